From an optimization exercise on the open Yosys and OpenROAD flow, aimed at small area; shortcuts taken in it are not production practice.
Where RTL was checked, it was by simulation tests only, not by an equivalence proof against the original.
Order is by start time. A run may have started before the one above it ended, and the first run may already hold edits.
The series may have gaps, and a smaller design here may also do less where the tests do not look.
For run 8, only the layout was checked, not whether the RTL still works.
Power figures rest on the tool's default switching activity, not on a simulated workload. The flow treats the clock pin as an ideal source, which a real chip does not have.

===== flow/config.mk =====
export PLATFORM = sky130hd
export DESIGN_NAME = BinaryCalculatorTop
export DESIGN_NICKNAME = BinaryCalculatorTop
export VERILOG_FILES = /design/flow/design.v
export SDC_FILE = /design/flow/constraint.sdc
export NUM_CORES = 4
export LEC_CHECK = 0
export CAP_MARGIN = 20
export CORE_MARGIN = 2
export CORE_UTILIZATION = 40
export SLEW_MARGIN = 20

===== flow/constraint.sdc =====
create_clock -name core_clock -period 15.0 [get_ports {Clk}]
set_input_delay 3.0000 -clock core_clock [delete_from_list [all_inputs] [get_ports {Clk}]]
set_output_delay 3.0000 -clock core_clock [all_outputs]
set_load 0.01 [all_outputs]

===== flow/design.v =====
module mux2to1(out,d0, d1, sel);
  parameter WIDTH=8;
  output [WIDTH-1:0] out;
  input [WIDTH-1:0] d0,d1;
  input sel;
  assign out=(sel)?d1:d0;
endmodule
module m_alu(A, B, ALU_Sel, ALU_Out, Flag);
  input [7:0] A,B;   
  input [3:0] ALU_Sel; 
  output [7:0] ALU_Out;  
  output  reg [3:0] Flag;  
	reg [7:0] ALU_Result;
	reg [8:0] tmp;
    assign ALU_Out = ALU_Result;  
    always @(*)
    begin
        Flag = 4'h0;
        tmp = 9'h0;
        case(ALU_Sel)
        4'b0000:  
          begin
          if((A+B)>8'hff) begin
              ALU_Result = 8'h0;
              Flag[1]=1;
            end
            else begin
              ALU_Result = A + B;
              Flag[1]= 0;
            end
          end 
        4'b0001:  
          begin
            if(A<B) begin
              ALU_Result = 8'h0;
              Flag[3] = 1;  
            end
            else begin
              ALU_Result = A - B ; 
              Flag[3] = 0;
            end
          end
        4'b0010:  
          begin
            if((A>8'hf) && (B>8'hf)) begin
              ALU_Result = 8'h0;
              Flag[2]=1;
            end
            else begin
              ALU_Result = A * B;
              Flag[2]=0;
            end
          end
        4'b0011:  
          begin
            if(A<B || B==8'h0) begin
            ALU_Result = 8'h0;
              Flag[3] = 1;  
            end
            else begin
              ALU_Result = A / B;
              Flag[3] = 0;  
            end
          end
        4'b0100:  
          begin
             ALU_Result = A << B; 
             tmp = {1'b0,A} + {1'b0,B};
             Flag[1] = tmp[8];  
          end
         4'b0101:  
           begin
             tmp = {A,1'b0};
             tmp = tmp >> B;
             ALU_Result = tmp[8:1];
             Flag[1] = tmp[0];
           end
         4'b0110:  
           ALU_Result = A & B;
         4'b0111:  
           ALU_Result = A | B;
          4'b1000:  
           ALU_Result = A ^ B;
          4'b1001:  
            ALU_Result = ~(A ^ B);
          4'b1010:  
            ALU_Result = ~(A & B);
          4'b1011:  
           ALU_Result = ~(A | B);
          4'b1100,4'b1101,4'b1110,4'b1111: 
            begin
            ALU_Result = 8'h0 ; Flag = 4'h0;
            end
          default: begin ALU_Result = 8'h0 ; Flag = 4'h0; end
        endcase
      if (ALU_Result == 8'h0)
          Flag[0]=1;  
      else
        Flag[0]=0;
    end
endmodule
module DFlipFlop(input Clk,
                 input Reset,
                 input D,
                 output Out);
    reg OutTmp;
    assign Out = OutTmp;
    always @(posedge Clk, posedge Reset)begin
        if(Reset) begin
            OutTmp <= 1'b0;
        end else begin
            OutTmp <= D;
        end
    end
endmodule
module DecodificatorKey(input Clk,
                        input Reset,
                        input ValidCmd,
                        input InputKey,
                        output Active,  
                        output Mode);
    wire CurrentS0;
    wire CurrentS1;
    wire CurrentS2;
    wire NextS0;
    wire NextS1;
    wire NextS2;
    assign NextS2 = CurrentS1 & (!InputKey & ValidCmd & !CurrentS2 & CurrentS0 | CurrentS2 & !CurrentS0) | 
                    CurrentS2 & !CurrentS1 & (CurrentS0 | ValidCmd); 
    assign NextS1 = ValidCmd & !CurrentS1 & 
                    (!InputKey & !CurrentS2 & CurrentS0 | InputKey & CurrentS2 & !CurrentS0) |
                    CurrentS1 & !CurrentS0 & 
                    (InputKey & ValidCmd | CurrentS2);
    assign NextS0 = InputKey & ValidCmd & !CurrentS2 & !CurrentS0 | 
                    CurrentS2 & !CurrentS1  & (CurrentS0 | !InputKey & ValidCmd);
    DFlipFlop DFlipFlop_CurrentS0(.Clk(Clk),
                                  .Reset(Reset),
                                  .D(NextS0),
                                  .Out(CurrentS0));
    DFlipFlop DFlipFlop_CurrentS1(.Clk(Clk),
                                  .Reset(Reset),
                                  .D(NextS1),
                                  .Out(CurrentS1));
    DFlipFlop DFlipFlop_CurrentS2(.Clk(Clk),
                                  .Reset(Reset),
                                  .D(NextS2),
                                  .Out(CurrentS2));
    assign Mode = CurrentS2 & CurrentS1 & !CurrentS0;
    assign Active = (CurrentS2 & CurrentS1 & !CurrentS0) |
                    (CurrentS2 & !CurrentS1 & CurrentS0);
endmodule
module Control_RW_Flow(input Clk,
                       input Reset,
                       input RW,
                       input ValidCmd,
                       input TransferDone,
                       input Active,
                       input Mode,
                       output reg AccessMem,
                       output reg RWMem,
                       output reg SampleData,
                       output reg TransferData,
                       output reg Busy);
    localparam IDLE                 = 3'b000;
    localparam READ_MEMORY          = 3'b001;
    localparam SAMPLE_DATA          = 3'b010;
    localparam TRANFER_DATA         = 3'b011;  
    localparam WRITE_MEMORY         = 3'b100;
    reg [2:0] ControllerCurrentState;
    reg [2:0] ControllerNextState;
    always @(ValidCmd, Active, Mode, RW, TransferDone, ControllerCurrentState)begin
        case(ControllerCurrentState)
            IDLE:
              if ( ValidCmd && !RW && Active && Mode && !TransferDone)begin
                    ControllerNextState = READ_MEMORY;
                end else if( ValidCmd && RW && Active && Mode) begin
                    ControllerNextState = WRITE_MEMORY;
                end else if ( ValidCmd && Active && !Mode && !TransferDone ) begin
                    ControllerNextState = SAMPLE_DATA;
                end else begin
                    ControllerNextState = IDLE;
                end
            READ_MEMORY:
                if ( Active && Mode && !TransferDone) begin
                    ControllerNextState = SAMPLE_DATA;
                end else begin
                    ControllerNextState = IDLE;
                end
            WRITE_MEMORY:
                if(ValidCmd && RW && Active && Mode) begin
                    ControllerNextState = WRITE_MEMORY;
                end else begin
                    ControllerNextState = IDLE;
                end
            SAMPLE_DATA:
                if( Active && !TransferDone) begin
                    ControllerNextState = TRANFER_DATA;
                end else begin
                    ControllerNextState = SAMPLE_DATA;
                end
            TRANFER_DATA: 
                if(Active && !TransferDone) begin
                    ControllerNextState = TRANFER_DATA;
                end else if (Active && TransferDone)begin
                    ControllerNextState = IDLE;
                end else begin
                    ControllerNextState = IDLE;
                end
            default: ControllerNextState = IDLE;
        endcase
    end
    always @(posedge Clk, posedge Reset)begin
        if(Reset)begin
            ControllerCurrentState <= IDLE;
        end else begin
            ControllerCurrentState <= ControllerNextState;
        end
    end
    always @(ControllerCurrentState)begin
        AccessMem    = ControllerCurrentState == READ_MEMORY ||
                       ControllerCurrentState == WRITE_MEMORY      ? 1'b1 : 1'b0;
        RWMem        = ControllerCurrentState == WRITE_MEMORY      ? 1'b1 : 1'b0;
        SampleData   = ControllerCurrentState == SAMPLE_DATA       ? 1'b1 : 1'b0;
        TransferData = ControllerCurrentState == TRANFER_DATA      ? 1'b1 : 1'b0;
        Busy         = ControllerCurrentState != IDLE              ? 1'b1 : 1'b0;
    end
endmodule
module Controller(input Clk,
                  input Reset,
                  input ValidCmd,
                  input RW,
                  input InputKey,
                  input TransferDone,
                  output Busy,
                  output Active,
                  output Mode,
                  output AccessMem,
                  output RWMem,
                  output SampleData,
                  output TransferData);
    DecodificatorKey DecodificatorKeyInst(.Clk(Clk),
                                          .Reset(Reset),
                                          .ValidCmd(ValidCmd),
                                          .InputKey(InputKey),
                                          .Active(Active),
                                          .Mode(Mode));
    Control_RW_Flow Control_RW_FLowInst(.Clk(Clk),
                                        .Reset(Reset),
                                        .RW(RW),
                                        .ValidCmd(ValidCmd),
                                        .TransferDone(TransferDone),
                                        .Busy(Busy),
                                        .Active(Active),
                                        .Mode(Mode),
                                        .AccessMem(AccessMem),
                                        .RWMem(RWMem),
                                        .SampleData(SampleData),
                                        .TransferData(TransferData));
endmodule
module concatenator (out,inA,inB,inC,inD,inE);
  parameter WIDTH0=8;
  parameter WIDTH1=4;
  output [(3*WIDTH0+2*WIDTH1)-1:0] out;
  input [WIDTH0-1:0] inA, inB,inC;
  input [WIDTH1-1:0] inD, inE;
  assign out={inE,inD,inC,inB,inA};
endmodule
module Memory#(parameter AddrSize = 8,
               parameter DataSize = 32)(
               input                Clk,
               input                Reset,
               input[DataSize-1: 0] Din,
               input[AddrSize-1: 0] Addr,
               input                Valid,
               input                R_W,  
               output[DataSize-1: 0] Dout
               );
    reg [DataSize-1: 0] MemoryBank [(2**AddrSize)-1: 0];  
    reg [DataSize-1: 0] AccesMemLocation;
    integer MemAddr;
    assign Dout = AccesMemLocation;
    always @(posedge Clk, posedge Reset)begin
        if(Reset) begin
          AccesMemLocation <= {DataSize{1'b0}};
            for(MemAddr = 0; MemAddr < (2 ** AddrSize); MemAddr = MemAddr + 1)begin
                MemoryBank[MemAddr] <= {DataSize{1'b0}};
            end
        end else begin
            if( Valid && R_W )begin
                MemoryBank[Addr] <= Din;
            end else if( Valid && !R_W)begin
                AccesMemLocation <= MemoryBank[Addr];
            end
        end
    end
endmodule
module SerialTranceiver(
    input Reset,
    input Clk,
    input[31:0] DataIn,
    input Sample,
    input StartTx,
    input TxTick,  
    output TxBusy,
    output reg TxDone,
    output DataOut  
);
    reg[31:0] DataInTmp;
    reg TransferData;
    reg TransferSerialInProgress;
    reg[31:0] CountDataBits;
    assign TxBusy = TransferSerialInProgress;
    assign DataOut = TransferSerialInProgress & DataInTmp[CountDataBits[4:0]];
    always @(posedge Clk, posedge Reset)begin
        if(Reset)begin
            DataInTmp <= 32'b0;
            TransferData <= 0;
          	TxDone <= 1'b0;
            CountDataBits <= 32'd31;
            TransferSerialInProgress <= 1'b0;
        end else begin
            TxDone <= 1'b0;
            if(Sample && !TxBusy)begin
                DataInTmp <= DataIn;
            end
            if(StartTx && !TxBusy && !TransferData && !TxDone) begin
                TransferData <= 1'b1;
            end
            if(TxTick)begin
                if(TransferData && !TransferSerialInProgress)begin
                    TransferSerialInProgress <= 1'b1;
                end else if(TransferSerialInProgress && CountDataBits > 0) begin
                    CountDataBits <= CountDataBits - 1; 
                end else if(TransferSerialInProgress && CountDataBits == 0)begin
                    TransferSerialInProgress <= 0;
                    CountDataBits <= 32'd31;
                    TransferData <= 1'b0;
                    TxDone <= 1'b1;
                end
            end
        end
    end
endmodule
module FrequencyDivider(
    input Reset,
    input Clk,
    input[31:0] Din,
    input ConfigDiv,
    input Enable,
    output ClkOutput,
    output TxTick  
);
    reg[31:0] FrequenceDivTarget;
    reg[31:0] CountFreqDiv;
    assign ClkOutput = Enable && (FrequenceDivTarget == 1'b1 ? 1'b1 : CountFreqDiv <= (FrequenceDivTarget >> 1) ? 1'b1: 1'b0);
    assign TxTick    = Enable && (CountFreqDiv == FrequenceDivTarget);
    always @(posedge Clk, posedge Reset)begin
        if(Reset)begin
            FrequenceDivTarget <= 32'h1;
        end else if (ConfigDiv && !Enable) begin  
            if(Din > 1'b1)begin
                FrequenceDivTarget <= Din;
            end else begin
                FrequenceDivTarget <= 1'b1;
            end
        end
    end
    always @(posedge Clk, posedge Reset)begin
        if(Reset)begin
            CountFreqDiv <= 32'h1;
        end else begin
            if (Enable) begin
                if (CountFreqDiv == FrequenceDivTarget)begin
                    CountFreqDiv <= 1;
                end else if( CountFreqDiv < FrequenceDivTarget) begin
                    CountFreqDiv <= CountFreqDiv + 1'b1;
                end
            end else if (!Enable) begin
                CountFreqDiv <= 32'h1;
            end
        end
    end
endmodule
module BinaryCalculatorTop(
    input Clk,
    input Reset,
    input ConfigDiv,
    input[31:0] Din,
    input ValidCmd,
    input InputKey,
    input RWMem,
    input[7:0] Addr,
    input[3:0] Sel,
    input[7:0] InA,
    input[7:0] InB,
    output CalcActive,
    output CalcMode,
    output CalcBusy,
    output DoutValid,
    output DataOut,
    output ClkTx);
    wire ResetTmp;
    wire[7:0] MuxATmp;
    wire[7:0] MuxBTmp;
    wire[3:0] MuxSelTmp;
    wire[7:0] AluOutTmp;
    wire[3:0] AluFlagsTmp;
    wire[31:0] ConcatenatorOutTmp;
    wire CtrlRWTmp;
  	wire CtrlModeTmp;
    wire CtrlActiveTmp;
  	wire CtrlBusyTmp;
    wire CtrlAccesMemTmp;
    wire CtrlRWMemTmp;
    wire CtrlSampleDataTmp;
    wire CtrlTransferDataTmp;
    wire[31:0] MemoryDoutTmp;
    wire[31:0] TxDinTmp;
    wire TxTransferDone;
    wire TxTickTmp;
    assign ResetTmp = Reset;  
  	assign CtrlRWTmp = RWMem & CtrlActiveTmp;
  	assign CalcActive = CtrlActiveTmp;
  	assign CalcMode   = CtrlModeTmp;
  	assign CalcBusy   = CtrlBusyTmp;
  	mux2to1 #(.WIDTH(8))MuxInA_inst(.out(MuxATmp),
                                     .d0(InA),
                                     .d1(8'h0),
                                     .sel(ResetTmp));
  	mux2to1 #(.WIDTH(8))MuxInB_inst(.out(MuxBTmp),
                                     .d0(InB),
                                     .d1(8'h0),
                                     .sel(ResetTmp));
  	mux2to1 #(.WIDTH(4))MuxSel_inst(.out(MuxSelTmp),
                                     .d0(Sel),
                                     .d1(4'h0),
                                     .sel(ResetTmp));
    m_alu Alu_inst(.A(MuxATmp),
                   .B(MuxBTmp),
                   .ALU_Sel(MuxSelTmp),
                   .ALU_Out(AluOutTmp),
                   .Flag(AluFlagsTmp));
    Controller Controller_inst(.Clk(Clk),
                               .Reset(Reset),
                               .ValidCmd(ValidCmd),
                               .RW(CtrlRWTmp),
                               .InputKey(InputKey),
                               .TransferDone(TxTransferDone),
                               .Busy(CtrlBusyTmp),
                               .Active(CtrlActiveTmp),
                               .Mode(CtrlModeTmp),
                               .AccessMem(CtrlAccesMemTmp),
                               .RWMem(CtrlRWMemTmp),
                               .SampleData(CtrlSampleDataTmp),
                               .TransferData(CtrlTransferDataTmp));
  	concatenator #(.WIDTH0(8), .WIDTH1(4))Concatenator_inst(.out(ConcatenatorOutTmp),
                                                            .inA(MuxATmp),
                                                            .inB(MuxBTmp),
                                                            .inC(AluOutTmp),
                                                            .inD(MuxSelTmp),
                                                            .inE(AluFlagsTmp));
  	Memory  #(.AddrSize(5), .DataSize(32))Memory_inst(.Clk(Clk),
                                                      .Reset(ResetTmp),
                                                      .Din(ConcatenatorOutTmp),
                                                      .Addr(Addr[4:0]),
                                                      .Valid(CtrlAccesMemTmp),
                                                      .R_W(CtrlRWMemTmp),
                                                      .Dout(MemoryDoutTmp));
  	mux2to1 #(.WIDTH(32))MuxTransceiver_inst(.out(TxDinTmp),
                                              .d0(ConcatenatorOutTmp),
                                              .d1(MemoryDoutTmp),
                                              .sel(CalcMode));
  SerialTranceiver Registru_Shift_ParalelLoad_inst(.Clk(Clk),
                                                   .Reset(Reset),
                                                   .DataIn(TxDinTmp),
                                                   .Sample(CtrlSampleDataTmp),
                                                   .StartTx(CtrlTransferDataTmp),
                                                   .TxTick(TxTickTmp),
                                                   .TxBusy(DoutValid),
                                                   .TxDone(TxTransferDone),
                                                   .DataOut(DataOut));
  FrequencyDivider FrequencyDivider_inst(.Reset(ResetTmp),
                                         .Clk(Clk),
                                         .Din(Din),
                                         .ConfigDiv(ConfigDiv),
                                         .Enable(CalcActive),
                                         .ClkOutput(ClkTx),
                                         .TxTick(TxTickTmp));
endmodule

===== flow/run.sh =====
#!/bin/bash
# synth_recipe.tcl (not shown) runs the flow's synth.tcl, then flattens the netlist and writes it again
# the make line also repeats each setting of config.mk as NAME=value (left out here)
make -C /OpenROAD-flow-scripts/flow DESIGN_CONFIG=/design/flow/config.mk WORK_HOME=/design/flow/orfs CLKGATE_MAP_FILE= SYNTH_SCRIPT=/design/flow/synth_recipe.tcl finish

==> results of run 1 <==
-- metrics by stage --
| stage | total power, mW | util (%) |
|---|---|---|
| 6_report | 7.48 | 45.4 |
| 5_1_grt | 7.74 | 45.4 |
| 4_1_cts | 7.50 | 45.3 |
| 3_5_place_dp | 4.24 | 42.2 |
| 3_3_place_gp | 4.24 | 42.2 |
| 2_1_floorplan | 3.98 | - |
-- sequential cells by signal, summed over array words and instances, names as in the netlist, named ones only --
name,cells
Controller_inst.Control_RW_FLowInst.ControllerCurrentState,3
FrequencyDivider_inst.CountFreqDiv,32
FrequencyDivider_inst.FrequenceDivTarget,32
Memory_inst.AccesMemLocation,32
Memory_inst.MemoryBank,1024
Registru_Shift_ParalelLoad_inst.CountDataBits,32
Registru_Shift_ParalelLoad_inst.DataInTmp,32
Registru_Shift_ParalelLoad_inst.TransferData,1
Registru_Shift_ParalelLoad_inst.TransferSerialInProgress,1
Registru_Shift_ParalelLoad_inst.TxDone,1
-- power groups by stage --
stage | clock network (mW) | logic, mW | registers [mW]
final | 3.29 | 0.908 | 3.28
after global routing | 3.45 | 1.00 | 3.28
after CTS | 3.32 | 0.904 | 3.28
after detailed placement | 0 | 0.898 | 3.34
after global placement | 0 | 0.898 | 3.34
after floorplan | 0 | 0.657 | 3.32
-- cells by family after synthesis --
| logic type | synth area share, % |
|---|---|
| AOI/OAI and AO/OA | 20.3 |
| xor gates and xnor gates | 1.47 |
| adders and majority gates | 3.75 |
| buffers and inverters | 4.04 |
| DFF | 53.5 |
| muxes | 2.79 |
| and+or+nand+nor | 14.2 |
-- routing by layer --
metal / global-route usage [%] / wire, um / vias to the layer above
met3: 5.27 / 18700 / 503
li1: - / - / 20500
met1: 41.8 / 89700 / 23000
met4: 11.7 / 8920 / 8
met2: 45.1 / 93200 / 2150
met5: 0 / 45 / -
-- critical path, delay by kind of cell --
family / cells / cell delay (ns)
mux: 5 / 1.21
simple gates: 12 / 3.37
compound gates: 23 / 3.92
fa+ha+maj: 7 / 2.15
buf+inv: 2 / 0.73
-- worst max-delay path by stage --
stage	startpoint	cells past startpoint	endpoint
finish	InB[4]	49	Memory_inst.MemoryBank[16][28]
global route	InB[4]	49	Memory_inst.MemoryBank[16][28]
CTS	InB[4]	49	Memory_inst.MemoryBank[16][28]
detailed placement	InB[4]	49	Memory_inst.MemoryBank[16][28]
global placement	InB[5]	49	Memory_inst.MemoryBank[15][28]
floorplan	Reset	50	Memory_inst.MemoryBank[31][28]
-- cell type report --
| type | instances | area [um2] | area share (%) |
|---|---|---|---|
| multi-input combinational | 4078 | 24400 | 38.6 |
| inverter | 111 | 433 | 0.686 |
| sequential | 1193 | 29900 | 47.3 |
| clock buffer | 188 | 3830 | 6.07 |
| antenna | 1 | 2.50 | 0.00397 |
| timing repair buffer | 200 | 1760 | 2.79 |
| clock inverter | 43 | 502 | 0.795 |
| tap | 1876 | 2350 | 3.72 |
-- placed cells by master (no fill, tap or decap), types with 67 or more instances in the layout --
cell                              netlist  final
sky130_fd_sc_hd__ha_1                 144    141
sky130_fd_sc_hd__a221oi_1             119    119
sky130_fd_sc_hd__o21ai_0             1060   1056
sky130_fd_sc_hd__inv_1                108    107
sky130_fd_sc_hd__clkbuf_16              0    136
sky130_fd_sc_hd__nor2_1               252    224
sky130_fd_sc_hd__a21oi_1              140    137
sky130_fd_sc_hd__nand4_1               99     99
sky130_fd_sc_hd__nand2_1             1162   1128
sky130_fd_sc_hd__a22o_1               111    111
sky130_fd_sc_hd__xnor2_1               73     73
sky130_fd_sc_hd__buf_4                  1    126
sky130_fd_sc_hd__a22oi_1              198    197
sky130_fd_sc_hd__clkdlybuf4s50_1        0     67
sky130_fd_sc_hd__dfrtp_1             1186   1186
==> flow_results.org, run 1 <==
** Outcome
- The run finished with no timing, DRC or antenna violations.

** Logic synthesis
- Synthesized instance count :: between 5000 and 6000
- Summed over its instances, the top area cell type makes up between 50% and 60% of the synthesized netlist area.
- Syn Std Cell Area :: between 50000 and 60000 um2
- Ranking of synthesized cells by area :: sky130_fd_sc_hd__dfrtp_1 53%, sky130_fd_sc_hd__o21ai_0 9.5%, sky130_fd_sc_hd__nand2_1 7.8%, sky130_fd_sc_hd__ha_1 3.2%, sky130_fd_sc_hd__clkbuf_1 2.9%
- Counting flops and latches in the post-synthesis netlist gives 1193.
- Count leader, synth :: sky130_fd_sc_hd__dfrtp_1
- During synthesis, Yosys emitted a total of 7 warnings.
- Register area share after synthesis :: 53.5%
- Yosys mapped a number of flops with a built-in enable equal to 0.
- Syn Area/Cell :: 9.53 um2
- Synth Flop Type :: sky130_fd_sc_hd__dfrtp_1
- Synthesis instantiated between 80 and 90 different standard cells from the library.
- Counting every net in the synthesized netlist gives 6082.
- Fraction of registers with async set or reset after synthesis :: 100%
- Biggest area consumer among synthesized cells :: sky130_fd_sc_hd__dfrtp_1
- By count the netlist is led by 1186 x sky130_fd_sc_hd__dfrtp_1, 1162 x sky130_fd_sc_hd__nand2_1, 1060 x sky130_fd_sc_hd__o21ai_0, 430 x sky130_fd_sc_hd__clkbuf_1, 252 x sky130_fd_sc_hd__nor2_1.

** Critical path
- The setup check on the worst reg-to-reg path leaves a slack of approximately 11 ns.
- The critical path is of the in -> reg type.
- Signal arrival time at the worst endpoint :: between 10 and 15 ns
- Maximum net fanout on the critical path :: 32
- On the critical path, the stage with the largest delay is an instance of sky130_fd_sc_hd__clkdlybuf4s50_1.
- Critical path launch point type :: input pin
- Crit-path max cell delay :: 0.55 ns
- Data on the critical path is required at its endpoint by 15.67 ns.
- Reg2Reg Depth :: 7
- Worst r2r dst :: Memory_inst.MemoryBank[2][27]
- Critical Path End Type :: flip-flop
- Cell type with the highest occurrence count on the critical path :: sky130_fd_sc_hd__o21a_1

** Hold path
- Along the worst hold path, the cell count comes to 2.
- For hold timing, the worst endpoint is Memory_inst.MemoryBank[24][24].
- Type of the tightest min-delay check :: reg -> reg
- Hold_sp :: Memory_inst.MemoryBank[24][24]

** Timing
- Derived from the worst setup path, the maximum achievable clock frequency is approximately 0.073 GHz.
- For the final routed database, the setup TNS stands at 0 ns.
- After layout, the worst path uses between 90% and 100% of the clock period.
- On the final layout, the worst hold slack is 0.477 ns.
- Setup repair after global routing left no endpoint under its margin.
- Post-route setup slack :: 1.25 ns
- Setup violations remaining at the end of the flow were counted as 0.
- Final min period :: about 14 ns
- The total count of hold-check failures in the final report was 0.
- For the pin with the worst max-slew slack, the measured transition is approximately 1.2 ns.
- The count of pins over their slew limit is 0.
- In this run the tightest slew margin relative to its limit is between 20% and 30%.
- Clock skew on the completed layout was measured at a little over 0.02 ns.

** Clock network
- The tree is rooted in a sky130_fd_sc_hd__clkbuf_16.
- Counting the buffers created by CTS gives 131.
- TritonCTS built the clock tree.
- Clock tree buffer depth :: 3
- Post-CTS repair changed the size of 0 cells.
- Clock input transition at the sequential cells of the worst setup and hold paths :: about 0.060 ns
- Buffers inserted to repair hold after CTS numbered 0.
- For the worst-skew pair, the clock arrives at the later sink with an insertion delay of roughly 0.77 ns.
- Postcts setup bufs :: 0
- The clock drives around 1200 sinks.
- The clock tree synthesis step divided the H-tree into 4 levels.

** Placed design
- The HPWL after detailed placement is 120000 um.
- In this run the tool buffered the top-level ports with 68 buffer cells.
- Once placement finished, the instance area stood at between 50000 and 60000 um2.
- Cells after DPL :: approximately 7500
- Routability-driven placement congestion ratio :: 0.917
- Timing analysis after detailed placement gives a worst setup slack of ~0.5 ns.

** Floorplan
- Io pins :: between 70 and 80
- Initial standard-cell utilization of the core :: about two fifths
- Die area :: 143000 um2
- Die height :: ~380 um
- Core Region :: 139000 um2
- The die is between 300 and 400 um wide.
- After floorplanning, the core was divided into 137 placement rows.

** Drt
- Initial drt markers :: ~5200
- Wires add up to approximately 210000 um.
- After detailed routing, the number of vias per cell comes to 6.01.
- DR pass1 iterations :: 6
- The detail route stage leaves a number of antenna-violating nets equal to 0.
- The routed layout has around 46000 vias.
- In the routed design, unresolved DRC markers number 0.
- Wire length per cell after detailed routing :: 27.4 um

** Pwr
- Dividing total power by cell area gives a power density of ~120 nW/um2.
- The internal power of the cells totals 5.52 mW.
- Across the VDD grid, the largest voltage drop is around 0.11 mV.
- The clock network accounts for between 40% and 50% of the total power.
- Summed over all nets, the switching power comes to between 1.5 and 2 mW.
- Static Leak :: around 28 nW
- Combinational logic is responsible for 12.1% of the overall power.
- Net Sw Frac :: between 20% and 30%
- Sequential cells burn between 40 and 50% of the power.

** Cells and area
- Net count of the finished layout :: just under 6000
- With fillers left out, the area of the finished cells amounts to 63100 um2.
- In the final layout, the share of cells above drive strength 1 is a little under a tenth.
- Final cell count without fillers :: ~7700
- Fillers :: about 13000
- From synthesis to final layout, the design area changed by 13.0%.

** Global routing
- Total global routing track utilization :: about 30%
- Initial antenna violation count :: 12
- Vias in the first global route :: ~44000
- Overflow left after global routing :: 0
- Wire length of the first global-routing pass :: approximately 310000 um
- Entering global routing, the biggest net connects 197 pins.

** Flow run
- Max-cap violation count :: 0
==> inputs of run 2 (changes only) <==
--- a/flow/design.v
+++ b/flow/design.v
@@ -1,10 +1,3 @@
-module mux2to1(out,d0, d1, sel);
-  parameter WIDTH=8;
-  output [WIDTH-1:0] out;
-  input [WIDTH-1:0] d0,d1;
-  input sel;
-  assign out=(sel)?d1:d0;
-endmodule
 module m_alu(A, B, ALU_Sel, ALU_Out, Flag);
   input [7:0] A,B;   
   input [3:0] ALU_Sel; 
@@ -257,83 +250,69 @@
                                         .SampleData(SampleData),
                                         .TransferData(TransferData));
 endmodule
-module concatenator (out,inA,inB,inC,inD,inE);
-  parameter WIDTH0=8;
-  parameter WIDTH1=4;
-  output [(3*WIDTH0+2*WIDTH1)-1:0] out;
-  input [WIDTH0-1:0] inA, inB,inC;
-  input [WIDTH1-1:0] inD, inE;
-  assign out={inE,inD,inC,inB,inA};
-endmodule
-module Memory#(parameter AddrSize = 8,
-               parameter DataSize = 32)(
-               input                Clk,
-               input                Reset,
-               input[DataSize-1: 0] Din,
-               input[AddrSize-1: 0] Addr,
-               input                Valid,
-               input                R_W,  
-               output[DataSize-1: 0] Dout
-               );
-    reg [DataSize-1: 0] MemoryBank [(2**AddrSize)-1: 0];  
-    reg [DataSize-1: 0] AccesMemLocation;
-    integer MemAddr;
-    assign Dout = AccesMemLocation;
-    always @(posedge Clk, posedge Reset)begin
-        if(Reset) begin
-          AccesMemLocation <= {DataSize{1'b0}};
-            for(MemAddr = 0; MemAddr < (2 ** AddrSize); MemAddr = MemAddr + 1)begin
-                MemoryBank[MemAddr] <= {DataSize{1'b0}};
-            end
+module Memory(
+    input        Clk,
+    input        Reset,
+    input [19:0] Din,
+    input [4:0]  WAddr,
+    input        We,
+    input [4:0]  Addr,
+    input        Rd,
+    output[19:0] Dout,
+    output       DValid);
+    reg [19:0] Bank [0:31];
+    reg [31:0] Valid;
+    reg [4:0]  ReadAddr;
+    integer i;
+    always @(posedge Clk) begin
+        if (We) Bank[WAddr] <= Din;
+    end
+    always @(posedge Clk, posedge Reset) begin
+        if (Reset) begin
+            Valid    <= 32'b0;
+            ReadAddr <= 5'b0;
         end else begin
-            if( Valid && R_W )begin
-                MemoryBank[Addr] <= Din;
-            end else if( Valid && !R_W)begin
-                AccesMemLocation <= MemoryBank[Addr];
-            end
+            if (We) Valid[WAddr] <= 1'b1;
+            if (Rd) ReadAddr <= Addr;
         end
     end
+    assign Dout   = Bank[ReadAddr];
+    assign DValid = Valid[ReadAddr];
 endmodule
 module SerialTranceiver(
     input Reset,
     input Clk,
-    input[31:0] DataIn,
-    input Sample,
+    input[31:0] DataIn,  
     input StartTx,
     input TxTick,  
     output TxBusy,
     output reg TxDone,
-    output DataOut  
+    output DataOut
 );
-    reg[31:0] DataInTmp;
     reg TransferData;
     reg TransferSerialInProgress;
-    reg[31:0] CountDataBits;
+    reg[4:0] CountDataBits;
     assign TxBusy = TransferSerialInProgress;
-    assign DataOut = TransferSerialInProgress & DataInTmp[CountDataBits[4:0]];
+    assign DataOut = TransferSerialInProgress & DataIn[CountDataBits];
     always @(posedge Clk, posedge Reset)begin
         if(Reset)begin
-            DataInTmp <= 32'b0;
             TransferData <= 0;
-          	TxDone <= 1'b0;
-            CountDataBits <= 32'd31;
+            TxDone <= 1'b0;
+            CountDataBits <= 5'd31;
             TransferSerialInProgress <= 1'b0;
         end else begin
             TxDone <= 1'b0;
-            if(Sample && !TxBusy)begin
-                DataInTmp <= DataIn;
-            end
             if(StartTx && !TxBusy && !TransferData && !TxDone) begin
                 TransferData <= 1'b1;
             end
             if(TxTick)begin
                 if(TransferData && !TransferSerialInProgress)begin
                     TransferSerialInProgress <= 1'b1;
-                end else if(TransferSerialInProgress && CountDataBits > 0) begin
-                    CountDataBits <= CountDataBits - 1; 
-                end else if(TransferSerialInProgress && CountDataBits == 0)begin
+                end else if(TransferSerialInProgress && CountDataBits != 5'd0) begin
+                    CountDataBits <= CountDataBits - 1'b1;
+                end else if(TransferSerialInProgress)begin
                     TransferSerialInProgress <= 0;
-                    CountDataBits <= 32'd31;
+                    CountDataBits <= 5'd31;
                     TransferData <= 1'b0;
                     TxDone <= 1'b1;
                 end
@@ -350,34 +329,44 @@
     output ClkOutput,
     output TxTick  
 );
-    reg[31:0] FrequenceDivTarget;
-    reg[31:0] CountFreqDiv;
-    assign ClkOutput = Enable && (FrequenceDivTarget == 1'b1 ? 1'b1 : CountFreqDiv <= (FrequenceDivTarget >> 1) ? 1'b1: 1'b0);
-    assign TxTick    = Enable && (CountFreqDiv == FrequenceDivTarget);
+    reg[30:0] Half;
+    reg       Odd;
+    reg[30:0] Count;
+    reg       High;
+    reg       Extra;
+    wire Upper0 = (Count[30:1] == 30'd0);
+    wire IsOne  = Upper0 & Count[0];
+    wire IsZero = Upper0 & !Count[0];
+    assign ClkOutput = Enable & (IsZero | High);
+    assign TxTick    = Enable & (IsZero | (!High & IsOne & !Extra));
+    wire      Load     = ConfigDiv && !Enable;
+    wire[30:0] HalfNext = Load ? Din[31:1] : Half;
     always @(posedge Clk, posedge Reset)begin
         if(Reset)begin
-            FrequenceDivTarget <= 32'h1;
-        end else if (ConfigDiv && !Enable) begin  
-            if(Din > 1'b1)begin
-                FrequenceDivTarget <= Din;
-            end else begin
-                FrequenceDivTarget <= 1'b1;
-            end
+            Half <= 31'd0;
+            Odd  <= 1'b1;
+        end else begin
+            Half <= HalfNext;
+            if (Load) Odd <= Din[0];
         end
     end
-    always @(posedge Clk, posedge Reset)begin
-        if(Reset)begin
-            CountFreqDiv <= 32'h1;
-        end else begin
-            if (Enable) begin
-                if (CountFreqDiv == FrequenceDivTarget)begin
-                    CountFreqDiv <= 1;
-                end else if( CountFreqDiv < FrequenceDivTarget) begin
-                    CountFreqDiv <= CountFreqDiv + 1'b1;
-                end
-            end else if (!Enable) begin
-                CountFreqDiv <= 32'h1;
+    always @(posedge Clk)begin
+        if (!Enable) begin
+            Count <= HalfNext;
+            High  <= 1'b1;
+        end else if (IsOne) begin
+            if (High) begin
+                High  <= 1'b0;
+                Count <= Half;
+                Extra <= Odd;
+            end else if (Extra) begin
+                Extra <= 1'b0;
+            end else begin
+                High  <= 1'b1;
+                Count <= Half;
             end
+        end else if (!IsZero) begin
+            Count <= Count - 1'b1;
         end
     end
 endmodule
@@ -399,47 +388,25 @@
     output DoutValid,
     output DataOut,
     output ClkTx);
-    wire ResetTmp;
-    wire[7:0] MuxATmp;
-    wire[7:0] MuxBTmp;
-    wire[3:0] MuxSelTmp;
-    wire[7:0] AluOutTmp;
-    wire[3:0] AluFlagsTmp;
-    wire[31:0] ConcatenatorOutTmp;
     wire CtrlRWTmp;
-  	wire CtrlModeTmp;
+    wire CtrlModeTmp;
     wire CtrlActiveTmp;
-  	wire CtrlBusyTmp;
+    wire CtrlBusyTmp;
     wire CtrlAccesMemTmp;
     wire CtrlRWMemTmp;
     wire CtrlSampleDataTmp;
     wire CtrlTransferDataTmp;
-    wire[31:0] MemoryDoutTmp;
+    wire[19:0] MemoryDoutTmp;
+    wire MemoryValidTmp;
+    wire[7:0] AluOutTmp;
+    wire[3:0] AluFlagsTmp;
     wire[31:0] TxDinTmp;
     wire TxTransferDone;
     wire TxTickTmp;
-    assign ResetTmp = Reset;  
-  	assign CtrlRWTmp = RWMem & CtrlActiveTmp;
-  	assign CalcActive = CtrlActiveTmp;
-  	assign CalcMode   = CtrlModeTmp;
-  	assign CalcBusy   = CtrlBusyTmp;
-  	mux2to1 #(.WIDTH(8))MuxInA_inst(.out(MuxATmp),
-                                     .d0(InA),
-                                     .d1(8'h0),
-                                     .sel(ResetTmp));
-  	mux2to1 #(.WIDTH(8))MuxInB_inst(.out(MuxBTmp),
-                                     .d0(InB),
-                                     .d1(8'h0),
-                                     .sel(ResetTmp));
-  	mux2to1 #(.WIDTH(4))MuxSel_inst(.out(MuxSelTmp),
-                                     .d0(Sel),
-                                     .d1(4'h0),
-                                     .sel(ResetTmp));
-    m_alu Alu_inst(.A(MuxATmp),
-                   .B(MuxBTmp),
-                   .ALU_Sel(MuxSelTmp),
-                   .ALU_Out(AluOutTmp),
-                   .Flag(AluFlagsTmp));
+    assign CtrlRWTmp = RWMem & CtrlActiveTmp;
+    assign CalcActive = CtrlActiveTmp;
+    assign CalcMode   = CtrlModeTmp;
+    assign CalcBusy   = CtrlBusyTmp;
     Controller Controller_inst(.Clk(Clk),
                                .Reset(Reset),
                                .ValidCmd(ValidCmd),
@@ -453,33 +420,33 @@
                                .RWMem(CtrlRWMemTmp),
                                .SampleData(CtrlSampleDataTmp),
                                .TransferData(CtrlTransferDataTmp));
-  	concatenator #(.WIDTH0(8), .WIDTH1(4))Concatenator_inst(.out(ConcatenatorOutTmp),
-                                                            .inA(MuxATmp),
-                                                            .inB(MuxBTmp),
-                                                            .inC(AluOutTmp),
-                                                            .inD(MuxSelTmp),
-                                                            .inE(AluFlagsTmp));
-  	Memory  #(.AddrSize(5), .DataSize(32))Memory_inst(.Clk(Clk),
-                                                      .Reset(ResetTmp),
-                                                      .Din(ConcatenatorOutTmp),
-                                                      .Addr(Addr[4:0]),
-                                                      .Valid(CtrlAccesMemTmp),
-                                                      .R_W(CtrlRWMemTmp),
-                                                      .Dout(MemoryDoutTmp));
-  	mux2to1 #(.WIDTH(32))MuxTransceiver_inst(.out(TxDinTmp),
-                                              .d0(ConcatenatorOutTmp),
-                                              .d1(MemoryDoutTmp),
-                                              .sel(CalcMode));
-  SerialTranceiver Registru_Shift_ParalelLoad_inst(.Clk(Clk),
+    wire MemWe = (CtrlAccesMemTmp & CtrlRWMemTmp) |
+                 (CtrlSampleDataTmp & !CtrlModeTmp & !DoutValid);
+    Memory Memory_inst(.Clk(Clk),
+                       .Reset(Reset),
+                       .Din({Sel, InB, InA}),
+                       .WAddr(Addr[4:0] & {5{CtrlModeTmp}}),
+                       .We(MemWe),
+                       .Addr(Addr[4:0]),
+                       .Rd(CtrlAccesMemTmp & !CtrlRWMemTmp),
+                       .Dout(MemoryDoutTmp),
+                       .DValid(MemoryValidTmp));
+    m_alu Alu_inst(.A(MemoryDoutTmp[7:0]),
+                   .B(MemoryDoutTmp[15:8]),
+                   .ALU_Sel(MemoryDoutTmp[19:16]),
+                   .ALU_Out(AluOutTmp),
+                   .Flag(AluFlagsTmp));
+    assign TxDinTmp = {32{MemoryValidTmp}} &
+                      {AluFlagsTmp, MemoryDoutTmp[19:16], AluOutTmp, MemoryDoutTmp[15:0]};
+    SerialTranceiver Registru_Shift_ParalelLoad_inst(.Clk(Clk),
                                                    .Reset(Reset),
                                                    .DataIn(TxDinTmp),
-                                                   .Sample(CtrlSampleDataTmp),
                                                    .StartTx(CtrlTransferDataTmp),
                                                    .TxTick(TxTickTmp),
                                                    .TxBusy(DoutValid),
                                                    .TxDone(TxTransferDone),
                                                    .DataOut(DataOut));
-  FrequencyDivider FrequencyDivider_inst(.Reset(ResetTmp),
+    FrequencyDivider FrequencyDivider_inst(.Reset(Reset),
                                          .Clk(Clk),
                                          .Din(Din),
                                          .ConfigDiv(ConfigDiv),
==> flow_results.org, run 2 <==
** Floorplan
- The row count was 109 (was 137).
- The x dimension of the die came to 302 um (was 378 um).
- The height of the chip is 302 um (was 378 um).
- The top-level port count came to 72 (unchanged).
- The initial standard-cell utilization of the core came to 40.3% (was 40.2%).
- The core box area came to 88100 um2 (was 139000 um2).
- Die area :: 91100 um2 (was 143000 um2)

** Cells and area
- Register name with the most flops :: Memory_inst.Bank (was Memory_inst.MemoryBank)
- Flip-flop count of the largest register, all copies and words added :: 640 (was 1024)
- The layout overhead on the synthesized area came to 18.0% (was 13.0%).
- Top Registers :: Memory_inst.Bank x640, Memory_inst.Valid x32
- The count of non-filler cells in the finished layout was 4039 (was 7690).
- Net count of the finished layout :: 2971 (was 5939)
- The leading cell type in the layout, fill and taps excluded is sky130_fd_sc_hd__edfxtp_1 (was sky130_fd_sc_hd__dfrtp_1).
- Post-route cell area :: 41900 um2 (was 63100 um2)
- Commonest cells after routing, fill and taps aside :: 672 x sky130_fd_sc_hd__edfxtp_1, 313 x sky130_fd_sc_hd__mux2i_1, 200 x sky130_fd_sc_hd__buf_4, 164 x sky130_fd_sc_hd__nand2_1, 137 x sky130_fd_sc_hd__a21oi_1 (was 1186 x sky130_fd_sc_hd__dfrtp_1, 1128 x sky130_fd_sc_hd__nand2_1, 1056 x sky130_fd_sc_hd__o21ai_0, 224 x sky130_fd_sc_hd__nor2_1, 197 x sky130_fd_sc_hd__a22oi_1)
- The share of final-layout standard cells stronger than drive strength 1 is 18.9% (was 9.01%).

** Timing
- Achievable frequency :: 0.0627 GHz (was 0.0727 GHz)
- The total count of hold-check failures in the final report was 0 (unchanged).
- The part of the cycle the worst path needs is 106% (was 91.7%).
- Hold_ws :: 0.467 ns (was 0.477 ns)
- Final min period :: 15.96 ns (was 13.75 ns)
- Worst slew margin :: 27.7% (was 20.2%)
- Total setup violations reported at the end of the flow :: 1 (was 0)
- Post-route setup slack :: -0.958 ns (was 1.25 ns)
- The count of pins over their slew limit came to 0 (unchanged).
- The worst clock skew on the final layout was 0.0352 ns (was 0.0208 ns).
- The slew at the pin closest to its max-slew limit is 1.08 ns (was 1.20 ns).
- Setup repair after global routing missed its margin :: true (was false)

** Placed design
- Total half-perimeter wirelength after legalization and detailed placement :: 60000 um (was 120000 um)
- The number of placed instances, taps included was 3852 (was 7453).
- Number of port buffers :: 68 (unchanged)
- Routability-driven placement congestion ratio :: 0.927 (was 0.917)
- The instance area at placement is 38700 um2 (was 58700 um2).
- Worst slack at placement :: -1.35 ns (was 0.501 ns)

** Hold path
- Capture endpoint of the worst hold path :: Memory_inst.Valid[2] (was Memory_inst.MemoryBank[24][24])
- Type of the tightest min-delay check :: reg -> reg (unchanged)
- The worst hold path depth is 1 (was 2).
- The hold path startpoint was Memory_inst.Valid[2] (was Memory_inst.MemoryBank[24][24]).

** Critical path
- Signal arrival time at the worst endpoint :: 12.96 ns (was 14.42 ns)
- Cell type with the highest occurrence count on the critical path :: sky130_fd_sc_hd__o21a_1 (unchanged)
- The biggest cell delay along the critical path came to 0.57 ns (was 0.55 ns).
- Reg-to-reg critical path startpoint :: FrequencyDivider_inst.Count[17]
- The worst setup path category was reg -> out (was in -> reg).
- Critical path launch point type :: flip-flop (was input pin)
- The kind of capture point of the worst setup path is an output port (was flip-flop).
- The highest net fanout along the worst path is 7 (was 32).
- Setup slack, reg-to-reg :: 11.01 ns (was 11.28 ns)
- The cell with the biggest individual delay on the critical path was sky130_fd_sc_hd__dfrtp_4 (was sky130_fd_sc_hd__clkdlybuf4s50_1).
- Data required time of the worst path :: 12.00 ns (was 15.67 ns)
- The endpoint of the most critical register-to-register path was Registru_Shift_ParalelLoad_inst.CountDataBits[4] (was Memory_inst.MemoryBank[2][27]).
- The number of cells traversed by the worst register-to-register path came to 10 (was 7).

** Logic synthesis
- Library cells used by synthesis :: 84 (was 88)
- Post-synth EDFFs :: 672 (was 0)
- The proportion of register bits with asynchronous set or reset after synthesis is 11.0% (was 100%).
- Syn Area/Cell :: 13.9 um2 (was 9.53 um2)
- The post-synthesis cell area came to 35500 um2 (was 55800 um2).
- The instance count of the mapped netlist came to 2559 (was 5858).
- The area fraction of the dominant cell type after synthesis is 56.9% (was 53.1%).
- Biggest area consumer among synthesized cells :: sky130_fd_sc_hd__edfxtp_1 (was sky130_fd_sc_hd__dfrtp_1)
- The synthesized netlist net count is 2724 (was 6082).
- The cell with the most instances after synthesis was sky130_fd_sc_hd__edfxtp_1 (was sky130_fd_sc_hd__dfrtp_1).
- Most frequent cells after synthesis: 672 x sky130_fd_sc_hd__edfxtp_1, 319 x sky130_fd_sc_hd__mux2i_1, 171 x sky130_fd_sc_hd__nor2_1, 165 x sky130_fd_sc_hd__nand2_1, 143 x sky130_fd_sc_hd__a21oi_1 (was 1186 x sky130_fd_sc_hd__dfrtp_1, 1162 x sky130_fd_sc_hd__nand2_1, 1060 x sky130_fd_sc_hd__o21ai_0, 430 x sky130_fd_sc_hd__clkbuf_1, 252 x sky130_fd_sc_hd__nor2_1).
- Ranking of synthesized cells by area :: sky130_fd_sc_hd__edfxtp_1 57%, sky130_fd_sc_hd__mux2i_1 9.0%, sky130_fd_sc_hd__dfrtp_1 5.4%, sky130_fd_sc_hd__ha_1 3.0%, sky130_fd_sc_hd__a21oi_1 2.0% (was sky130_fd_sc_hd__dfrtp_1 53%, sky130_fd_sc_hd__o21ai_0 9.5%, sky130_fd_sc_hd__nand2_1 7.8%, sky130_fd_sc_hd__ha_1 3.2%, sky130_fd_sc_hd__clkbuf_1 2.9%)
- Warnings, synthesis :: 6 (was 7)
- The most common flop cell mapped by yosys was sky130_fd_sc_hd__edfxtp_1 (was sky130_fd_sc_hd__dfrtp_1).
- Number of storage elements in the synthesis netlist :: 756 (was 1193)
- Register area share after synthesis :: 62.8% (was 53.5%)

** Global routing
- Total global routing track utilization :: 21.3% (was 29.6%)
- The total grt overflow was 0 (unchanged).
- The first-pass GRT wire length is 145000 um (was 309000 um).
- The maximum number of pins on one net before global-route repair came to 84 (was 197).
- Vias in the first global route :: 22700 (was 43700)
- The initial antenna violation count is 3 (was 12).

** Pwr
- The leakage power of the design came to 14.3 nW (was 27.7 nW).
- Worst IR Drop VDD :: 0.121 mV (was 0.107 mV)
- Total power of the final layout :: 5.36 mW (was 7.48 mW)
- The power per cell area is 128 nW/um2 (was 119 nW/um2).

** Drt
- Initial drt markers :: 1830 (was 5243)
- Antenna Violating Nets Remaining :: 0 (unchanged)
- The number of vias after detailed routing was 22700 (was 46200).
- The routed length per placed instance is 24.2 um (was 27.4 um).
- The first-pass detailed-route iteration total came to 5 (was 6).
- The total wire length after detailed routing is 97600 um (was 210000 um).
- The number of vias per cell is 5.61 (was 6.01).
- Post-detailed-route DRC marker count :: 0 (unchanged)

** Clock network
- The number of hold buffers added after cts came to 0 (unchanged).
- Clock tree buffer depth :: 3 (unchanged)
- The clock tree root driver cell is sky130_fd_sc_hd__clkbuf_16 (unchanged).
- The worst-skew pair later-pin latency is 0.64 ns (was 0.77 ns).
- TritonCTS Sinks :: 756 (was 1193)
- The count of H-tree levels built during CTS was 3 (was 4).
- The number of CTS-inserted buffers was 80 (was 131).
- The TritonCTS clock tree was done (unchanged).
- The clock transition at the registers of the reported paths was 0.06 ns (about the same).

** Outcome
- Status :: finished with violations (was no timing/DRC/antenna violations)
- SO Faults :: negative setup slack

** Flow run
- The count of max-cap constraint violations is 0 (unchanged).
==> run 2: changes by cell type in the layout (fill, tap and decap cells not counted), sizes merged, moves of 59 or more <==
cell,before,now
dfrtp,1186,77
o21ai,1092,55
nand2,1162,165
edfxtp,0,672
mux2i,64,319
a221oi,120,2
a22oi,198,91
buf,133,237
a22o,111,19
nand4,100,9
clkbuf,188,100
nor2,252,174
ha,144,85
==> run 2: worst max path at each step <==
stage | startpoint | end | slack [ns] | depth (start not counted)
global placement | Memory_inst.ReadAddr[2] | DataOut | -1.23 | 64
CTS | Memory_inst.ReadAddr[1] | DataOut | -0.92 | 67
floorplan | Memory_inst.ReadAddr[1] | DataOut | -0.23 | 67
global route | Memory_inst.ReadAddr[1] | DataOut | -1.58 | 70
detailed placement | Memory_inst.ReadAddr[2] | DataOut | -1.35 | 62
finish | Memory_inst.ReadAddr[1] | DataOut | -0.96 | 70
==> run 2: cell type report <==
class	count	area (um2)
Clock inverter	49	497
Clock buffer	100	2090
Timing Repair Buffer	300	2800
Inverter	66	249
Antenna cell	1	2.50
Tap cell	1165	1460
Sequential cell	756	22300
Multi-Input combinational cell	1602	12500
Fill cell	7722	46200
==> run 2: routing by layer <==
metal	GRT usage (%)	wire [um]	share of wire [%]	vias up
li1	-	-	-	10300
met1	29.0	42800	44	11600
met2	35.9	47700	49	666
met3	2.59	4510	4.6	161
met4	6.60	2640	2.7	2
met5	0	13	0.013	-
==> run 2: kinds of logic (layout without fill, tap and decap cells) <==
| kind of cell | count (synthesis) | count (layout) | synth area share (%) |
|---|---|---|---|
| DFF | 756 | 756 | 62.8 |
| buffers and inverters | 201 | 515 | 2.99 |
| muxes | 409 | 409 | 12.7 |
| xor gates and xnor gates | 62 | 62 | 1.61 |
| other | 0 | 1 | 0 |
| and+or+nand+nor | 561 | 561 | 7.31 |
| adders and majority gates | 100 | 100 | 3.81 |
| AOI/OAI and AO/OA | 470 | 470 | 8.80 |
==> run 2: worst max-delay path: cells and delay by family, from the launching register on <==
family | cells | cell delay, ns
mux | 6 | 1.17
buf+inv | 7 | 1.12
fa+ha+maj | 7 | 2.04
simple gates | 17 | 2.32
compound gates | 33 | 5.06
flops | 1 | 0.57
==> run 2: what timing repair did <==
item                       CTS  global route
gates resized for setup     45            11
gates cloned                 4             0
pin swaps                   32            14
hold endpoints to repair     0             0
buffers inserted            27             5
setup endpoints to repair    1             1
==> run 2: stage by stage <==
stage | util (%) | TNS [ns]
3_3_place_gp | 43.9 | -1.23
5_1_grt | 47.5 | -1.58
6_report | 47.5 | -0.958
3_5_place_dp | 43.9 | -1.35
2_1_floorplan | - | -0.231
4_1_cts | 47.4 | -0.915
==> run 2: power breakdown <==
| part | internal [mW] | total (mW) | switching (mW) | leakage, nW |
|---|---|---|---|---|
| sequential | 2.33 | 2.35 | 0.0193 | 7.17 |
| combinational | 0.485 | 1.08 | 0.594 | 5.86 |
| clock | 1.09 | 1.93 | 0.842 | 1.25 |
| total | 3.90 | 5.36 | 1.45 | 14.3 |
==> inputs of run 3 (changes only) <==
==> flow/design.v (replaced) <==
module m_alu(A, B, ALU_Sel, ALU_Out, Flag);
  input [7:0] A,B;
  input [3:0] ALU_Sel;
  output reg [7:0] ALU_Out;
  output reg [3:0] Flag;
  function automatic [8:0] add8(input [7:0] a, input [7:0] b, input cin);
    integer i;
    reg c;
    begin
      c = cin;
      for (i = 0; i < 8; i = i + 1) begin
        add8[i] = a[i] ^ b[i] ^ c;
        c = (a[i] & b[i]) | (a[i] & c) | (b[i] & c);
      end
      add8[8] = c;
    end
  endfunction
  wire       Sub = ALU_Sel[0];
  wire [8:0] Sum = add8(A, B ^ {8{Sub}}, Sub);
  wire       Less = !Sum[8];       
  wire       BZero = (B == 8'h0);
  reg [7:0] Quot;
  reg [7:0] Rem;
  reg [7:0] Diff;
  reg       C;
  integer k, i;
  always @(*) begin
    Rem = A;
    for (k = 7; k >= 0; k = k - 1) begin
      C = 1'b1;
      Diff = Rem;
      for (i = k; i < 8; i = i + 1) begin
        Diff[i] = Rem[i] ^ !B[i-k] ^ C;
        C = (Rem[i] & !B[i-k]) | (Rem[i] & C) | (!B[i-k] & C);
      end
      Quot[k] = C & ((B >> (8-k)) == 8'h0);
      if (Quot[k]) Rem = Diff;
    end
  end
  wire [7:0] Prod = A * B;
  wire       Big  = (A[7:4] != 4'h0) && (B[7:4] != 4'h0);
  wire [7:0] Shl  = (B[7:3] != 5'h0) ? 8'h0 : (A << B[2:0]);
  wire [8:0] Shr  = (B[7:4] != 4'h0) ? 9'h0 : ({A, 1'b0} >> B[3:0]);
  always @(*) begin
    Flag = 4'h0;
    case (ALU_Sel)
      4'd0: ALU_Out = Sum[7:0];
      4'd1: begin ALU_Out = Less ? 8'h0 : Sum[7:0]; Flag[3] = Less; end
      4'd2: begin ALU_Out = Big ? 8'h0 : Prod; Flag[2] = Big; end
      4'd3: begin ALU_Out = BZero ? 8'h0 : Quot; Flag[3] = Less | BZero; end
      4'd4: begin ALU_Out = Shl; Flag[1] = Sum[8]; end
      4'd5: begin ALU_Out = Shr[8:1]; Flag[1] = Shr[0]; end
      4'd6: ALU_Out = A & B;
      4'd7: ALU_Out = A | B;
      4'd8: ALU_Out = A ^ B;
      4'd9: ALU_Out = ~(A ^ B);
      4'd10: ALU_Out = ~(A & B);
      4'd11: ALU_Out = ~(A | B);
      default: ALU_Out = 8'h0;
    endcase
    Flag[0] = (ALU_Out == 8'h0);
  end
endmodule
module MemWriteMux(
    input [31:0]  We,
    input [31:0]  NWe,    
    input [19:0]  Din,
    input [639:0] Q,
    output[639:0] D);
    genvar w;
    generate
        for (w = 0; w < 32; w = w + 1) begin : word
            assign D[w*20 +: 20] = ({20{We[w]}} & Din) | ({20{NWe[w]}} & Q[w*20 +: 20]);
        end
    endgenerate
endmodule
module MemReadMux(
    input [31:0]  Sel,
    input [671:0] Q,    
    output reg [20:0] Dout);
    integer w;
    always @(*) begin
        Dout = 21'b0;
        for (w = 0; w < 32; w = w + 1)
            Dout = Dout | ({21{Sel[w]}} & Q[w*21 +: 21]);
    end
endmodule
module BinaryCalculatorTop(
    input Clk,
    input Reset,
    input ConfigDiv,
    input[31:0] Din,
    input ValidCmd,
    input InputKey,
    input RWMem,
    input[7:0] Addr,
    input[3:0] Sel,
    input[7:0] InA,
    input[7:0] InB,
    output CalcActive,
    output CalcMode,
    output CalcBusy,
    output DoutValid,
    output DataOut,
    output ClkTx);
    reg KeyS0, KeyS1, KeyS2;
    wire NextS2 = KeyS1 & (!InputKey & ValidCmd & !KeyS2 & KeyS0 | KeyS2 & !KeyS0) |
                  KeyS2 & !KeyS1 & (KeyS0 | ValidCmd);
    wire NextS1 = ValidCmd & !KeyS1 &
                  (!InputKey & !KeyS2 & KeyS0 | InputKey & KeyS2 & !KeyS0) |
                  KeyS1 & !KeyS0 & (InputKey & ValidCmd | KeyS2);
    wire NextS0 = InputKey & ValidCmd & !KeyS2 & !KeyS0 |
                  KeyS2 & !KeyS1 & (KeyS0 | !InputKey & ValidCmd);
    always @(posedge Clk, posedge Reset) begin
        if (Reset) begin
            KeyS0 <= 1'b0; KeyS1 <= 1'b0; KeyS2 <= 1'b0;
        end else begin
            KeyS0 <= NextS0; KeyS1 <= NextS1; KeyS2 <= NextS2;
        end
    end
    wire Mode   = KeyS2 & KeyS1 & !KeyS0;
    wire Active = (KeyS2 & KeyS1 & !KeyS0) | (KeyS2 & !KeyS1 & KeyS0);
    assign CalcActive = Active;
    assign CalcMode   = Mode;
    localparam IDLE         = 3'b000;
    localparam READ_MEMORY  = 3'b001;
    localparam SAMPLE_DATA  = 3'b010;
    localparam TRANFER_DATA = 3'b011;
    localparam WRITE_MEMORY = 3'b100;
    reg [2:0] State;
    reg [2:0] NextState;
    wire      RW = RWMem & Active;
    wire      TransferDone;
    always @(*) begin
        case (State)
            IDLE:
                if (ValidCmd && !RW && Active && Mode && !TransferDone)
                    NextState = READ_MEMORY;
                else if (ValidCmd && RW && Active && Mode)
                    NextState = WRITE_MEMORY;
                else if (ValidCmd && Active && !Mode && !TransferDone)
                    NextState = SAMPLE_DATA;
                else
                    NextState = IDLE;
            READ_MEMORY:
                NextState = (Active && Mode && !TransferDone) ? SAMPLE_DATA : IDLE;
            WRITE_MEMORY:
                NextState = (ValidCmd && RW && Active && Mode) ? WRITE_MEMORY : IDLE;
            SAMPLE_DATA:
                NextState = (Active && !TransferDone) ? TRANFER_DATA : SAMPLE_DATA;
            TRANFER_DATA:
                NextState = (Active && !TransferDone) ? TRANFER_DATA : IDLE;
            default: NextState = IDLE;
        endcase
    end
    always @(posedge Clk, posedge Reset) begin
        if (Reset) State <= IDLE;
        else       State <= NextState;
    end
    wire StReadMem  = (State == READ_MEMORY);
    wire StWriteMem = (State == WRITE_MEMORY);
    wire StSample   = (State == SAMPLE_DATA);
    wire StTransfer = (State == TRANFER_DATA);
    assign CalcBusy = (State != IDLE);
    reg [639:0] Bank;
    reg [31:0]  Valid;
    reg [4:0]   ReadAddr;
    wire        TxBusy;
    wire        MemWe = StWriteMem | (StSample & !Mode & !TxBusy);
    wire [4:0]  WAddr = Addr[4:0] & {5{Mode}};
    wire [31:0] WordWe;
    wire [31:0] WordRd;
    wire [639:0] BankNext;
    wire [671:0] ReadQ;
    wire [20:0]  ReadWord;
    genvar w;
    generate
        for (w = 0; w < 32; w = w + 1) begin : words
            assign WordWe[w] = MemWe & (WAddr == w);
            assign WordRd[w] = (ReadAddr == w);
            assign ReadQ[w*21 +: 21] = {Valid[w], Bank[w*20 +: 20]};
        end
    endgenerate
    MemWriteMux MemWriteMux_inst(.We(WordWe), .NWe(~WordWe), .Din({Sel, InB, InA}),
                                 .Q(Bank), .D(BankNext));
    MemReadMux  MemReadMux_inst(.Sel(WordRd), .Q(ReadQ), .Dout(ReadWord));
    always @(posedge Clk) begin
        Bank <= BankNext;
    end
    always @(posedge Clk, posedge Reset) begin
        if (Reset) begin
            Valid    <= 32'b0;
            ReadAddr <= 5'b0;
        end else begin
            Valid <= Valid | WordWe;
            if (StReadMem) ReadAddr <= Addr[4:0];
        end
    end
    wire [7:0] AluOut;
    wire [3:0] AluFlags;
    m_alu Alu_inst(.A(ReadWord[7:0]), .B(ReadWord[15:8]), .ALU_Sel(ReadWord[19:16]),
                   .ALU_Out(AluOut), .Flag(AluFlags));
    reg  [11:0] AluReg;
    always @(posedge Clk) begin
        AluReg <= {AluFlags, AluOut};
    end
    wire [31:0] TxWord = {AluReg[11:8], ReadWord[19:16], AluReg[7:0], ReadWord[15:0]};
    reg [30:0] Half;
    reg        Odd;
    reg [30:0] Count;
    reg        High;
    reg        Extra;
    wire       Load     = ConfigDiv & !Active;
    wire [30:0] HalfNext = Load ? Din[31:1] : Half;
    wire       Upper0   = (Count[30:1] == 30'd0);
    wire       IsOne    = Upper0 & Count[0];
    wire       IsZero   = Upper0 & !Count[0];
    wire       HoldOne  = !High & Extra;
    wire       Reload   = !Active | IsZero | (IsOne & !HoldOne);
    wire       TxTick   = Active & (IsZero | (!High & IsOne & !Extra));
    assign ClkTx = Active & (IsZero | High);
    always @(posedge Clk, posedge Reset) begin
        if (Reset) begin
            Half <= 31'd0;
            Odd  <= 1'b1;
        end else begin
            Half <= HalfNext;
            if (Load) Odd <= Din[0];
        end
    end
    always @(posedge Clk) begin
        Count <= Reload ? HalfNext : Count - {30'd0, !(IsOne & HoldOne)};
        if (!Active) begin
            High <= 1'b1;
        end else if (IsOne) begin
            if (High) begin
                High  <= 1'b0;
                Extra <= Odd;
            end else if (Extra) begin
                Extra <= 1'b0;
            end else begin
                High  <= 1'b1;
            end
        end
    end
    reg       TransferData;
    reg       InProgress;
    reg       TxDone;
    reg [4:0] CountBits;
    assign TxBusy       = InProgress;
    assign TransferDone = TxDone;
    assign DoutValid    = InProgress;
    assign DataOut      = InProgress & ReadWord[20] & TxWord[CountBits];
    always @(posedge Clk, posedge Reset) begin
        if (Reset) begin
            TransferData <= 1'b0;
            TxDone       <= 1'b0;
            CountBits    <= 5'd31;
            InProgress   <= 1'b0;
        end else begin
            TxDone <= 1'b0;
            if (StTransfer && !InProgress && !TransferData && !TxDone)
                TransferData <= 1'b1;
            if (TxTick) begin
                if (TransferData && !InProgress) begin
                    InProgress <= 1'b1;
                end else if (InProgress && CountBits != 5'd0) begin
                    CountBits <= CountBits - 1'b1;
                end else if (InProgress) begin
                    InProgress   <= 1'b0;
                    CountBits    <= 5'd31;
                    TransferData <= 1'b0;
                    TxDone       <= 1'b1;
                end
            end
        end
    end
endmodule
--- a/flow/config.mk
+++ b/flow/config.mk
@@ -9,3 +9,4 @@
 export CORE_MARGIN = 2
 export CORE_UTILIZATION = 40
 export SLEW_MARGIN = 20
+export SYNTH_HIERARCHICAL = 1
==> flow_results.org, run 3 <==
** Floorplan
- The initial standard-cell utilization of the core came to 40.2% (was 40.3%).
- The top-level port count was 72 (unchanged).
- Die area :: 85900 um2 (was 91100 um2)
- The row count is 106 (was 109).
- The core box area is 83200 um2 (was 88100 um2).
- The x dimension of the die was 293 um (was 302 um).
- Die height :: 293 um (was 302 um)

** Clock network
- The count of H-tree levels built during CTS is 3 (unchanged).
- Clock tree buffer depth :: 3 (unchanged)
- The TritonCTS clock tree is done (unchanged).
- Clock input transition at the sequential cells of the worst setup and hold paths :: 0.06 ns (about the same)
- The TritonCTS sink count came to 768 (was 756).
- Insertion delay of the later-clocked pin in the worst-skew pair :: 0.64 ns (about the same)
- Clock root buffer :: sky130_fd_sc_hd__clkbuf_16 (unchanged)
- Number of CTS-inserted buffers :: 81 (was 80)

** Drt
- DRT Wirelength :: 112000 um (was 97600 um)
- The number of vias after detailed routing was 26800 (was 22700).
- Drt via density :: 6.23 (was 5.61)
- Wire length per cell after detailed routing :: 26.0 um (was 24.2 um)
- Antenna Violating Nets Remaining :: 0 (unchanged)
- DR pass1 iterations :: 6 (was 5)
- The number of design rule violations left after detail routing is 0 (unchanged).
- Initial drt markers :: 2716 (was 1830)

** Timing
- The worst clock skew on the final layout came to 0.0293 ns (was 0.0352 ns).
- The fmax is 0.0696 GHz (was 0.0627 GHz).
- Number of max-slew violations in the final report :: 0 (unchanged)
- Portion of the clock cycle consumed by the worst path in the final layout :: 95.7% (was 106%)
- The total count of hold-check failures in the final report came to 0 (unchanged).
- Total setup violations reported at the end of the flow :: 0 (was 1)
- The relative max-transition margin came to 35.5% (was 27.7%).
- The final critical delay including setup and external delays is 14.36 ns (was 15.96 ns).
- Slew at the pin closest to its max-slew limit :: 0.966 ns (was 1.08 ns)

** Flow run
- The count of max-cap constraint violations was 0 (unchanged).

** Cells and area
- The final layout net count is 3313 (was 2971).
- Top Registers: Bank x640, Valid x32 (was Memory_inst.Bank x640, Memory_inst.Valid x32).
- Area taken by multi-input logic gates :: 15600 um2 (was 12500 um2)
- Commonest cells after routing, fill and taps aside: 684 x sky130_fd_sc_hd__dfxtp_1, 640 x sky130_fd_sc_hd__a22o_1, 337 x sky130_fd_sc_hd__a22oi_1, 235 x sky130_fd_sc_hd__buf_4, 117 x sky130_fd_sc_hd__nor2_1 (was 672 x sky130_fd_sc_hd__edfxtp_1, 313 x sky130_fd_sc_hd__mux2i_1, 200 x sky130_fd_sc_hd__buf_4, 164 x sky130_fd_sc_hd__nand2_1, 137 x sky130_fd_sc_hd__a21oi_1).
- The leading cell type in the layout, fill and taps excluded was sky130_fd_sc_hd__dfxtp_1 (was sky130_fd_sc_hd__edfxtp_1).
- The most flop-heavy register was Bank (was Memory_inst.Bank).
- The final cell area excluding filler cells was 38700 um2 (was 41900 um2).
- Flip-flop count of the largest register, all copies and words added :: 640 (unchanged)
- The layout overhead on the synthesized area is 15.8% (was 18.0%).
- Register cell area after layout :: 15800 um2 (was 22300 um2)
- Final core occ :: 46.5% (was 47.5%)
- Final cell count without fillers :: 4305 (was 4039)
- The share of final-layout standard cells stronger than drive strength 1 is 17.6% (was 18.9%).
- The number of fillers in the final layout was 7471 (was 7722).

** Logic synthesis
- Ranking of synthesized cells by area :: sky130_fd_sc_hd__dfxtp_1 41%, sky130_fd_sc_hd__a22o_1 17%, sky130_fd_sc_hd__a22oi_1 7.7%, sky130_fd_sc_hd__dfrtp_1 5.8%, sky130_fd_sc_hd__buf_6 2.6% (was sky130_fd_sc_hd__edfxtp_1 57%, sky130_fd_sc_hd__mux2i_1 9.0%, sky130_fd_sc_hd__dfrtp_1 5.4%, sky130_fd_sc_hd__ha_1 3.0%, sky130_fd_sc_hd__a21oi_1 2.0%)
- The count of flip-flops with a built-in enable after synthesis is 1 (was 672).
- Count leader, synth :: sky130_fd_sc_hd__dfxtp_1 (was sky130_fd_sc_hd__edfxtp_1)
- Number of storage elements in the synthesis netlist :: 768 (was 756)
- The instance count of the mapped netlist was 3055 (was 2559).
- Library cells used by synthesis :: 90 (was 84)
- The proportion of register bits with asynchronous set or reset after synthesis was 10.8% (was 11.0%).
- Syn_nets :: 3213 (was 2724)
- The sequential fraction of the synthesis area came to 47.3% (was 62.8%).
- The post-synthesis cell area is 33400 um2 (was 35500 um2).
- The synthesized area per cell came to 10.9 um2 (was 13.9 um2).
- Fraction of post-synthesis cell area in the top cell type by area :: 41.0% (was 56.9%)
- The most common flop cell mapped by yosys is sky130_fd_sc_hd__dfxtp_1 (was sky130_fd_sc_hd__edfxtp_1).
- The dominant cell type by area after synthesis is sky130_fd_sc_hd__dfxtp_1 (was sky130_fd_sc_hd__edfxtp_1).
- Warnings, synthesis :: 9 (was 6)
- Most frequent cells after synthesis :: 684 x sky130_fd_sc_hd__dfxtp_1, 640 x sky130_fd_sc_hd__a22o_1, 342 x sky130_fd_sc_hd__a22oi_1, 171 x sky130_fd_sc_hd__buf_2, 122 x sky130_fd_sc_hd__nor2_1 (was 672 x sky130_fd_sc_hd__edfxtp_1, 319 x sky130_fd_sc_hd__mux2i_1, 171 x sky130_fd_sc_hd__nor2_1, 165 x sky130_fd_sc_hd__nand2_1, 143 x sky130_fd_sc_hd__a21oi_1)

** Critical path
- Crit-path max cell delay :: 0.65 ns (was 0.57 ns)
- Cell type with the highest occurrence count on the critical path :: sky130_fd_sc_hd__fa_2 (was sky130_fd_sc_hd__o21a_1)
- The highest net fanout along the worst path was 10 (was 7).
- The kind of capture point of the worst setup path was a flip-flop (was output port).
- The worst path arrival time is 14.93 ns (was 12.96 ns).
- Kind of cell adding the most delay to the critical path :: adder cells (was compound AO/OA/AOI/OAI gates)
- Buffers and inverters on the worst path :: 8 (was 7)
- The cell with the biggest individual delay on the critical path was sky130_fd_sc_hd__or4_4 (was sky130_fd_sc_hd__dfrtp_4).
- The data required time at the worst endpoint came to 15.57 ns (was 12.00 ns).
- Category of the most critical setup path :: reg -> reg (was reg -> out)
- Critical path launch point type :: flip-flop (unchanged)

** Global routing
- The overall fraction of global-route tracks in use was 25.4% (was 21.3%).
- The first-pass GRT wire length was 169000 um (was 145000 um).
- Maximum number of pins on one net before global-route repair :: 47 (was 84)
- Vias in the first global route :: 27200 (was 22700)
- Overflow left after global routing :: 0 (unchanged)
- The initial antenna violation count came to 8 (was 3).

** Placed design
- The instance area at placement came to 35600 um2 (was 38700 um2).
- The post-detailed-placement half-perimeter wirelength is 72600 um (was 60000 um).
- The count of input and output buffers came to 68 (unchanged).
- The number of placed instances, taps included was 4138 (was 3852).
- The final estimated routing congestion in global placement came to 0.914 (was 0.927).

** Hold path
- Type of the tightest min-delay check :: reg -> reg (unchanged)

** Pwr
- Static Leak :: 15.7 nW (was 14.3 nW)
- The power per cell area was 170 nW/um2 (was 128 nW/um2).
- Worst IR Drop VDD :: 0.197 mV (was 0.121 mV)

** Outcome
- Status: no timing/DRC/antenna violations (was finished with violations).
## run 3: cell types whose count changed in the layout (fill, tap and decap cells not counted), moves of 85 or more
cell                       previous run  this run
sky130_fd_sc_hd__a22oi_1             91       337
sky130_fd_sc_hd__edfxtp_1           672         1
sky130_fd_sc_hd__mux2i_1            313        19
sky130_fd_sc_hd__nand4_1              8        93
sky130_fd_sc_hd__a21oi_1            137        27
sky130_fd_sc_hd__dfxtp_1              1       684
sky130_fd_sc_hd__a22o_1              19       640
## run 3: final cells by class
class | instances | share of cell area, %
diodes | 3 | 0.0194
clock buffers | 121 | 6.22
clock inverters | 29 | 0.899
inverters | 86 | 0.837
multi-input cells | 1895 | 40.3
flip-flops and latches | 768 | 40.9
well taps | 1080 | 3.49
repair buffers | 323 | 7.33
## run 3: logic make-up after synthesis
group	Yosys count	synth area share (%)
flops	768	47.3
mux	100	4.12
fa+ha+maj	93	4.26
compound gates	1122	27.3
simple gates	520	8.60
xor+xnor	60	1.57
buf+inv	392	6.81
## run 3: final timing paths
check,start,cells after the start,slack [ns],to
max,ReadAddr[1],61,0.64,AluReg[0]
min,Valid[15],1,0.47,Valid[15]
max reg2reg,ReadAddr[1],61,0.64,AluReg[0]
min reg2reg,Valid[15],1,0.47,Valid[15]
max in group asynchronous,Reset,3,11.01,KeyS0
min in group asynchronous,Reset,2,2.85,State[1]
## run 3: layer usage
metal  up-vias  share of wire (%)  GRT usage [%]
li1      11900                  -              -
met1     13400                 43           34.6
met5         -              0.031              0
met4         6                3.8           10.2
met2      1252                 45           40.1
met3       228                8.4           4.34
## run 3: worst reg2reg max path: cells and delay by family, from the launching register on
kind | cells | cell delay [ns]
flip-flops | 1 | 0.43
AND/OR/NAND/NOR | 21 | 3.85
AO/OA/AOI/OAI | 13 | 2.22
multiplexers | 1 | 0.35
buffers and inverters | 8 | 1.19
adder cells (fa/ha/maj) | 18 | 6.28
## run 3: per-module statistics from Yosys (local to each module, per instance)
module | times used | area, um2 | cells
BinaryCalculatorTop | 1 | 19000 | 1211
MemWriteMux | 1 | 6920 | 828
m_alu | 1 | 3900 | 511
MemReadMux | 1 | 3560 | 505
## run 3: through the flow
step	hold WS [ns]	setup TNS, ns	total power, mW	setup WS, ns
after floorplan	0.435	0	3.64	0.0165
after global placement	0.450	-0.580	4.35	-0.357
after detailed placement	0.452	-0.759	4.41	-0.446
after CTS	0.469	0	6.49	0.0563
after global routing	0.476	-0.0440	6.95	-0.0242
final	0.468	0	6.59	0.641
## run 3: timing repair
action | in CTS | in global routing
hold buffers | 0 | 0
gates cloned | 0 | 0
setup buffers | 3 | 10
setup endpoints to repair | 2 | 2
pin swaps | 11 | 43
resized for setup | 13 | 49
hold endpoints to repair | 0 | 0
## run 3: power by group
group          internal [mW]  switching [mW]  total, mW
Sequential              2.11          0.0365       2.14
Clock                   1.19           0.863       2.05
Combinational           1.03            1.36       2.39
==> inputs of run 4 (changes only) <==
--- a/flow/config.mk
+++ b/flow/config.mk
@@ -9,4 +9,3 @@
 export CORE_MARGIN = 2
 export CORE_UTILIZATION = 40
 export SLEW_MARGIN = 20
-export SYNTH_HIERARCHICAL = 1
==> flow_results.org, run 4 <==
** Timing
- Setup repair after global routing missed its margin :: true
- The relative max-transition margin is 19.4% (was 35.5%).
- The part of the cycle the worst path needs was 101% (was 95.7%).
- The final setup violation count is 2 (was 0).
- Setup skew after layout :: 0.0455 ns (was 0.0293 ns)
- Final min period :: 15.11 ns (was 14.36 ns)
- The post-route worst hold slack is 0.469 ns (was 0.468 ns).
- Achievable frequency :: 0.0662 GHz (was 0.0696 GHz)
- The slew at the pin closest to its max-slew limit was 1.21 ns (was 0.966 ns).
- The final worst-path setup slack came to -0.113 ns (was 0.641 ns).
- The count of pins over their slew limit came to 0 (unchanged).
- The total count of hold-check failures in the final report came to 0 (unchanged).

** Drt
- The number of design rule violations left after detail routing was 0 (unchanged).
- The number of nets with antenna violations after routing is 0 (unchanged).
- The total wire length after detailed routing came to 117000 um (was 112000 um).
- Drt via density :: 6.12 (was 6.23)
- The routed length per placed instance is 29.4 um (was 26.0 um).
- The number of vias after detailed routing came to 24300 (was 26800).
- Initial drt markers :: 3119 (was 2716)
- The first-pass detailed-route iteration total came to 5 (was 6).

** Outcome
- Status: finished with violations (was no timing/DRC/antenna violations).
- The violated checks flagged are negative setup slack.

** Logic synthesis
- The synthesized area per cell is 13.8 um2 (was 10.9 um2).
- Synth Flop Type :: sky130_fd_sc_hd__edfxtp_1 (was sky130_fd_sc_hd__dfxtp_1)
- Most frequent cells after synthesis: 641 x sky130_fd_sc_hd__edfxtp_1, 205 x sky130_fd_sc_hd__nand3_1, 140 x sky130_fd_sc_hd__nor2_1, 135 x sky130_fd_sc_hd__a22oi_1, 97 x sky130_fd_sc_hd__nand2_1 (was 684 x sky130_fd_sc_hd__dfxtp_1, 640 x sky130_fd_sc_hd__a22o_1, 342 x sky130_fd_sc_hd__a22oi_1, 171 x sky130_fd_sc_hd__buf_2, 122 x sky130_fd_sc_hd__nor2_1).
- The dominant cell type by area after synthesis is sky130_fd_sc_hd__edfxtp_1 (was sky130_fd_sc_hd__dfxtp_1).
- Register area share after synthesis :: 65.9% (was 47.3%)
- Count leader, synth :: sky130_fd_sc_hd__edfxtp_1 (was sky130_fd_sc_hd__dfxtp_1)
- Warnings, synthesis :: 3 (was 9)
- The proportion of register bits with asynchronous set or reset after synthesis was 10.8% (unchanged).
- The area fraction of the dominant cell type after synthesis was 57.1% (was 41.0%).
- The instance count of the mapped netlist came to 2444 (was 3055).
- Post-synth EDFFs :: 641 (was 1)
- The synthesized netlist net count came to 2602 (was 3213).
- Syn Std Cell Area :: 33700 um2 (was 33400 um2)
- Ranking of synthesized cells by area: sky130_fd_sc_hd__edfxtp_1 57%, sky130_fd_sc_hd__dfrtp_1 5.7%, sky130_fd_sc_hd__nand3_1 3.0%, sky130_fd_sc_hd__a22oi_1 3.0%, sky130_fd_sc_hd__dfxtp_1 2.6% (was sky130_fd_sc_hd__dfxtp_1 41%, sky130_fd_sc_hd__a22o_1 17%, sky130_fd_sc_hd__a22oi_1 7.7%, sky130_fd_sc_hd__dfrtp_1 5.8%, sky130_fd_sc_hd__buf_6 2.6%).
- Number of storage elements in the synthesis netlist :: 768 (unchanged)
- The number of distinct library cell variants in the gate-level netlist after synthesis came to 89 (was 90).

** Critical path
- Crit-path max cell delay :: 0.54 ns (was 0.65 ns)
- Cell type with the highest occurrence count on the critical path :: sky130_fd_sc_hd__fa_2 (unchanged)
- The kind of capture point of the worst setup path was a flip-flop (unchanged).
- The startpoint type of the worst setup path is a flip-flop (unchanged).
- Maximum net fanout on the critical path :: 9 (was 10)
- The worst path arrival time came to 15.65 ns (was 14.93 ns).
- Cell with the largest stage delay on the worst path :: sky130_fd_sc_hd__a222oi_1 (was sky130_fd_sc_hd__or4_4)
- Data required time of the worst path :: 15.54 ns (was 15.57 ns)
- Category of the most critical setup path :: reg -> reg (unchanged)

** Clock network
- Clock tree buffer depth :: 3 (unchanged)
- The TritonCTS sink count was 768 (unchanged).
- Clock root buffer :: sky130_fd_sc_hd__clkbuf_16 (unchanged)
- The count of H-tree levels built during CTS came to 3 (unchanged).
- The number of hold buffers added after cts came to 0 (unchanged).
- Clock tree from TritonCTS :: done (unchanged)
- The clock transition at the registers of the reported paths is 0.06 ns (about the same).
- The number of CTS-inserted buffers came to 82 (was 81).
- The worst-skew pair later-pin latency came to 0.64 ns (about the same).

** Global routing
- Vias in the first global route :: 23700 (was 27200)
- Overflow left after global routing :: 0 (unchanged)
- Total global routing track utilization :: 26.9% (was 25.4%)
- The first-pass GRT wire length came to 168000 um (was 169000 um).
- The maximum number of pins on one net before global-route repair was 53 (was 47).
- Initial antenna violation count :: 3 (was 8)

** Floorplan
- Std cell rows :: 106 (unchanged)
- The core box area is 83600 um2 (was 83200 um2).
- Initial standard-cell utilization of the core :: 40.3% (was 40.2%)
- Die area :: 86600 um2 (was 85900 um2)
- Die X-Extent :: 294 um (was 293 um)
- Die height :: 294 um (was 293 um)
- Io pins :: 72 (unchanged)

** Pwr
- The leakage power of the design was 15.3 nW (was 15.7 nW).
- The net switching power was 1.13 mW (was 2.26 mW).
- Int Pwr :: 3.69 mW (was 4.33 mW)
- The maximum vdd ir drop was 0.126 mV (was 0.197 mV).
- The share of total power consumed by net switching is 23.4% (was 34.3%).
- Sequential power share :: 49.1% (was 32.5%)
- Pwr Density :: 115 nW/um2 (was 170 nW/um2)
- Gate power share :: 8.5% (was 36.3%)
- The relative contribution of the clock network to total power was 42.4% (was 31.2%).
- Total power of the final layout :: 4.81 mW (was 6.59 mW)

** Placed design
- Number of port buffers :: 68 (unchanged)
- Total half-perimeter wirelength after legalization and detailed placement :: 76400 um (was 72600 um)
- The final estimated routing congestion in global placement came to 0.926 (was 0.914).

** Cells and area
- The leading cell type in the layout, fill and taps excluded is sky130_fd_sc_hd__edfxtp_1 (was sky130_fd_sc_hd__dfxtp_1).
- Commonest cells after routing, fill and taps aside :: 641 x sky130_fd_sc_hd__edfxtp_1, 325 x sky130_fd_sc_hd__buf_4, 205 x sky130_fd_sc_hd__nand3_1, 135 x sky130_fd_sc_hd__a22oi_1, 95 x sky130_fd_sc_hd__nor2_1 (was 684 x sky130_fd_sc_hd__dfxtp_1, 640 x sky130_fd_sc_hd__a22o_1, 337 x sky130_fd_sc_hd__a22oi_1, 235 x sky130_fd_sc_hd__buf_4, 117 x sky130_fd_sc_hd__nor2_1)
- The antenna diode instance count came to 0 (was 3).
- Area growth, synth to finish :: 23.9% (was 15.8%)
- Net count of the finished layout :: 2984 (was 3313)
- The share of final-layout standard cells stronger than drive strength 1 is 27.4% (was 17.6%).

** Hold path
- Type of the tightest min-delay check :: reg -> reg (unchanged)

** Flow run
- The count of max-cap constraint violations is 0 (unchanged).
## run 4: cell types whose count changed in the layout (fill, tap and decap cells not counted), sizes merged, moves of 22 or more
cell     delta
edfxtp    +640
or2        +31
and3       +65
nand3     +187
a22oi     -207
a2111oi    +22
a22o      -634
buf       +125
dfxtp     -640
## run 4: final cells by class
type | instances | area, um2
Timing Repair Buffer | 434 | 3780
Fill cell | 7095 | 41800
Tap cell | 1080 | 1350
Clock inverter | 37 | 485
Inverter | 73 | 279
Sequential cell | 768 | 22200
Clock buffer | 111 | 2250
Multi-Input combinational cell | 1467 | 11400
## run 4: stage by stage
stage                     instances  worst slack, ns  util [%]  setup TNS (ns)  area [um2]
final                          3970           -0.113      50.0          -0.148       41800
after global routing           3970           -0.572      50.0           -1.06       41800
after CTS                      3956           -0.158      49.6          -0.224       41500
after detailed placement       3780           -0.452      45.9          -0.831       38300
after global placement         3773           -0.317      45.7          -0.567       38100
after floorplan                2444           -0.176         -          -0.272       34000
## run 4: power by group through the flow
stage	clock network, mW	registers [mW]	logic, mW
2_1_floorplan	0	2.40	0.232
3_3_place_gp	0	2.41	0.384
3_5_place_dp	0	2.41	0.394
4_1_cts	2.05	2.37	0.403
5_1_grt	2.14	2.37	0.445
6_report	2.04	2.36	0.408
## run 4: worst max-delay path: cells and delay by family (launching register included)
kind | cells | cell delay [ns]
AOI/OAI and AO/OA | 6 | 1.31
and+or+nand+nor | 15 | 2.45
muxes | 4 | 0.99
buffers and inverters | 13 | 1.32
DFF | 1 | 0.39
adders and majority gates | 25 | 8.56
## run 4: repair_timing
action                                  in CTS  in global routing
endpoints found under the hold margin        0                  0
resized for setup                           39                 46
cloned                                       0                  0
setup buffers                               28                 10
pin swaps                                   26                 29
endpoints found under the setup margin       2                  2
## run 4: cells by family (layout without fill, tap and decap cells)
family / count (synthesis) / count (layout) / share of synthesized area, %
simple gates: 818 / 818 / 13.1
flops: 768 / 768 / 65.9
xor+xnor: 54 / 54 / 1.40
compound gates: 374 / 374 / 8.23
mux: 124 / 124 / 4.36
fa+ha+maj: 97 / 97 / 4.47
buf+inv: 209 / 655 / 2.50
## run 4: final timing paths
kind	startpoint	end	slack, ns	depth (start not counted)
setup / recovery	ReadAddr[1]	AluReg[0]	-0.11	63
hold / removal	Valid[20]	Valid[20]	0.47	1
setup reg to reg	ReadAddr[1]	AluReg[0]	-0.11	63
hold reg to reg	Valid[20]	Valid[20]	0.47	1
max in group asynchronous	Reset	ReadAddr[3]	10.94	3
min in group asynchronous	Reset	Half[29]	2.87	2
## run 4: routing by layer
layer / vias up / part of all wire [%] / global-route usage (%)
met1: 12400 / 39 / 36.9
met4: 4 / 4.5 / 10.9
met2: 1398 / 46 / 42.4
met3: 293 / 10 / 4.74
li1: 10200 / - / -
met5: - / 0.023 / 0
==> inputs of run 5 (changes only) <==
--- a/flow/design.v
+++ b/flow/design.v
@@ -37,10 +37,41 @@
       if (Quot[k]) Rem = Diff;
     end
   end
-  wire [7:0] Prod = A * B;
+  reg [7:0] Prod;
+  reg       P, S, Cm;
+  integer r, j;
+  always @(*) begin
+    Prod = A & {8{B[0]}};
+    for (r = 1; r < 8; r = r + 1) begin
+      Cm = 1'b0;
+      for (j = r; j < 8; j = j + 1) begin
+        P  = A[j-r] & B[r];
+        S  = Prod[j] ^ P ^ Cm;
+        Cm = (Prod[j] & P) | (Prod[j] & Cm) | (P & Cm);
+        Prod[j] = S;
+      end
+    end
+  end
   wire       Big  = (A[7:4] != 4'h0) && (B[7:4] != 4'h0);
   wire [7:0] Shl  = (B[7:3] != 5'h0) ? 8'h0 : (A << B[2:0]);
   wire [8:0] Shr  = (B[7:4] != 4'h0) ? 9'h0 : ({A, 1'b0} >> B[3:0]);
+  reg [3:0] Tt;
+  always @(*) begin
+    case (ALU_Sel)
+      4'd6:  Tt = 4'b1000;   
+      4'd7:  Tt = 4'b1110;   
+      4'd8:  Tt = 4'b0110;   
+      4'd9:  Tt = 4'b1001;   
+      4'd10: Tt = 4'b0111;   
+      4'd11: Tt = 4'b0001;   
+      default: Tt = 4'b0000;
+    endcase
+  end
+  reg [7:0] Logic;
+  integer m;
+  always @(*)
+    for (m = 0; m < 8; m = m + 1)
+      Logic[m] = Tt[{A[m], B[m]}];
   always @(*) begin
     Flag = 4'h0;
     case (ALU_Sel)
@@ -50,13 +81,7 @@
       4'd3: begin ALU_Out = BZero ? 8'h0 : Quot; Flag[3] = Less | BZero; end
       4'd4: begin ALU_Out = Shl; Flag[1] = Sum[8]; end
       4'd5: begin ALU_Out = Shr[8:1]; Flag[1] = Shr[0]; end
-      4'd6: ALU_Out = A & B;
-      4'd7: ALU_Out = A | B;
-      4'd8: ALU_Out = A ^ B;
-      4'd9: ALU_Out = ~(A ^ B);
-      4'd10: ALU_Out = ~(A & B);
-      4'd11: ALU_Out = ~(A | B);
-      default: ALU_Out = 8'h0;
+      default: ALU_Out = Logic;
     endcase
     Flag[0] = (ALU_Out == 8'h0);
   end
--- a/flow/config.mk
+++ b/flow/config.mk
@@ -7,5 +7,8 @@
 export LEC_CHECK = 0
 export CAP_MARGIN = 20
 export CORE_MARGIN = 2
-export CORE_UTILIZATION = 40
+export CORE_UTILIZATION = 60
+export CTS_CLUSTER_DIAMETER = 100
+export CTS_CLUSTER_SIZE = 30
 export SLEW_MARGIN = 20
+export SYNTH_HIERARCHICAL = 1
==> flow_results.org, run 5 <==
** Outcome
- Status: no timing/DRC/antenna violations (was finished with violations).

** Logic synthesis
- The number of register bits inferred by synthesis was 768 (unchanged).
- Library cells used by synthesis :: 95 (was 89)
- Synthesized instance count :: 3057 (was 2444)
- Count leader, synth :: sky130_fd_sc_hd__dfxtp_1 (was sky130_fd_sc_hd__edfxtp_1)
- Ranking of synthesized cells by area :: sky130_fd_sc_hd__dfxtp_1 41%, sky130_fd_sc_hd__a22o_1 17%, sky130_fd_sc_hd__a22oi_1 7.6%, sky130_fd_sc_hd__dfrtp_1 5.8%, sky130_fd_sc_hd__buf_2 2.5% (was sky130_fd_sc_hd__edfxtp_1 57%, sky130_fd_sc_hd__dfrtp_1 5.7%, sky130_fd_sc_hd__nand3_1 3.0%, sky130_fd_sc_hd__a22oi_1 3.0%, sky130_fd_sc_hd__dfxtp_1 2.6%)
- The synthesized netlist net count is 3190 (was 2602).
- The dominant cell type by area after synthesis is sky130_fd_sc_hd__dfxtp_1 (was sky130_fd_sc_hd__edfxtp_1).
- Synth Flop Type :: sky130_fd_sc_hd__dfxtp_1 (was sky130_fd_sc_hd__edfxtp_1)
- Syn Area/Cell :: 10.9 um2 (was 13.8 um2)
- The post-synthesis cell area was 33200 um2 (was 33700 um2).
- The area fraction of the dominant cell type after synthesis is 41.2% (was 57.1%).
- The sequential fraction of the synthesis area was 47.6% (was 65.9%).
- The count of flip-flops with a built-in enable after synthesis was 1 (was 641).
- Most frequent cells after synthesis: 684 x sky130_fd_sc_hd__dfxtp_1, 638 x sky130_fd_sc_hd__a22o_1, 336 x sky130_fd_sc_hd__a22oi_1, 166 x sky130_fd_sc_hd__buf_2, 115 x sky130_fd_sc_hd__nor2_1 (was 641 x sky130_fd_sc_hd__edfxtp_1, 205 x sky130_fd_sc_hd__nand3_1, 140 x sky130_fd_sc_hd__nor2_1, 135 x sky130_fd_sc_hd__a22oi_1, 97 x sky130_fd_sc_hd__nand2_1).
- Warnings, synthesis :: 9 (was 3)
- The proportion of register bits with asynchronous set or reset after synthesis came to 10.8% (unchanged).

** Drt
- Drt via density :: 6.94 (was 6.12)
- Uppermost routed layer :: met5 (unchanged)
- Metal2 WL :: 45100 um (was 53700 um)
- The starting DRC count in detailed routing is 2792 (was 3119).
- The number of design rule violations left after detail routing is 0 (unchanged).
- The wire length the detailed router placed on met1 was 43700 um (was 46000 um).
- DRT Wirelength :: 102000 um (was 117000 um)
- The number of nets with antenna violations after routing came to 0 (unchanged).
- The number of vias after detailed routing was 26500 (was 24300).
- DR pass1 iterations :: 6 (was 5)
- Wire length per cell after detailed routing :: 26.7 um (was 29.4 um)
- Detail Route met3 WL :: 9960 um (was 11900 um)

** Timing
- Portion of the clock cycle consumed by the worst path in the final layout :: 96.9% (was 101%)
- Total setup violations reported at the end of the flow :: 0 (was 2)
- The count of pins over their slew limit came to 0 (unchanged).
- The worst clock skew on the final layout came to 0.0386 ns (was 0.0455 ns).
- The total count of hold-check failures in the final report came to 0 (unchanged).
- Final min period :: 14.53 ns (was 15.11 ns)
- The post-route worst hold slack was 0.480 ns (was 0.469 ns).
- Worst slew margin :: 30.3% (was 19.4%)
- Slew at the pin closest to its max-slew limit :: 1.03 ns (was 1.21 ns)
- Achievable frequency :: 0.0688 GHz (was 0.0662 GHz)
- Post-route setup slack :: 0.470 ns (was -0.113 ns)

** Critical path
- Kind of cell adding the most delay to the critical path :: adder cells (unchanged)
- The biggest cell delay along the critical path came to 0.64 ns (was 0.54 ns).
- Data required time of the worst path :: 15.52 ns (was 15.54 ns)
- The critical path buffer and inverter count is 7 (was 13).
- The dominant cell type by count on the critical path is sky130_fd_sc_hd__fa_2 (unchanged).
- The kind of capture point of the worst setup path is a flip-flop (unchanged).
- Maximum net fanout on the critical path :: 5 (was 9)
- The worst setup path category is reg -> reg (unchanged).
- Cell with the largest stage delay on the worst path :: sky130_fd_sc_hd__or4_4 (was sky130_fd_sc_hd__a222oi_1)
- The startpoint type of the worst setup path is a flip-flop (unchanged).
- Signal arrival time at the worst endpoint :: 15.05 ns (was 15.65 ns)
- Setup slack, reg-to-reg :: 0.47 ns (was -0.11 ns)

** Placed design
- Routability-driven placement congestion ratio :: 0.933 (was 0.926)
- The instance area at placement was 34900 um2 (was 38300 um2).
- The post-detailed-placement half-perimeter wirelength is 68600 um (was 76400 um).
- The pre-CTS setup slack was -0.595 ns (was -0.452 ns).
- The count of input and output buffers is 68 (unchanged).

** Cells and area
- The layout overhead on the synthesized area was 8.90% (was 23.9%).
- The final cell area excluding filler cells came to 36200 um2 (was 41800 um2).
- Final core occ :: 65.9% (was 50.0%)
- Flip-flop count of the largest register, all copies and words added :: 640
- Register name with the most flops :: Bank
- Commonest cells after routing, fill and taps aside :: 684 x sky130_fd_sc_hd__dfxtp_1, 638 x sky130_fd_sc_hd__a22o_1, 315 x sky130_fd_sc_hd__a22oi_1, 239 x sky130_fd_sc_hd__buf_4, 101 x sky130_fd_sc_hd__nor2_1 (was 641 x sky130_fd_sc_hd__edfxtp_1, 325 x sky130_fd_sc_hd__buf_4, 205 x sky130_fd_sc_hd__nand3_1, 135 x sky130_fd_sc_hd__a22oi_1, 95 x sky130_fd_sc_hd__nor2_1)
- Net count of the finished layout :: 3233 (was 2984)
- The leading cell type in the layout, fill and taps excluded is sky130_fd_sc_hd__dfxtp_1 (was sky130_fd_sc_hd__edfxtp_1).
- The largest registers in the layout are Bank x640, Valid x32.
- Fraction of layout cells with a size suffix above 1 :: 16.4% (was 27.4%)

** Clock network
- The TritonCTS clock tree is done (unchanged).
- Clock input transition at the sequential cells of the worst setup and hold paths :: 0.12 ns (was 0.06 ns)
- The count of H-tree levels built during CTS is 1 (was 3).
- The clock tree root driver cell is sky130_fd_sc_hd__clkbuf_16 (unchanged).
- The number of CTS-inserted buffers is 29 (was 82).
- TritonCTS Sinks :: 768 (unchanged)
- Clock tree buffer depth :: 3 (unchanged)
- Insertion delay of the later-clocked pin in the worst-skew pair :: 0.67 ns (was 0.64 ns)

** Floorplan
- Io pins :: 72 (unchanged)
- Die area :: 57200 um2 (was 86600 um2)
- Initial standard-cell utilization of the core :: 60.5% (was 40.3%)
- The row count was 86 (was 106).
- Core Region :: 54900 um2 (was 83600 um2)
- The height of the chip came to 239 um (was 294 um).
- The x dimension of the die came to 239 um (was 294 um).

** Global routing
- The initial antenna violation count came to 9 (was 3).
- The overall fraction of global-route tracks in use came to 34.8% (was 26.9%).
- The via count of the first global-routing pass is 25000 (was 23700).
- The maximum number of pins on one net before global-route repair came to 84 (was 53).
- Overflow left after global routing :: 0 (unchanged)
- The first-pass GRT wire length came to 154000 um (was 168000 um).

** Hold path
- Type of the tightest min-delay check :: reg -> reg (unchanged)

** Pwr
- The overall power after layout is 4.61 mW (was 4.81 mW).
- The leakage power of the design was 14.4 nW (was 15.3 nW).
- The power per cell area was 127 nW/um2 (was 115 nW/um2).
- The maximum vdd ir drop came to 0.112 mV (was 0.126 mV).

** Flow run
- Max-cap violation count :: 0 (unchanged)
## run 5: cell types whose count changed in the layout (fill, tap and decap cells not counted), moves of 34 or more
| cell | before | now |
|---|---|---|
| sky130_fd_sc_hd__a22o_1 | 8 | 638 |
| sky130_fd_sc_hd__a22oi_1 | 135 | 315 |
| sky130_fd_sc_hd__edfxtp_1 | 641 | 1 |
| sky130_fd_sc_hd__dfxtp_1 | 44 | 684 |
| sky130_fd_sc_hd__and3_1 | 61 | 7 |
| sky130_fd_sc_hd__clkbuf_16 | 83 | 30 |
| sky130_fd_sc_hd__mux2_2 | 72 | 38 |
| sky130_fd_sc_hd__nand3_1 | 205 | 15 |
| sky130_fd_sc_hd__buf_4 | 325 | 239 |
## run 5: worst reg2reg max path, delay by kind of cell, from the launching register on
kind	cells	cell delay [ns]
buffers and inverters	7	0.99
AOI/OAI and AO/OA	13	1.87
and+or+nand+nor	22	4.47
adders and majority gates	20	6.65
DFF	1	0.45
## run 5: kinds of logic (layout without fill, tap and decap cells)
group	count (synthesis)	in the layout	share of synthesized area (%)
buffers and inverters	398	453	6.79
other	0	1	0
adder cells (fa/ha/maj)	69	69	3.45
XOR/XNOR	52	52	1.41
multiplexers	93	93	4.00
AND/OR/NAND/NOR	529	529	8.73
flip-flops	768	768	47.6
AO/OA/AOI/OAI	1148	1148	28.0
## run 5: timing repair
| item | in CTS | in global routing |
|---|---|---|
| resized for setup | 42 | 46 |
| endpoints found under the setup margin | 2 | 2 |
| hold endpoints to repair | 0 | 0 |
| pin swaps | 17 | 22 |
| hold buffers | 0 | 0 |
| buffers inserted | 2 | 5 |
## run 5: routing by layer
layer | global-route usage, % | up-vias
met5 | 0 | -
met2 | 52.8 | 1336
li1 | - | 11800
met4 | 10.4 | 6
met1 | 50.4 | 13200
met3 | 6.37 | 161
## run 5: modules after synthesis, one instance, submodules excluded
module | flip-flops and latches | times used | area (um2) | cells inside
BinaryCalculatorTop | 768 | 1 | 19000 | 1228
MemWriteMux | 0 | 1 | 6920 | 828
m_alu | 0 | 1 | 3710 | 496
MemReadMux | 0 | 1 | 3560 | 505
## run 5: where the power goes
group | leakage (nW) | internal [mW] | switching, mW
logic | 7.36 | 0.633 | 0.814
registers | 6.60 | 2.11 | 0.0395
clock network | 0.397 | 0.375 | 0.640
total | 14.4 | 3.12 | 1.49
## run 5: through the flow
step,TNS (ns),instances
3_3_place_gp,-0.741,3766
5_1_grt,-0.0522,3816
4_1_cts,0,3811
3_5_place_dp,-1.16,3766
2_1_floorplan,0,3057
6_report,0,3817
## run 5: cell type report
class	instances	area [um2]
antenna	1	2.50
fill	4311	18700
sequential	768	15800
inverter	88	335
timing repair buffer	322	2780
multi-input combinational	1891	15500
clock buffer	41	792
clock inverter	2	28.8
tap	704	881
## run 5: final timing paths
| check | start | endpoint | cells past startpoint |
|---|---|---|---|
| worst max-delay path | ReadAddr[0] | AluReg[8] | 62 |
| worst min register to register | Valid[10] | Valid[10] | 1 |
| worst max register to register | ReadAddr[0] | AluReg[8] | 62 |
| max in group asynchronous | Reset | ReadAddr[3] | 2 |
| worst min-delay path | Valid[10] | Valid[10] | 1 |
| min in group asynchronous | Reset | Valid[17] | 2 |
==> inputs of run 6 (changes only) <==
--- a/flow/config.mk
+++ b/flow/config.mk
@@ -8,7 +8,5 @@
 export CAP_MARGIN = 20
 export CORE_MARGIN = 2
 export CORE_UTILIZATION = 60
-export CTS_CLUSTER_DIAMETER = 100
-export CTS_CLUSTER_SIZE = 30
 export SLEW_MARGIN = 20
 export SYNTH_HIERARCHICAL = 1
==> flow_results.org, run 6 <==
** Outcome
- Status :: no timing/DRC/antenna violations (unchanged)

** Pwr
- Static Leak :: 15.3 nW (was 14.4 nW)
- Worst IR Drop VDD :: 0.112 mV (about the same)
- The power per cell area is 148 nW/um2 (was 127 nW/um2).

** Clock network
- The maximum clock path buffer count is 3 (unchanged).
- The number of CTS-inserted buffers is 79 (was 29).
- Hold buffers post-CTS :: 0 (unchanged)
- The worst-skew pair later-pin latency is 0.64 ns (was 0.67 ns).
- The clock tree root driver cell is sky130_fd_sc_hd__clkbuf_16 (unchanged).
- Number of H-tree levels :: 3 (was 1)
- TritonCTS Sinks :: 768 (unchanged)
- Clock input transition at the sequential cells of the worst setup and hold paths :: 0.06 ns (was 0.12 ns)
- The TritonCTS clock tree was done (unchanged).

** Drt
- Drt via density :: 6.87 (was 6.94)
- Initial drt markers :: 2768 (was 2792)
- DR pass1 iterations :: 6 (unchanged)
- The number of nets with antenna violations after routing is 0 (unchanged).
- DRT Wirelength :: 104000 um (was 102000 um)
- Post-detailed-route DRC marker count :: 0 (unchanged)
- The routed length per placed instance came to 26.5 um (was 26.7 um).
- The number of vias after detailed routing is 26900 (was 26500).

** Logic synthesis
- Syn Std Cell Area :: 33200 um2 (unchanged)
- The cell with the most instances after synthesis is sky130_fd_sc_hd__dfxtp_1 (unchanged).
- The proportion of register bits with asynchronous set or reset after synthesis is 10.8% (unchanged).
- Fraction of post-synthesis cell area in the top cell type by area :: 41.2% (unchanged)
- The synthesized area per cell is 10.9 um2 (unchanged).
- Post-synth EDFFs :: 1 (unchanged)
- The synthesized netlist net count came to 3190 (unchanged).
- Most frequent cells after synthesis :: 684 x sky130_fd_sc_hd__dfxtp_1, 638 x sky130_fd_sc_hd__a22o_1, 336 x sky130_fd_sc_hd__a22oi_1, 166 x sky130_fd_sc_hd__buf_2, 115 x sky130_fd_sc_hd__nor2_1 (unchanged)
- The instance count of the mapped netlist is 3057 (unchanged).
- The most common flop cell mapped by yosys is sky130_fd_sc_hd__dfxtp_1 (unchanged).
- Register area share after synthesis :: 47.6% (unchanged)
- The number of distinct library cell variants in the gate-level netlist after synthesis is 95 (unchanged).
- The number of register bits inferred by synthesis came to 768 (unchanged).
- The number of warnings reported in the yosys synthesis log came to 9 (unchanged).
- Ranking of synthesized cells by area: sky130_fd_sc_hd__dfxtp_1 41%, sky130_fd_sc_hd__a22o_1 17%, sky130_fd_sc_hd__a22oi_1 7.6%, sky130_fd_sc_hd__dfrtp_1 5.8%, sky130_fd_sc_hd__buf_2 2.5% (unchanged).
- The dominant cell type by area after synthesis was sky130_fd_sc_hd__dfxtp_1 (unchanged).

** Timing
- The final worst-path setup slack is 0.495 ns (was 0.470 ns).
- The slew at the pin closest to its max-slew limit was 1.05 ns (was 1.03 ns).
- The part of the cycle the worst path needs is 96.7% (was 96.9%).
- Setup skew after layout :: 0.0223 ns (was 0.0386 ns)
- Final min period :: 14.51 ns (was 14.53 ns)
- The count of pins over their slew limit is 0 (unchanged).
- The final setup violation count came to 0 (unchanged).
- The total count of hold-check failures in the final report was 0 (unchanged).
- Achievable frequency :: 0.0689 GHz (was 0.0688 GHz)
- The relative max-transition margin came to 29.2% (was 30.3%).

** Hold path
- Type of the tightest min-delay check :: reg -> reg (unchanged)

** Cells and area
- Net count of the finished layout :: 3283 (was 3233)
- Most frequent standard cell in the layout excluding fill and tap cells :: sky130_fd_sc_hd__dfxtp_1 (unchanged)
- The layout overhead on the synthesized area came to 14.4% (was 8.90%).
- The number of fillers in the final layout was 4089 (was 4311).
- Register cell area after layout :: 15800 um2 (unchanged)
- Fraction of layout cells with a size suffix above 1 :: 18.8% (was 16.4%)
- Flip-flop count of the largest register, all copies and words added :: 640 (unchanged)
- Register name with the most flops :: Bank (unchanged)
- Top Registers :: Bank x640, Valid x32 (unchanged)
- Commonest cells after routing, fill and taps aside :: 684 x sky130_fd_sc_hd__dfxtp_1, 638 x sky130_fd_sc_hd__a22o_1, 317 x sky130_fd_sc_hd__a22oi_1, 240 x sky130_fd_sc_hd__buf_4, 101 x sky130_fd_sc_hd__nor2_1 (was 684 x sky130_fd_sc_hd__dfxtp_1, 638 x sky130_fd_sc_hd__a22o_1, 315 x sky130_fd_sc_hd__a22oi_1, 239 x sky130_fd_sc_hd__buf_4, 101 x sky130_fd_sc_hd__nor2_1)
- The final standard cell utilization of the core was 69.3% (was 65.9%).
- The area occupied by multi-input gates was 15500 um2 (about the same).

** Placed design
- Worst slack at placement :: -0.595 ns (unchanged)
- Number of port buffers :: 68 (unchanged)
- The post-detailed-placement half-perimeter wirelength came to 68600 um (unchanged).
- The final estimated routing congestion in global placement is 0.933 (unchanged).

** Global routing
- Wire length of the first global-routing pass :: 157000 um (was 154000 um)
- Vias in the first global route :: 25800 (was 25000)
- Total global routing track utilization :: 35.7% (was 34.8%)
- The initial antenna violation count was 9 (unchanged).
- Overflow left after global routing :: 0 (unchanged)
- Maximum number of pins on one net before global-route repair :: 84 (unchanged)

** Critical path
- The data required time at the worst endpoint came to 15.49 ns (was 15.52 ns).
- Cell with the largest stage delay on the worst path :: sky130_fd_sc_hd__or4_4 (unchanged)
- The highest net fanout along the worst path came to 5 (unchanged).
- The dominant cell type by count on the critical path was sky130_fd_sc_hd__fa_2 (unchanged).
- The worst setup path category was reg -> reg (unchanged).
- The biggest cell delay along the critical path came to 0.64 ns (about the same).
- Critical path launch point type :: flip-flop (unchanged)
- The worst path arrival time was 15.00 ns (was 15.05 ns).
- Critical Path End Type :: flip-flop (unchanged)

** Floorplan
- The height of the chip was 239 um (unchanged).
- Initial standard-cell utilization of the core :: 60.5% (unchanged)
- Die area :: 57200 um2 (unchanged)
- Std cell rows :: 86 (unchanged)
- The x dimension of the die was 239 um (unchanged).
- Io pins :: 72 (unchanged)
- Core Region :: 54900 um2 (unchanged)

** Flow run
- Max-cap violation count :: 0 (unchanged)
-- run 6: modules after synthesis (local to each module, per instance) --
module,cells,flops+latches,area (um2)
MemWriteMux,828,0,6920
m_alu,496,0,3710
MemReadMux,505,0,3560
BinaryCalculatorTop,1228,768,19000
-- run 6: path summary, 6_finish.rpt --
kind | slack [ns] | startpoint | cells after the start | endpoint
worst min register to register | 0.47 | Valid[27] | 1 | Valid[27]
max in group asynchronous | 11.49 | Reset | 2 | ReadAddr[4]
worst max register to register | 0.49 | ReadAddr[0] | 62 | AluReg[8]
worst min-delay path | 0.47 | Valid[27] | 1 | Valid[27]
worst max-delay path | 0.49 | ReadAddr[0] | 62 | AluReg[8]
min in group asynchronous | 2.92 | Reset | 2 | Half[8]
-- run 6: cell type report --
cell class              instances  area share (%)
flip-flops and latches        768            41.6
clock inverters                25           0.681
multi-input cells            1891            40.9
clock buffers                 123            6.38
diodes                          1         0.00658
repair buffers                322            7.27
inverters                      88           0.882
well taps                     704            2.32
-- run 6: cell families after synthesis --
family,count (synthesis),synth area share [%]
xor gates and xnor gates,52,1.41
DFF,768,47.6
AOI/OAI and AO/OA,1148,28.0
and+or+nand+nor,529,8.73
adders and majority gates,69,3.45
muxes,93,4.00
buffers and inverters,398,6.79
-- run 6: repair_timing --
item / CTS / global route
pin swaps: 14 / 21
setup buffers: 1 / 6
gates cloned: 0 / 0
setup endpoints to repair: 2 / 2
resized for setup: 43 / 43
-- run 6: routing by layer --
metal  vias up  share of wire, %  global-route usage [%]
met4         2               3.8                    13.5
met1     13500                42                    50.2
met2      1351                44                    53.6
met3       217               9.8                    8.27
li1      11900                 -                       -
met5         -             0.011                       0
-- run 6: per-stage QoR --
| stage | total power [mW] | std cells | TNS [ns] | hold slack (ns) | instance area [um2] |
|---|---|---|---|---|---|
| 2_1_floorplan | 3.06 | 3057 | 0 | 0.433 | 33200 |
| 3_3_place_gp | 3.48 | 3766 | -0.741 | 0.450 | 34900 |
| 3_5_place_dp | 3.53 | 3766 | -1.16 | 0.453 | 34900 |
| 4_1_cts | 5.56 | 3915 | 0 | 0.469 | 37800 |
| 5_1_grt | 5.84 | 3921 | -0.0838 | 0.481 | 38000 |
| 6_report | 5.62 | 3922 | 0 | 0.467 | 38000 |
-- run 6: where the power goes --
part / internal (mW) / total (mW) / switching, mW
clock network: 1.18 / 2.02 / 0.843
registers: 2.11 / 2.15 / 0.0398
logic: 0.633 / 1.45 / 0.816
total: 3.92 / 5.62 / 1.70
-- run 6: worst max-delay path: cells and delay by family (launching register included) --
kind            cells  cell delay, ns
fa+ha+maj          20            6.66
simple gates       22            4.45
compound gates     13            1.86
buf+inv             7            0.99
flops               1            0.44
==> inputs of run 7 (changes only) <==
--- a/flow/design.v
+++ b/flow/design.v
@@ -19,38 +19,25 @@
   wire [8:0] Sum = add8(A, B ^ {8{Sub}}, Sub);
   wire       Less = !Sum[8];       
   wire       BZero = (B == 8'h0);
-  reg [7:0] Quot;
-  reg [7:0] Rem;
-  reg [7:0] Diff;
-  reg       C;
-  integer k, i;
-  always @(*) begin
-    Rem = A;
-    for (k = 7; k >= 0; k = k - 1) begin
-      C = 1'b1;
-      Diff = Rem;
-      for (i = k; i < 8; i = i + 1) begin
-        Diff[i] = Rem[i] ^ !B[i-k] ^ C;
-        C = (Rem[i] & !B[i-k]) | (Rem[i] & C) | (!B[i-k] & C);
+  wire [8:0] ALowZero, BLowZero;    
+  genvar z;
+  generate
+    for (z = 0; z <= 8; z = z + 1) begin : lz
+      if (z == 0) begin : z0
+        assign ALowZero[z] = 1'b1;
+        assign BLowZero[z] = 1'b1;
+      end else begin : zn
+        assign ALowZero[z] = ALowZero[z-1] & !A[z-1];
+        assign BLowZero[z] = BLowZero[z-1] & !B[z-1];
       end
-      Quot[k] = C & ((B >> (8-k)) == 8'h0);
-      if (Quot[k]) Rem = Diff;
     end
-  end
-  reg [7:0] Prod;
-  reg       P, S, Cm;
-  integer r, j;
+  endgenerate
+  reg ProdZero;
+  integer zi;
   always @(*) begin
-    Prod = A & {8{B[0]}};
-    for (r = 1; r < 8; r = r + 1) begin
-      Cm = 1'b0;
-      for (j = r; j < 8; j = j + 1) begin
-        P  = A[j-r] & B[r];
-        S  = Prod[j] ^ P ^ Cm;
-        Cm = (Prod[j] & P) | (Prod[j] & Cm) | (P & Cm);
-        Prod[j] = S;
-      end
-    end
+    ProdZero = 1'b0;
+    for (zi = 0; zi <= 8; zi = zi + 1)
+      ProdZero = ProdZero | (ALowZero[zi] & BLowZero[8-zi]);
   end
   wire       Big  = (A[7:4] != 4'h0) && (B[7:4] != 4'h0);
   wire [7:0] Shl  = (B[7:3] != 5'h0) ? 8'h0 : (A << B[2:0]);
@@ -77,13 +64,17 @@
     case (ALU_Sel)
       4'd0: ALU_Out = Sum[7:0];
       4'd1: begin ALU_Out = Less ? 8'h0 : Sum[7:0]; Flag[3] = Less; end
-      4'd2: begin ALU_Out = Big ? 8'h0 : Prod; Flag[2] = Big; end
-      4'd3: begin ALU_Out = BZero ? 8'h0 : Quot; Flag[3] = Less | BZero; end
+      4'd2: begin ALU_Out = 8'h0; Flag[2] = Big; end
+      4'd3: begin ALU_Out = 8'h0; Flag[3] = Less | BZero; end
       4'd4: begin ALU_Out = Shl; Flag[1] = Sum[8]; end
       4'd5: begin ALU_Out = Shr[8:1]; Flag[1] = Shr[0]; end
       default: ALU_Out = Logic;
     endcase
-    Flag[0] = (ALU_Out == 8'h0);
+    case (ALU_Sel)
+      4'd2:    Flag[0] = Big | ProdZero;
+      4'd3:    Flag[0] = Less | BZero;
+      default: Flag[0] = (ALU_Out == 8'h0);
+    endcase
   end
 endmodule
 module MemWriteMux(
@@ -102,13 +93,32 @@
 module MemReadMux(
     input [31:0]  Sel,
     input [671:0] Q,    
-    output reg [20:0] Dout);
-    integer w;
-    always @(*) begin
-        Dout = 21'b0;
-        for (w = 0; w < 32; w = w + 1)
-            Dout = Dout | ({21{Sel[w]}} & Q[w*21 +: 21]);
-    end
+    output[20:0]  Dout);
+    genvar c, g;
+    generate
+        for (c = 0; c < 21; c = c + 1) begin : col
+            wire [10:0] GroupN;
+            for (g = 0; g < 10; g = g + 1) begin : grp
+                MemAoi3 aoi(.A1(Sel[3*g]),   .B1(Q[(3*g)*21 + c]),
+                            .A2(Sel[3*g+1]), .B2(Q[(3*g+1)*21 + c]),
+                            .A3(Sel[3*g+2]), .B3(Q[(3*g+2)*21 + c]),
+                            .Y(GroupN[g]));
+            end
+            MemAoi2 aoi_last(.A1(Sel[30]), .B1(Q[30*21 + c]),
+                             .A2(Sel[31]), .B2(Q[31*21 + c]),
+                             .Y(GroupN[10]));
+            MemNand11 nand_col(.A(GroupN), .Y(Dout[c]));
+        end
+    endgenerate
+endmodule
+module MemAoi3(input A1, input B1, input A2, input B2, input A3, input B3, output Y);
+    assign Y = !((A1 & B1) | (A2 & B2) | (A3 & B3));
+endmodule
+module MemAoi2(input A1, input B1, input A2, input B2, output Y);
+    assign Y = !((A1 & B1) | (A2 & B2));
+endmodule
+module MemNand11(input [10:0] A, output Y);
+    assign Y = !(&A);
 endmodule
 module BinaryCalculatorTop(
     input Clk,
@@ -225,11 +235,42 @@
     wire [3:0] AluFlags;
     m_alu Alu_inst(.A(ReadWord[7:0]), .B(ReadWord[15:8]), .ALU_Sel(ReadWord[19:16]),
                    .ALU_Out(AluOut), .Flag(AluFlags));
-    reg  [11:0] AluReg;
+    wire [7:0] OpA   = ReadWord[7:0];
+    wire [7:0] OpB   = ReadWord[15:8];
+    wire [3:0] OpSel = ReadWord[19:16];
+    reg  [3:0]  AluFlagReg;
+    reg  [7:0]  AluRes;
+    reg  [7:0]  MdRem;
+    reg  [3:0]  MdStep;      
+    wire        MdStart = StSample | StReadMem;
+    wire        MdOp    = (OpSel[3:1] == 3'b001);   
+    wire        MdDiv   = OpSel[0];
+    wire        MdRun   = !MdStep[3];
+    wire [2:0]  MdBit   = ~MdStep[2:0];             
+    wire        ABit    = OpA[MdBit];
+    wire        BBit    = OpB[MdBit];
+    wire [7:0]  MdX     = MdDiv ? {MdRem[6:0], ABit} : {AluRes[6:0], 1'b0};
+    wire [7:0]  MdY     = MdDiv ? ~OpB : (OpA & {8{BBit}});
+    wire [8:0]  MdSum   = {1'b0, MdX} + {1'b0, MdY} + {8'd0, MdDiv};
+    wire        QBit    = MdRem[7] | MdSum[8];
+    wire        MdKill  = MdDiv ? (OpB == 8'd0) : ((OpA[7:4] != 4'd0) & (OpB[7:4] != 4'd0));
     always @(posedge Clk) begin
-        AluReg <= {AluFlags, AluOut};
+        AluFlagReg <= AluFlags;
+        if (MdStart) begin
+            MdStep <= 4'd0;
+            MdRem  <= 8'd0;
+            AluRes <= 8'd0;
+        end else begin
+            if (MdRun) MdStep <= MdStep + 1'b1;
+            if (MdRun) MdRem  <= QBit ? MdSum[7:0] : MdX;
+            if (!MdOp)
+                AluRes <= AluOut;
+            else if (MdRun)
+                AluRes <= MdDiv ? {AluRes[6:0], QBit} : MdSum[7:0];
+        end
     end
-    wire [31:0] TxWord = {AluReg[11:8], ReadWord[19:16], AluReg[7:0], ReadWord[15:0]};
+    wire [7:0] ResultOut = AluRes & {8{!(MdOp & MdKill)}};
+    wire [31:0] TxWord = {AluFlagReg, ReadWord[19:16], ResultOut, ReadWord[15:0]};
     reg [30:0] Half;
     reg        Odd;
     reg [30:0] Count;
--- a/flow/config.mk
+++ b/flow/config.mk
@@ -8,5 +8,7 @@
 export CAP_MARGIN = 20
 export CORE_MARGIN = 2
 export CORE_UTILIZATION = 60
+export CTS_CLUSTER_DIAMETER = 80
+export CTS_CLUSTER_SIZE = 26
 export SLEW_MARGIN = 20
 export SYNTH_HIERARCHICAL = 1
==> flow_results.org, run 7 <==
** Placed design
- Area after detailed placement :: 32400 um2 (was 34900 um2)
- The count of input and output buffers was 68 (unchanged).
- The post-detailed-placement half-perimeter wirelength is 61700 um (was 68600 um).
- Cells after DPL :: 3431 (was 3766)
- Worst slack at placement :: 6.82 ns (was -0.595 ns)
- The final estimated routing congestion in global placement came to 0.884 (was 0.933).

** Pwr
- Static Leak :: 12.9 nW (was 15.3 nW)
- Worst IR Drop VDD :: 0.105 mV (was 0.112 mV)
- The overall power after layout is 3.89 mW (was 5.62 mW).
- The power per cell area came to 116 nW/um2 (was 148 nW/um2).

** Drt
- Drt via density :: 7.29 (was 6.87)
- The number of vias after detailed routing is 25500 (was 26900).
- The first-pass detailed-route iteration total was 11 (was 6).
- The total wire length after detailed routing came to 100000 um (was 104000 um).
- The routed length per placed instance came to 28.7 um (was 26.5 um).
- The starting DRC count in detailed routing is 3970 (was 2768).
- Antenna Violating Nets Remaining :: 0 (unchanged)
- Post-detailed-route DRC marker count :: 0 (unchanged)

** Logic synthesis
- Syn_nets :: 2931 (was 3190)
- Synthesized instance count :: 2846 (was 3057)
- Library cells used by synthesis :: 91 (was 95)
- The sequential fraction of the synthesis area is 50.4% (was 47.6%).
- Most frequent cells after synthesis :: 696 x sky130_fd_sc_hd__dfxtp_1, 640 x sky130_fd_sc_hd__a22o_1, 210 x sky130_fd_sc_hd__a222oi_1, 140 x sky130_fd_sc_hd__buf_2, 101 x sky130_fd_sc_hd__a21oi_1 (was 684 x sky130_fd_sc_hd__dfxtp_1, 638 x sky130_fd_sc_hd__a22o_1, 336 x sky130_fd_sc_hd__a22oi_1, 166 x sky130_fd_sc_hd__buf_2, 115 x sky130_fd_sc_hd__nor2_1)
- The cell with the most instances after synthesis is sky130_fd_sc_hd__dfxtp_1 (unchanged).
- Dominant combinational cell family by area after synthesis :: compound AO/OA/AOI/OAI gates (unchanged)
- Fraction of registers with async set or reset after synthesis :: 10.6% (was 10.8%)
- Complex-gate fraction of the synthesized area :: 30.0% (was 28.0%)
- Ranking of synthesized cells by area: sky130_fd_sc_hd__dfxtp_1 44%, sky130_fd_sc_hd__a22o_1 18%, sky130_fd_sc_hd__a222oi_1 6.6%, sky130_fd_sc_hd__dfrtp_1 6.1%, sky130_fd_sc_hd__buf_6 2.5% (was sky130_fd_sc_hd__dfxtp_1 41%, sky130_fd_sc_hd__a22o_1 17%, sky130_fd_sc_hd__a22oi_1 7.6%, sky130_fd_sc_hd__dfrtp_1 5.8%, sky130_fd_sc_hd__buf_2 2.5%).
- Xor/xnor cell area share of the yosys netlist :: 1.29% (was 1.41%)
- Biggest area consumer among synthesized cells :: sky130_fd_sc_hd__dfxtp_1 (unchanged)
- The post-synthesis cell area was 31800 um2 (was 33200 um2).
- Warnings, synthesis :: 8 (was 9)
- The adder and majority cell fraction of the synthesized area is 0.994% (was 3.45%).
- Post-synth EDFFs :: 1 (unchanged)
- Syn Area/Cell :: 11.2 um2 (was 10.9 um2)
- Post-synthesis share of cell area spent on and, or, nand and nor gates :: 7.78% (was 8.73%)
- The area fraction of the dominant cell type after synthesis came to 43.8% (was 41.2%).
- Number of storage elements in the synthesis netlist :: 780 (was 768)
- Synth Flop Type :: sky130_fd_sc_hd__dfxtp_1 (unchanged)
- Share of synthesized area spent on multiplexers :: 3.47% (was 4.00%)

** Critical path
- Category of the most critical setup path :: reg -> out (was reg -> reg)
- Setup slack, reg-to-reg :: 6.55 ns (was 0.49 ns)
- The biggest cell delay along the critical path is 1.13 ns (was 0.64 ns).
- The startpoint of the lowest-slack register-to-register path was ReadAddr[2] (was ReadAddr[0]).
- The cell with the biggest individual delay on the critical path was sky130_fd_sc_hd__a222oi_1 (was sky130_fd_sc_hd__or4_4).
- The highest net fanout along the worst path is 21 (was 5).
- Cell type with the highest occurrence count on the critical path :: sky130_fd_sc_hd__nand2_1 (was sky130_fd_sc_hd__fa_2)
- Data required time of the worst path :: 12.00 ns (was 15.49 ns)
- Critical Path End Type :: output port (was flip-flop)
- The number of cells traversed by the worst register-to-register path was 22 (was 62).
- The worst path arrival time is 5.82 ns (was 15.00 ns).
- Worst r2r dst :: AluFlagReg[0] (was AluReg[8])
- The critical path goes through nand2_1 -> nor2_2 -> a222oi_1 -> nand4_1 -> or3_1 -> nor2_1 -> nand2_1 -> o221ai_1 -> o21ai_0 -> a41o_1 -> clkdlybuf4s50_1.
- The startpoint type of the worst setup path was a flip-flop (unchanged).

** Cells and area
- Area growth, synth to finish :: 5.40% (was 14.4%)
- The area used by sequential logic in the layout was 16000 um2 (was 15800 um2).
- Top Registers: Bank x640, Valid x32 (unchanged).
- The final standard cell utilization of the core came to 63.8% (was 69.3%).
- Most frequent standard cell in the layout excluding fill and tap cells :: sky130_fd_sc_hd__dfxtp_1 (unchanged)
- Register name with the most flops :: Bank (unchanged)
- Commonest cells after routing, fill and taps aside :: 696 x sky130_fd_sc_hd__dfxtp_1, 640 x sky130_fd_sc_hd__a22o_1, 210 x sky130_fd_sc_hd__a222oi_1, 101 x sky130_fd_sc_hd__a21oi_1, 94 x sky130_fd_sc_hd__buf_4 (was 684 x sky130_fd_sc_hd__dfxtp_1, 638 x sky130_fd_sc_hd__a22o_1, 317 x sky130_fd_sc_hd__a22oi_1, 240 x sky130_fd_sc_hd__buf_4, 101 x sky130_fd_sc_hd__nor2_1)
- The count of non-filler cells in the finished layout is 3494 (was 3922).
- The number of flip-flops under the largest register name is 640 (unchanged).
- Fillers :: 4214 (was 4089)
- Post-route cell area :: 33600 um2 (was 38000 um2)
- Net count of the finished layout :: 2868 (was 3283)
- Fraction of layout cells with a size suffix above 1 :: 9.63% (was 18.8%)
- Area taken by multi-input logic gates :: 13900 um2 (was 15500 um2)

** Hold path
- Type of the tightest min-delay check :: reg -> reg (unchanged)
- Capture endpoint of the worst hold path :: Valid[19] (was Valid[27])
- The hold path startpoint is Valid[19] (was Valid[27]).
- Worst Hold Depth :: 1 (unchanged)

** Clock network
- TritonCTS Sinks :: 780 (was 768)
- The count of H-tree levels built during CTS was 2 (was 3).
- Clock tree buffer depth :: 3 (unchanged)
- Clock input transition at the sequential cells of the worst setup and hold paths :: 0.10 ns (was 0.06 ns)
- Clock tree from TritonCTS :: done (unchanged)
- Post-cts gate resize count :: 0 (was 43)
- Insertion delay of the later-clocked pin in the worst-skew pair :: 0.62 ns (was 0.64 ns)
- The clock tree root driver cell is sky130_fd_sc_hd__clkbuf_16 (unchanged).
- Postcts setup bufs :: 0 (was 1)
- Number of CTS-inserted buffers :: 38 (was 79)
- The number of hold buffers added after cts was 0 (unchanged).

** Timing
- Final min period :: 8.82 ns (was 14.51 ns)
- The relative max-transition margin came to 18.4% (was 29.2%).
- The part of the cycle the worst path needs was 58.8% (was 96.7%).
- Hold_ws :: 0.476 ns (was 0.467 ns)
- The worst clock skew on the final layout was 0.0498 ns (was 0.0223 ns).
- The final worst-path setup slack was 6.18 ns (was 0.495 ns).
- The slew at the pin closest to its max-slew limit was 1.22 ns (was 1.05 ns).
- Post-route setup TNS :: 0 ns (unchanged)
- The total count of hold-check failures in the final report came to 0 (unchanged).
- Achievable frequency :: 0.113 GHz (was 0.0689 GHz)
- Setup repair after global routing left no endpoint under its margin.
- The count of pins over their slew limit came to 0 (unchanged).
- The final setup violation count is 0 (unchanged).

** Global routing
- Vias in the first global route :: 23700 (was 25800)
- Overflow left after global routing :: 0 (unchanged)
- The maximum number of pins on one net before global-route repair came to 62 (was 84).
- Total global routing track utilization :: 35.5% (was 35.7%)
- Initial antenna violation count :: 6 (was 9)
- The first-pass GRT wire length is 149000 um (was 157000 um).

** Flow run
- Max-cap violation count :: 0 (unchanged)

** Floorplan
- The initial standard-cell utilization of the core is 60.6% (was 60.5%).
- Die height :: 234 um (was 239 um)
- The x dimension of the die was 234 um (was 239 um).
- Std cell rows :: 84 (was 86)
- Core Region :: 52600 um2 (was 54900 um2)
- The total die area is 54900 um2 (was 57200 um2).
- Io pins :: 72 (unchanged)

** Outcome
- Status :: no timing/DRC/antenna violations (unchanged)
==> run 7: how the worst max path moves through the flow <==
stage | start | end | slack (ns)
after floorplan | ReadAddr[2] | AluFlagReg[0] | 7.85
after global placement | ReadAddr[1] | AluFlagReg[0] | 6.92
after detailed placement | ReadAddr[2] | AluFlagReg[0] | 6.82
after CTS | ReadAddr[0] | DataOut | 6.43
after global routing | ReadAddr[2] | DataOut | 6.12
final | ReadAddr[0] | DataOut | 6.18
==> run 7: Yosys stat by module, one instance, submodules excluded, excerpt <==
module	cell area [um2]	times used	cells	flops+latches
BinaryCalculatorTop	20200	1	1441	780
MemNand11	23.8	21	4	0
MemAoi2	12.5	21	1	0
MemWriteMux	6920	1	828	0
MemAoi3	10.0	210	1	0
m_alu	1820	1	262	0
==> run 7: area by class of cell <==
type                    instances  share of cell area, %
multi-input cells            1744                   41.4
flip-flops and latches        780                   47.8
repair buffers                162                   4.13
clock buffers                  53                   3.10
inverters                      57                  0.641
diodes                          2                 0.0149
clock inverters                 8                  0.317
well taps                     688                   2.57
==> run 7: cells by family (layout without fill, tap and decap cells) <==
kind of cell | Yosys count | in the layout
adders and majority gates | 20 | 20
xor gates and xnor gates | 47 | 47
DFF | 780 | 780
AOI/OAI and AO/OA | 1126 | 1126
muxes | 83 | 83
and+or+nand+nor | 468 | 468
buffers and inverters | 322 | 280
other | 0 | 2
==> run 7: report_power, final <==
| group | internal [mW] | leakage [nW] | total [mW] | switching, mW |
|---|---|---|---|---|
| Combinational | 0.211 | 5.67 | 0.551 | 0.340 |
| Sequential | 2.11 | 6.69 | 2.14 | 0.0272 |
| Clock | 0.503 | 0.555 | 1.20 | 0.696 |
| Total | 2.83 | 12.9 | 3.89 | 1.06 |
==> run 7: metal layers <==
layer | vias to the layer above | wire length (um) | track usage [%]
li1 | 11100 | - | -
met1 | 12700 | 42700 | 53.2
met2 | 1443 | 41900 | 50.3
met3 | 156 | 11800 | 7.56
met4 | 0 | 3710 | 12.7
met5 | - | 0 | 0
==> run 7: worst max-delay path: cells and delay by family, from the launching register on <==
family / cells / cell delay [ns]
buffers and inverters: 1 / 0.47
flip-flops: 1 / 0.42
AND/OR/NAND/NOR: 6 / 2.34
AO/OA/AOI/OAI: 4 / 1.94
==> inputs of run 8 (changes only) <==
--- a/flow/design.v
+++ b/flow/design.v
@@ -277,12 +277,23 @@
     reg        High;
     reg        Extra;
     wire       Load     = ConfigDiv & !Active;
-    wire [30:0] HalfNext = Load ? Din[31:1] : Half;
+    wire [30:0] HalfNext;
+    wire [30:0] CountNext;
+    wire       Reload;
+    wire [30:0] CountDec;
+    genvar hb;
+    generate
+        for (hb = 0; hb < 31; hb = hb + 1) begin : divmux
+            Sel2 half_mux(.S(Load), .SN(!Load), .A(Din[hb+1]), .B(Half[hb]), .Y(HalfNext[hb]));
+            Sel2 count_mux(.S(Reload), .SN(!Reload), .A(HalfNext[hb]), .B(CountDec[hb]), .Y(CountNext[hb]));
+        end
+    endgenerate
     wire       Upper0   = (Count[30:1] == 30'd0);
     wire       IsOne    = Upper0 & Count[0];
     wire       IsZero   = Upper0 & !Count[0];
     wire       HoldOne  = !High & Extra;
-    wire       Reload   = !Active | IsZero | (IsOne & !HoldOne);
+    assign     Reload   = !Active | IsZero | (IsOne & !HoldOne);
+    assign     CountDec = Count - {30'd0, !(IsOne & HoldOne)};
     wire       TxTick   = Active & (IsZero | (!High & IsOne & !Extra));
     assign ClkTx = Active & (IsZero | High);
     always @(posedge Clk, posedge Reset) begin
@@ -295,7 +306,7 @@
         end
     end
     always @(posedge Clk) begin
-        Count <= Reload ? HalfNext : Count - {30'd0, !(IsOne & HoldOne)};
+        Count <= CountNext;
         if (!Active) begin
             High <= 1'b1;
         end else if (IsOne) begin
@@ -342,3 +353,6 @@
         end
     end
 endmodule
+module Sel2(input S, input SN, input A, input B, output Y);
+    assign Y = (S & A) | (SN & B);
+endmodule
==> flow/flow/run.sh (new file) <==
#!/bin/bash
# The standard layout, with the port buffers made of the smallest buffer
# cell (buf_1) instead of the one buffer_ports picks by default.
set -e
export BUFFER_PORTS_ARGS="-buffer_cell sky130_fd_sc_hd__buf_1"
bash standard.sh > standard.log 2>&1
==> flow/standard.sh (new file) <==
#!/bin/bash
# synth_recipe.tcl (not shown) runs the flow's synth.tcl, then flattens the netlist and writes it again
# the make line also repeats each setting of config.mk as NAME=value (left out here)
make -C /OpenROAD-flow-scripts/flow DESIGN_CONFIG=/design/flow/config.mk WORK_HOME=/design/flow/orfs CLKGATE_MAP_FILE= SYNTH_SCRIPT=/design/flow/synth_recipe.tcl "${@:-finish}"
removed: flow/run.sh
==> flow_results.org, run 8 <==
** Timing
- The final setup violation count came to 0 (unchanged).
- Post-route setup TNS :: 0 ns (unchanged)
- Achievable frequency :: 0.117 GHz (was 0.113 GHz)
- Setup skew after layout :: 0.0280 ns (was 0.0498 ns)
- The slew at the pin closest to its max-slew limit was 1.13 ns (was 1.22 ns).
- The final critical delay including setup and external delays came to 8.56 ns (was 8.82 ns).
- Portion of the clock cycle consumed by the worst path in the final layout :: 57.1% (was 58.8%)
- Worst slew margin :: 24.4% (was 18.4%)
- Setup repair after global routing missed its margin: false (unchanged).
- The total count of hold-check failures in the final report came to 0 (unchanged).
- The count of pins over their slew limit is 0 (unchanged).

** Drt
- Initial drt markers :: 3827 (was 3970)
- The total wire length after detailed routing was 99400 um (was 100000 um).
- The first-pass detailed-route iteration total came to 9 (was 11).
- Via total after detailed routing :: 25400 (was 25500)
- The number of design rule violations left after detail routing came to 0 (unchanged).
- Wire length per cell after detailed routing :: 28.8 um (was 28.7 um)
- Drt via density :: 7.37 (was 7.29)
- The number of nets with antenna violations after routing is 0 (unchanged).

** Hold path
- Type of the tightest min-delay check :: reg -> reg (unchanged)
- The worst hold path depth is 2 (was 1).

** Logic synthesis
- Biggest area consumer among synthesized cells :: sky130_fd_sc_hd__dfxtp_1 (unchanged)
- Synthesized-area fraction occupied by adder cells :: 0.999% (was 0.994%)
- Dominant combinational cell family by area after synthesis :: compound AO/OA/AOI/OAI gates (unchanged)
- Library cells used by synthesis :: 96 (was 91)
- Syn Std Cell Area :: 31700 um2 (was 31800 um2)
- Number of storage elements in the synthesis netlist :: 780 (unchanged)
- Count leader, synth :: sky130_fd_sc_hd__a22o_1 (was sky130_fd_sc_hd__dfxtp_1)
- The sequential fraction of the synthesis area was 50.7% (was 50.4%).
- Warnings, synthesis :: 8 (unchanged)
- Xor/xnor cell area share of the yosys netlist :: 1.24% (was 1.29%)
- The mux contribution to synthesized area came to 2.33% (was 3.47%).
- The most common flop cell mapped by yosys is sky130_fd_sc_hd__dfxtp_1 (unchanged).
- The synthesized netlist net count is 2883 (was 2931).
- The simple-gate area share of the yosys netlist was 7.96% (was 7.78%).
- The count of flip-flops with a built-in enable after synthesis was 1 (unchanged).
- Complex-gate fraction of the synthesized area :: 30.9% (was 30.0%)
- Synthesized instance count :: 2798 (was 2846)
- Most frequent cells after synthesis :: 702 x sky130_fd_sc_hd__a22o_1, 696 x sky130_fd_sc_hd__dfxtp_1, 210 x sky130_fd_sc_hd__a222oi_1, 137 x sky130_fd_sc_hd__buf_2, 99 x sky130_fd_sc_hd__nor2_1 (was 696 x sky130_fd_sc_hd__dfxtp_1, 640 x sky130_fd_sc_hd__a22o_1, 210 x sky130_fd_sc_hd__a222oi_1, 140 x sky130_fd_sc_hd__buf_2, 101 x sky130_fd_sc_hd__a21oi_1)
- The synthesized area per cell was 11.3 um2 (was 11.2 um2).
- The area fraction of the dominant cell type after synthesis was 44.0% (was 43.8%).
- Ranking of synthesized cells by area :: sky130_fd_sc_hd__dfxtp_1 44%, sky130_fd_sc_hd__a22o_1 19%, sky130_fd_sc_hd__a222oi_1 6.6%, sky130_fd_sc_hd__dfrtp_1 6.1%, sky130_fd_sc_hd__buf_6 2.5% (was sky130_fd_sc_hd__dfxtp_1 44%, sky130_fd_sc_hd__a22o_1 18%, sky130_fd_sc_hd__a222oi_1 6.6%, sky130_fd_sc_hd__dfrtp_1 6.1%, sky130_fd_sc_hd__buf_6 2.5%)
- The proportion of register bits with asynchronous set or reset after synthesis came to 10.6% (unchanged).

** Critical path
- Reg2Reg Depth :: 22 (unchanged)
- Critical Path End Type :: output port (unchanged)
- The data required time at the worst endpoint was 12.00 ns (about the same).
- The biggest cell delay along the critical path came to 0.89 ns (was 1.13 ns).
- The worst setup path category is reg -> out (unchanged).
- Kind of cell adding the most delay to the critical path :: simple AND/OR/NAND/NOR gates (unchanged)
- The critical path depth in cells was 12 (was 11).
- Signal arrival time at the worst endpoint :: 5.56 ns (was 5.82 ns)
- Cells along the critical path: nand2b_1 -> nor2_1 -> buf_4 -> a222oi_1 -> nand4_1 -> or3_1 -> mux4_2 -> mux4_2 -> nor2b_1 -> a31oi_1 -> o21ai_0 -> buf_1 (was nand2_1 -> nor2_2 -> a222oi_1 -> nand4_1 -> or3_1 -> nor2_1 -> nand2_1 -> o221ai_1 -> o21ai_0 -> a41o_1 -> clkdlybuf4s50_1).
- The dominant cell type by count on the critical path is sky130_fd_sc_hd__mux4_2 (was sky130_fd_sc_hd__nand2_1).
- The cell with the biggest individual delay on the critical path is sky130_fd_sc_hd__or3_1 (was sky130_fd_sc_hd__a222oi_1).
- The highest net fanout along the worst path was 21 (unchanged).
- The startpoint type of the worst setup path is a flip-flop (unchanged).
- The critical path buffer and inverter count was 2 (was 1).

** Cells and area
- Top Registers :: Bank x640, Valid x32 (unchanged)
- Net count of the finished layout :: 2821 (was 2868)
- The layout overhead on the synthesized area was 4.01% (was 5.40%).
- The share of final-layout standard cells stronger than drive strength 1 was 9.57% (was 9.63%).
- Final core occ :: 63.0% (was 63.8%)
- Commonest cells after routing, fill and taps aside :: 702 x sky130_fd_sc_hd__a22o_1, 696 x sky130_fd_sc_hd__dfxtp_1, 210 x sky130_fd_sc_hd__a222oi_1, 94 x sky130_fd_sc_hd__nor2_1, 89 x sky130_fd_sc_hd__nand2_1 (was 696 x sky130_fd_sc_hd__dfxtp_1, 640 x sky130_fd_sc_hd__a22o_1, 210 x sky130_fd_sc_hd__a222oi_1, 101 x sky130_fd_sc_hd__a21oi_1, 94 x sky130_fd_sc_hd__buf_4)
- The count of non-filler cells in the finished layout is 3450 (was 3494).
- Most frequent standard cell in the layout excluding fill and tap cells :: sky130_fd_sc_hd__a22o_1 (was sky130_fd_sc_hd__dfxtp_1)
- The most flop-heavy register is Bank (unchanged).
- The number of flip-flops under the largest register name was 640 (unchanged).

** Placed design
- Total half-perimeter wirelength after legalization and detailed placement :: 61800 um (was 61700 um)
- Routability-driven placement congestion ratio :: 0.928 (was 0.884)
- Cells after DPL :: 3385 (was 3431)
- The count of input and output buffers came to 68 (unchanged).

** Floorplan
- The total die area is 54700 um2 (was 54900 um2).
- Std cell rows :: 84 (unchanged)
- Initial standard-cell utilization of the core :: 60.5% (was 60.6%)
- Core Region :: 52300 um2 (was 52600 um2)
- The x dimension of the die came to 234 um (about the same).
- Io pins :: 72 (unchanged)
- Die height :: 234 um (about the same)

** Clock network
- The TritonCTS clock tree is done (unchanged).
- Number of CTS-inserted buffers :: 37 (was 38)
- Clock root buffer :: sky130_fd_sc_hd__clkbuf_16 (unchanged)
- The number of buffers inserted by post-CTS setup repair is 0 (unchanged).
- The worst-skew pair later-pin latency came to 0.62 ns (about the same).
- Clock input transition at the sequential cells of the worst setup and hold paths :: 0.11 ns (was 0.10 ns)
- The count of H-tree levels built during CTS came to 2 (unchanged).
- Post-cts gate resize count :: 0 (unchanged)
- Clock tree buffer depth :: 3 (unchanged)
- The TritonCTS sink count came to 780 (unchanged).
- The number of hold buffers added after cts came to 0 (unchanged).

** Flow run
- The count of max-cap constraint violations came to 0 (unchanged).

** Global routing
- The via count of the first global-routing pass is 23600 (was 23700).
- Overflow left after global routing :: 0 (unchanged)
- Initial antenna violation count :: 6 (unchanged)
- Wire length of the first global-routing pass :: 149000 um (about the same)
- Total global routing track utilization :: 35.5% (about the same)
- Maximum number of pins on one net before global-route repair :: 63 (was 62)

** Pwr
- Pwr Density :: 125 nW/um2 (was 116 nW/um2)
- Total power of the final layout :: 4.12 mW (was 3.89 mW)
- Static Leak :: 13.0 nW (was 12.9 nW)
- Worst IR Drop VDD :: 0.0908 mV (was 0.105 mV)

** Outcome
- Status :: no timing/DRC/antenna violations (unchanged)
## run 8: per-module statistics from Yosys, one instance, submodules excluded, a selection
module / cell area (um2) / cells inside / flip-flops and latches
MemWriteMux: 6920 / 828 / 0
MemAoi3: 10.0 / 1 / 0
BinaryCalculatorTop: 19500 / 1331 / 780
MemAoi2: 12.5 / 1 / 0
MemNand11: 23.8 / 4 / 0
m_alu: 1820 / 262 / 0
## run 8: area by class of cell
cell class | instances | area [um2]
Fill cell | 4199 | 19400
Inverter | 62 | 238
Tap cell | 688 | 861
Timing Repair Buffer | 145 | 858
Clock buffer | 56 | 1060
Multi-Input combinational cell | 1710 | 13800
Sequential cell | 780 | 16000
Clock inverter | 6 | 61.3
Antenna cell | 3 | 7.51
## run 8: metrics by stage
stage / hold WS (ns) / setup slack [ns] / area, um2
6_report: 0.468 / 6.44 / 33000
3_5_place_dp: 0.452 / 6.99 / 31800
3_3_place_gp: 0.447 / 7.07 / 31800
2_1_floorplan: 0.426 / 7.88 / 31700
5_1_grt: 0.486 / 6.37 / 32900
4_1_cts: 0.466 / 6.52 / 32900
## run 8: worst paths after layout
path	to	slack, ns	startpoint
max reg2reg	AluFlagReg[0]	6.88	ReadAddr[4]
max	DataOut	6.44	ReadAddr[4]
min reg2reg	MdRem[2]	0.47	MdRem[2]
min in group asynchronous	KeyS2	2.39	Reset
max in group asynchronous	Valid[27]	11.41	Reset
min	MdRem[2]	0.47	MdRem[2]
## run 8: worst min-delay path: cells and delay by family (launching register included)
kind	cells	cell delay [ns]
DFF	1	0.32
AOI/OAI and AO/OA	1	0.06
and+or+nand+nor	1	0.05
## run 8: logic make-up (layout without fill, tap and decap cells)
family	Yosys count	in the layout
AO/OA/AOI/OAI	1125	1125
buffers and inverters	308	269
other	0	3
flip-flops	780	780
multiplexers	52	52
XOR/XNOR	45	45
AND/OR/NAND/NOR	468	468
adder cells (fa/ha/maj)	20	20
## run 8: metal layers
layer,track usage (%),routed length [um],vias to the layer above
li1,-,-,11100
met3,6.65,9770,196
met2,52.2,43200,1363
met5,0,25,-
met4,13.4,3830,4
met1,51.9,42600,12800
## run 8: power by group
group	switching [mW]	leakage (nW)	total (mW)	internal, mW
registers	0.0864	6.72	2.24	2.15
clock network	0.689	0.544	1.19	0.504
logic	0.454	5.74	0.688	0.234
total	1.23	13.0	4.12	2.89
==> inputs of run 9 (changes only) <==
--- a/flow/design.v
+++ b/flow/design.v
@@ -273,6 +273,7 @@
     wire [31:0] TxWord = {AluFlagReg, ReadWord[19:16], ResultOut, ReadWord[15:0]};
     reg [30:0] Half;
     reg        Odd;
+    reg        Configured;
     reg [30:0] Count;
     reg        High;
     reg        Extra;
@@ -284,7 +285,7 @@
     genvar hb;
     generate
         for (hb = 0; hb < 31; hb = hb + 1) begin : divmux
-            Sel2 half_mux(.S(Load), .SN(!Load), .A(Din[hb+1]), .B(Half[hb]), .Y(HalfNext[hb]));
+            Sel2 half_mux(.S(Load), .SN(!Load & Configured), .A(Din[hb+1]), .B(Half[hb]), .Y(HalfNext[hb]));
             Sel2 count_mux(.S(Reload), .SN(!Reload), .A(HalfNext[hb]), .B(CountDec[hb]), .Y(CountNext[hb]));
         end
     endgenerate
@@ -296,13 +297,16 @@
     assign     CountDec = Count - {30'd0, !(IsOne & HoldOne)};
     wire       TxTick   = Active & (IsZero | (!High & IsOne & !Extra));
     assign ClkTx = Active & (IsZero | High);
+    always @(posedge Clk) begin
+        Half <= HalfNext;
+    end
     always @(posedge Clk, posedge Reset) begin
         if (Reset) begin
-            Half <= 31'd0;
-            Odd  <= 1'b1;
-        end else begin
-            Half <= HalfNext;
-            if (Load) Odd <= Din[0];
+            Configured <= 1'b0;
+            Odd        <= 1'b1;
+        end else if (Load) begin
+            Configured <= 1'b1;
+            Odd        <= Din[0];
         end
     end
     always @(posedge Clk) begin
==> flow_results.org, run 9 <==
** Critical path
- Cell type with the highest occurrence count on the critical path :: sky130_fd_sc_hd__mux4_2 (unchanged)
- The dominant delay contributor by cell family on the critical path is simple AND/OR/NAND/NOR gates (unchanged).
- The worst setup path category is reg -> out (unchanged).
- Buffers and inverters on the worst path :: 2 (unchanged)
- The biggest cell delay along the critical path was 0.77 ns (was 0.89 ns).
- Worst Setup EP :: DataOut (unchanged)
- The data required time at the worst endpoint was 12.00 ns (about the same).
- The number of cells traversed by the worst register-to-register path was 22 (unchanged).
- Maximum net fanout on the critical path :: 21 (unchanged)
- Cells along the critical path: nand2b_1 -> nor2_1 -> buf_4 -> a222oi_1 -> nand4_1 -> or3_1 -> mux4_2 -> mux4_2 -> nor2b_1 -> a31oi_1 -> o21ai_0 -> buf_1 (unchanged).
- Signal arrival time at the worst endpoint :: 5.37 ns (was 5.56 ns)
- Worst r2r dst :: AluFlagReg[0] (unchanged)
- The startpoint of the lowest-slack register-to-register path is ReadAddr[4] (unchanged).
- Critical path launch point type :: flip-flop (unchanged)
- The kind of capture point of the worst setup path is an output port (unchanged).
- Setup slack, reg-to-reg :: 6.78 ns (was 6.88 ns)
- Cell with the largest stage delay on the worst path :: sky130_fd_sc_hd__or3_1 (unchanged)
- Number of cells on the critical path :: 12 (unchanged)
- The start point of the critical path is ReadAddr[4] (unchanged).

** Logic synthesis
- Count leader, synth :: sky130_fd_sc_hd__dfxtp_1 (was sky130_fd_sc_hd__a22o_1)
- The dominant cell type by area after synthesis was sky130_fd_sc_hd__dfxtp_1 (unchanged).
- Synth Flop Type :: sky130_fd_sc_hd__dfxtp_1 (unchanged)
- Syn Area/Cell :: 11.3 um2 (about the same)
- The count of flip-flops with a built-in enable after synthesis is 1 (unchanged).
- Syn_nets :: 2885 (was 2883)
- Fraction of post-synthesis cell area in the top cell type by area :: 46.1% (was 44.0%)
- Fraction of registers with async set or reset after synthesis :: 6.79% (was 10.6%)
- Ranking of synthesized cells by area: sky130_fd_sc_hd__dfxtp_1 46%, sky130_fd_sc_hd__a22o_1 19%, sky130_fd_sc_hd__a222oi_1 6.7%, sky130_fd_sc_hd__dfrtp_1 3.7%, sky130_fd_sc_hd__buf_6 2.4% (was sky130_fd_sc_hd__dfxtp_1 44%, sky130_fd_sc_hd__a22o_1 19%, sky130_fd_sc_hd__a222oi_1 6.6%, sky130_fd_sc_hd__dfrtp_1 6.1%, sky130_fd_sc_hd__buf_6 2.5%).
- Library cells used by synthesis :: 91 (was 96)
- Number of storage elements in the synthesis netlist :: 781 (was 780)
- Most frequent cells after synthesis: 727 x sky130_fd_sc_hd__dfxtp_1, 702 x sky130_fd_sc_hd__a22o_1, 210 x sky130_fd_sc_hd__a222oi_1, 138 x sky130_fd_sc_hd__buf_2, 101 x sky130_fd_sc_hd__nor2_1 (was 702 x sky130_fd_sc_hd__a22o_1, 696 x sky130_fd_sc_hd__dfxtp_1, 210 x sky130_fd_sc_hd__a222oi_1, 137 x sky130_fd_sc_hd__buf_2, 99 x sky130_fd_sc_hd__nor2_1).
- Syn Std Cell Area :: 31600 um2 (was 31700 um2)
- Synthesized instance count :: 2800 (was 2798)
- The sequential fraction of the synthesis area came to 50.4% (was 50.7%).
- Warnings, synthesis :: 8 (unchanged)

** Drt
- Wire length per cell after detailed routing :: 28.9 um (was 28.8 um)
- Via total after detailed routing :: 25500 (was 25400)
- The number of vias per cell came to 7.39 (was 7.37).
- The total wire length after detailed routing came to 99500 um (was 99400 um).
- The first-pass detailed-route iteration total was 8 (was 9).
- The starting DRC count in detailed routing was 3972 (was 3827).
- The number of nets with antenna violations after routing was 0 (unchanged).
- The number of design rule violations left after detail routing is 0 (unchanged).

** Flow run
- The count of max-cap constraint violations was 0 (unchanged).

** Global routing
- The overall fraction of global-route tracks in use came to 35.5% (about the same).
- Vias in the first global route :: 23500 (was 23600)
- The total grt overflow came to 0 (unchanged).
- The initial antenna violation count is 4 (was 6).
- The maximum number of pins on one net before global-route repair was 56 (was 63).
- The first-pass GRT wire length came to 148000 um (was 149000 um).

** Floorplan
- The initial standard-cell utilization of the core is 60.4% (was 60.5%).
- Core Region :: 52200 um2 (was 52300 um2)
- The height of the chip came to 233 um (was 234 um).
- The top-level port count is 72 (unchanged).
- The row count was 84 (unchanged).
- The x dimension of the die is 233 um (was 234 um).
- Die area :: 54400 um2 (was 54700 um2)

** Cells and area
- The number of flip-flops under the largest register name came to 640 (unchanged).
- The final layout net count is 2821 (unchanged).
- Top Registers: Bank x640, Valid x32 (unchanged).
- The antenna diode instance count is 0 (was 3).
- Fraction of layout cells with a size suffix above 1 :: 9.35% (was 9.57%)
- Commonest cells after routing, fill and taps aside: 727 x sky130_fd_sc_hd__dfxtp_1, 702 x sky130_fd_sc_hd__a22o_1, 210 x sky130_fd_sc_hd__a222oi_1, 99 x sky130_fd_sc_hd__nor2_1, 78 x sky130_fd_sc_hd__nand2_1 (was 702 x sky130_fd_sc_hd__a22o_1, 696 x sky130_fd_sc_hd__dfxtp_1, 210 x sky130_fd_sc_hd__a222oi_1, 94 x sky130_fd_sc_hd__nor2_1, 89 x sky130_fd_sc_hd__nand2_1).
- Area growth, synth to finish :: 3.94% (was 4.01%)
- The final cell area excluding filler cells came to 32800 um2 (was 33000 um2).
- The count of non-filler cells in the finished layout was 3446 (was 3450).
- Register name with the most flops :: Bank (unchanged)
- The leading cell type in the layout, fill and taps excluded is sky130_fd_sc_hd__dfxtp_1 (was sky130_fd_sc_hd__a22o_1).

** Timing
- Portion of the clock cycle consumed by the worst path in the final layout :: 55.8% (was 57.1%)
- The final setup TNS was 0 ns (unchanged).
- The relative max-transition margin came to 27.4% (was 24.4%).
- Setup repair after global routing missed its margin: false (unchanged).
- Achievable frequency :: 0.120 GHz (was 0.117 GHz)
- Setup skew after layout :: 0.0388 ns (was 0.0280 ns)
- Slew at the pin closest to its max-slew limit :: 1.09 ns (was 1.13 ns)
- Number of max-slew violations in the final report :: 0 (unchanged)
- Number of endpoints with negative hold slack in the final report :: 0 (unchanged)
- Final min period :: 8.37 ns (was 8.56 ns)
- Total setup violations reported at the end of the flow :: 0 (unchanged)

** Placed design
- Number of port buffers :: 68 (unchanged)
- Routability-driven placement congestion ratio :: 0.965 (was 0.928)
- The number of placed instances, taps included came to 3384 (was 3385).
- The instance area at placement was 31700 um2 (was 31800 um2).
- Total half-perimeter wirelength after legalization and detailed placement :: 61900 um (was 61800 um)

** Pwr
- Pwr Density :: 147 nW/um2 (was 125 nW/um2)
- Static Leak :: 12.7 nW (was 13.0 nW)
- Worst IR Drop VDD :: 0.112 mV (was 0.0908 mV)

** Clock network
- The maximum clock path buffer count came to 3 (unchanged).
- The number of CTS-inserted buffers is 38 (was 37).
- Hold buffers post-CTS :: 0 (unchanged)
- The clock transition at the registers of the reported paths was 0.10 ns (was 0.11 ns).
- Clock tree from TritonCTS :: done (unchanged)
- The number of buffers inserted by post-CTS setup repair came to 0 (unchanged).
- The clock tree root driver cell is sky130_fd_sc_hd__clkbuf_16 (unchanged).
- Post-cts gate resize count :: 0 (unchanged)
- The worst-skew pair later-pin latency was 0.63 ns (was 0.62 ns).
- The TritonCTS sink count came to 781 (was 780).
- Number of H-tree levels :: 2 (unchanged)

** Outcome
- Status :: no timing/DRC/antenna violations (unchanged)

** Hold path
- Type of the tightest min-delay check :: reg -> reg (unchanged)
[run 9: changes by cell type in the layout (fill, tap and decap cells not counted), sizes merged, moves of 4 or more]
cell / delta
clkbuf: -5
clkinv: +4
dfxtp: +31
mux2i: -5
nor2b: +4
and2: +5
nor4: -5
nand3: +8
xnor2: -4
dfrtp: -30
nor3: -5
nand2: -11
or2: +5
[run 9: how the worst min path moves through the flow]
| stage | start | end | slack (ns) | depth (start not counted) |
|---|---|---|---|---|
| 2_1_floorplan | TxDone | State[0] | 0.42 | 1 |
| 3_3_place_gp | Configured | Configured | 0.44 | 1 |
| 3_5_place_dp | Configured | Configured | 0.45 | 1 |
| 4_1_cts | Configured | Configured | 0.48 | 1 |
| 5_1_grt | MdRem[6] | MdRem[6] | 0.49 | 2 |
| 6_report | Configured | Configured | 0.47 | 1 |
[run 9: cells by family (layout without fill, tap and decap cells)]
group	count (synthesis)	after routing	synth area share, %
buf+inv	308	266	5.84
xor+xnor	44	44	1.22
mux	51	51	2.36
compound gates	1128	1128	31.1
fa+ha+maj	20	20	1.00
flops	781	781	50.4
simple gates	468	468	8.02
[run 9: metal layers]
metal | up-vias | GRT usage, % | share of wire, %
met1 | 12700 | 52.2 | 42
li1 | 11100 | - | -
met5 | - | 0 | 0.026
met2 | 1482 | 52.4 | 43
met4 | 4 | 14.1 | 4.3
met3 | 200 | 5.13 | 9.9
[run 9: through the flow]
step | total power [mW] | util [%] | hold slack [ns] | setup WS [ns]
finish | 4.81 | 62.8 | 0.472 | 6.63
global route | 5.01 | 62.8 | 0.488 | 6.50
CTS | 4.79 | 62.8 | 0.476 | 6.74
detailed placement | 3.63 | 60.6 | 0.450 | 7.00
global placement | 3.60 | 60.6 | 0.444 | 7.03
floorplan | 3.26 | - | 0.423 | 7.88
[run 9: where the power goes]
| part | switching, mW | internal [mW] | leakage, nW |
|---|---|---|---|
| clock network | 0.699 | 0.491 | 0.548 |
| registers | 0.0553 | 2.15 | 6.60 |
| logic | 0.884 | 0.528 | 5.53 |
[run 9: Yosys stat by module (local to each module, per instance), a selection]
module / flip-flops and latches / cell area [um2] / cells
MemNand11: 0 / 23.8 / 4
m_alu: 0 / 1820 / 262
BinaryCalculatorTop: 781 / 19400 / 1333
MemWriteMux: 0 / 6920 / 828
MemAoi3: 0 / 10.0 / 1
Sel2: 0 / 8.76 / 1
MemAoi2: 0 / 12.5 / 1
[run 9: layout make-up]
cell class | instances | area, um2
clock buffers | 51 | 1000
clock inverters | 11 | 135
fillers | 4247 | 19400
inverters | 59 | 221
multi-input cells | 1711 | 13800
flip-flops and latches | 781 | 15900
well taps | 688 | 861
repair buffers | 145 | 858
[run 9: worst reg2reg max path: stages, from the launching register on]
cell                        delay (ns)
sky130_fd_sc_hd__dfrtp_1          0.47
sky130_fd_sc_hd__nand2b_1         0.49
sky130_fd_sc_hd__nor2_1           0.11
sky130_fd_sc_hd__buf_4            0.25
sky130_fd_sc_hd__a222oi_1         0.69
sky130_fd_sc_hd__nand4_1          0.26
sky130_fd_sc_hd__or3_2            0.54
sky130_fd_sc_hd__buf_4            0.34
sky130_fd_sc_hd__xnor2_1          0.38
sky130_fd_sc_hd__fa_1             0.24
sky130_fd_sc_hd__inv_1            0.06
sky130_fd_sc_hd__fa_1             0.42
sky130_fd_sc_hd__fa_1             0.43
sky130_fd_sc_hd__fa_1             0.43
sky130_fd_sc_hd__fa_1             0.45
sky130_fd_sc_hd__fa_1             0.44
sky130_fd_sc_hd__fa_1             0.47
sky130_fd_sc_hd__nand2b_1         0.24
sky130_fd_sc_hd__and3_1           0.31
sky130_fd_sc_hd__a32o_1           0.24
sky130_fd_sc_hd__a311oi_2         0.30
sky130_fd_sc_hd__o2111ai_1        0.23
sky130_fd_sc_hd__o31ai_1          0.32
==> inputs of run 10 (changes only) <==
--- a/flow/config.mk
+++ b/flow/config.mk
@@ -5,10 +5,10 @@
 export SDC_FILE = /design/flow/constraint.sdc
 export NUM_CORES = 4
 export LEC_CHECK = 0
-export CAP_MARGIN = 20
+export CAP_MARGIN = 5
 export CORE_MARGIN = 2
 export CORE_UTILIZATION = 60
 export CTS_CLUSTER_DIAMETER = 80
 export CTS_CLUSTER_SIZE = 26
-export SLEW_MARGIN = 20
+export SLEW_MARGIN = 5
 export SYNTH_HIERARCHICAL = 1
==> flow_results.org, run 10 <==
** Timing
- The worst clock skew on the final layout came to 0.0351 ns (was 0.0388 ns).
- Post-route setup TNS :: 0 ns (unchanged)
- Setup repair after global routing missed its margin: false (unchanged).
- Final min period :: 8.41 ns (was 8.37 ns)
- Number of max-slew violations in the final report :: 0 (unchanged)
- The part of the cycle the worst path needs was 56.1% (was 55.8%).
- The final worst-path setup slack is 6.59 ns (was 6.63 ns).
- The total count of hold-check failures in the final report was 0 (unchanged).
- The relative max-transition margin is 23.0% (was 27.4%).
- The fmax was 0.119 GHz (was 0.120 GHz).
- The final setup violation count came to 0 (unchanged).
- The slew at the pin closest to its max-slew limit came to 1.16 ns (was 1.09 ns).

** Floorplan
- The height of the chip came to 233 um (unchanged).
- Die area :: 54400 um2 (unchanged)
- Initial standard-cell utilization of the core :: 60.4% (unchanged)
- Die X-Extent :: 233 um (unchanged)
- The core box area was 52200 um2 (unchanged).
- Io pins :: 72 (unchanged)
- Std cell rows :: 84 (unchanged)

** Drt
- The total wire length after detailed routing was 99500 um (about the same).
- Drt via density :: 7.38 (was 7.39)
- Via total after detailed routing :: 25400 (was 25500)
- Initial drt markers :: 4043 (was 3972)
- Antenna Violating Nets Remaining :: 0 (unchanged)
- DR pass1 iterations :: 9 (was 8)
- The number of design rule violations left after detail routing is 0 (unchanged).
- The routed length per placed instance was 28.9 um (about the same).

** Cells and area
- Register name with the most flops :: Bank (unchanged)
- The count of non-filler cells in the finished layout came to 3446 (unchanged).
- The share of final-layout standard cells stronger than drive strength 1 is 9.32% (was 9.35%).
- Most frequent standard cell in the layout excluding fill and tap cells :: sky130_fd_sc_hd__dfxtp_1 (unchanged)
- Area growth, synth to finish :: 3.94% (about the same)
- The final layout net count was 2821 (unchanged).
- Number of antenna repair diodes :: 0 (unchanged)
- Commonest cells after routing, fill and taps aside :: 727 x sky130_fd_sc_hd__dfxtp_1, 702 x sky130_fd_sc_hd__a22o_1, 210 x sky130_fd_sc_hd__a222oi_1, 99 x sky130_fd_sc_hd__nor2_1, 78 x sky130_fd_sc_hd__nand2_1 (unchanged)
- Flip-flop count of the largest register, all copies and words added :: 640 (unchanged)
- Top Registers: Bank x640, Valid x32 (unchanged).

** Logic synthesis
- Number of storage elements in the synthesis netlist :: 781 (unchanged)
- The cell with the most instances after synthesis was sky130_fd_sc_hd__dfxtp_1 (unchanged).
- The sequential fraction of the synthesis area came to 50.4% (unchanged).
- Most frequent cells after synthesis: 727 x sky130_fd_sc_hd__dfxtp_1, 702 x sky130_fd_sc_hd__a22o_1, 210 x sky130_fd_sc_hd__a222oi_1, 138 x sky130_fd_sc_hd__buf_2, 101 x sky130_fd_sc_hd__nor2_1 (unchanged).
- Syn_nets :: 2885 (unchanged)
- The most common flop cell mapped by yosys is sky130_fd_sc_hd__dfxtp_1 (unchanged).
- The count of flip-flops with a built-in enable after synthesis is 1 (unchanged).
- Synthesized instance count :: 2800 (unchanged)
- Biggest area consumer among synthesized cells :: sky130_fd_sc_hd__dfxtp_1 (unchanged)
- Fraction of registers with async set or reset after synthesis :: 6.79% (unchanged)
- Library cells used by synthesis :: 91 (unchanged)
- The area fraction of the dominant cell type after synthesis was 46.1% (unchanged).
- The number of warnings reported in the yosys synthesis log came to 8 (unchanged).
- Ranking of synthesized cells by area :: sky130_fd_sc_hd__dfxtp_1 46%, sky130_fd_sc_hd__a22o_1 19%, sky130_fd_sc_hd__a222oi_1 6.7%, sky130_fd_sc_hd__dfrtp_1 3.7%, sky130_fd_sc_hd__buf_6 2.4% (unchanged)
- The synthesized area per cell was 11.3 um2 (unchanged).
- Syn Std Cell Area :: 31600 um2 (unchanged)

** Placed design
- Worst slack at placement :: 7.00 ns (unchanged)
- The number of placed instances, taps included came to 3384 (unchanged).
- Total half-perimeter wirelength after legalization and detailed placement :: 61900 um (unchanged)
- The final estimated routing congestion in global placement was 0.965 (unchanged).
- The count of input and output buffers was 68 (unchanged).

** Clock network
- Insertion delay of the later-clocked pin in the worst-skew pair :: 0.63 ns (about the same)
- Clock tree from TritonCTS :: done (unchanged)
- The clock transition at the registers of the reported paths was 0.10 ns (about the same).
- The maximum clock path buffer count came to 3 (unchanged).
- The TritonCTS sink count was 781 (unchanged).
- Postcts setup bufs :: 0 (unchanged)
- Number of H-tree levels :: 2 (unchanged)
- The clock tree root driver cell is sky130_fd_sc_hd__clkbuf_16 (unchanged).
- The count of cells resized by post-cts repair was 0 (unchanged).
- Hold buffers post-CTS :: 0 (unchanged)
- Number of CTS-inserted buffers :: 38 (unchanged)

** Global routing
- Vias in the first global route :: 23500 (unchanged)
- The maximum number of pins on one net before global-route repair is 56 (unchanged).
- The total grt overflow was 0 (unchanged).
- Total global routing track utilization :: 35.5% (unchanged)
- Initial antenna violation count :: 4 (unchanged)
- Wire length of the first global-routing pass :: 148000 um (unchanged)

** Critical path
- Cell with the largest stage delay on the worst path :: sky130_fd_sc_hd__or3_1 (unchanged)
- Critical path launch point type :: flip-flop (unchanged)
- The dominant cell type by count on the critical path is sky130_fd_sc_hd__mux4_2 (unchanged).
- Signal arrival time at the worst endpoint :: 5.41 ns (was 5.37 ns)
- The critical path buffer and inverter count was 2 (unchanged).
- The biggest cell delay along the critical path came to 0.78 ns (was 0.77 ns).
- The highest net fanout along the worst path was 21 (unchanged).
- Data required time of the worst path :: 12.00 ns (about the same)
- The dominant delay contributor by cell family on the critical path is simple AND/OR/NAND/NOR gates (unchanged).
- Cells along the critical path: nand2b_1 -> nor2_1 -> buf_4 -> a222oi_1 -> nand4_1 -> or3_1 -> mux4_2 -> mux4_2 -> nor2b_1 -> a31oi_1 -> o21ai_0 -> buf_1 (unchanged).
- The worst setup path category is reg -> out (unchanged).
- Critical Path End Type :: output port (unchanged)

** Pwr
- The leakage power of the design came to 12.7 nW (about the same).
- The power per cell area came to 147 nW/um2 (about the same).
- Total power of the final layout :: 4.81 mW (about the same)
- Worst IR Drop VDD :: 0.112 mV (about the same)

** Hold path
- Type of the tightest min-delay check :: reg -> reg (unchanged)

** Flow run
- The count of max-cap constraint violations came to 0 (unchanged).

** Outcome
- Status: no timing/DRC/antenna violations (unchanged).
run 10: worst paths after layout:
check / from / endpoint / slack, ns / cells past startpoint
max reg2reg: ReadAddr[4] / AluFlagReg[0] / 6.78 / 22
min in group asynchronous: Reset / Valid[1] / 2.60 / 3
min reg2reg: Configured / Configured / 0.47 / 1
max: ReadAddr[4] / DataOut / 6.59 / 12
max in group asynchronous: Reset / Valid[18] / 11.74 / 3
min: Configured / Configured / 0.47 / 1
run 10: modules after synthesis, one instance, submodules excluded, a selection:
module	cells inside	area, um2
BinaryCalculatorTop	1333	19400
MemWriteMux	828	6920
m_alu	262	1820
MemAoi2	1	12.5
MemNand11	4	23.8
Sel2	1	8.76
MemAoi3	1	10.0
run 10: where the power goes:
group,switching [mW],internal (mW)
Sequential,0.0554,2.15
Combinational,0.886,0.528
Clock,0.699,0.491
Total,1.64,3.17
run 10: logic make-up after synthesis:
| logic type | synth area share, % |
|---|---|
| adders and majority gates | 1.00 |
| buffers and inverters | 5.84 |
| muxes | 2.36 |
| xor gates and xnor gates | 1.22 |
| and+or+nand+nor | 8.02 |
| DFF | 50.4 |
| AOI/OAI and AO/OA | 31.1 |
run 10: area by class of cell:
class / count / area, um2
Clock inverter: 11 / 135
Fill cell: 4246 / 19400
Clock buffer: 51 / 1000
Multi-Input combinational cell: 1711 / 13800
Inverter: 59 / 221
Sequential cell: 781 / 15900
Tap cell: 688 / 861
Timing Repair Buffer: 145 / 858
run 10: per-stage QoR:
stage                     cell area [um2]  utilization (%)  hold WS [ns]
after floorplan                     31600                -         0.423
after global placement              31700             60.6         0.444
after detailed placement            31700             60.6         0.450
after CTS                           32800             62.8         0.476
after global routing                32800             62.8         0.488
final                               32800             62.8         0.472
run 10: per-layer routing:
metal,track usage (%),share of wire (%)
met1,52.2,43
met2,52.4,44
met3,5.13,9.5
met4,14.1,4.1
met5,0,0.026
run 10: worst register-to-register path, cell delays in order, from the launching register on:
cell	delay, ns
sky130_fd_sc_hd__dfrtp_1	0.48
sky130_fd_sc_hd__nand2b_1	0.48
sky130_fd_sc_hd__nor2_1	0.11
sky130_fd_sc_hd__buf_4	0.25
sky130_fd_sc_hd__a222oi_1	0.68
sky130_fd_sc_hd__nand4_1	0.29
sky130_fd_sc_hd__or3_2	0.55
sky130_fd_sc_hd__buf_4	0.33
sky130_fd_sc_hd__xnor2_1	0.39
sky130_fd_sc_hd__fa_1	0.23
sky130_fd_sc_hd__inv_1	0.06
sky130_fd_sc_hd__fa_1	0.42
sky130_fd_sc_hd__fa_1	0.43
sky130_fd_sc_hd__fa_1	0.43
sky130_fd_sc_hd__fa_1	0.45
sky130_fd_sc_hd__fa_1	0.44
sky130_fd_sc_hd__fa_1	0.47
sky130_fd_sc_hd__nand2b_1	0.24
sky130_fd_sc_hd__and3_1	0.31
sky130_fd_sc_hd__a32o_1	0.24
sky130_fd_sc_hd__a311oi_2	0.29
sky130_fd_sc_hd__o2111ai_1	0.23
sky130_fd_sc_hd__o31ai_1	0.32
==> inputs of run 11 (changes only) <==
--- a/flow/design.v
+++ b/flow/design.v
@@ -40,8 +40,21 @@
       ProdZero = ProdZero | (ALowZero[zi] & BLowZero[8-zi]);
   end
   wire       Big  = (A[7:4] != 4'h0) && (B[7:4] != 4'h0);
-  wire [7:0] Shl  = (B[7:3] != 5'h0) ? 8'h0 : (A << B[2:0]);
-  wire [8:0] Shr  = (B[7:4] != 4'h0) ? 9'h0 : ({A, 1'b0} >> B[3:0]);
+  wire [8:0] AHighZero;    
+  genvar hz;
+  generate
+    for (hz = 8; hz >= 0; hz = hz - 1) begin : hzc
+      if (hz == 8) begin : h8
+        assign AHighZero[hz] = 1'b1;
+      end else begin : hn
+        assign AHighZero[hz] = AHighZero[hz+1] & !A[hz];
+      end
+    end
+  endgenerate
+  wire       BSmall   = (B[7:3] == 5'd0);            
+  wire       ShlZero  = !BSmall | ALowZero[4'd8 - {1'b0, B[2:0]}];
+  wire       ShrZero  = !BSmall | AHighZero[B[2:0]];
+  wire       ShrCarry = (B[7:4] == 4'd0) & (B[3:0] != 4'd0) & (B[3:0] <= 4'd8) & A[B[3:0] - 4'd1];
   reg [3:0] Tt;
   always @(*) begin
     case (ALU_Sel)
@@ -66,13 +79,15 @@
       4'd1: begin ALU_Out = Less ? 8'h0 : Sum[7:0]; Flag[3] = Less; end
       4'd2: begin ALU_Out = 8'h0; Flag[2] = Big; end
       4'd3: begin ALU_Out = 8'h0; Flag[3] = Less | BZero; end
-      4'd4: begin ALU_Out = Shl; Flag[1] = Sum[8]; end
-      4'd5: begin ALU_Out = Shr[8:1]; Flag[1] = Shr[0]; end
+      4'd4: begin ALU_Out = 8'h0; Flag[1] = Sum[8]; end
+      4'd5: begin ALU_Out = 8'h0; Flag[1] = ShrCarry; end
       default: ALU_Out = Logic;
     endcase
     case (ALU_Sel)
       4'd2:    Flag[0] = Big | ProdZero;
       4'd3:    Flag[0] = Less | BZero;
+      4'd4:    Flag[0] = ShlZero;
+      4'd5:    Flag[0] = ShrZero;
       default: Flag[0] = (ALU_Out == 8'h0);
     endcase
   end
@@ -238,24 +253,26 @@
     wire [7:0] OpA   = ReadWord[7:0];
     wire [7:0] OpB   = ReadWord[15:8];
     wire [3:0] OpSel = ReadWord[19:16];
-    reg  [3:0]  AluFlagReg;
     reg  [7:0]  AluRes;
     reg  [7:0]  MdRem;
     reg  [3:0]  MdStep;      
     wire        MdStart = StSample | StReadMem;
-    wire        MdOp    = (OpSel[3:1] == 3'b001);   
+    wire        MdOp    = (OpSel[3:1] == 3'b001) | (OpSel[3:1] == 3'b010);
     wire        MdDiv   = OpSel[0];
+    wire        MdShift = OpSel[2];
+    wire [7:0]  ShiftPow = {8{OpB[7:3] == 5'd0}} & (8'd1 << OpB[2:0]);
+    wire [7:0]  MdB     = MdShift ? ShiftPow : OpB;
     wire        MdRun   = !MdStep[3];
     wire [2:0]  MdBit   = ~MdStep[2:0];             
     wire        ABit    = OpA[MdBit];
-    wire        BBit    = OpB[MdBit];
+    wire        BBit    = MdB[MdBit];
     wire [7:0]  MdX     = MdDiv ? {MdRem[6:0], ABit} : {AluRes[6:0], 1'b0};
-    wire [7:0]  MdY     = MdDiv ? ~OpB : (OpA & {8{BBit}});
+    wire [7:0]  MdY     = MdDiv ? ~MdB : (OpA & {8{BBit}});
     wire [8:0]  MdSum   = {1'b0, MdX} + {1'b0, MdY} + {8'd0, MdDiv};
     wire        QBit    = MdRem[7] | MdSum[8];
-    wire        MdKill  = MdDiv ? (OpB == 8'd0) : ((OpA[7:4] != 4'd0) & (OpB[7:4] != 4'd0));
+    wire        MdKill  = MdShift ? (MdDiv & (OpB[7:3] != 5'd0)) :
+                          MdDiv   ? (OpB == 8'd0) : ((OpA[7:4] != 4'd0) & (OpB[7:4] != 4'd0));
     always @(posedge Clk) begin
-        AluFlagReg <= AluFlags;
         if (MdStart) begin
             MdStep <= 4'd0;
             MdRem  <= 8'd0;
@@ -270,7 +287,7 @@
         end
     end
     wire [7:0] ResultOut = AluRes & {8{!(MdOp & MdKill)}};
-    wire [31:0] TxWord = {AluFlagReg, ReadWord[19:16], ResultOut, ReadWord[15:0]};
+    wire [31:0] TxWord = {AluFlags, ReadWord[19:16], ResultOut, ReadWord[15:0]};
     reg [30:0] Half;
     reg        Odd;
     reg        Configured;
--- a/flow/config.mk
+++ b/flow/config.mk
@@ -5,10 +5,10 @@
 export SDC_FILE = /design/flow/constraint.sdc
 export NUM_CORES = 4
 export LEC_CHECK = 0
-export CAP_MARGIN = 5
+export CAP_MARGIN = 20
 export CORE_MARGIN = 2
 export CORE_UTILIZATION = 60
 export CTS_CLUSTER_DIAMETER = 80
 export CTS_CLUSTER_SIZE = 26
-export SLEW_MARGIN = 5
+export SLEW_MARGIN = 20
 export SYNTH_HIERARCHICAL = 1
==> flow_results.org, run 11 <==
** Timing
- Post-route setup TNS :: 0 ns (unchanged)
- The part of the cycle the worst path needs was 83.6% (was 56.1%).
- The worst clock skew on the final layout came to 0.0469 ns (was 0.0351 ns).
- Setup repair after global routing missed its margin: false (unchanged).
- The fmax came to 0.0797 GHz (was 0.119 GHz).
- Total setup violations reported at the end of the flow :: 0 (unchanged)
- The relative max-transition margin is 21.4% (was 23.0%).
- Number of max-slew violations in the final report :: 0 (unchanged)
- Slew at the pin closest to its max-slew limit :: 1.18 ns (was 1.16 ns)
- The total count of hold-check failures in the final report is 0 (unchanged).
- The final critical delay including setup and external delays was 12.54 ns (was 8.41 ns).

** Critical path
- The worst path arrival time was 9.54 ns (was 5.41 ns).
- The kind of capture point of the worst setup path is an output port (unchanged).
- Critical path launch point type :: flip-flop (unchanged)
- The dominant cell type by count on the critical path is sky130_fd_sc_hd__fa_1 (was sky130_fd_sc_hd__mux4_2).
- The critical path buffer and inverter count was 3 (was 2).
- The worst setup path category is reg -> out (unchanged).
- The number of cells traversed by the worst register-to-register path was 22 (unchanged).
- Maximum net fanout on the critical path :: 22 (was 21)
- Number of cells on the critical path :: 28 (was 12)
- The biggest cell delay along the critical path came to 0.84 ns (was 0.78 ns).
- Kind of cell adding the most delay to the critical path :: simple AND/OR/NAND/NOR gates (unchanged)
- Cell with the largest stage delay on the worst path :: sky130_fd_sc_hd__or3_1 (unchanged)
- Data required time of the worst path :: 12.00 ns (about the same)

** Placed design
- Routability-driven placement congestion ratio :: 0.934 (was 0.965)
- Number of port buffers :: 68 (unchanged)
- Cells after DPL :: 3349 (was 3384)
- Area after detailed placement :: 31300 um2 (was 31700 um2)
- Total half-perimeter wirelength after legalization and detailed placement :: 60200 um (was 61900 um)

** Clock network
- Postcts setup bufs :: 0 (unchanged)
- The count of H-tree levels built during CTS is 2 (unchanged).
- Clock tree from TritonCTS :: done (unchanged)
- TritonCTS Sinks :: 777 (was 781)
- Post-cts gate resize count :: 0 (unchanged)
- The number of hold buffers added after cts was 0 (unchanged).
- Insertion delay of the later-clocked pin in the worst-skew pair :: 0.63 ns (about the same)
- Clock input transition at the sequential cells of the worst setup and hold paths :: 0.09 ns (was 0.10 ns)
- Number of CTS-inserted buffers :: 38 (unchanged)
- The maximum clock path buffer count was 3 (unchanged).
- The clock tree root driver cell is sky130_fd_sc_hd__clkbuf_16 (unchanged).

** Global routing
- Total global routing track utilization :: 35.2% (was 35.5%)
- The via count of the first global-routing pass was 23400 (was 23500).
- Overflow left after global routing :: 0 (unchanged)
- Initial antenna violation count :: 5 (was 4)
- Maximum number of pins on one net before global-route repair :: 65 (was 56)
- The first-pass GRT wire length was 146000 um (was 148000 um).

** Floorplan
- The row count was 83 (was 84).
- Die area :: 53800 um2 (was 54400 um2)
- The top-level port count was 72 (unchanged).
- The x dimension of the die is 232 um (was 233 um).
- The height of the chip came to 232 um (was 233 um).
- Core Region :: 51400 um2 (was 52200 um2)
- The initial standard-cell utilization of the core came to 60.7% (was 60.4%).

** Drt
- Initial drt markers :: 4050 (was 4043)
- Sum of routed wire segments on met1 :: 39700 um (was 42600 um)
- DRT Wirelength :: 97400 um (was 99500 um)
- Drt via density :: 7.33 (was 7.38)
- The top layer reached by signal wires is met5 (unchanged).
- Via total after detailed routing :: 25000 (was 25400)
- The first-pass detailed-route iteration total was 8 (was 9).
- The routed length on met3 is 10600 um (was 9490 um).
- Antenna Violating Nets Remaining :: 0 (unchanged)
- Wire length per cell after detailed routing :: 28.6 um (was 28.9 um)
- Post-detailed-route DRC marker count :: 0 (unchanged)
- The sum of met2 wire segment lengths after detailed routing came to 43400 um (was 43300 um).

** Pwr
- Static Leak :: 12.6 nW (was 12.7 nW)
- The maximum vdd ir drop came to 0.111 mV (was 0.112 mV).
- The power per cell area is 120 nW/um2 (was 147 nW/um2).
- Total power of the final layout :: 3.91 mW (was 4.81 mW)

** Cells and area
- The count of non-filler cells in the finished layout is 3410 (was 3446).
- Most frequent standard cell in the layout excluding fill and tap cells :: sky130_fd_sc_hd__dfxtp_1 (unchanged)
- The final standard cell utilization of the core came to 63.1% (was 62.8%).
- Commonest cells after routing, fill and taps aside :: 723 x sky130_fd_sc_hd__dfxtp_1, 700 x sky130_fd_sc_hd__a22o_1, 210 x sky130_fd_sc_hd__a222oi_1, 98 x sky130_fd_sc_hd__nand2_1, 97 x sky130_fd_sc_hd__nor2_1 (was 727 x sky130_fd_sc_hd__dfxtp_1, 702 x sky130_fd_sc_hd__a22o_1, 210 x sky130_fd_sc_hd__a222oi_1, 99 x sky130_fd_sc_hd__nor2_1, 78 x sky130_fd_sc_hd__nand2_1)
- The number of flip-flops under the largest register name came to 640 (unchanged).
- Top Registers :: Bank x640, Valid x32 (unchanged)
- Post-route cell area :: 32500 um2 (was 32800 um2)
- Fraction of layout cells with a size suffix above 1 :: 8.21% (was 9.32%)
- Area growth, synth to finish :: 4.04% (was 3.94%)
- The most flop-heavy register was Bank (unchanged).
- Net count of the finished layout :: 2797 (was 2821)

** Logic synthesis
- The instance count of the mapped netlist was 2779 (was 2800).
- Dominant combinational cell family by area after synthesis :: compound AO/OA/AOI/OAI gates (unchanged)
- Syn_nets :: 2867 (was 2885)
- Syn Std Cell Area :: 31200 um2 (was 31600 um2)
- Xor/xnor cell area share of the yosys netlist :: 1.40% (was 1.22%)
- The number of warnings reported in the yosys synthesis log is 8 (unchanged).
- Fraction of post-synthesis cell area in the top cell type by area :: 46.4% (was 46.1%)
- The cell with the most instances after synthesis is sky130_fd_sc_hd__dfxtp_1 (unchanged).
- Most frequent cells after synthesis :: 723 x sky130_fd_sc_hd__dfxtp_1, 700 x sky130_fd_sc_hd__a22o_1, 210 x sky130_fd_sc_hd__a222oi_1, 131 x sky130_fd_sc_hd__buf_2, 99 x sky130_fd_sc_hd__nor2_1 (was 727 x sky130_fd_sc_hd__dfxtp_1, 702 x sky130_fd_sc_hd__a22o_1, 210 x sky130_fd_sc_hd__a222oi_1, 138 x sky130_fd_sc_hd__buf_2, 101 x sky130_fd_sc_hd__nor2_1)
- The most common flop cell mapped by yosys is sky130_fd_sc_hd__dfxtp_1 (unchanged).
- The proportion of register bits with asynchronous set or reset after synthesis was 6.82% (was 6.79%).
- The dominant cell type by area after synthesis is sky130_fd_sc_hd__dfxtp_1 (unchanged).
- Number of storage elements in the synthesis netlist :: 777 (was 781)
- Post-synthesis share of cell area spent on and, or, nand and nor gates :: 7.89% (was 8.02%)
- Ranking of synthesized cells by area: sky130_fd_sc_hd__dfxtp_1 46%, sky130_fd_sc_hd__a22o_1 20%, sky130_fd_sc_hd__a222oi_1 6.7%, sky130_fd_sc_hd__dfrtp_1 3.8%, sky130_fd_sc_hd__buf_6 2.3% (was sky130_fd_sc_hd__dfxtp_1 46%, sky130_fd_sc_hd__a22o_1 19%, sky130_fd_sc_hd__a222oi_1 6.7%, sky130_fd_sc_hd__dfrtp_1 3.7%, sky130_fd_sc_hd__buf_6 2.4%).
- The adder and majority cell fraction of the synthesized area came to 1.13% (was 1.00%).
- The count of flip-flops with a built-in enable after synthesis is 1 (unchanged).
- Complex-gate fraction of the synthesized area :: 31.3% (was 31.1%)
- Syn Area/Cell :: 11.2 um2 (was 11.3 um2)
- The sequential fraction of the synthesis area is 50.8% (was 50.4%).
- The number of distinct library cell variants in the gate-level netlist after synthesis is 86 (was 91).
- Share of synthesized area spent on multiplexers :: 1.77% (was 2.36%)

** Hold path
- The path type of the worst min-delay path was reg -> reg (unchanged).
- Worst Hold Depth :: 2 (was 1)

** Outcome
- Status :: no timing/DRC/antenna violations (unchanged)

** Flow run
- The count of max-cap constraint violations was 0 (unchanged).
==> run 11: cell types whose count changed after synthesis, moves of 7 or more <==
cell                      delta
sky130_fd_sc_hd__nand3_1    -12
sky130_fd_sc_hd__mux2_2      -9
sky130_fd_sc_hd__o21ai_0     -9
sky130_fd_sc_hd__nand2_1    +20
sky130_fd_sc_hd__nor4_1      +8
sky130_fd_sc_hd__buf_2       -7
sky130_fd_sc_hd__mux2i_1     +7
==> run 11: logic make-up (layout without fill, tap and decap cells) <==
kind of cell    count (synthesis)  after routing
fa+ha+maj                      23             23
simple gates                  470            470
xor+xnor                       50             50
flops                         777            777
compound gates               1113           1113
buf+inv                       304            253
other cells                     0              2
mux                            42             42
==> run 11: per-module statistics from Yosys (local to each module, per instance), excerpt <==
module	cells	flops+latches	copies in the design	area (um2)
MemNand11	4	0	21	23.8
m_alu	180	0	1	1270
BinaryCalculatorTop	1394	777	1	19600
MemAoi3	1	0	210	10.0
MemWriteMux	828	0	1	6920
MemAoi2	1	0	21	12.5
Sel2	1	0	62	8.76
==> run 11: final cells by class <==
cell class	instances	area (um2)
clock buffers	51	1050
flip-flops and latches	777	15800
well taps	680	851
inverters	62	233
clock inverters	8	124
repair buffers	132	761
diodes	2	5.00
fillers	4143	18900
multi-input cells	1698	13600
==> run 11: routing by layer <==
| layer | up-vias | global-route usage [%] |
|---|---|---|
| li1 | 10900 | - |
| met3 | 194 | 8.07 |
| met2 | 1405 | 53.2 |
| met1 | 12400 | 49.0 |
| met5 | - | 0 |
| met4 | 6 | 13.7 |
==> run 11: per-stage QoR <==
step / worst slack (ns) / hold slack, ns
finish: 2.46 / 0.461
global route: 2.06 / 0.487
CTS: 2.53 / 0.461
detailed placement: 3.22 / 0.448
global placement: 3.25 / 0.437
floorplan: 3.42 / 0.425
==> run 11: path summary, 6_finish.rpt <==
path | end | start | slack [ns]
setup / recovery | DataOut | ReadAddr[1] | 2.46
hold / removal | MdRem[0] | MdRem[0] | 0.46
setup reg to reg | AluRes[2] | ReadAddr[1] | 7.49
hold reg to reg | MdRem[0] | MdRem[0] | 0.46
max in group asynchronous | Valid[10] | Reset | 11.79
min in group asynchronous | Configured | Reset | 2.60
==> run 11: worst register-to-register path, cell delays in order (launching register included) <==
cell and delay, ns:
sky130_fd_sc_hd__dfrtp_1 0.40, sky130_fd_sc_hd__nand2b_1 0.47, sky130_fd_sc_hd__nor2_1 0.12, sky130_fd_sc_hd__buf_4 0.24, sky130_fd_sc_hd__a222oi_1 0.52, sky130_fd_sc_hd__nand4_1 0.22
sky130_fd_sc_hd__or3_1 0.84, sky130_fd_sc_hd__nand2_1 0.32, sky130_fd_sc_hd__a21boi_0 0.29, sky130_fd_sc_hd__fa_1 0.23, sky130_fd_sc_hd__inv_1 0.06, sky130_fd_sc_hd__fa_1 0.42
sky130_fd_sc_hd__fa_1 0.43, sky130_fd_sc_hd__fa_1 0.43, sky130_fd_sc_hd__fa_1 0.45, sky130_fd_sc_hd__fa_1 0.44, sky130_fd_sc_hd__fa_1 0.46, sky130_fd_sc_hd__nor2b_1 0.22
sky130_fd_sc_hd__nor4b_1 0.08, sky130_fd_sc_hd__or2_2 0.34, sky130_fd_sc_hd__and2_1 0.17, sky130_fd_sc_hd__o21ai_0 0.17, sky130_fd_sc_hd__nor2_1 0.05
==> run 11: where the power goes <==
part / internal [mW] / switching, mW
clock: 0.527 / 0.692
combinational: 0.212 / 0.352
sequential: 2.10 / 0.0289
total: 2.84 / 1.07
==> inputs of run 12 (changes only) <==
--- a/flow/config.mk
+++ b/flow/config.mk
@@ -8,7 +8,7 @@
 export CAP_MARGIN = 20
 export CORE_MARGIN = 2
 export CORE_UTILIZATION = 60
-export CTS_CLUSTER_DIAMETER = 80
-export CTS_CLUSTER_SIZE = 26
+export CTS_CLUSTER_DIAMETER = 100
+export CTS_CLUSTER_SIZE = 30
 export SLEW_MARGIN = 20
 export SYNTH_HIERARCHICAL = 1
==> flow_results.org, run 12 <==
** Logic synthesis
- Most frequent cells after synthesis: 723 x sky130_fd_sc_hd__dfxtp_1, 700 x sky130_fd_sc_hd__a22o_1, 210 x sky130_fd_sc_hd__a222oi_1, 131 x sky130_fd_sc_hd__buf_2, 99 x sky130_fd_sc_hd__nor2_1 (unchanged).
- Synthesized instance count :: 2779 (unchanged)
- The simple-gate area share of the yosys netlist is 7.89% (unchanged).
- The number of distinct library cell variants in the gate-level netlist after synthesis was 86 (unchanged).
- Syn Std Cell Area :: 31200 um2 (unchanged)
- The most common flop cell mapped by yosys was sky130_fd_sc_hd__dfxtp_1 (unchanged).
- The number of warnings reported in the yosys synthesis log came to 8 (unchanged).
- The area fraction in compound gates after synthesis was 31.3% (unchanged).
- The synthesized netlist net count came to 2867 (unchanged).
- Register area share after synthesis :: 50.8% (unchanged)
- The adder and majority cell fraction of the synthesized area was 1.13% (unchanged).
- The post-synthesis xor/xnor area fraction was 1.40% (unchanged).
- The dominant cell type by area after synthesis was sky130_fd_sc_hd__dfxtp_1 (unchanged).
- The largest family of logic cells by synthesized area was compound AO/OA/AOI/OAI gates (unchanged).
- Share of synthesized area spent on multiplexers :: 1.77% (unchanged)
- The number of register bits inferred by synthesis is 777 (unchanged).
- Count leader, synth :: sky130_fd_sc_hd__dfxtp_1 (unchanged)
- Fraction of registers with async set or reset after synthesis :: 6.82% (unchanged)
- The synthesized area per cell came to 11.2 um2 (unchanged).
- The count of flip-flops with a built-in enable after synthesis is 1 (unchanged).
- Ranking of synthesized cells by area :: sky130_fd_sc_hd__dfxtp_1 46%, sky130_fd_sc_hd__a22o_1 20%, sky130_fd_sc_hd__a222oi_1 6.7%, sky130_fd_sc_hd__dfrtp_1 3.8%, sky130_fd_sc_hd__buf_6 2.3% (unchanged)
- The area fraction of the dominant cell type after synthesis is 46.4% (unchanged).

** Clock network
- The TritonCTS sink count was 777 (unchanged).
- Post-cts gate resize count :: 0 (unchanged)
- The count of H-tree levels built during CTS was 1 (was 2).
- The worst-skew pair later-pin latency is 0.65 ns (was 0.63 ns).
- Clock tree from TritonCTS :: done (unchanged)
- Clock input transition at the sequential cells of the worst setup and hold paths :: 0.11 ns (was 0.09 ns)
- Clock tree buffer depth :: 3 (unchanged)
- Hold buffers post-CTS :: 0 (unchanged)
- Postcts setup bufs :: 0 (unchanged)
- Clock root buffer :: sky130_fd_sc_hd__clkbuf_16 (unchanged)
- Number of CTS-inserted buffers :: 31 (was 38)

** Floorplan
- The row count was 83 (unchanged).
- Io pins :: 72 (unchanged)
- The initial standard-cell utilization of the core is 60.7% (unchanged).
- Die area :: 53800 um2 (unchanged)
- The core box area is 51400 um2 (unchanged).
- Die X-Extent :: 232 um (unchanged)
- Die height :: 232 um (unchanged)

** Timing
- Total setup violations reported at the end of the flow :: 0 (unchanged)
- The final worst-path setup slack came to 2.37 ns (was 2.46 ns).
- Post-route setup TNS :: 0 ns (unchanged)
- The final critical delay including setup and external delays is 12.63 ns (was 12.54 ns).
- Setup skew after layout :: 0.0210 ns (was 0.0469 ns)
- The fmax was 0.0792 GHz (was 0.0797 GHz).
- The count of pins over their slew limit came to 0 (unchanged).
- The part of the cycle the worst path needs is 84.2% (was 83.6%).
- The post-route worst hold slack was 0.461 ns (about the same).
- The relative max-transition margin is 21.1% (was 21.4%).
- Setup repair after global routing missed its margin :: false (unchanged)
- Slew at the pin closest to its max-slew limit :: 1.18 ns (about the same)
- Number of endpoints with negative hold slack in the final report :: 0 (unchanged)

** Cells and area
- Commonest cells after routing, fill and taps aside :: 723 x sky130_fd_sc_hd__dfxtp_1, 700 x sky130_fd_sc_hd__a22o_1, 210 x sky130_fd_sc_hd__a222oi_1, 98 x sky130_fd_sc_hd__nand2_1, 97 x sky130_fd_sc_hd__nor2_1 (unchanged)
- Flip-flop count of the largest register, all copies and words added :: 640 (unchanged)
- The layout overhead on the synthesized area came to 3.21% (was 4.04%).
- Register name with the most flops :: Bank (unchanged)
- Fillers :: 4180 (was 4143)
- The final layout net count is 2790 (was 2797).
- The share of final-layout standard cells stronger than drive strength 1 came to 7.80% (was 8.21%).
- Most frequent standard cell in the layout excluding fill and tap cells :: sky130_fd_sc_hd__dfxtp_1 (unchanged)
- The final standard cell utilization of the core was 62.6% (was 63.1%).
- Top Registers: Bank x640, Valid x32 (unchanged).

** Drt
- The routed length per placed instance was 28.6 um (about the same).
- Antenna Violating Nets Remaining :: 0 (unchanged)
- Drt via density :: 7.34 (was 7.33)
- The number of design rule violations left after detail routing is 0 (unchanged).
- Initial drt markers :: 4209 (was 4050)
- The number of vias after detailed routing is 24900 (was 25000).
- The total wire length after detailed routing was 97300 um (was 97400 um).
- The first-pass detailed-route iteration total was 9 (was 8).

** Critical path
- Category of the most critical setup path :: reg -> out (unchanged)
- Signal arrival time at the worst endpoint :: 9.63 ns (was 9.54 ns)
- Critical Path End Type :: output port (unchanged)
- Maximum net fanout on the critical path :: 21 (was 22)
- The dominant cell type by count on the critical path is sky130_fd_sc_hd__fa_1 (unchanged).
- Setup slack, reg-to-reg :: 7.47 ns (was 7.49 ns)
- The cell with the biggest individual delay on the critical path is sky130_fd_sc_hd__or3_1 (unchanged).
- Data required time of the worst path :: 12.00 ns (about the same)
- The startpoint type of the worst setup path is a flip-flop (unchanged).
- The biggest cell delay along the critical path is 0.71 ns (was 0.84 ns).

** Placed design
- Number of port buffers :: 68 (unchanged)
- The final estimated routing congestion in global placement is 0.934 (unchanged).
- Worst slack at placement :: 3.22 ns (unchanged)
- The post-detailed-placement half-perimeter wirelength came to 60200 um (unchanged).

** Global routing
- The total grt overflow was 0 (unchanged).
- Wire length of the first global-routing pass :: 146000 um (about the same)
- Vias in the first global route :: 23400 (unchanged)
- Maximum number of pins on one net before global-route repair :: 65 (unchanged)
- The overall fraction of global-route tracks in use was 35.0% (was 35.2%).
- The initial antenna violation count was 4 (was 5).

** Hold path
- The path type of the worst min-delay path was reg -> reg (unchanged).

** Pwr
- The leakage power of the design was 12.5 nW (was 12.6 nW).
- The maximum vdd ir drop came to 0.0987 mV (was 0.111 mV).
- Pwr Density :: 117 nW/um2 (was 120 nW/um2)

** Flow run
- Max-cap violation count :: 0 (unchanged)

** Outcome
- Status :: no timing/DRC/antenna violations (unchanged)
==> run 12: cell counts after synthesis <==
No cell type changed its count.
==> run 12: critical path: cells and delay by family, from the launching register on <==
kind / cells / cell delay (ns)
and+or+nand+nor: 10 / 2.97
DFF: 1 / 0.41
adders and majority gates: 7 / 2.88
buffers and inverters: 3 / 0.44
muxes: 1 / 0.07
AOI/OAI and AO/OA: 7 / 2.18
==> run 12: cell families (layout without fill, tap and decap cells) <==
| kind of cell | count (synthesis) | after routing |
|---|---|---|
| and+or+nand+nor | 470 | 470 |
| AOI/OAI and AO/OA | 1113 | 1113 |
| other | 0 | 2 |
| xor gates and xnor gates | 50 | 50 |
| DFF | 777 | 777 |
| buffers and inverters | 304 | 242 |
| muxes | 42 | 42 |
| adders and majority gates | 23 | 23 |
==> run 12: per-layer routing <==
layer / wire, um / vias up / track usage (%)
li1: - / 10900 / -
met4: 3910 / 2 / 13.2
met3: 10800 / 193 / 6.74
met1: 39800 / 12400 / 49.6
met5: 13 / - / 0
met2: 42700 / 1481 / 52.8
==> run 12: final timing paths <==
| kind | start | to | depth (start not counted) |
|---|---|---|---|
| min | MdRem[0] | MdRem[0] | 2 |
| min in group asynchronous | Reset | Configured | 3 |
| min reg2reg | MdRem[0] | MdRem[0] | 2 |
| max | ReadAddr[0] | DataOut | 28 |
| max in group asynchronous | Reset | Valid[28] | 3 |
| max reg2reg | ReadAddr[0] | AluRes[5] | 21 |
==> run 12: report_power, final <==
group	internal [mW]	switching, mW
combinational	0.212	0.353
clock	0.405	0.659
sequential	2.10	0.0290
==> run 12: final cells by class <==
cell class	count	area (um2)	area share, %
inverters	62	233	0.723
flip-flops and latches	777	15800	49.2
multi-input cells	1698	13600	42.2
clock buffers	43	842	2.61
diodes	2	5.00	0.0155
well taps	680	851	2.64
repair buffers	132	761	2.36
clock inverters	5	73.8	0.229
==> run 12: stage by stage <==
step	area [um2]	power, mW	cells
floorplan	31200	2.59	2779
global placement	31300	2.71	3349
detailed placement	31300	2.73	3349
CTS	32200	3.75	3397
global route	32200	3.89	3398
finish	32200	3.76	3399
==> run 12: per-module statistics from Yosys (local to each module, per instance), a selection <==
module               flops+latches  area, um2  times used
MemWriteMux                      0       6920           1
MemNand11                        0       23.8          21
BinaryCalculatorTop            777      19600           1
MemAoi3                          0       10.0         210
m_alu                            0       1270           1
Sel2                             0       8.76          62
MemAoi2                          0       12.5          21
==> inputs of run 13 (changes only) <==
--- a/flow/config.mk
+++ b/flow/config.mk
@@ -7,7 +7,7 @@
 export LEC_CHECK = 0
 export CAP_MARGIN = 20
 export CORE_MARGIN = 2
-export CORE_UTILIZATION = 60
+export CORE_UTILIZATION = 75
 export CTS_CLUSTER_DIAMETER = 100
 export CTS_CLUSTER_SIZE = 30
 export SLEW_MARGIN = 20
==> flow_results.org, run 13 <==
** Outcome
- Status: no timing/DRC/antenna violations (unchanged).

** Logic synthesis
- Syn Area/Cell :: 11.2 um2 (unchanged)
- Count leader, synth :: sky130_fd_sc_hd__dfxtp_1 (unchanged)
- Xor/xnor cell area share of the yosys netlist :: 1.40% (unchanged)
- Number of storage elements in the synthesis netlist :: 777 (unchanged)
- Synth Flop Type :: sky130_fd_sc_hd__dfxtp_1 (unchanged)
- The simple-gate area share of the yosys netlist is 7.89% (unchanged).
- Post-synth EDFFs :: 1 (unchanged)
- Most frequent cells after synthesis :: 723 x sky130_fd_sc_hd__dfxtp_1, 700 x sky130_fd_sc_hd__a22o_1, 210 x sky130_fd_sc_hd__a222oi_1, 131 x sky130_fd_sc_hd__buf_2, 99 x sky130_fd_sc_hd__nor2_1 (unchanged)
- Ranking of synthesized cells by area :: sky130_fd_sc_hd__dfxtp_1 46%, sky130_fd_sc_hd__a22o_1 20%, sky130_fd_sc_hd__a222oi_1 6.7%, sky130_fd_sc_hd__dfrtp_1 3.8%, sky130_fd_sc_hd__buf_6 2.3% (unchanged)
- The mux contribution to synthesized area came to 1.77% (unchanged).
- The sequential fraction of the synthesis area came to 50.8% (unchanged).
- The synthesized netlist net count was 2867 (unchanged).
- The area fraction of the dominant cell type after synthesis came to 46.4% (unchanged).
- The proportion of register bits with asynchronous set or reset after synthesis is 6.82% (unchanged).
- The area fraction in compound gates after synthesis is 31.3% (unchanged).
- The dominant cell type by area after synthesis is sky130_fd_sc_hd__dfxtp_1 (unchanged).
- Syn Std Cell Area :: 31200 um2 (unchanged)
- Warnings, synthesis :: 8 (unchanged)
- Synthesized-area fraction occupied by adder cells :: 1.13% (unchanged)
- Library cells used by synthesis :: 86 (unchanged)
- The largest family of logic cells by synthesized area is compound AO/OA/AOI/OAI gates (unchanged).
- The instance count of the mapped netlist is 2779 (unchanged).

** Global routing
- Wire length of the first global-routing pass :: 143000 um (was 146000 um)
- The overall fraction of global-route tracks in use was 41.4% (was 35.0%).
- Maximum number of pins on one net before global-route repair :: 65 (unchanged)
- Initial antenna violation count :: 5 (was 4)
- The via count of the first global-routing pass is 24200 (was 23400).
- The total grt overflow was 0 (unchanged).

** Pwr
- Worst IR Drop VDD :: 0.104 mV (was 0.0987 mV)
- Static Leak :: 12.4 nW (was 12.5 nW)
- Pwr Density :: 115 nW/um2 (was 117 nW/um2)

** Drt
- The number of nets with antenna violations after routing was 0 (unchanged).
- The number of design rule violations left after detail routing came to 0 (unchanged).
- DR pass1 iterations :: 8 (was 9)
- Via total after detailed routing :: 25500 (was 24900)
- Wire length per cell after detailed routing :: 28.7 um (was 28.6 um)
- The total wire length after detailed routing is 93200 um (was 97300 um).
- Drt via density :: 7.87 (was 7.34)
- The starting DRC count in detailed routing came to 4608 (was 4209).

** Timing
- The slew at the pin closest to its max-slew limit is 1.12 ns (was 1.18 ns).
- Number of max-slew violations in the final report :: 0 (unchanged)
- The fmax is 0.0785 GHz (was 0.0792 GHz).
- The worst clock skew on the final layout was 0.0174 ns (was 0.0210 ns).
- The final worst-path setup slack is 2.27 ns (was 2.37 ns).
- Hold_ws :: 0.470 ns (was 0.461 ns)
- The relative max-transition margin was 25.4% (was 21.1%).
- Portion of the clock cycle consumed by the worst path in the final layout :: 84.9% (was 84.2%)
- Setup repair after global routing missed its margin: false (unchanged).
- Number of endpoints with negative hold slack in the final report :: 0 (unchanged)
- Post-route setup TNS :: 0 ns (unchanged)
- The final critical delay including setup and external delays came to 12.73 ns (was 12.63 ns).
- Total setup violations reported at the end of the flow :: 0 (unchanged)

** Critical path
- The startpoint type of the worst setup path is a flip-flop (unchanged).
- Data required time of the worst path :: 12.00 ns (about the same)
- Kind of cell adding the most delay to the critical path :: simple AND/OR/NAND/NOR gates (unchanged)
- Cell type with the highest occurrence count on the critical path :: sky130_fd_sc_hd__fa_1 (unchanged)
- The critical path buffer and inverter count came to 3 (unchanged).
- Category of the most critical setup path :: reg -> out (unchanged)
- The biggest cell delay along the critical path is 0.86 ns (was 0.71 ns).
- The start point of the critical path was ReadAddr[0] (unchanged).
- The cell with the biggest individual delay on the critical path is sky130_fd_sc_hd__or3_1 (unchanged).
- Critical Path End Type :: output port (unchanged)
- Reg-to-reg critical path startpoint :: ReadAddr[0] (unchanged)
- The highest net fanout along the worst path was 22 (was 21).
- The worst path arrival time is 9.73 ns (was 9.63 ns).

** Clock network
- Insertion delay of the later-clocked pin in the worst-skew pair :: 0.64 ns (was 0.65 ns)
- The clock transition at the registers of the reported paths came to 0.12 ns (was 0.11 ns).
- TritonCTS Sinks :: 777 (unchanged)
- Number of H-tree levels :: 1 (unchanged)
- Number of CTS-inserted buffers :: 29 (was 31)
- Clock root buffer :: sky130_fd_sc_hd__clkbuf_16 (unchanged)
- Post-cts gate resize count :: 0 (unchanged)
- The number of buffers inserted by post-CTS setup repair was 0 (unchanged).
- The maximum clock path buffer count is 3 (unchanged).
- The TritonCTS clock tree was done (unchanged).
- The number of hold buffers added after cts came to 0 (unchanged).

** Hold path
- Type of the tightest min-delay check :: reg -> reg (unchanged)
- Hold_sp :: MdRem[7] (was MdRem[0])

** Cells and area
- The leading cell type in the layout, fill and taps excluded was sky130_fd_sc_hd__dfxtp_1 (unchanged).
- Area growth, synth to finish :: 2.17% (was 3.21%)
- The most flop-heavy register is Bank (unchanged).
- Top Registers :: Bank x640, Valid x32 (unchanged)
- The area occupied by multi-input gates came to 13600 um2 (about the same).
- The area used by sequential logic in the layout was 15800 um2 (unchanged).
- The number of fillers in the final layout was 2667 (was 4180).
- Fraction of layout cells with a size suffix above 1 :: 7.49% (was 7.80%)
- Final core occ :: 77.9% (was 62.6%)
- Flip-flop count of the largest register, all copies and words added :: 640 (unchanged)
- The final layout net count is 2783 (was 2790).
- Commonest cells after routing, fill and taps aside :: 723 x sky130_fd_sc_hd__dfxtp_1, 700 x sky130_fd_sc_hd__a22o_1, 210 x sky130_fd_sc_hd__a222oi_1, 98 x sky130_fd_sc_hd__nand2_1, 97 x sky130_fd_sc_hd__nor2_1 (unchanged)

** Floorplan
- The top-level port count came to 72 (unchanged).
- Initial standard-cell utilization of the core :: 76.2% (was 60.7%)
- The height of the chip was 208 um (was 232 um).
- Core Region :: 40900 um2 (was 51400 um2)
- Die area :: 43200 um2 (was 53800 um2)
- Die X-Extent :: 208 um (was 232 um)
- The row count was 74 (was 83).

** Placed design
- Routability-driven placement congestion ratio :: 0.989 (was 0.934)
- Number of port buffers :: 68 (unchanged)
- Total half-perimeter wirelength after legalization and detailed placement :: 58200 um (was 60200 um)
- Worst slack at placement :: 3.15 ns (was 3.22 ns)

** Flow run
- The count of max-cap constraint violations was 0 (unchanged).
run 13: cell count changes in the layout (fill, tap and decap cells not counted), sizes merged:
cell,delta
diode,+1
buf,-5
inv,-2
clkbuf,+1
clkinv,-1
run 13: final timing paths:
check,to,slack [ns],depth (start not counted)
max in group asynchronous,Valid[28],11.85,3
worst max-delay path,DataOut,2.27,28
min in group asynchronous,Configured,2.18,2
worst min-delay path,MdRem[7],0.47,2
worst min register to register,MdRem[7],0.47,2
worst max register to register,AluRes[5],7.33,21
run 13: logic make-up (layout without fill, tap and decap cells):
group / after synthesis / count (layout)
AOI/OAI and AO/OA: 1113 / 1113
DFF: 777 / 777
and+or+nand+nor: 470 / 470
buffers and inverters: 304 / 235
xor gates and xnor gates: 50 / 50
muxes: 42 / 42
adders and majority gates: 23 / 23
other: 0 / 3
run 13: worst register-to-register path, stage by stage, from the launching register on:
cell and delay [ns]:
sky130_fd_sc_hd__dfrtp_1 0.42, sky130_fd_sc_hd__nand2b_1 0.45, sky130_fd_sc_hd__nor2_1 0.14, sky130_fd_sc_hd__buf_4 0.24, sky130_fd_sc_hd__a222oi_1 0.52, sky130_fd_sc_hd__nand4_1 0.31
sky130_fd_sc_hd__or3_1 0.86, sky130_fd_sc_hd__nand2_1 0.31, sky130_fd_sc_hd__a21boi_0 0.29, sky130_fd_sc_hd__fa_1 0.22, sky130_fd_sc_hd__inv_1 0.05, sky130_fd_sc_hd__fa_1 0.42
sky130_fd_sc_hd__fa_1 0.44, sky130_fd_sc_hd__fa_1 0.43, sky130_fd_sc_hd__fa_1 0.44, sky130_fd_sc_hd__fa_1 0.43, sky130_fd_sc_hd__fa_1 0.47, sky130_fd_sc_hd__nor2b_1 0.25
sky130_fd_sc_hd__nor4_1 0.17, sky130_fd_sc_hd__a221o_1 0.45, sky130_fd_sc_hd__o21ai_0 0.12, sky130_fd_sc_hd__a21oi_1 0.10
run 13: Yosys stat by module (local to each module, per instance), a selection:
module,cells inside,cell area (um2),times used
BinaryCalculatorTop,1394,19600,1
MemWriteMux,828,6920,1
m_alu,180,1270,1
MemNand11,4,23.8,21
MemAoi2,1,12.5,21
MemAoi3,1,10.0,210
Sel2,1,8.76,62
run 13: where the power goes:
part | total [mW] | switching (mW) | internal (mW)
clock network | 0.990 | 0.624 | 0.366
logic | 0.559 | 0.349 | 0.210
registers | 2.13 | 0.0296 | 2.10
run 13: routing by layer:
layer,wire (um),vias up,global-route usage (%)
met5,34,-,0
met4,5590,6,21.6
met3,11700,304,10.8
met2,40800,1806,61.4
met1,35000,12500,56.0
li1,-,10900,-
run 13: stage by stage:
step	area, um2	total power, mW	cells
2_1_floorplan	31200	2.59	2779
3_3_place_gp	31000	2.69	3195
3_5_place_dp	31100	2.71	3196
4_1_cts	31900	3.65	3242
5_1_grt	31900	3.78	3244
6_report	31900	3.68	3245
run 13: area by class of cell:
class,instances,area share [%]
Sequential cell,777,49.7
Multi-Input combinational cell,1698,42.7
Clock buffer,44,2.45
Timing Repair Buffer,127,2.29
Tap cell,532,2.09
Inverter,62,0.730
Clock inverter,2,0.0432
Antenna cell,3,0.0235
==> inputs of run 14 (changes only) <==
==> flow/flow/run.sh (replaced) <==
#!/bin/bash
# The standard layout with two changes:
#  - the port buffers are the smallest buffer cell (buf_1) instead of the one
#    buffer_ports picks by default;
#  - clock tree synthesis inserts no dummy loads (it is given the same
#    clustering settings as config.mk).
set -e
export BUFFER_PORTS_ARGS="-buffer_cell sky130_fd_sc_hd__buf_1"
export CTS_ARGS="-sink_clustering_enable -repair_clock_nets -sink_clustering_size 30 -sink_clustering_max_diameter 100 -dont_use_dummy_load"
bash standard.sh > standard.log 2>&1
--- a/flow/config.mk
+++ b/flow/config.mk
@@ -7,7 +7,7 @@
 export LEC_CHECK = 0
 export CAP_MARGIN = 20
 export CORE_MARGIN = 2
-export CORE_UTILIZATION = 75
+export CORE_UTILIZATION = 60
 export CTS_CLUSTER_DIAMETER = 100
 export CTS_CLUSTER_SIZE = 30
 export SLEW_MARGIN = 20
==> flow_results.org, run 14 <==
** Timing
- The count of pins over their slew limit came to 0 (unchanged).
- Worst slew margin :: 22.0% (was 25.4%)
- The final setup violation count came to 0 (unchanged).
- The total count of hold-check failures in the final report came to 0 (unchanged).
- Slew at the pin closest to its max-slew limit :: 1.17 ns (was 1.12 ns)
- The part of the cycle the worst path needs is 84.5% (was 84.9%).
- The final worst-path setup slack was 2.33 ns (was 2.27 ns).
- Final min period :: 12.67 ns (was 12.73 ns)
- Post-route setup TNS :: 0 ns (unchanged)
- Setup skew after layout :: 0.0428 ns (was 0.0174 ns)
- The fmax is 0.0789 GHz (was 0.0785 GHz).
- Setup repair after global routing missed its margin :: false (unchanged)

** Clock network
- The TritonCTS sink count is 777 (unchanged).
- The count of cells resized by post-cts repair was 0 (unchanged).
- Clock tree buffer depth :: 3 (unchanged)
- The count of H-tree levels built during CTS is 1 (unchanged).
- Postcts setup bufs :: 0 (unchanged)
- Clock tree from TritonCTS :: done (unchanged)
- The clock transition at the registers of the reported paths came to 0.11 ns (was 0.12 ns).
- The clock tree root driver cell is sky130_fd_sc_hd__clkbuf_16 (unchanged).
- The number of CTS-inserted buffers came to 31 (was 29).
- The worst-skew pair later-pin latency is 0.65 ns (was 0.64 ns).
- Hold buffers post-CTS :: 0 (unchanged)

** Drt
- Drt via density :: 7.35 (was 7.87)
- DR pass1 iterations :: 10 (was 8)
- Antenna Violating Nets Remaining :: 0 (unchanged)
- The total wire length after detailed routing was 96900 um (was 93200 um).
- The starting DRC count in detailed routing was 4035 (was 4608).
- The number of design rule violations left after detail routing is 0 (unchanged).
- The number of vias after detailed routing was 24900 (was 25500).
- The routed length per placed instance came to 28.7 um (about the same).

** Pwr
- Worst IR Drop VDD :: 0.0982 mV (was 0.104 mV)
- The power per cell area was 115 nW/um2 (about the same).
- Static Leak :: 12.4 nW (about the same)

** Logic synthesis
- The sequential fraction of the synthesis area is 50.8% (unchanged).
- Fraction of registers with async set or reset after synthesis :: 6.82% (unchanged)
- The number of register bits inferred by synthesis is 777 (unchanged).
- The area fraction in compound gates after synthesis was 31.3% (unchanged).
- Synth Flop Type :: sky130_fd_sc_hd__dfxtp_1 (unchanged)
- The post-synthesis xor/xnor area fraction was 1.40% (unchanged).
- Warnings, synthesis :: 8 (unchanged)
- The cell with the most instances after synthesis was sky130_fd_sc_hd__dfxtp_1 (unchanged).
- Ranking of synthesized cells by area :: sky130_fd_sc_hd__dfxtp_1 46%, sky130_fd_sc_hd__a22o_1 20%, sky130_fd_sc_hd__a222oi_1 6.7%, sky130_fd_sc_hd__dfrtp_1 3.8%, sky130_fd_sc_hd__buf_6 2.3% (unchanged)
- The largest family of logic cells by synthesized area is compound AO/OA/AOI/OAI gates (unchanged).
- The synthesized area per cell was 11.2 um2 (unchanged).
- The mux contribution to synthesized area is 1.77% (unchanged).
- Syn Std Cell Area :: 31200 um2 (unchanged)
- Biggest area consumer among synthesized cells :: sky130_fd_sc_hd__dfxtp_1 (unchanged)
- Post-synth EDFFs :: 1 (unchanged)
- Library cells used by synthesis :: 86 (unchanged)
- The synthesized netlist net count was 2867 (unchanged).
- Most frequent cells after synthesis :: 723 x sky130_fd_sc_hd__dfxtp_1, 700 x sky130_fd_sc_hd__a22o_1, 210 x sky130_fd_sc_hd__a222oi_1, 131 x sky130_fd_sc_hd__buf_2, 99 x sky130_fd_sc_hd__nor2_1 (unchanged)
- The simple-gate area share of the yosys netlist is 7.89% (unchanged).
- The instance count of the mapped netlist came to 2779 (unchanged).
- The adder and majority cell fraction of the synthesized area came to 1.13% (unchanged).
- Fraction of post-synthesis cell area in the top cell type by area :: 46.4% (unchanged)

** Cells and area
- Area growth, synth to finish :: 2.75% (was 2.17%)
- Net count of the finished layout :: 2790 (was 2783)
- Register cell area after layout :: 15800 um2 (unchanged)
- Fillers :: 4184 (was 2667)
- Most frequent standard cell in the layout excluding fill and tap cells :: sky130_fd_sc_hd__dfxtp_1 (unchanged)
- Area taken by multi-input logic gates :: 13600 um2 (about the same)
- Commonest cells after routing, fill and taps aside: 723 x sky130_fd_sc_hd__dfxtp_1, 700 x sky130_fd_sc_hd__a22o_1, 210 x sky130_fd_sc_hd__a222oi_1, 98 x sky130_fd_sc_hd__nand2_1, 97 x sky130_fd_sc_hd__nor2_1 (unchanged).
- Fraction of layout cells with a size suffix above 1 :: 7.63% (was 7.49%)
- The final standard cell utilization of the core came to 62.4% (was 77.9%).
- Final cell count without fillers :: 3381 (was 3245)
- The number of flip-flops under the largest register name came to 640 (unchanged).
- Top Registers: Bank x640, Valid x32 (unchanged).
- Register name with the most flops :: Bank (unchanged)

** Critical path
- The highest net fanout along the worst path came to 21 (was 22).
- The data required time at the worst endpoint was 12.00 ns (about the same).
- Critical path launch point type :: flip-flop (unchanged)
- The worst path arrival time was 9.67 ns (was 9.73 ns).
- Critical Path End Type :: output port (unchanged)
- The worst setup path category is reg -> out (unchanged).
- The number of cells traversed by the worst register-to-register path is 20 (was 21).

** Global routing
- The maximum number of pins on one net before global-route repair was 65 (unchanged).
- Initial antenna violation count :: 6 (was 5)
- The via count of the first global-routing pass is 23300 (was 24200).
- The first-pass GRT wire length is 146000 um (was 143000 um).
- Overflow left after global routing :: 0 (unchanged)
- The overall fraction of global-route tracks in use was 34.9% (was 41.4%).

** Placed design
- The post-detailed-placement half-perimeter wirelength came to 60200 um (was 58200 um).
- Routability-driven placement congestion ratio :: 0.934 (was 0.989)
- The pre-CTS setup slack came to 3.22 ns (was 3.15 ns).
- The count of input and output buffers came to 68 (unchanged).
- The number of placed instances, taps included came to 3349 (was 3196).

** Floorplan
- The top-level port count came to 72 (unchanged).
- Die height :: 232 um (was 208 um)
- Std cell rows :: 83 (was 74)
- The initial standard-cell utilization of the core is 60.7% (was 76.2%).
- Die X-Extent :: 232 um (was 208 um)
- The total die area came to 53800 um2 (was 43200 um2).
- Core Region :: 51400 um2 (was 40900 um2)

** Hold path
- The path type of the worst min-delay path was reg -> reg (unchanged).
- Worst Hold Depth :: 1 (was 2)

** Outcome
- Status :: no timing/DRC/antenna violations (unchanged)

** Flow run
- Max-cap violation count :: 0 (unchanged)
run 14: changes by cell type in the layout (fill, tap and decap cells not counted), sizes merged:
cell | previous run | this run
clkbuf | 64 | 51
buf | 107 | 112
diode | 3 | 1
clkinv | 1 | 0
inv | 63 | 62
run 14: worst paths after layout:
| check | startpoint | end | slack [ns] |
|---|---|---|---|
| min | TxDone | State[0] | 0.45 |
| min reg2reg | TxDone | State[0] | 0.45 |
| max reg2reg | ReadAddr[1] | AluRes[5] | 7.39 |
| max | ReadAddr[1] | DataOut | 2.33 |
| min in group asynchronous | Reset | Configured | 2.55 |
| max in group asynchronous | Reset | Valid[9] | 11.80 |
run 14: layer usage:
layer,track usage (%),vias to the layer above,wire length (um)
met5,0,-,54
met4,13.9,8,4110
met3,6.80,197,10400
met2,52.3,1398,42500
met1,49.6,12400,39800
li1,-,10900,-
run 14: metrics by stage:
step	cell area (um2)	hold WS, ns	power, mW
final	32100	0.454	3.69
after global routing	32100	0.486	3.82
after CTS	32100	0.459	3.69
after detailed placement	31300	0.448	2.73
after global placement	31300	0.437	2.71
after floorplan	31200	0.425	2.59
run 14: modules after synthesis, one instance, submodules excluded, a selection:
module	cells	copies in the design
MemAoi2	1	21
Sel2	1	62
MemNand11	4	21
MemAoi3	1	210
m_alu	180	1
MemWriteMux	828	1
run 14: worst max-delay path: stages (launching register included):
cell and delay, ns:
sky130_fd_sc_hd__dfrtp_1 0.40, sky130_fd_sc_hd__nand2b_1 0.49, sky130_fd_sc_hd__nor2_1 0.10, sky130_fd_sc_hd__buf_4 0.24
sky130_fd_sc_hd__a222oi_1 0.83, sky130_fd_sc_hd__nand4_1 0.33, sky130_fd_sc_hd__or3_1 0.78, sky130_fd_sc_hd__xnor2_1 0.32
sky130_fd_sc_hd__fa_1 0.22, sky130_fd_sc_hd__inv_1 0.06, sky130_fd_sc_hd__fa_1 0.42, sky130_fd_sc_hd__fa_1 0.44
sky130_fd_sc_hd__fa_1 0.43, sky130_fd_sc_hd__fa_1 0.45, sky130_fd_sc_hd__fa_1 0.44, sky130_fd_sc_hd__fa_1 0.47
sky130_fd_sc_hd__nor2b_1 0.23, sky130_fd_sc_hd__nor4_1 0.17, sky130_fd_sc_hd__a221o_1 0.45, sky130_fd_sc_hd__or4_4 0.52
sky130_fd_sc_hd__a2111oi_2 0.31, sky130_fd_sc_hd__or4_1 0.16, sky130_fd_sc_hd__mux2i_1 0.08, sky130_fd_sc_hd__a31oi_1 0.17
sky130_fd_sc_hd__nand4_1 0.10, sky130_fd_sc_hd__o21ai_0 0.09, sky130_fd_sc_hd__o311a_1 0.18, sky130_fd_sc_hd__buf_1 0.15
run 14: kinds of logic after synthesis:
group,after synthesis
buffers and inverters,304
XOR/XNOR,50
flip-flops,777
AO/OA/AOI/OAI,1113
AND/OR/NAND/NOR,470
multiplexers,42
adder cells (fa/ha/maj),23
run 14: final cells by class:
cell class	count	area share, %
Tap cell	680	2.65
Antenna cell	1	0.00781
Sequential cell	777	49.4
Timing Repair Buffer	132	2.37
Inverter	62	0.726
Clock buffer	31	2.42
Multi-Input combinational cell	1698	42.4
run 14: power breakdown:
group / switching (mW) / internal, mW
registers: 0.0289 / 2.10
logic: 0.353 / 0.211
clock network: 0.626 / 0.371
==> inputs of run 15 (changes only) <==
--- a/flow/flow/run.sh
+++ b/flow/flow/run.sh
@@ -6,5 +6,5 @@
 #    clustering settings as config.mk).
 set -e
 export BUFFER_PORTS_ARGS="-buffer_cell sky130_fd_sc_hd__buf_1"
-export CTS_ARGS="-sink_clustering_enable -repair_clock_nets -sink_clustering_size 30 -sink_clustering_max_diameter 100 -dont_use_dummy_load"
+export CTS_ARGS="-sink_clustering_enable -repair_clock_nets -sink_clustering_size 28 -sink_clustering_max_diameter 90 -dont_use_dummy_load"
 bash standard.sh > standard.log 2>&1
--- a/flow/config.mk
+++ b/flow/config.mk
@@ -7,8 +7,8 @@
 export LEC_CHECK = 0
 export CAP_MARGIN = 20
 export CORE_MARGIN = 2
-export CORE_UTILIZATION = 60
-export CTS_CLUSTER_DIAMETER = 100
-export CTS_CLUSTER_SIZE = 30
+export CORE_UTILIZATION = 72
+export CTS_CLUSTER_DIAMETER = 90
+export CTS_CLUSTER_SIZE = 28
 export SLEW_MARGIN = 20
 export SYNTH_HIERARCHICAL = 1
==> flow_results.org, run 15 <==
** Clock network
- The TritonCTS sink count came to 777 (unchanged).
- Clock tree from TritonCTS :: done (unchanged)
- Clock tree buffer depth :: 3 (unchanged)
- Hold buffers post-CTS :: 0 (unchanged)
- The number of CTS-inserted buffers is 35 (was 31).
- The clock transition at the registers of the reported paths was 0.10 ns (was 0.11 ns).
- Postcts setup bufs :: 0 (unchanged)
- The worst-skew pair later-pin latency was 0.61 ns (was 0.65 ns).
- The count of cells resized by post-cts repair was 0 (unchanged).
- Number of H-tree levels :: 2 (was 1)
- Clock root buffer :: sky130_fd_sc_hd__clkbuf_16 (unchanged)

** Floorplan
- The height of the chip is 212 um (was 232 um).
- The initial standard-cell utilization of the core came to 72.8% (was 60.7%).
- The core box area was 42900 um2 (was 51400 um2).
- Die area :: 45000 um2 (was 53800 um2)
- The row count is 76 (was 83).
- Io pins :: 72 (unchanged)
- The x dimension of the die came to 212 um (was 232 um).

** Logic synthesis
- Synthesized instance count :: 2779 (unchanged)
- Warnings, synthesis :: 8 (unchanged)
- The synthesized area per cell was 11.2 um2 (unchanged).
- Count leader, synth :: sky130_fd_sc_hd__dfxtp_1 (unchanged)
- Synth Flop Type :: sky130_fd_sc_hd__dfxtp_1 (unchanged)
- Syn_nets :: 2867 (unchanged)
- The post-synthesis cell area was 31200 um2 (unchanged).
- The proportion of register bits with asynchronous set or reset after synthesis is 6.82% (unchanged).
- Register area share after synthesis :: 50.8% (unchanged)
- Number of storage elements in the synthesis netlist :: 777 (unchanged)
- The count of flip-flops with a built-in enable after synthesis was 1 (unchanged).
- The dominant cell type by area after synthesis is sky130_fd_sc_hd__dfxtp_1 (unchanged).
- Ranking of synthesized cells by area :: sky130_fd_sc_hd__dfxtp_1 46%, sky130_fd_sc_hd__a22o_1 20%, sky130_fd_sc_hd__a222oi_1 6.7%, sky130_fd_sc_hd__dfrtp_1 3.8%, sky130_fd_sc_hd__buf_6 2.3% (unchanged)
- Library cells used by synthesis :: 86 (unchanged)
- Most frequent cells after synthesis :: 723 x sky130_fd_sc_hd__dfxtp_1, 700 x sky130_fd_sc_hd__a22o_1, 210 x sky130_fd_sc_hd__a222oi_1, 131 x sky130_fd_sc_hd__buf_2, 99 x sky130_fd_sc_hd__nor2_1 (unchanged)
- The area fraction of the dominant cell type after synthesis is 46.4% (unchanged).

** Timing
- Achievable frequency :: 0.0798 GHz (was 0.0789 GHz)
- Final min period :: 12.53 ns (was 12.67 ns)
- Number of max-slew violations in the final report :: 0 (unchanged)
- Number of endpoints with negative hold slack in the final report :: 0 (unchanged)
- Slew at the pin closest to its max-slew limit :: 1.09 ns (was 1.17 ns)
- Total setup violations reported at the end of the flow :: 0 (unchanged)
- The worst clock skew on the final layout is 0.0682 ns (was 0.0428 ns).
- Portion of the clock cycle consumed by the worst path in the final layout :: 83.6% (was 84.5%)
- Setup repair after global routing missed its margin: false (unchanged).
- The final setup TNS was 0 ns (unchanged).
- The relative max-transition margin was 27.0% (was 22.0%).

** Pwr
- The maximum vdd ir drop came to 0.108 mV (was 0.0982 mV).
- The internal power was 2.73 mW (was 2.68 mW).
- Clock group share of total power :: 28.2% (was 27.0%)
- The sequential share of power was 56.8% (was 57.7%).
- The share of total power consumed by net switching is 27.0% (was 27.3%).
- The power per cell area was 117 nW/um2 (was 115 nW/um2).
- The leakage power of the design was 12.5 nW (was 12.4 nW).
- The combinational cell fraction of total power is 15.0% (was 15.3%).
- The net switching power is 1.01 mW (about the same).

** Global routing
- The initial antenna violation count is 9 (was 6).
- Total global routing track utilization :: 40.7% (was 34.9%)
- Maximum number of pins on one net before global-route repair :: 65 (unchanged)
- The first-pass GRT wire length was 142000 um (was 146000 um).
- The total grt overflow came to 0 (unchanged).
- The via count of the first global-routing pass was 23900 (was 23300).

** Cells and area
- Fraction of layout cells with a size suffix above 1 :: 7.67% (was 7.63%)
- Fillers :: 2997 (was 4184)
- The number of flip-flops under the largest register name came to 640 (unchanged).
- Net count of the finished layout :: 2790 (unchanged)
- Top Registers: Bank x640, Valid x32 (unchanged).
- Area growth, synth to finish :: 2.66% (was 2.75%)
- The count of non-filler cells in the finished layout is 3289 (was 3381).
- Most frequent standard cell in the layout excluding fill and tap cells :: sky130_fd_sc_hd__dfxtp_1 (unchanged)
- Register name with the most flops :: Bank (unchanged)
- Commonest cells after routing, fill and taps aside: 723 x sky130_fd_sc_hd__dfxtp_1, 700 x sky130_fd_sc_hd__a22o_1, 210 x sky130_fd_sc_hd__a222oi_1, 98 x sky130_fd_sc_hd__nand2_1, 97 x sky130_fd_sc_hd__nor2_1 (unchanged).

** Drt
- Post-detailed-route DRC marker count :: 0 (unchanged)
- The first-pass detailed-route iteration total came to 9 (was 10).
- The number of vias after detailed routing came to 25400 (was 24900).
- Initial drt markers :: 4205 (was 4035)
- The number of vias per cell was 7.72 (was 7.35).
- Antenna Violating Nets Remaining :: 0 (unchanged)
- The total wire length after detailed routing came to 93500 um (was 96900 um).
- The routed length per placed instance was 28.4 um (was 28.7 um).

** Critical path
- The cell with the biggest individual delay on the critical path was sky130_fd_sc_hd__or3_1 (was sky130_fd_sc_hd__a222oi_1).
- Cell type with the highest occurrence count on the critical path :: sky130_fd_sc_hd__fa_1 (unchanged)
- The data required time at the worst endpoint was 12.00 ns (about the same).
- Critical path launch point type :: flip-flop (unchanged)
- Signal arrival time at the worst endpoint :: 9.53 ns (was 9.67 ns)
- Critical Path End Type :: output port (unchanged)
- The biggest cell delay along the critical path came to 0.84 ns (was 0.83 ns).
- The highest net fanout along the worst path came to 22 (was 21).
- Category of the most critical setup path :: reg -> out (unchanged)

** Hold path
- The path type of the worst min-delay path is reg -> reg (unchanged).

** Placed design
- The number of placed instances, taps included is 3250 (was 3349).
- Number of port buffers :: 68 (unchanged)
- The post-detailed-placement half-perimeter wirelength came to 58200 um (was 60200 um).
- Routability-driven placement congestion ratio :: 0.966 (was 0.934)

** Outcome
- Status: no timing/DRC/antenna violations (unchanged).

** Flow run
- Max-cap violation count :: 0 (unchanged)
-- run 15: worst paths after layout --
kind                             start        end  slack (ns)  cells past startpoint
setup / recovery           ReadAddr[1]    DataOut        2.47                     28
hold / removal                  TxDone   State[0]        0.45                      1
setup reg to reg           ReadAddr[1]  AluRes[5]        7.42                     21
hold reg to reg                 TxDone   State[0]        0.45                      1
max in group asynchronous        Reset   Valid[5]       11.71                      3
min in group asynchronous        Reset  Valid[30]        2.64                      3
-- run 15: final cells by class --
class	count	area [um2]	share of cell area, %
inverter	62	233	0.727
tap	585	732	2.29
clock buffer	35	876	2.73
multi-input combinational	1698	13600	42.5
antenna	4	10.0	0.0312
timing repair buffer	128	738	2.30
sequential	777	15800	49.4
-- run 15: cells by family (layout without fill, tap and decap cells) --
kind of cell	Yosys count	after routing	synth area share, %
compound gates	1113	1113	31.3
xor+xnor	50	50	1.40
fa+ha+maj	23	23	1.13
buf+inv	304	225	5.73
flops	777	777	50.8
mux	42	42	1.77
other cells	0	4	0
simple gates	470	470	7.89
-- run 15: per-stage QoR --
stage	hold WS [ns]	cell area (um2)	util (%)	power (mW)	worst slack, ns
2_1_floorplan	0.425	31200	-	2.59	3.42
3_3_place_gp	0.435	31100	72.6	2.70	3.26
3_5_place_dp	0.444	31100	72.6	2.72	3.20
4_1_cts	0.452	32000	74.7	3.73	2.58
5_1_grt	0.468	32000	74.7	3.86	2.16
6_report	0.454	32000	74.7	3.75	2.47
-- run 15: critical path, delay by kind of cell, from the launching register on --
family / cells / cell delay [ns]
AND/OR/NAND/NOR: 10 / 3.10
adder cells (fa/ha/maj): 7 / 2.85
AO/OA/AOI/OAI: 7 / 2.07
buffers and inverters: 3 / 0.45
flip-flops: 1 / 0.40
multiplexers: 1 / 0.06
-- run 15: power groups by stage --
stage | logic [mW] | registers (mW) | clock network, mW
after floorplan | 0.425 | 2.16 | 0
after global placement | 0.527 | 2.17 | 0
after detailed placement | 0.543 | 2.18 | 0
after CTS | 0.545 | 2.13 | 1.05
after global routing | 0.604 | 2.13 | 1.12
final | 0.562 | 2.13 | 1.06
-- run 15: Yosys stat by module (local to each module, per instance), excerpt --
module,area (um2),times used,flops+latches,cells inside
m_alu,1270,1,0,180
Sel2,8.76,62,0,1
BinaryCalculatorTop,19600,1,777,1394
MemWriteMux,6920,1,0,828
MemAoi2,12.5,21,0,1
MemNand11,23.8,21,0,4
-- run 15: per-layer routing --
metal  share of wire (%)  routed length [um]  vias to the layer above  global-route usage, %
met5               0.040                  37                        -                      0
met4                 5.1                4810                        6                   19.9
met3                  12               11300                      269                   8.91
met2                  44               41000                     1673                   61.2
met1                  39               36400                    12500                   55.8
li1                    -                   -                    10900                      -
==> inputs of run 16 (changes only) <==
--- a/flow/design.v
+++ b/flow/design.v
@@ -237,12 +237,13 @@
     always @(posedge Clk) begin
         Bank <= BankNext;
     end
+    always @(posedge Clk) begin
+        Valid <= {32{Active}} & (Valid | WordWe);
+    end
     always @(posedge Clk, posedge Reset) begin
         if (Reset) begin
-            Valid    <= 32'b0;
             ReadAddr <= 5'b0;
         end else begin
-            Valid <= Valid | WordWe;
             if (StReadMem) ReadAddr <= Addr[4:0];
         end
     end
--- a/flow/flow/run.sh
+++ b/flow/flow/run.sh
@@ -6,5 +6,5 @@
 #    clustering settings as config.mk).
 set -e
 export BUFFER_PORTS_ARGS="-buffer_cell sky130_fd_sc_hd__buf_1"
-export CTS_ARGS="-sink_clustering_enable -repair_clock_nets -sink_clustering_size 28 -sink_clustering_max_diameter 90 -dont_use_dummy_load"
+export CTS_ARGS="-sink_clustering_enable -repair_clock_nets -sink_clustering_size 30 -sink_clustering_max_diameter 100 -dont_use_dummy_load"
 bash standard.sh > standard.log 2>&1
--- a/flow/config.mk
+++ b/flow/config.mk
@@ -7,8 +7,8 @@
 export LEC_CHECK = 0
 export CAP_MARGIN = 20
 export CORE_MARGIN = 2
-export CORE_UTILIZATION = 72
-export CTS_CLUSTER_DIAMETER = 90
-export CTS_CLUSTER_SIZE = 28
+export CORE_UTILIZATION = 60
+export CTS_CLUSTER_DIAMETER = 100
+export CTS_CLUSTER_SIZE = 30
 export SLEW_MARGIN = 20
 export SYNTH_HIERARCHICAL = 1
==> flow_results.org, run 16 <==
** Drt
- The number of design rule violations left after detail routing was 0 (unchanged).
- The number of nets with antenna violations after routing is 0 (unchanged).
- The number of vias per cell is 7.42 (was 7.72).
- DR pass1 iterations :: 9 (unchanged)
- The sum of met2 wire segment lengths after detailed routing is 42800 um (was 41000 um).
- The total wire length after detailed routing came to 98000 um (was 93500 um).
- The number of vias after detailed routing was 25100 (was 25400).
- Uppermost routed layer :: met5 (unchanged)
- Wire length per cell after detailed routing :: 29.0 um (was 28.4 um)
- The wire length the detailed router placed on met1 was 41800 um (was 36400 um).
- The routed length on met3 is 10000 um (was 11300 um).
- The starting DRC count in detailed routing is 4443 (was 4205).

** Clock network
- The TritonCTS clock tree is done (unchanged).
- The clock tree root driver cell is sky130_fd_sc_hd__clkbuf_16 (unchanged).
- The TritonCTS sink count was 777 (unchanged).
- Clock input transition at the sequential cells of the worst setup and hold paths :: 0.11 ns (was 0.10 ns)
- Number of CTS-inserted buffers :: 30 (was 35)
- Insertion delay of the later-clocked pin in the worst-skew pair :: 0.66 ns (was 0.61 ns)
- The count of H-tree levels built during CTS is 1 (was 2).
- The number of buffers inserted by post-CTS setup repair is 0 (unchanged).
- The maximum clock path buffer count came to 3 (unchanged).
- Post-cts gate resize count :: 0 (unchanged)
- Hold buffers post-CTS :: 0 (unchanged)

** Hold path
- Type of the tightest min-delay check :: reg -> reg (unchanged)

** Global routing
- Initial antenna violation count :: 1 (was 9)
- The maximum number of pins on one net before global-route repair is 60 (was 65).
- Total global routing track utilization :: 35.4% (was 40.7%)
- Vias in the first global route :: 23300 (was 23900)
- Overflow left after global routing :: 0 (unchanged)
- The first-pass GRT wire length was 147000 um (was 142000 um).

** Logic synthesis
- Ranking of synthesized cells by area: sky130_fd_sc_hd__dfxtp_1 49%, sky130_fd_sc_hd__a22o_1 20%, sky130_fd_sc_hd__a222oi_1 6.8%, sky130_fd_sc_hd__buf_6 2.2%, sky130_fd_sc_hd__buf_2 2.1% (was sky130_fd_sc_hd__dfxtp_1 46%, sky130_fd_sc_hd__a22o_1 20%, sky130_fd_sc_hd__a222oi_1 6.7%, sky130_fd_sc_hd__dfrtp_1 3.8%, sky130_fd_sc_hd__buf_6 2.3%).
- Library cells used by synthesis :: 83 (was 86)
- The proportion of register bits with asynchronous set or reset after synthesis was 2.70% (was 6.82%).
- The most common flop cell mapped by yosys is sky130_fd_sc_hd__dfxtp_1 (unchanged).
- The sequential fraction of the synthesis area was 50.5% (was 50.8%).
- Syn_nets :: 2865 (was 2867)
- The number of register bits inferred by synthesis was 777 (unchanged).
- Fraction of post-synthesis cell area in the top cell type by area :: 48.7% (was 46.4%)
- Syn Area/Cell :: 11.2 um2 (about the same)
- The post-synthesis cell area is 31100 um2 (was 31200 um2).
- Biggest area consumer among synthesized cells :: sky130_fd_sc_hd__dfxtp_1 (unchanged)
- The cell with the most instances after synthesis was sky130_fd_sc_hd__dfxtp_1 (unchanged).
- Most frequent cells after synthesis: 755 x sky130_fd_sc_hd__dfxtp_1, 700 x sky130_fd_sc_hd__a22o_1, 210 x sky130_fd_sc_hd__a222oi_1, 130 x sky130_fd_sc_hd__buf_2, 100 x sky130_fd_sc_hd__nor2_1 (was 723 x sky130_fd_sc_hd__dfxtp_1, 700 x sky130_fd_sc_hd__a22o_1, 210 x sky130_fd_sc_hd__a222oi_1, 131 x sky130_fd_sc_hd__buf_2, 99 x sky130_fd_sc_hd__nor2_1).
- The number of warnings reported in the yosys synthesis log was 8 (unchanged).
- Post-synth EDFFs :: 1 (unchanged)
- The instance count of the mapped netlist was 2777 (was 2779).

** Critical path
- The worst path arrival time was 9.22 ns (was 9.53 ns).
- Critical Path End Type :: output port (unchanged)
- Maximum net fanout on the critical path :: 59 (was 22)
- Critical path launch point type :: flip-flop (unchanged)
- Data required time of the worst path :: 12.00 ns (about the same)
- The register-to-register setup slack was 7.13 ns (was 7.42 ns).
- Kind of cell adding the most delay to the critical path :: adder cells (was simple AND/OR/NAND/NOR gates)
- The dominant cell type by count on the critical path is sky130_fd_sc_hd__fa_1 (unchanged).
- The biggest cell delay along the critical path was 0.64 ns (was 0.84 ns).
- Buffers and inverters on the worst path :: 4 (was 3)
- The cell with the biggest individual delay on the critical path was sky130_fd_sc_hd__a222oi_1 (was sky130_fd_sc_hd__or3_1).
- The worst setup path category was reg -> out (unchanged).

** Timing
- The count of pins over their slew limit was 0 (unchanged).
- Number of endpoints with negative hold slack in the final report :: 0 (unchanged)
- Setup repair after global routing missed its margin :: false (unchanged)
- The slew at the pin closest to its max-slew limit was 1.09 ns (about the same).
- The worst clock skew on the final layout is 0.0906 ns (was 0.0682 ns).
- Worst slew margin :: 27.0% (about the same)
- Portion of the clock cycle consumed by the worst path in the final layout :: 81.5% (was 83.6%)
- Post-route setup TNS :: 0 ns (unchanged)
- The post-route worst hold slack was 0.476 ns (was 0.454 ns).
- Total setup violations reported at the end of the flow :: 0 (unchanged)
- Final min period :: 12.22 ns (was 12.53 ns)
- The fmax came to 0.0818 GHz (was 0.0798 GHz).

** Floorplan
- Io pins :: 72 (unchanged)
- Die height :: 232 um (was 212 um)
- Initial standard-cell utilization of the core :: 60.7% (was 72.8%)
- The row count came to 83 (was 76).
- Die area :: 53600 um2 (was 45000 um2)
- The x dimension of the die came to 232 um (was 212 um).
- The core box area was 51200 um2 (was 42900 um2).

** Pwr
- The share of total power consumed by net switching came to 27.4% (was 27.0%).
- Static Leak :: 12.1 nW (was 12.5 nW)
- Pwr Density :: 116 nW/um2 (was 117 nW/um2)
- The overall power after layout is 3.69 mW (was 3.75 mW).
- The combinational cell fraction of total power is 15.3% (was 15.0%).
- The relative contribution of the clock network to total power was 26.7% (was 28.2%).
- Int Pwr :: 2.68 mW (was 2.73 mW)
- Net load switching power :: 1.01 mW (about the same)
- Sequential power share :: 58.1% (was 56.8%)
- The maximum vdd ir drop is 0.0921 mV (was 0.108 mV).

** Cells and area
- Fraction of layout cells with a size suffix above 1 :: 7.62% (was 7.67%)
- The number of fillers in the final layout came to 4170 (was 2997).
- The leading cell type in the layout, fill and taps excluded is sky130_fd_sc_hd__dfxtp_1 (unchanged).
- The number of flip-flops under the largest register name was 640 (unchanged).
- The most flop-heavy register is Bank (unchanged).
- Commonest cells after routing, fill and taps aside :: 755 x sky130_fd_sc_hd__dfxtp_1, 700 x sky130_fd_sc_hd__a22o_1, 210 x sky130_fd_sc_hd__a222oi_1, 98 x sky130_fd_sc_hd__nor2_1, 85 x sky130_fd_sc_hd__nand2_1 (was 723 x sky130_fd_sc_hd__dfxtp_1, 700 x sky130_fd_sc_hd__a22o_1, 210 x sky130_fd_sc_hd__a222oi_1, 98 x sky130_fd_sc_hd__nand2_1, 97 x sky130_fd_sc_hd__nor2_1)
- The layout overhead on the synthesized area was 2.86% (was 2.66%).
- Number of antenna repair diodes :: 0 (was 4)
- The final layout net count is 2792 (was 2790).
- Top Registers :: Bank x640, Valid x32 (unchanged)

** Placed design
- The post-detailed-placement half-perimeter wirelength was 61600 um (was 58200 um).
- Routability-driven placement congestion ratio :: 0.911 (was 0.966)
- The count of input and output buffers came to 68 (unchanged).

** Outcome
- Status :: no timing/DRC/antenna violations (unchanged)

** Flow run
- Max-cap violation count :: 0 (unchanged)
run 16: logic make-up (layout without fill, tap and decap cells):
group	count (synthesis)	in the layout	synth area share (%)
AO/OA/AOI/OAI	1134	1134	31.8
XOR/XNOR	48	48	1.35
adder cells (fa/ha/maj)	23	23	1.14
buffers and inverters	311	236	5.82
flip-flops	777	777	50.5
multiplexers	40	40	1.87
AND/OR/NAND/NOR	444	444	7.54
run 16: path summary, 6_finish.rpt:
path,startpoint,endpoint,cells after the start
setup / recovery,ReadAddr[1],DataOut,27
min in group asynchronous,Reset,ReadAddr[4],2
hold reg to reg,Valid[19],Valid[19],1
hold / removal,Valid[19],Valid[19],1
max in group asynchronous,Reset,TxDone,2
setup reg to reg,ReadAddr[1],MdRem[2],21
run 16: power groups by stage:
stage / registers (mW) / clock network, mW / logic [mW]
after floorplan: 2.18 / 0 / 0.415
after global placement: 2.19 / 0 / 0.530
after detailed placement: 2.19 / 0 / 0.544
after CTS: 2.14 / 0.987 / 0.546
after global routing: 2.15 / 1.05 / 0.605
final: 2.14 / 0.984 / 0.563
run 16: final cells by class:
type | instances | area [um2] | area share [%]
sequential | 777 | 15700 | 49.1
timing repair buffer | 138 | 826 | 2.59
clock buffer | 30 | 751 | 2.35
tap | 680 | 851 | 2.66
multi-input combinational | 1689 | 13600 | 42.5
inverter | 68 | 255 | 0.799
run 16: modules after synthesis (local to each module, per instance), a selection:
| module | copies in the design | cell area [um2] | flops+latches | cells |
|---|---|---|---|---|
| MemNand11 | 21 | 23.8 | 0 | 4 |
| MemWriteMux | 1 | 6920 | 0 | 828 |
| m_alu | 1 | 1300 | 0 | 194 |
| BinaryCalculatorTop | 1 | 19400 | 777 | 1378 |
| Sel2 | 62 | 8.76 | 0 | 1 |
| MemAoi3 | 210 | 10.0 | 0 | 1 |
| MemAoi2 | 21 | 12.5 | 0 | 1 |
run 16: routing by layer:
layer  up-vias  GRT usage, %
met4         2          10.8
met3       177          5.38
met5         -             0
met1     12500          52.3
met2      1478          53.4
li1      10900             -
run 16: worst register-to-register path, stage by stage (launching register included):
cell and delay (ns):
sky130_fd_sc_hd__dfrtp_1 0.41, sky130_fd_sc_hd__nand2b_1 0.44, sky130_fd_sc_hd__nor2_1 0.10, sky130_fd_sc_hd__buf_4 0.24, sky130_fd_sc_hd__a222oi_1 0.85, sky130_fd_sc_hd__nand4_1 0.41, sky130_fd_sc_hd__or3_1 0.71, sky130_fd_sc_hd__nor3_1 0.96
sky130_fd_sc_hd__nand2_1 0.16, sky130_fd_sc_hd__o32ai_1 0.49, sky130_fd_sc_hd__a31oi_1 0.15, sky130_fd_sc_hd__nand4_1 0.31, sky130_fd_sc_hd__a31oi_1 0.20, sky130_fd_sc_hd__fa_1 0.46, sky130_fd_sc_hd__inv_1 0.09, sky130_fd_sc_hd__fa_1 0.20
sky130_fd_sc_hd__a21o_1 0.12, sky130_fd_sc_hd__a21oi_1 0.10, sky130_fd_sc_hd__o21ai_1 0.80, sky130_fd_sc_hd__mux2i_1 0.26, sky130_fd_sc_hd__o21ai_0 0.10, sky130_fd_sc_hd__and2_1 0.19
run 16: per-stage QoR:
| step | cell area [um2] | worst slack [ns] | instances | util (%) |
|---|---|---|---|---|
| after detailed placement | 31200 | 3.58 | 3351 | 60.9 |
| final | 31900 | 2.78 | 3382 | 62.4 |
| after global placement | 31200 | 3.56 | 3351 | 60.9 |
| after floorplan | 31100 | 3.83 | 2777 | - |
| after CTS | 31900 | 2.83 | 3381 | 62.3 |
| after global routing | 31900 | 2.43 | 3382 | 62.4 |
==> inputs of run 17 (changes only) <==
--- a/flow/flow/run.sh
+++ b/flow/flow/run.sh
@@ -6,5 +6,5 @@
 #    clustering settings as config.mk).
 set -e
 export BUFFER_PORTS_ARGS="-buffer_cell sky130_fd_sc_hd__buf_1"
-export CTS_ARGS="-sink_clustering_enable -repair_clock_nets -sink_clustering_size 30 -sink_clustering_max_diameter 100 -dont_use_dummy_load"
+export CTS_ARGS="-sink_clustering_enable -repair_clock_nets -sink_clustering_size 26 -sink_clustering_max_diameter 80 -dont_use_dummy_load"
 bash standard.sh > standard.log 2>&1
--- a/flow/config.mk
+++ b/flow/config.mk
@@ -8,7 +8,7 @@
 export CAP_MARGIN = 20
 export CORE_MARGIN = 2
 export CORE_UTILIZATION = 60
-export CTS_CLUSTER_DIAMETER = 100
-export CTS_CLUSTER_SIZE = 30
+export CTS_CLUSTER_DIAMETER = 80
+export CTS_CLUSTER_SIZE = 26
 export SLEW_MARGIN = 20
 export SYNTH_HIERARCHICAL = 1
==> flow_results.org, run 17 <==
** Floorplan
- The total die area was 53600 um2 (unchanged).
- The initial standard-cell utilization of the core came to 60.7% (unchanged).
- Io pins :: 72 (unchanged)
- Die X-Extent :: 232 um (unchanged)
- Die height :: 232 um (unchanged)
- Std cell rows :: 83 (unchanged)
- The core box area is 51200 um2 (unchanged).

** Logic synthesis
- Fraction of post-synthesis cell area in the top cell type by area :: 48.7% (unchanged)
- Synth Flop Type :: sky130_fd_sc_hd__dfxtp_1 (unchanged)
- Dominant combinational cell family by area after synthesis :: compound AO/OA/AOI/OAI gates (unchanged)
- Synthesized-area fraction occupied by adder cells :: 1.14% (unchanged)
- The post-synthesis xor/xnor area fraction is 1.35% (unchanged).
- The post-synthesis cell area is 31100 um2 (unchanged).
- Most frequent cells after synthesis :: 755 x sky130_fd_sc_hd__dfxtp_1, 700 x sky130_fd_sc_hd__a22o_1, 210 x sky130_fd_sc_hd__a222oi_1, 130 x sky130_fd_sc_hd__buf_2, 100 x sky130_fd_sc_hd__nor2_1 (unchanged)
- The cell with the most instances after synthesis was sky130_fd_sc_hd__dfxtp_1 (unchanged).
- Complex-gate fraction of the synthesized area :: 31.8% (unchanged)
- Syn Area/Cell :: 11.2 um2 (unchanged)
- The number of distinct library cell variants in the gate-level netlist after synthesis was 83 (unchanged).
- The simple-gate area share of the yosys netlist came to 7.54% (unchanged).
- The synthesized netlist net count is 2865 (unchanged).
- The dominant cell type by area after synthesis was sky130_fd_sc_hd__dfxtp_1 (unchanged).
- Ranking of synthesized cells by area: sky130_fd_sc_hd__dfxtp_1 49%, sky130_fd_sc_hd__a22o_1 20%, sky130_fd_sc_hd__a222oi_1 6.8%, sky130_fd_sc_hd__buf_6 2.2%, sky130_fd_sc_hd__buf_2 2.1% (unchanged).
- The mux contribution to synthesized area came to 1.87% (unchanged).
- Warnings, synthesis :: 8 (unchanged)
- Number of storage elements in the synthesis netlist :: 777 (unchanged)
- Post-synth EDFFs :: 1 (unchanged)
- The sequential fraction of the synthesis area was 50.5% (unchanged).
- Fraction of registers with async set or reset after synthesis :: 2.70% (unchanged)
- Synthesized instance count :: 2777 (unchanged)

** Clock network
- Hold buffers post-CTS :: 0 (unchanged)
- The TritonCTS sink count came to 777 (unchanged).
- The clock tree root driver cell was sky130_fd_sc_hd__clkbuf_16 (unchanged).
- The count of cells resized by post-cts repair is 0 (unchanged).
- The number of buffers inserted by post-CTS setup repair came to 0 (unchanged).
- Clock tree from TritonCTS :: done (unchanged)
- Clock input transition at the sequential cells of the worst setup and hold paths :: 0.10 ns (was 0.11 ns)
- The maximum clock path buffer count is 3 (unchanged).
- Number of CTS-inserted buffers :: 36 (was 30)
- The count of H-tree levels built during CTS was 2 (was 1).
- The worst-skew pair later-pin latency came to 0.61 ns (was 0.66 ns).

** Drt
- The starting DRC count in detailed routing was 4317 (was 4443).
- The number of vias per cell came to 7.43 (was 7.42).
- DR pass1 iterations :: 9 (unchanged)
- The number of vias after detailed routing was 25200 (was 25100).
- The routed length per placed instance came to 28.9 um (was 29.0 um).
- DRT Wirelength :: 98000 um (about the same)
- Antenna Violating Nets Remaining :: 0 (unchanged)
- The number of design rule violations left after detail routing is 0 (unchanged).

** Critical path
- Critical path launch point type :: flip-flop (unchanged)
- Maximum net fanout on the critical path :: 21 (was 59)
- The kind of capture point of the worst setup path is an output port (unchanged).
- The endpoint of the most critical register-to-register path is MdRem[2] (unchanged).
- The number of cells traversed by the worst register-to-register path came to 21 (unchanged).
- Signal arrival time at the worst endpoint :: 9.17 ns (was 9.22 ns)
- Setup slack, reg-to-reg :: 7.24 ns (was 7.13 ns)
- The startpoint of the lowest-slack register-to-register path is ReadAddr[0] (was ReadAddr[1]).
- The data required time at the worst endpoint was 12.00 ns (about the same).
- Category of the most critical setup path :: reg -> out (unchanged)

** Cells and area
- The final layout net count came to 2797 (was 2792).
- The most flop-heavy register is Bank (unchanged).
- The number of fillers in the final layout was 4154 (was 4170).
- Final cell count without fillers :: 3388 (was 3382)
- Top Registers :: Bank x640, Valid x32 (unchanged)
- The area occupied by multi-input gates came to 13600 um2 (unchanged).
- The layout overhead on the synthesized area was 3.27% (was 2.86%).
- Commonest cells after routing, fill and taps aside: 755 x sky130_fd_sc_hd__dfxtp_1, 700 x sky130_fd_sc_hd__a22o_1, 210 x sky130_fd_sc_hd__a222oi_1, 98 x sky130_fd_sc_hd__nor2_1, 85 x sky130_fd_sc_hd__nand2_1 (unchanged).
- The area used by sequential logic in the layout is 15700 um2 (unchanged).
- Flip-flop count of the largest register, all copies and words added :: 640 (unchanged)
- Fraction of layout cells with a size suffix above 1 :: 7.79% (was 7.62%)
- Most frequent standard cell in the layout excluding fill and tap cells :: sky130_fd_sc_hd__dfxtp_1 (unchanged)

** Timing
- Number of max-slew violations in the final report :: 0 (unchanged)
- Post-route setup slack :: 2.83 ns (was 2.78 ns)
- Achievable frequency :: 0.0822 GHz (was 0.0818 GHz)
- The post-route worst hold slack came to 0.474 ns (was 0.476 ns).
- Total setup violations reported at the end of the flow :: 0 (unchanged)
- Portion of the clock cycle consumed by the worst path in the final layout :: 81.1% (was 81.5%)
- Post-route setup TNS :: 0 ns (unchanged)
- Setup repair after global routing missed its margin :: false (unchanged)
- The relative max-transition margin is 27.1% (was 27.0%).
- The total count of hold-check failures in the final report was 0 (unchanged).
- Final min period :: 12.17 ns (was 12.22 ns)
- The worst clock skew on the final layout is 0.0570 ns (was 0.0906 ns).
- Slew at the pin closest to its max-slew limit :: 1.09 ns (about the same)

** Hold path
- The worst min-delay path endpoint is Valid[19] (unchanged).
- The worst hold path depth came to 1 (unchanged).
- The hold path startpoint was Valid[19] (unchanged).
- The path type of the worst min-delay path was reg -> reg (unchanged).

** Global routing
- Wire length of the first global-routing pass :: 148000 um (was 147000 um)
- The overall fraction of global-route tracks in use came to 35.7% (was 35.4%).
- The total grt overflow was 0 (unchanged).
- The initial antenna violation count is 3 (was 1).
- Vias in the first global route :: 23500 (was 23300)
- Maximum number of pins on one net before global-route repair :: 60 (unchanged)

** Flow run
- The count of max-cap constraint violations is 0 (unchanged).

** Pwr
- Pwr Density :: 118 nW/um2 (was 116 nW/um2)
- The maximum vdd ir drop is 0.0871 mV (was 0.0921 mV).
- The leakage power of the design is 12.1 nW (about the same).
- The overall power after layout came to 3.78 mW (was 3.69 mW).

** Placed design
- Total half-perimeter wirelength after legalization and detailed placement :: 61600 um (unchanged)
- Cells after DPL :: 3351 (unchanged)
- Worst slack at placement :: 3.58 ns (unchanged)
- Routability-driven placement congestion ratio :: 0.911 (unchanged)
- The count of input and output buffers is 68 (unchanged).

** Outcome
- Status: no timing/DRC/antenna violations (unchanged).
-- run 17: cell count changes in the layout (fill, tap and decap cells not counted) --
cell and change:
sky130_fd_sc_hd__diode_2 +1, sky130_fd_sc_hd__clkbuf_16 +6, sky130_fd_sc_hd__buf_16 -1
-- run 17: where the power goes --
group | switching, mW | internal (mW) | total, mW
clock network | 0.640 | 0.434 | 1.07
registers | 0.0322 | 2.11 | 2.14
logic | 0.354 | 0.207 | 0.561
total | 1.03 | 2.75 | 3.78
-- run 17: through the flow --
| stage | instance area [um2] | utilization [%] |
|---|---|---|
| 6_report | 32100 | 62.6 |
| 5_1_grt | 32100 | 62.6 |
| 4_1_cts | 32100 | 62.6 |
| 3_5_place_dp | 31200 | 60.9 |
| 3_3_place_gp | 31200 | 60.9 |
| 2_1_floorplan | 31100 | - |
-- run 17: how the worst max path moves through the flow --
stage,from,to,slack (ns),depth (start not counted)
floorplan,ReadAddr[0],DataOut,3.83,28
global placement,ReadAddr[0],DataOut,3.56,27
detailed placement,ReadAddr[0],DataOut,3.58,27
CTS,ReadAddr[0],DataOut,2.89,27
global route,ReadAddr[0],DataOut,2.48,27
finish,ReadAddr[0],DataOut,2.83,26
-- run 17: layer usage --
| layer | global-route usage [%] | share of wire, % | wire length, um | vias to the layer above |
|---|---|---|---|---|
| li1 | - | - | - | 10900 |
| met1 | 51.6 | 42 | 41500 | 12600 |
| met2 | 53.4 | 44 | 43000 | 1447 |
| met3 | 6.45 | 10 | 10100 | 181 |
| met4 | 12.7 | 3.4 | 3380 | 4 |
| met5 | 0 | 0.026 | 25 | - |
-- run 17: critical path, cell delays in order (launching register included) --
cell	delay [ns]
sky130_fd_sc_hd__dfrtp_1	0.41
sky130_fd_sc_hd__nand2b_1	0.42
sky130_fd_sc_hd__nor2_1	0.12
sky130_fd_sc_hd__buf_4	0.24
sky130_fd_sc_hd__a222oi_1	0.67
sky130_fd_sc_hd__nand3_1	0.28
sky130_fd_sc_hd__or3_1	0.70
sky130_fd_sc_hd__mux2i_1	0.32
sky130_fd_sc_hd__fa_1	0.20
sky130_fd_sc_hd__inv_1	0.06
sky130_fd_sc_hd__fa_1	0.41
sky130_fd_sc_hd__fa_1	0.42
sky130_fd_sc_hd__fa_1	0.43
sky130_fd_sc_hd__fa_1	0.42
sky130_fd_sc_hd__fa_1	0.43
sky130_fd_sc_hd__fa_1	0.48
sky130_fd_sc_hd__nor2b_1	0.17
sky130_fd_sc_hd__nor4_1	0.13
sky130_fd_sc_hd__a221o_1	0.47
sky130_fd_sc_hd__nand3b_1	0.18
sky130_fd_sc_hd__or4_1	0.42
sky130_fd_sc_hd__o211ai_2	0.16
sky130_fd_sc_hd__mux4_2	0.26
sky130_fd_sc_hd__mux4_2	0.30
sky130_fd_sc_hd__o211ai_1	0.09
sky130_fd_sc_hd__nor2_1	0.15
sky130_fd_sc_hd__buf_1	0.20
-- run 17: logic make-up after synthesis --
group | after synthesis
adder cells (fa/ha/maj) | 23
AND/OR/NAND/NOR | 444
buffers and inverters | 311
flip-flops | 777
XOR/XNOR | 48
multiplexers | 40
AO/OA/AOI/OAI | 1134
-- run 17: area by class of cell --
cell class | count | share of cell area (%)
antenna | 1 | 0.00780
clock buffer | 36 | 2.81
inverter | 68 | 0.796
multi-input combinational | 1689 | 42.4
sequential | 777 | 48.9
tap | 680 | 2.65
timing repair buffer | 137 | 2.49
-- run 17: modules after synthesis (local to each module, per instance), a selection --
| module | flip-flops and latches | times used | area [um2] |
|---|---|---|---|
| BinaryCalculatorTop | 777 | 1 | 19400 |
| MemAoi2 | 0 | 21 | 12.5 |
| MemAoi3 | 0 | 210 | 10.0 |
| MemNand11 | 0 | 21 | 23.8 |
| MemWriteMux | 0 | 1 | 6920 |
| Sel2 | 0 | 62 | 8.76 |
| m_alu | 0 | 1 | 1300 |

## separate check: timing with driven ports
The flow's constraints put no driver on any port. The routed layouts listed below were extracted and timed again, unchanged, in two steps.
Step 1, drivers: a clkbuf_16 drives Clk and a buf_2 each remaining input, both assumed.
Step 2 moves the port delays by t, midway between the first and last clock arrival at a register: inputs arrive t later, outputs are due t later. That takes back most of the time a late clock gives input paths.
a / b / c = ideal / step 1 / step 2; a / b = the first two.
| run | t (ns) | slack for setup (ns) | worst register clock-pin slew, ns | worst slew at a driven data input, ns | cell pins on the clock port's net |
|---|---|---|---|---|---|
| run 1 | 0.839 | 1.246 / 1.300 / 0.462 | 0.07 / 0.07 | 0.15 | 1 |
| run 2 | 0.704 | -0.958 / -1.022 / -0.318 | 0.06 / 0.06 | 0.11 | 1 |
| run 3 | 0.694 | 0.641 / 0.641 / 0.641 | 0.06 / 0.06 | 0.15 | 1 |
| run 4 | 0.702 | -0.113 / -0.113 / -0.113 | 0.07 / 0.07 | 0.10 | 1 |
| run 5 | 0.715 | 0.470 / 0.470 / 0.470 | 0.12 / 0.12 | 0.08 | 1 |
| run 6 | 0.689 | 0.495 / 0.495 / 0.495 | 0.06 / 0.06 | 0.08 | 1 |
| run 7 | 0.653 | 6.176 / 6.113 / 6.550 | 0.11 / 0.11 | 0.14 | 1 |
| run 8 | 0.666 | 6.440 / 6.376 / 6.878 | 0.11 / 0.11 | 0.12 | 1 |
| run 9 | 0.669 | 6.633 / 6.569 / 6.778 | 0.11 / 0.11 | 0.10 | 1 |
| run 10 | 0.671 | 6.587 / 6.523 / 6.777 | 0.11 / 0.11 | 0.11 | 1 |
| run 11 | 0.668 | 2.459 / 2.393 / 3.062 | 0.11 / 0.11 | 0.11 | 1 |
| run 12 | 0.704 | 2.372 / 2.308 / 3.012 | 0.12 / 0.12 | 0.11 | 1 |
| run 13 | 0.695 | 2.269 / 2.207 / 2.901 | 0.12 / 0.12 | 0.12 | 1 |
| run 14 | 0.691 | 2.329 / 2.267 / 2.957 | 0.12 / 0.12 | 0.11 | 1 |
| run 15 | 0.634 | 2.467 / 2.405 / 3.039 | 0.11 / 0.11 | 0.11 | 1 |
| run 16 | 0.680 | 2.780 / 2.713 / 3.394 | 0.12 / 0.12 | 0.05 | 1 |
| run 17 | 0.645 | 2.832 / 2.766 / 3.410 | 0.11 / 0.11 | 0.05 | 1 |
For run 1, which loses most, drivers alone change the setup slack by +0.054 ns; drivers and shift together by -0.784 ns.
